From an optimization exercise on the open Yosys and OpenROAD flow, aimed at small area, a short achievable clock period and few clock cycles per item; shortcuts taken in it are not production practice. Where RTL was checked, it was by simulation tests only, not by an equivalence proof against the original. Runs are listed by start time; runs that overlapped did not see each other's results, and the first one shown may already differ from the original design. Some runs may be left out. An edit can pass the tests and still lose a function that they never use. Only the layout flow was run in runs 7 and 8; the RTL was not checked for function there.

**design/flow/run.sh**
```bash
#!/bin/bash
# synth_recipe.tcl (not shown) runs the flow's synth.tcl, then flattens the netlist and writes it again
# the make line also repeats each setting of config.mk as NAME=value (left out here)
make -C /OpenROAD-flow-scripts/flow DESIGN_CONFIG=/design/flow/config.mk WORK_HOME=/design/flow/orfs CLKGATE_MAP_FILE= SYNTH_SCRIPT=/design/flow/synth_recipe.tcl finish
```
**design/flow/config.mk**
```make
export PLATFORM = sky130hd
export DESIGN_NAME = hash
export DESIGN_NICKNAME = hash
export VERILOG_FILES = /design/flow/design.v
export SDC_FILE = /design/flow/constraint.sdc
export NUM_CORES = 4
export LEC_CHECK = 0
export CAP_MARGIN = 20
export CORE_MARGIN = 2
export CORE_UTILIZATION = 40
export SLEW_MARGIN = 20
```
**design/flow/constraint.sdc**
```tcl
create_clock -name core_clock -period 11.0 [get_ports {clk}]
set_input_delay 2.2000 -clock core_clock [delete_from_list [all_inputs] [get_ports {clk}]]
set_output_delay 2.2000 -clock core_clock [all_outputs]
set_load 0.01 [all_outputs]
```
**design/flow/design.v**
```verilog
`timescale 1ns / 1ps
module preproc (
    input  logic       clk,
    input  logic       rst_n,
    input  logic       rx_valid,
    input  logic [7:0] rx_data,
    output logic       valid_o,      
    output logic [31:0] M_o          
);
typedef enum logic [2:0] {
    IDLE, RECEIVE, PAD1, SEND
} state_t;
state_t state;
logic [7:0] block [0:63];
logic [63:0] bit_length;
logic [6:0]  byte_cnt;
logic [3:0]  word_cnt;
always_ff @(posedge clk or negedge rst_n) begin
    if (!rst_n) begin
        state      <= IDLE;
        byte_cnt   <= '0;
        bit_length <= '0;
        word_cnt   <= '0;
        valid_o    <= 1'b0;
        M_o        <= '0;
        for (int i=0; i<64; i++) block[i] <= '0;
    end else begin
        valid_o <= 1'b0;
        case (state)
            IDLE: begin
                if (rx_valid && rx_data != 8'h0D) begin
                    block[0]   <= rx_data;
                    byte_cnt   <= 7'd1;
                    bit_length <= 64'd8;
                    state      <= RECEIVE;
                end
            end
            RECEIVE: begin
                if (rx_valid) begin
                    if (rx_data == 8'h0d) begin           
                        state <= PAD1;
                    end else if (byte_cnt < 64) begin
                        block[byte_cnt] <= rx_data;
                        byte_cnt        <= byte_cnt + 1'd1;
                        bit_length      <= bit_length + 64'd8;
                    end
                end
            end
            PAD1: begin
                block[byte_cnt] <= 8'h80;      
                block[56] <= bit_length[63:56];
                block[57] <= bit_length[55:48];
                block[58] <= bit_length[47:40];
                block[59] <= bit_length[39:32];
                block[60] <= bit_length[31:24];
                block[61] <= bit_length[23:16];
                block[62] <= bit_length[15:8];
                block[63] <= bit_length[7:0];
                state     <= SEND;
                word_cnt  <= '0;
            end
            SEND: begin
                valid_o <= 1'b1;
                M_o <= {block[word_cnt*4],   block[word_cnt*4+1],
                        block[word_cnt*4+2], block[word_cnt*4+3]};
                if (word_cnt == 15) begin
                    state <= IDLE;
                    byte_cnt   <= '0;
                    bit_length <= '0;
                    for (int i=0; i<64; i++) block[i] <= '0;
                end else begin
                    word_cnt <= word_cnt + 1'd1;
                end
            end
            default: state <= IDLE;
        endcase
    end
end
endmodule
`timescale 1ns / 1ps
module msg_sch(
    input  logic clk,
    input  logic rst_n, 
    input  logic [31:0] M_i,
    input  logic M_dv,
    output logic [31:0] W_o,
    output logic W_dv
);
    logic [5:0]  W_count;       
    logic [31:0] W_reg [0:15];  
    logic [31:0] w_next;        
    always_comb begin
        if (W_count < 16) begin
            w_next = M_i;
        end else begin
            w_next = sigma1(W_reg[14]) + W_reg[9] + sigma0(W_reg[1]) + W_reg[0];
        end
    end
    always_ff @(posedge clk or negedge rst_n) begin
        if (!rst_n) begin
            W_count <= '0;
            W_o     <= '0;
            W_dv    <= 1'b0;
            for(int i=0; i<16; i++) W_reg[i] <= '0;
        end
        else begin
            if (W_count < 16) begin
                if (M_dv) begin
                    W_reg[W_count] <= w_next;  
                    W_o            <= w_next;  
                    W_dv           <= 1'b1;
                    W_count        <= W_count + 1;
                end
                else begin
                    W_dv <= 1'b0;  
                end
            end
            else if (W_count < 64) begin
                for (int i = 0; i < 15; i++) begin
                    W_reg[i] <= W_reg[i+1];
                end
                W_reg[15] <= w_next;
                W_o       <= w_next;
                W_dv      <= 1'b1;
                if (W_count == 63) begin
                    W_count <= '0;  
                end else begin
                    W_count <= W_count + 1;
                end
            end
        end
    end
function automatic [31:0] ROTR;
    input [31:0] x;
    input [4:0]  n;
    begin
            ROTR = (x >> n) | (x << (32-n));
    end
endfunction
function automatic [31:0] SHR;
    input [31:0] x;
    input [4:0]  n;
    begin
            SHR = x >> n;
    end
endfunction
function automatic [31:0] sigma0;
    input [31:0] x;
    begin
        sigma0 = ROTR(x,7) ^ ROTR(x,18) ^ SHR(x,3);
    end
endfunction
function automatic [31:0] sigma1;
    input [31:0] x;
    begin
        sigma1 = ROTR(x,17) ^ ROTR(x,19) ^ SHR(x,10);
    end
endfunction
endmodule
`timescale 1ns / 1ps
module hash_core(
    input logic clk,
    input logic rst_n,
    input bit d_valid,
    input logic [31:0] Wt_i,       
    output logic [255:0] fin_hash,
    output logic done          
);
    logic [31:0] H0, H1, H2, H3, H4, H5, H6, H7;
  logic [31:0] a, b, c, d, e, f, g, h;
  logic [31:0] A_o, B_o, C_o, D_o, E_o, F_o, G_o, H_o;
  logic [6:0] count;
  logic [31:0] Kt_i;
  logic [31:0] T1, T2;
  function automatic logic [31:0] ROM(input logic [5:0] idx);
    case (idx)
      6'd0: ROM = 32'h428a2f98;
      6'd1: ROM = 32'h71374491;
      6'd2: ROM = 32'hb5c0fbcf;
      6'd3: ROM = 32'he9b5dba5;
      6'd4: ROM = 32'h3956c25b;
      6'd5: ROM = 32'h59f111f1;
      6'd6: ROM = 32'h923f82a4;
      6'd7: ROM = 32'hab1c5ed5;
      6'd8: ROM = 32'hd807aa98;
      6'd9: ROM = 32'h12835b01;
      6'd10: ROM = 32'h243185be;
      6'd11: ROM = 32'h550c7dc3;
      6'd12: ROM = 32'h72be5d74;
      6'd13: ROM = 32'h80deb1fe;
      6'd14: ROM = 32'h9bdc06a7;
      6'd15: ROM = 32'hc19bf174;
      6'd16: ROM = 32'he49b69c1;
      6'd17: ROM = 32'hefbe4786;
      6'd18: ROM = 32'h0fc19dc6;
      6'd19: ROM = 32'h240ca1cc;
      6'd20: ROM = 32'h2de92c6f;
      6'd21: ROM = 32'h4a7484aa;
      6'd22: ROM = 32'h5cb0a9dc;
      6'd23: ROM = 32'h76f988da;
      6'd24: ROM = 32'h983e5152;
      6'd25: ROM = 32'ha831c66d;
      6'd26: ROM = 32'hb00327c8;
      6'd27: ROM = 32'hbf597fc7;
      6'd28: ROM = 32'hc6e00bf3;
      6'd29: ROM = 32'hd5a79147;
      6'd30: ROM = 32'h06ca6351;
      6'd31: ROM = 32'h14292967;
      6'd32: ROM = 32'h27b70a85;
      6'd33: ROM = 32'h2e1b2138;
      6'd34: ROM = 32'h4d2c6dfc;
      6'd35: ROM = 32'h53380d13;
      6'd36: ROM = 32'h650a7354;
      6'd37: ROM = 32'h766a0abb;
      6'd38: ROM = 32'h81c2c92e;
      6'd39: ROM = 32'h92722c85;
      6'd40: ROM = 32'ha2bfe8a1;
      6'd41: ROM = 32'ha81a664b;
      6'd42: ROM = 32'hc24b8b70;
      6'd43: ROM = 32'hc76c51a3;
      6'd44: ROM = 32'hd192e819;
      6'd45: ROM = 32'hd6990624;
      6'd46: ROM = 32'hf40e3585;
      6'd47: ROM = 32'h106aa070;
      6'd48: ROM = 32'h19a4c116;
      6'd49: ROM = 32'h1e376c08;
      6'd50: ROM = 32'h2748774c;
      6'd51: ROM = 32'h34b0bcb5;
      6'd52: ROM = 32'h391c0cb3;
      6'd53: ROM = 32'h4ed8aa4a;
      6'd54: ROM = 32'h5b9cca4f;
      6'd55: ROM = 32'h682e6ff3;
      6'd56: ROM = 32'h748f82ee;
      6'd57: ROM = 32'h78a5636f;
      6'd58: ROM = 32'h84c87814;
      6'd59: ROM = 32'h8cc70208;
      6'd60: ROM = 32'h90befffa;
      6'd61: ROM = 32'ha4506ceb;
      6'd62: ROM = 32'hbef9a3f7;
      6'd63: ROM = 32'hc67178f2;
      default: ROM = 32'h0;
    endcase
  endfunction
        assign Kt_i = ROM(count[5:0]);
function automatic logic [31:0] rotr(input logic [31:0] x, input int n);
   rotr = (x>>n) | (x << (32-n));
endfunction
function automatic logic [31:0] Ch(input logic [31:0] x, y, z);
    Ch = (x & y) ^ (~x & z);
endfunction
function automatic logic [31:0] Maj(input logic [31:0] x, y, z);
    Maj = (x & y)^(x & z)^(y & z);
endfunction
function automatic logic [31:0] sigma_0(input logic [31:0] x);
    sigma_0 = rotr(x,2) ^ rotr(x,13) ^ rotr(x,22);
endfunction
function automatic logic [31:0] sigma_1(input logic [31:0] x);
    sigma_1 = rotr(x,6) ^ rotr(x,11) ^ rotr(x,25);
endfunction
  logic [31:0] ra, rb, rc, rd, re, rf, rg, rh;
  assign ra = (count == 7'd0) ? H0 : a;
  assign rb = (count == 7'd0) ? H1 : b;
  assign rc = (count == 7'd0) ? H2 : c;
  assign rd = (count == 7'd0) ? H3 : d;
  assign re = (count == 7'd0) ? H4 : e;
  assign rf = (count == 7'd0) ? H5 : f;
  assign rg = (count == 7'd0) ? H6 : g;
  assign rh = (count == 7'd0) ? H7 : h;
   assign  T1 = rh + sigma_1(re) + Ch(re,rf,rg) + Kt_i + Wt_i;
   assign  T2 = sigma_0(ra) + Maj(ra,rb,rc);
always_ff @(posedge clk or negedge rst_n)
 begin
    if (!rst_n) 
        begin
                count <= 7'd0;
                done <= 1'b0;
                    a <= 32'h6a09e667;
                    b <= 32'hbb67ae85; 
                    c <= 32'h3c6ef372; 
                    d <= 32'ha54ff53a;
                    e <= 32'h510e527f; 
                    f <= 32'h9b05688c; 
                    g <= 32'h1f83d9ab; 
                    h <= 32'h5be0cd19;
                    H0 <= 32'h6a09e667;
                    H1 <= 32'hbb67ae85; 
                    H2 <= 32'h3c6ef372; 
                    H3 <= 32'ha54ff53a;
                    H4 <= 32'h510e527f; 
                    H5 <= 32'h9b05688c; 
                    H6 <= 32'h1f83d9ab; 
                    H7 <= 32'h5be0cd19;
        end
    else 
        begin    
            if(d_valid == 1'b1 && count < 64)
                 begin
                    h <= rg;
                    g <= rf;
                    f <= re; 
                    d <= rc;
                    c <= rb;
                    b <= ra;
                    e <= rd + T1;
                    a <= T1 + T2;
                    count <= count + 1'b1;
                    if (count == 7'd63) begin
                        done <= 1'b1;
                        count <= 7'd0;
                    end else begin
                        done <= 1'b0;
                    end
                 end
            else if (count >= 64) begin
                done <= 1'b1;
            end
            else begin
                done <= 1'b0;
            end
        end
end
    assign A_o = a + H0;
    assign B_o = b + H1;
    assign C_o = c + H2;
    assign D_o = d + H3;
    assign E_o = e + H4;
    assign F_o = f + H5;
    assign G_o = g + H6;
    assign H_o = h + H7;
    assign fin_hash = {A_o,B_o,C_o,D_o,E_o,F_o,G_o,H_o};
endmodule
`timescale 1ns / 1ps
module hash (
    input  logic        clk,
    input  logic        rst_n,
    input  logic       rx_valid,         
    input  logic [7:0] rx_data,   
    output logic        hash_done,
    output logic [255:0] fin_hash
);
    logic        valid_o;       
    logic [31:0] M_o;           
    logic        W_dv;          
    logic [31:0] W_o;           
    preproc u_padder (
        .clk            (clk),
        .rst_n          (rst_n),
        .rx_valid     (rx_valid),
        .rx_data        (rx_data),
        .valid_o        (valid_o),
        .M_o            (M_o)
    );
    msg_sch u_sched (
        .clk        (clk),
        .rst_n      (rst_n),
        .M_dv       (valid_o),
        .M_i        (M_o),
        .W_o        (W_o),
        .W_dv       (W_dv)
    );
    hash_core u_hash (
        .clk            (clk),
        .rst_n          (rst_n),
        .d_valid        (W_dv),
        .Wt_i           (W_o),
        .fin_hash       (fin_hash),
        .done           (hash_done)
    );
endmodule
```
==> flow_metrics.tcl, run 1 <==
set metrics [dict create \
    outcome "finished clean" \
    cp.arrival_ps 10020 \
    setup_viol 0 \
    synthTopCellsByCount "1,622 x nand2_1, 1,335 x o21ai_0, 1,298 x dfrtp_1, 726 x nor2_1, 682 x clkbuf_1" \
    layoutNonFillerInstCount 12000 \
    cts_tree "built" \
    clock_sinks 1434 \
    period_minus_slack_ps 9240 \
    dp.final_hpwl_um 217000 \
    grt_setup_unrepaired "no" \
    hold_buffers 0 \
    skew_ps 55.8 \
    drtIter0Drc 7020 \
    final_nets 9530 \
    clk_latency_ps 860 \
    hold_viol_final 0 \
    ys_warn_count 5 \
    ys_seq_elements 1434 \
    antenna_found_initial 9 \
    synth.avg_cell_area_um2 8.86 \
    cts_resized 0 \
    dp.cells 11700 \
    max_freq_ghz 0.108 \
    synth_top_area_share_pct 39.1 \
    crit_path_start_kind "flop" \
    num_rows 167 \
    post_cts_buffers 0 \
    synth_area_leader_cell "dfrtp_1" \
    wl_um 307000 \
    criticalPathCategory "flop to flop" \
    endpoint_kind "flop" \
    dieArea_um2 211000 \
    avgViaCountPerCell 5.74 \
    first_global_vias 66600 \
    gp_congestion 0.976 \
    cp.required_ps 11780 \
    cts_buffers 160 \
    async_reset_ff_share_pct 100 \
    worstMarginPinSlew_ps 1160 \
    area_growth_pct 12.1 \
    hold_ws_ps 446 \
    clk_path_buf_depth 3 \
    slowest_stage "dfrtp_2" \
    portBuffers 267 \
    die_x_um 459 \
    critPathMaxFanout 42 \
    core-area_um2 207000 \
    antenna_left 0 \
    cp_top_family "adder cells" \
    cp_common_cell "fa_1" \
    track_usage_pct 28.8 \
    synth_top_cells_by_area "dfrtp_1 39%, o21ai_0 8.1%, nand2_1 7.3%" \
    synthDistinctLibCells 97 \
    fin_crit_sh_pct 84.0 \
    clockRootBuffer "clkbuf_16" \
    num_io_pins 268 \
    drive_gt1_share_pct 7.14 \
    first_pass_iters 6 \
    wl_per_cell_um 25.6 \
    grt_overflow_total 0 \
    syn_nets 9733 \
    syn_inst 9367 \
    relSlewSlack_pct 23.0 \
    synth_enable_flop_cells 0 \
    synthFlopType "dfrtp_1" \
    grt_pass1_wl_um 456000 \
    hold_class "flop to flop" \
    dieHeight_um 459 \
    synth_most_common_cell "nand2_1" \
    nFillCells 20000 \
    cts.htree.levels 4 \
    worst-path-buf-inv 3 \
    maxCapViolCount 0 \
    route.detailed.drc 0 \
    fin_tns_setup_ps 0 \
    clk_pin_slew_ps 60 \
    grt_max_degree 260 \
    cpPeakStageDelay_ps 650 \
    syn_area_um2 83000 \
    synth.yosys.seq_area_share_pct 43.4 \
    start_util_pct 40.2 \
    slew_viol_final 0 \
    vias 68900 \
]
-- metrics by stage --
step	util (%)	instance area, um2	worst slack (ps)
2_1_floorplan	-	83000	2560
3_3_place_gp	42.4	87500	1800
3_5_place_dp	42.4	87600	1760
4_1_cts	45.0	93000	1810
5_1_grt	45.0	93000	1270
6_report	45.0	93000	1760
-- metal layers --
| layer | up-vias | wire length, um | part of all wire [%] | track usage [%] |
|---|---|---|---|---|
| met2 | 2487 | 142000 | 46 | 46.1 |
| met5 | - | 35 | 0.011 | 0 |
| li1 | 31500 | - | - | - |
| met1 | 34400 | 131000 | 43 | 38.8 |
| met4 | 6 | 15300 | 5.0 | 13.0 |
| met3 | 558 | 18700 | 6.1 | 3.77 |
-- area by class of cell --
cell class	count	area [um2]	share of cell area [%]
Clock buffer	224	4500	4.84
Clock inverter	64	880	0.946
Antenna cell	2	5.00	0.00538
Timing Repair Buffer	432	4040	4.34
Multi-Input combinational cell	6917	43300	46.6
Tap cell	2704	3380	3.64
Inverter	219	822	0.884
Sequential cell	1434	36100	38.8
-- tightest hold or removal path, cell delays in order, from the launching register on --
cell,delay [ps]
dfrtp_1,340
nand2_1,50
o21ai_0,60
-- logic make-up (layout without fill, tap and decap cells) --
family | after synthesis | after routing | synth area share (%)
mux | 463 | 463 | 5.66
simple gates | 2883 | 2883 | 14.5
fa+ha+maj | 368 | 368 | 7.20
buf+inv | 1016 | 939 | 4.63
flops | 1434 | 1434 | 43.4
compound gates | 2575 | 2575 | 18.0
xor+xnor | 628 | 628 | 6.63
other cells | 0 | 2 | 0
-- path summary, 6_finish.rpt --
kind	endpoint	cells after the start	from	slack, ps
setup / recovery	u_hash.a[31]$_DFFE_PN0P_	28	u_hash.count[4]$_DFFE_PN0P_	1760
hold / removal	u_sched.W_reg[9][30]$_DFFE_PN0P_	2	u_sched.W_reg[10][30]$_DFFE_PN0P_	450
setup reg to reg	u_hash.a[31]$_DFFE_PN0P_	28	u_hash.count[4]$_DFFE_PN0P_	1760
hold reg to reg	u_sched.W_reg[9][30]$_DFFE_PN0P_	2	u_sched.W_reg[10][30]$_DFFE_PN0P_	450
max in group asynchronous	u_sched.W_reg[5][23]$_DFFE_PN0P_	3	rst_n	7410
min in group asynchronous	u_padder.block[59][0]$_DFFE_PN0P_	1	rst_n	1340
-- layout by cell type (no fill, tap or decap), drive strengths merged, types with 14 or more instances in the layout --
| master | count |
|---|---|
| a221oi | 73 |
| o21ai | 1424 |
| nor2b | 34 |
| a22o | 65 |
| nor2 | 726 |
| xor2 | 245 |
| clkbuf | 224 |
| mux2i | 450 |
| a21o | 38 |
| dfrtp | 1298 |
| buf | 166 |
| dfstp | 136 |
| o21bai | 23 |
| nand2b | 53 |
| a31oi | 54 |
| o211ai | 25 |
| o21a | 36 |
| clkdlybuf4s50 | 266 |
| or3 | 35 |
| nand4 | 44 |
| a21oi | 509 |
| a211oi | 36 |
| inv | 223 |
| a22oi | 126 |
| a21boi | 15 |
| o31ai | 31 |
| and3 | 43 |
| clkinv | 45 |
| nand2 | 1622 |
| nor3 | 72 |
| and2 | 62 |
| ha | 168 |
| xnor2 | 383 |
| nand3 | 126 |
| nor4 | 15 |
| fa | 187 |
| o221ai | 14 |
Testbench counts, summed over its fixed seeds: cycles 18,504, items 192.
Power of run 1 is left out: the tool's default activity adds up to more than one toggle a clock period on the data nets, which glitch-free logic cannot reach.
==> run 2: changes to the inputs <==
==> design/flow/design.v (replaced) <==
`timescale 1ns / 1ps
module hash (
    input  logic         clk,
    input  logic         rst_n,
    input  logic         rx_valid,
    input  logic [7:0]   rx_data,
    output logic         hash_done,
    output logic [255:0] fin_hash
);
  localparam logic [31:0] IV0 = 32'h6a09e667, IV1 = 32'hbb67ae85,
                          IV2 = 32'h3c6ef372, IV3 = 32'ha54ff53a,
                          IV4 = 32'h510e527f, IV5 = 32'h9b05688c,
                          IV6 = 32'h1f83d9ab, IV7 = 32'h5be0cd19;
  logic       in_byte, in_term;    
  logic [7:0] in_data;
  always_ff @(posedge clk or negedge rst_n)
    if (!rst_n) begin
      in_byte <= 1'b0;
      in_term <= 1'b0;
    end else begin
      in_byte <= rx_valid && (rx_data != 8'h0d);
      in_term <= rx_valid && (rx_data == 8'h0d);
    end
  always_ff @(posedge clk) in_data <= rx_data;
  logic       recv;       
  logic       gen;        
  logic [5:0] cnt;        
  logic [5:0] w;          
  logic       wf;         
  logic       qv, ql;     
  logic       done;
  logic wr, term, put, newword, shift, start;
  assign wr      = in_byte && !gen;           
  assign term    = in_term && recv;           
  assign start   = in_byte && !recv && !gen;  
  assign put     = wr || term;                
  assign newword = (cnt[1:0] == 2'd0);
  assign shift   = (put && newword) || (gen && (w != 6'd63));
  always_ff @(posedge clk or negedge rst_n)
    if (!rst_n) begin
      recv <= 1'b0;
      gen  <= 1'b0;
      cnt  <= '0;
      w    <= '0;
      wf   <= 1'b0;
      qv   <= 1'b0;
      ql   <= 1'b0;
      done <= 1'b0;
    end else begin
      qv   <= wf;
      ql   <= wf && (w == 6'd63);
      done <= qv && ql;
      wf   <= 1'b0;
      if (gen) begin
        if (w != 6'd63) begin
          w  <= w + 6'd1;
          wf <= 1'b1;
        end else begin
          gen <= 1'b0;
          cnt <= '0;
        end
      end else if (term) begin
        recv <= 1'b0;
        gen  <= 1'b1;
        w    <= cnt[5:2];
        wf   <= 1'b1;
      end else if (wr) begin
        recv <= 1'b1;
        cnt  <= cnt + 6'd1;
        w    <= cnt[5:2];
        wf   <= (cnt[1:0] == 2'd3);
      end
    end
  logic [31:0] W [0:15];
  logic [31:0] sched, genword;
  logic [7:0]  pbyte;
  assign sched   = ssig1(W[14]) + W[9] + ssig0(W[1]) + W[0];
  assign genword = (w[5:4] != 2'b00 || w[3:0] == 4'd15) ? sched :
                   (w[3:0] == 4'd14) ? {23'd0, cnt, 3'd0} : 32'd0;
  assign pbyte   = term ? 8'h80 : in_data;
  always_ff @(posedge clk) begin
    if (shift)
      for (int i = 0; i < 15; i++) W[i] <= W[i+1];
    if (gen) begin
      if (w != 6'd63) W[15] <= genword;
    end else if (put) begin
      for (int j = 0; j < 4; j++) begin
        if (cnt[1:0] == 2'(j))
          W[15][31-8*j -: 8] <= pbyte;
        else if (newword)
          W[15][31-8*j -: 8] <= 8'd0;
      end
    end
  end
  logic [31:0] q;
  always_ff @(posedge clk) q <= ROM(w) + W[15];
  logic [31:0] a, b, c, d, e, f, g, h;
  logic [31:0] t1, an, en;
  assign t1 = h + q + bsig1(e) + ch(e, f, g);
  assign an = t1 + bsig0(a) + maj(a, b, c);
  assign en = d + t1;
  always_ff @(posedge clk) begin
    if (start) begin
      a <= IV0; b <= IV1; c <= IV2; d <= IV3;
      e <= IV4; f <= IV5; g <= IV6; h <= IV7;
    end else if (qv) begin
      a <= an; b <= a; c <= b; d <= c;
      e <= en; f <= e; g <= f; h <= g;
    end
  end
  assign hash_done = done;
  assign fin_hash  = {a + IV0, b + IV1, c + IV2, d + IV3,
                      e + IV4, f + IV5, g + IV6, h + IV7};
  function automatic logic [31:0] rotr(input logic [31:0] x, input int n);
    rotr = (x >> n) | (x << (32 - n));
  endfunction
  function automatic logic [31:0] bsig0(input logic [31:0] x);
    bsig0 = rotr(x, 2) ^ rotr(x, 13) ^ rotr(x, 22);
  endfunction
  function automatic logic [31:0] bsig1(input logic [31:0] x);
    bsig1 = rotr(x, 6) ^ rotr(x, 11) ^ rotr(x, 25);
  endfunction
  function automatic logic [31:0] ssig0(input logic [31:0] x);
    ssig0 = rotr(x, 7) ^ rotr(x, 18) ^ (x >> 3);
  endfunction
  function automatic logic [31:0] ssig1(input logic [31:0] x);
    ssig1 = rotr(x, 17) ^ rotr(x, 19) ^ (x >> 10);
  endfunction
  function automatic logic [31:0] ch(input logic [31:0] x, y, z);
    ch = (x & y) ^ (~x & z);
  endfunction
  function automatic logic [31:0] maj(input logic [31:0] x, y, z);
    maj = (x & y) ^ (x & z) ^ (y & z);
  endfunction
  function automatic logic [31:0] ROM(input logic [5:0] idx);
    case (idx)
      6'd0: ROM = 32'h428a2f98;
      6'd1: ROM = 32'h71374491;
      6'd2: ROM = 32'hb5c0fbcf;
      6'd3: ROM = 32'he9b5dba5;
      6'd4: ROM = 32'h3956c25b;
      6'd5: ROM = 32'h59f111f1;
      6'd6: ROM = 32'h923f82a4;
      6'd7: ROM = 32'hab1c5ed5;
      6'd8: ROM = 32'hd807aa98;
      6'd9: ROM = 32'h12835b01;
      6'd10: ROM = 32'h243185be;
      6'd11: ROM = 32'h550c7dc3;
      6'd12: ROM = 32'h72be5d74;
      6'd13: ROM = 32'h80deb1fe;
      6'd14: ROM = 32'h9bdc06a7;
      6'd15: ROM = 32'hc19bf174;
      6'd16: ROM = 32'he49b69c1;
      6'd17: ROM = 32'hefbe4786;
      6'd18: ROM = 32'h0fc19dc6;
      6'd19: ROM = 32'h240ca1cc;
      6'd20: ROM = 32'h2de92c6f;
      6'd21: ROM = 32'h4a7484aa;
      6'd22: ROM = 32'h5cb0a9dc;
      6'd23: ROM = 32'h76f988da;
      6'd24: ROM = 32'h983e5152;
      6'd25: ROM = 32'ha831c66d;
      6'd26: ROM = 32'hb00327c8;
      6'd27: ROM = 32'hbf597fc7;
      6'd28: ROM = 32'hc6e00bf3;
      6'd29: ROM = 32'hd5a79147;
      6'd30: ROM = 32'h06ca6351;
      6'd31: ROM = 32'h14292967;
      6'd32: ROM = 32'h27b70a85;
      6'd33: ROM = 32'h2e1b2138;
      6'd34: ROM = 32'h4d2c6dfc;
      6'd35: ROM = 32'h53380d13;
      6'd36: ROM = 32'h650a7354;
      6'd37: ROM = 32'h766a0abb;
      6'd38: ROM = 32'h81c2c92e;
      6'd39: ROM = 32'h92722c85;
      6'd40: ROM = 32'ha2bfe8a1;
      6'd41: ROM = 32'ha81a664b;
      6'd42: ROM = 32'hc24b8b70;
      6'd43: ROM = 32'hc76c51a3;
      6'd44: ROM = 32'hd192e819;
      6'd45: ROM = 32'hd6990624;
      6'd46: ROM = 32'hf40e3585;
      6'd47: ROM = 32'h106aa070;
      6'd48: ROM = 32'h19a4c116;
      6'd49: ROM = 32'h1e376c08;
      6'd50: ROM = 32'h2748774c;
      6'd51: ROM = 32'h34b0bcb5;
      6'd52: ROM = 32'h391c0cb3;
      6'd53: ROM = 32'h4ed8aa4a;
      6'd54: ROM = 32'h5b9cca4f;
      6'd55: ROM = 32'h682e6ff3;
      6'd56: ROM = 32'h748f82ee;
      6'd57: ROM = 32'h78a5636f;
      6'd58: ROM = 32'h84c87814;
      6'd59: ROM = 32'h8cc70208;
      6'd60: ROM = 32'h90befffa;
      6'd61: ROM = 32'ha4506ceb;
      6'd62: ROM = 32'hbef9a3f7;
      6'd63: ROM = 32'hc67178f2;
      default: ROM = 32'h0;
    endcase
  endfunction
endmodule
==> flow_metrics.tcl, run 2 <==
set metrics [dict create \
    outcome "finished clean" \
    cts_resized 0 \
    period_minus_slack_ps 8220 \
    hold_buffers 0 \
    async_reset_ff_share_pct 2.42 \
    dp.final_hpwl_um 110000 \
    route.detailed.drc 0 \
    fin_tns_setup_ps 0 \
    synth_enable_flop_cells 512 \
    relSlewSlack_pct 20.6 \
    maxCapViolCount 0 \
    hold_class "flop to flop" \
    nFillCells 11000 \
    largest_reg_flops 512 \
    antenna_found_initial 2 \
    avgViaCountPerCell 5.50 \
    synthFlopType "edfxtp_1" \
    dieHeight_um 349 \
    wl_per_cell_um 23.6 \
    setup_viol 0 \
    syn_area_um2 47500 \
    grt_overflow_total 0 \
    endpoint_kind "flop" \
    syn_nets 4749 \
    critPathMaxFanout 9 \
    rr_endpoint "a[29]$_SDFFE_PP1P_" \
    criticalPathCategory "flop to flop" \
    n_antenna_cell 0 \
    grt_setup_unrepaired "no" \
    clk_path_buf_depth 3 \
    syn_inst 4393 \
    post_cts_buffers 0 \
    hold_viol_final 0 \
    cts_tree "built" \
    vias 33900 \
    largest-register "W" \
    dpl_cell_area_um2 51500 \
    gp_congestion 0.908 \
    max_freq_ghz 0.122 \
    fin_crit_sh_pct 74.7 \
    area_growth_pct 14.6 \
    num_rows 126 \
    hold_depth 0 \
    core-area_um2 118000 \
    synth_most_common_cell "edfxtp_1" \
    synth_top_area_share_pct 32.3 \
    slew_viol_final 0 \
    final_common_cell "edfxtp_1" \
    clk_pin_slew_ps 60 \
    synth.yosys.seq_area_share_pct 45.9 \
    first_pass_iters 6 \
    cp.arrival_ps 8770 \
    synth.avg_cell_area_um2 10.8 \
    final_nets 4910 \
    drtIter0Drc 3552 \
    wl_um 145000 \
    drive_gt1_share_pct 5.47 \
    cpPeakStageDelay_ps 730 \
    start_util_pct 40.3 \
    cts.htree.levels 3 \
    grt_pass1_wl_um 215000 \
    track_usage_pct 23.6 \
    skew_ps 51.1 \
    synth_area_leader_cell "edfxtp_1" \
    synthDistinctLibCells 101 \
    die_x_um 349 \
    synthTopCellsByCount "512 x edfxtp_1, 427 x xnor2_1, 357 x nand2_1, 332 x nor2_1, 296 x dfxtp_1" \
    synth_top_cells_by_area "edfxtp_1 32%, dfxtp_1 12%, xnor2_1 7.9%" \
    cts_buffers 89 \
    clock_sinks 828 \
    cp.required_ps 11550 \
    final_cell_mix "512 x edfxtp_1, 427 x xnor2_1, 357 x nand2_1" \
    ys_seq_elements 828 \
    clk_latency_ps 690 \
    worstMarginPinSlew_ps 1180 \
    holdPathEnd "W[6][26]$_DFFE_PP_" \
    finish.instance_area_um2 54500 \
    worstRegToRegCells 28 \
    clockRootBuffer "clkbuf_16" \
    num_io_pins 268 \
    crit_path_start_kind "flop" \
    slowest_stage "a211oi_1" \
    antenna_left 0 \
    first_global_vias 32400 \
    r2r_slack_ps 2780 \
    min_from "W[7][26]$_DFFE_PP_" \
    ys_warn_count 2 \
    dieArea_um2 122000 \
    r2r_start "e[27]$_SDFFE_PP0P_" \
    portBuffers 267 \
    grt_max_degree 188 \
]
==> run 2: changes by cell type in the layout (fill, tap and decap cells not counted), sizes merged, moves of 78 or more <==
cell    before  now
dfxtp        0  296
buf        166   41
xor2       245  167
a21oi      509  239
edfxtp       0  512
a22oi      126    1
nand2     1622  357
dfrtp     1298   20
nor2       726  333
dfstp      136    0
o21ai     1424  201
clkbuf     224  124
mux2i      450  216
==> run 2: worst max-delay path: cells and delay by family, from the launching register on <==
family / cells / cell delay (ps)
buffers and inverters: 1 / 60
AOI/OAI and AO/OA: 14 / 3750
xor gates and xnor gates: 4 / 820
and+or+nand+nor: 4 / 720
DFF: 1 / 660
adders and majority gates: 5 / 2040
==> run 2: stage by stage <==
step | hold slack [ps] | util (%) | instances | setup WS, ps
after global routing | 382 | 46.2 | 6161 | 2260
after global placement | 351 | 43.7 | 5999 | 3240
after floorplan | 346 | - | 4393 | 1650
after CTS | 364 | 46.2 | 6161 | 2990
final | 369 | 46.2 | 6161 | 2780
after detailed placement | 350 | 43.7 | 5999 | 3050
==> run 2: area by class of cell <==
cell class                 count  area, um2  share of cell area (%)
multi-input combinational   3136      24100                    44.2
sequential                   828      21800                    40.0
timing repair buffer         308       3000                    5.50
clock buffer                 124       2460                    4.52
tap                         1536       1920                    3.53
inverter                     191        717                    1.32
clock inverter                38        482                   0.884
==> run 2: worst max path at each step <==
| stage | from | slack, ps | depth (start not counted) | to |
|---|---|---|---|---|
| finish | e[27]$_SDFFE_PP0P_ | 2780 | 28 | a[29]$_SDFFE_PP1P_ |
| global route | e[27]$_SDFFE_PP0P_ | 2260 | 28 | a[29]$_SDFFE_PP1P_ |
| CTS | e[27]$_SDFFE_PP0P_ | 2990 | 28 | a[29]$_SDFFE_PP1P_ |
| detailed placement | e[27]$_SDFFE_PP0P_ | 3050 | 28 | a[29]$_SDFFE_PP1P_ |
| global placement | e[27]$_SDFFE_PP0P_ | 3240 | 28 | a[29]$_SDFFE_PP1P_ |
| floorplan | gen$_DFF_PN0_ | 1650 | 4 | W[0][0]$_DFFE_PP_ |
==> run 2: cell families (layout without fill, tap and decap cells) <==
kind of cell	Yosys count	after routing	synth area share [%]
multiplexers	237	237	5.24
XOR/XNOR	595	595	11.0
AND/OR/NAND/NOR	1053	1053	10.0
adder cells (fa/ha/maj)	374	374	12.2
buffers and inverters	429	661	3.50
flip-flops	828	828	45.9
AO/OA/AOI/OAI	877	877	12.2
==> run 2: metal layers <==
layer / GRT usage, % / routed length (um) / vias to the layer above
met5: 0 / 0 / -
met3: 4.31 / 10100 / 156
met2: 35.2 / 63200 / 1126
li1: - / - / 15800
met1: 35.4 / 69100 / 16800
met4: 5.10 / 2900 / 0
Testbench counts for the RTL of run 2, summed over its fixed seeds: cycles 17,024, items 192.
Power of run 2 is left out for the same reason.
==> run 3: changes to the inputs <==
--- a/design/flow/design.v
+++ b/design/flow/design.v
@@ -76,3 +76,6 @@
   logic [7:0]  pbyte;
-  assign sched   = ssig1(W[14]) + W[9] + ssig0(W[1]) + W[0];
+  logic [31:0] w1s, w1c, w2s, w2c;
+  assign {w1c, w1s} = csa(W[9], W[0], ssig0(W[1]));
+  assign {w2c, w2s} = csa(w1s, w1c, ssig1(W[14]));
+  assign sched   = w2s + w2c;
   assign genword = (w[5:4] != 2'b00 || w[3:0] == 4'd15) ? sched :
@@ -97,6 +100,18 @@
   logic [31:0] a, b, c, d, e, f, g, h;
-  logic [31:0] t1, an, en;
-  assign t1 = h + q + bsig1(e) + ch(e, f, g);
-  assign an = t1 + bsig0(a) + maj(a, b, c);
-  assign en = d + t1;
+  logic [31:0] s1, chv, s0, mj, an, en;
+  logic [31:0] a1s, a1c, b1s, b1c, a2s, a2c, a3s, a3c;
+  logic [31:0] e1s, e1c, e2s, e2c, e3s, e3c;
+  assign s1  = bsig1(e);
+  assign chv = ch(e, f, g);
+  assign s0  = bsig0(a);
+  assign mj  = maj(a, b, c);
+  assign {a1c, a1s} = csa(h, q, mj);
+  assign {b1c, b1s} = csa(s1, chv, s0);
+  assign {a2c, a2s} = csa(a1s, a1c, b1s);
+  assign {a3c, a3s} = csa(a2s, a2c, b1c);
+  assign an = a3s + a3c;
+  assign {e1c, e1s} = csa(d, h, q);
+  assign {e2c, e2s} = csa(e1s, e1c, s1);
+  assign {e3c, e3s} = csa(e2s, e2c, chv);
+  assign en = e3s + e3c;
   always_ff @(posedge clk) begin
@@ -113,2 +128,5 @@
                       e + IV4, f + IV5, g + IV6, h + IV7};
+  function automatic logic [63:0] csa(input logic [31:0] x, y, z);
+    csa = {((x & y) | (x & z) | (y & z)) << 1, x ^ y ^ z};
+  endfunction
   function automatic logic [31:0] rotr(input logic [31:0] x, input int n);
==> flow_metrics.tcl, run 3 <==
set metrics [dict create \
    syn_area_um2 49000 \
    synth.yosys.seq_area_share_pct 44.5 \
    hold_viol_final 0 \
    ys_seq_elements 828 \
    area_growth_pct 14.4 \
    drive_gt1_share_pct 4.64 \
    largest_reg_flops 512 \
    crit_path_start_kind "flop" \
    worstMarginPinSlew_ps 1070 \
    ys_warn_count 2 \
    hold_buffers 0 \
    first_global_vias 33700 \
    async_reset_ff_share_pct 2.42 \
    fin_tns_setup_ps 0 \
    criticalPathCategory "flop to output pin" \
    wl_per_cell_um 23.7 \
    clk_pin_slew_ps 60 \
    syn_inst 4530 \
    slew_viol_final 0 \
    drtIter0Drc 3464 \
    cts_resized 0 \
    final_common_cell "edfxtp_1" \
    num_rows 128 \
    post_cts_buffers 0 \
    route.detailed.drc 0 \
    synth.avg_cell_area_um2 10.8 \
    synth_area_leader_cell "edfxtp_1" \
    endpoint_kind "output pin" \
    vias 34400 \
    multi_input_area_um2 24900 \
    wl_um 151000 \
    critPathMaxFanout 11 \
    antenna_found_initial 8 \
    fin_crit_sh_pct 62.2 \
    cts.htree.levels 3 \
    syn_nets 4976 \
    final_cell_mix "512 x edfxtp_1, 373 x nand2_1, 369 x xnor2_1" \
    grt_pass1_wl_um 222000 \
    synthFlopType "edfxtp_1" \
    synth_most_common_cell "edfxtp_1" \
    synth_top_cells_by_area "edfxtp_1 31%, dfxtp_1 12%, fa_1 11%" \
    setup_viol 0 \
    clk_latency_ps 690 \
    seqCellArea_um2 21800 \
    dp.final_hpwl_um 116000 \
    cts_tree "built" \
    grt_overflow_total 0 \
    dieHeight_um 354 \
    start_util_pct 40.3 \
    skew_ps 49.2 \
    hold_ws_ps 383 \
    hold_class "flop to flop" \
    clk_path_buf_depth 3 \
    maxCapViolCount 0 \
    largest-register "W" \
    period_minus_slack_ps 6840 \
    max_freq_ghz 0.146 \
    cts_buffers 88 \
    portBuffers 267 \
    num_io_pins 268 \
    first_pass_iters 5 \
    final_nets 5137 \
    avgViaCountPerCell 5.39 \
    relSlewSlack_pct 28.8 \
    die_x_um 354 \
    grt_setup_unrepaired "no" \
    cp.required_ps 8800 \
    gp_congestion 0.968 \
    outcome "finished clean" \
    core-area_um2 122000 \
    grt_max_degree 198 \
    nFillCells 11600 \
    synth_top_area_share_pct 31.4 \
    dieArea_um2 125000 \
    synth_enable_flop_cells 512 \
    antenna_left 0 \
    clock_sinks 828 \
    synthDistinctLibCells 89 \
    cp.arrival_ps 4640 \
    track_usage_pct 23.8 \
    clockRootBuffer "clkbuf_16" \
    synthTopCellsByCount "512 x edfxtp_1, 373 x nand2_1, 369 x xnor2_1, 365 x inv_1, 317 x nor2_1" \
]
[run 3: cell types whose count changed in the layout (fill, tap and decap cells not counted), sizes merged, moves of 18 or more]
cell,change
fa,+120
ha,-30
xor2,+32
xnor2,-58
o21ai,+18
a21o,-31
inv,+180
[run 3: path summary, 6_finish.rpt]
kind | startpoint | slack (ps) | end | cells after the start
worst max-delay path | a[3]$_SDFFE_PP0P_ | 4160 | fin_hash[255] | 10
worst min-delay path | wf$_DFF_PN0_ | 380 | qv$_DFF_PN0_ | 0
worst max register to register | w[0]$_DFFE_PN0P_ | 4820 | q[29]$_DFF_P_ | 15
worst min register to register | wf$_DFF_PN0_ | 380 | qv$_DFF_PN0_ | 0
max in group asynchronous | rst_n | 8270 | w[3]$_DFFE_PN0P_ | 1
min in group asynchronous | rst_n | 2050 | done$_DFF_PN0_ | 1
[run 3: logic make-up (layout without fill, tap and decap cells)]
group	count (synthesis)	count (layout)	synth area share, %
other cells	0	1	0
flops	828	828	44.5
simple gates	1008	1008	9.15
xor+xnor	568	568	10.1
buf+inv	605	837	4.69
mux	232	232	4.91
compound gates	824	824	10.6
fa+ha+maj	465	465	16.0
[run 3: routing by layer]
layer / vias up / global-route usage [%] / routed length (um)
li1: 15900 / - / -
met1: 17100 / 33.0 / 65700
met2: 1203 / 38.5 / 70800
met3: 225 / 3.84 / 10400
met4: 2 / 7.05 / 4470
met5: - / 0 / 13
[run 3: cell type report]
type	instances	area share [%]
antenna	1	0.00446
clock buffer	113	4.33
clock inverter	48	0.823
inverter	369	2.47
multi-input combinational	3097	44.5
sequential	828	38.9
tap	1625	3.63
timing repair buffer	307	5.37
[run 3: worst max-delay path, cell delays in order (launching register included)]
cell	delay (ps)
dfxtp_1	790
o311ai_1	370
a21oi_1	780
o311ai_2	220
a21oi_1	350
o21ai_1	180
a21oi_1	300
o21ai_1	140
nand2_1	130
xor2_1	150
clkdlybuf4s50_1	560
[run 3: stage by stage]
stage	utilization, %	setup WS [ps]	instance area [um2]	cells
after detailed placement	43.7	4960	53200	6226
after floorplan	-	1410	49000	4530
final	46.1	4160	56100	6388
after global routing	46.1	3940	56100	6387
after global placement	43.7	4760	53200	6226
after CTS	46.1	4220	56100	6387
Testbench counts for the RTL of run 3, summed over its fixed seeds: cycles 17,024, items 192.
Power of run 3 is left out for the same reason.
==> run 4: changes to the inputs <==
--- a/design/flow/config.mk
+++ b/design/flow/config.mk
@@ -10,2 +10,3 @@
 export CORE_UTILIZATION = 40
+export SETUP_SLACK_MARGIN = 5
 export SLEW_MARGIN = 20
==> flow_metrics.tcl, run 4 <==
set metrics [dict create \
    utilization_pct 46.7 \
    num_rows 128 \
    period_minus_slack_ps 6000 \
    synth_enable_flop_cells 512 \
    antenna_found_initial 4 \
    first_global_vias 33800 \
    nFillCells 11400 \
    largest_reg_flops 512 \
    fin_crit_sh_pct 54.5 \
    fin_tns_setup_ps 0 \
    cp.arrival_ps 3800 \
    maxCapViolCount 0 \
    synth_top_area_share_pct 31.4 \
    finish.instance_area_um2 56900 \
    num_io_pins 268 \
    hold_class "flop to flop" \
    ys_seq_elements 828 \
    wl_um 152000 \
    final_cell_mix "512 x edfxtp_1, 372 x nand2_1, 369 x xnor2_1" \
    cp.required_ps 8800 \
    portBuffers 267 \
    worstMarginPinSlew_ps 1440 \
    cpPeakStageDelay_ps 620 \
    route.detailed.drc 0 \
    track_usage_pct 23.9 \
    synth_area_leader_cell "edfxtp_1" \
    slew_viol_final 0 \
    synth_top_cells_by_area "edfxtp_1 31%, dfxtp_1 12%, fa_1 11%" \
    start_util_pct 40.3 \
    synth_most_common_cell "edfxtp_1" \
    synth.yosys.seq_area_share_pct 44.5 \
    async_reset_ff_share_pct 2.42 \
    avgViaCountPerCell 5.41 \
    clk_pin_slew_ps 60 \
    synth.avg_cell_area_um2 10.8 \
    cts_tree "built" \
    seqCellArea_um2 21900 \
    worst-path-buf-inv 3 \
    core-area_um2 122000 \
    slowest_stage "clkdlybuf4s50_1" \
    clk_latency_ps 690 \
    largest-register "W" \
    dp.cells 6218 \
    vias 34700 \
    synthFlopType "edfxtp_1" \
    criticalPathCategory "flop to output pin" \
    wl_per_cell_um 23.7 \
    clock_sinks 828 \
    clockRootBuffer "clkbuf_16" \
    drive_gt1_share_pct 7.18 \
    grt_overflow_total 0 \
    gp_congestion 0.945 \
    first_pass_iters 6 \
    setup_viol 0 \
    hold_viol_final 0 \
    syn_inst 4530 \
    syn_nets 4976 \
    grt_setup_unrepaired "yes" \
    critPathMaxFanout 7 \
    drtIter0Drc 3581 \
    worstPathCellList "inv_2, ha_1, nand2b_1, a311o_1, a311oi_2, o21ai_2, a31o_2, buf_4, xor2_1, clkdlybuf4s50_1" \
    relSlewSlack_pct 4.26 \
    cp_top_family "compound AO/OA/AOI/OAI gates" \
    max_freq_ghz 0.167 \
    synthTopCellsByCount "512 x edfxtp_1, 373 x nand2_1, 369 x xnor2_1, 365 x inv_1, 317 x nor2_1" \
    dieArea_um2 125000 \
    crit_path_start_kind "flop" \
    grt_pass1_wl_um 223000 \
    dp.final_hpwl_um 115000 \
    synthDistinctLibCells 89 \
    multi_input_area_um2 25500 \
    cts.htree.levels 3 \
    final_nets 5154 \
    cts_buffers 90 \
    dpl_cell_area_um2 53200 \
    skew_ps 57.8 \
    n_antenna_cell 0 \
    endpoint_kind "output pin" \
    dieHeight_um 354 \
    final_common_cell "edfxtp_1" \
    ys_warn_count 2 \
    clk_path_buf_depth 3 \
    antenna_left 0 \
    die_x_um 354 \
    area_growth_pct 16.1 \
    syn_area_um2 49000 \
    grt_max_degree 205 \
    layoutNonFillerInstCount 6402 \
    outcome "finished clean" \
]
run 4: final timing paths:
path                                     from            endpoint  slack, ps  cells past startpoint
max                         a[1]$_SDFFE_PP1P_       fin_hash[244]       5000                     10
min                              wf$_DFF_PN0_        qv$_DFF_PN0_        380                      0
max reg2reg                a[24]$_SDFFE_PP0P_  a[31]$_SDFFE_PP0P_       5140                     18
min reg2reg                      wf$_DFF_PN0_        qv$_DFF_PN0_        380                      0
max in group asynchronous               rst_n    w[0]$_DFFE_PN0P_       9140                      1
min in group asynchronous               rst_n       gen$_DFF_PN0_       1490                      1
run 4: final cells by class:
cell class | instances | area share (%)
flip-flops and latches | 828 | 38.4
clock inverters | 51 | 1.07
repair buffers | 322 | 5.51
multi-input cells | 3097 | 44.7
inverters | 369 | 2.46
well taps | 1625 | 3.57
clock buffers | 110 | 4.23
run 4: timing repair:
item | CTS | global route
pin swaps | 18 | 23
buffers inserted | 14 | 9
hold endpoints to repair | 0 | 0
gates resized for setup | 77 | 72
setup endpoints to repair | 69 | 58
hold buffers | 0 | 0
cloned | 0 | 0
run 4: logic make-up (layout without fill, tap and decap cells):
kind of cell	after synthesis	after routing	synth area share [%]
AOI/OAI and AO/OA	824	824	10.6
xor gates and xnor gates	568	568	10.1
adders and majority gates	465	465	16.0
buffers and inverters	605	852	4.69
DFF	828	828	44.5
muxes	232	232	4.91
and+or+nand+nor	1008	1008	9.15
run 4: metal layers:
| metal | up-vias | share of wire, % | global-route usage (%) |
|---|---|---|---|
| li1 | 15900 | - | - |
| met1 | 17300 | 43 | 33.2 |
| met5 | - | 0.0073 | 0 |
| met2 | 1225 | 46 | 38.1 |
| met3 | 213 | 7.2 | 4.05 |
| met4 | 2 | 3.1 | 7.31 |
run 4: worst register-to-register path: stages (launching register included):
cell and delay, ps:
dfxtp_1 680, xor2_1 400, xnor2_1 180, fa_1 550, inv_1 50, fa_1 530, inv_1 50, fa_1 470
inv_1 40, ha_1 220, a211oi_1 250, nor2_1 130, a31oi_1 420, a21boi_1 230, a211oi_2 490, o221ai_1 390
o21a_1 280, o31ai_1 240, a211oi_1 110
run 4: per-stage QoR:
stage	worst slack, ps	hold slack [ps]
after floorplan	1650	346
after global placement	4970	356
after detailed placement	4970	354
after CTS	4950	380
after global routing	4810	388
final	5000	377
Power of run 4 is left out for the same reason.
==> run 5: changes to the inputs <==
--- a/design/flow/design.v
+++ b/design/flow/design.v
@@ -112,4 +112,7 @@
   assign an = a3s + a3c;
+  logic [31:0] ef, exs, exc;
+  assign ef = ql ? (IV4 - IV0) : 32'd0;
   assign {e1c, e1s} = csa(d, h, q);
-  assign {e2c, e2s} = csa(e1s, e1c, s1);
+  assign {exc, exs} = csa(e1s, e1c, ef);
+  assign {e2c, e2s} = csa(exs, exc, s1);
   assign {e3c, e3s} = csa(e2s, e2c, chv);
@@ -121,4 +124,6 @@
     end else if (qv) begin
-      a <= an; b <= a; c <= b; d <= c;
-      e <= en; f <= e; g <= f; h <= g;
+      a <= an;                         b <= a + (ql ? IV1 : 32'd0);
+      c <= b + (ql ? IV2 : 32'd0);     d <= c + (ql ? IV3 : 32'd0);
+      e <= en;                         f <= e + (ql ? IV5 : 32'd0);
+      g <= f + (ql ? IV6 : 32'd0);     h <= g + (ql ? IV7 : 32'd0);
     end
@@ -126,4 +131,3 @@
   assign hash_done = done;
-  assign fin_hash  = {a + IV0, b + IV1, c + IV2, d + IV3,
-                      e + IV4, f + IV5, g + IV6, h + IV7};
+  assign fin_hash  = {a, b, c, d, e, f, g, h};
   function automatic logic [63:0] csa(input logic [31:0] x, y, z);
@@ -217,3 +221,3 @@
       6'd62: ROM = 32'hbef9a3f7;
-      6'd63: ROM = 32'hc67178f2;
+      6'd63: ROM = 32'hc67178f2 + 32'h6a09e667;  
       default: ROM = 32'h0;
==> flow_metrics.tcl, run 5 <==
set metrics [dict create \
    drtIter0Drc 3757 \
    synth_most_common_cell "edfxtp_1" \
    vias 37300 \
    cp.arrival_ps 6390 \
    cp_common_cell "fa_1" \
    grt_pass1_wl_um 244000 \
    max_freq_ghz 0.172 \
    antenna_left 0 \
    cts_tree "built" \
    syn_inst 4767 \
    core-area_um2 126000 \
    antenna_found_initial 2 \
    clock_sinks 828 \
    clockRootBuffer "clkbuf_16" \
    start_util_pct 40.4 \
    synthFlopType "edfxtp_1" \
    synth_top_cells_by_area "edfxtp_1 30%, dfxtp_1 12%, fa_1 11%" \
    wl_per_cell_um 24.8 \
    criticalPathCategory "flop to flop" \
    worstMarginPinSlew_ps 1140 \
    die_x_um 360 \
    area_growth_pct 14.7 \
    setup_viol 0 \
    final_nets 5507 \
    route.detailed.drc 0 \
    fin_tns_setup_ps 0 \
    synthDistinctLibCells 95 \
    ys_warn_count 2 \
    hold_ws_ps 375 \
    slew_viol_final 0 \
    clk_pin_slew_ps 60 \
    synth.avg_cell_area_um2 10.7 \
    largest_reg_flops 512 \
    slowest_stage "dfxtp_1" \
    cp.required_ps 11590 \
    fin_crit_sh_pct 52.7 \
    synth_top_area_share_pct 30.3 \
    cpPeakStageDelay_ps 780 \
    syn_nets 5338 \
    avgViaCountPerCell 5.60 \
    largest-register "W" \
    skew_ps 51.4 \
    hold_class "flop to flop" \
    cts.htree.levels 3 \
    period_minus_slack_ps 5800 \
    syn_area_um2 50800 \
    portBuffers 267 \
    num_rows 130 \
    clk_latency_ps 730 \
    synth_area_leader_cell "edfxtp_1" \
    hold_viol_final 0 \
    track_usage_pct 25.2 \
    synth.yosys.seq_area_share_pct 42.9 \
    drive_gt1_share_pct 5.27 \
    relSlewSlack_pct 23.8 \
    worstPathCellList "mux2i_1, fa_1, fa_1, inv_1, fa_1, ha_1, a2111oi_2, o21ai_1, and3_4, and3_4, o41a_4, a31o_1, a41oi_2, o21ai_1, xnor2_1, a21oi_1" \
    num_io_pins 268 \
    outcome "finished clean" \
    first_global_vias 36000 \
    dieHeight_um 360 \
    maxCapViolCount 0 \
    synth_enable_flop_cells 512 \
    grt_setup_unrepaired "yes" \
    endpoint_kind "flop" \
    first_pass_iters 6 \
    dieArea_um2 130000 \
    final_common_cell "edfxtp_1" \
    utilization_pct 46.3 \
    crit_path_start_kind "flop" \
    grt_max_degree 201 \
    critPathMaxFanout 10 \
    final_cell_mix "512 x edfxtp_1, 421 x inv_1, 359 x xnor2_1" \
    dp.final_hpwl_um 126000 \
    wl_um 165000 \
    synthTopCellsByCount "512 x edfxtp_1, 422 x inv_1, 361 x xnor2_1, 339 x nor2_1, 324 x nand2_1" \
    ys_seq_elements 828 \
    grt_overflow_total 0 \
    async_reset_ff_share_pct 2.42 \
    cts_buffers 91 \
    gp_congestion 0.967 \
    clk_path_buf_depth 3 \
]
==> run 5: final timing paths <==
path,cells after the start,start,slack [ps],to
setup / recovery,16,e[8]$_SDFFE_PP0P_,5200,a[31]$_SDFFE_PP0P_
hold / removal,0,wf$_DFF_PN0_,370,qv$_DFF_PN0_
setup reg to reg,16,e[8]$_SDFFE_PP0P_,5200,a[31]$_SDFFE_PP0P_
hold reg to reg,0,wf$_DFF_PN0_,370,qv$_DFF_PN0_
max in group asynchronous,2,rst_n,8850,w[0]$_DFFE_PN0P_
min in group asynchronous,2,rst_n,1840,cnt[0]$_DFFE_PN0P_
==> run 5: repair_timing <==
action | in CTS | in global routing
hold buffers | 0 | 0
gates resized for setup | 3 | 20
pin swaps | 0 | 0
setup endpoints to repair | 7 | 11
buffers inserted | 0 | 0
==> run 5: logic make-up after synthesis <==
family	Yosys count	share of synthesized area [%]
DFF	828	42.9
and+or+nand+nor	1033	9.17
adders and majority gates	590	18.7
buffers and inverters	644	4.82
xor gates and xnor gates	507	8.74
AOI/OAI and AO/OA	1043	13.1
muxes	122	2.58
==> run 5: worst max-delay path: cells and delay by family, from the launching register on <==
kind	cells	cell delay (ps)
AO/OA/AOI/OAI	7	1690
buffers and inverters	1	50
AND/OR/NAND/NOR	2	430
adder cells (fa/ha/maj)	4	1940
multiplexers	1	660
flip-flops	1	780
XOR/XNOR	1	160
==> run 5: cell type report <==
class | instances | area (um2)
fillers | 11700 | 67600
multi-input cells | 3295 | 26700
flip-flops and latches | 828 | 21800
repair buffers | 296 | 2960
clock buffers | 123 | 2500
well taps | 1650 | 2060
inverters | 424 | 1600
clock inverters | 44 | 613
diodes | 5 | 12.5
==> run 5: stage by stage <==
stage / area, um2 / setup WS (ps) / std cells
global route: 58200 / 4940 / 6660
finish: 58300 / 5200 / 6665
global placement: 55000 / 4720 / 6493
CTS: 58200 / 5110 / 6660
detailed placement: 55000 / 4710 / 6493
floorplan: 50900 / 1940 / 4767
==> run 5: metal layers <==
metal	vias to the layer above	wire (um)	global-route usage, %
li1	16900	-	-
met1	18700	74300	36.3
met2	1453	74000	39.1
met3	264	11700	3.96
met4	0	5190	7.77
met5	-	0	0
Testbench counts for the RTL of run 5, summed over its fixed seeds: cycles 17,024, items 192.
Power of run 5 is left out for the same reason.
==> run 6: changes to the inputs <==
==> design/flow/flow/run.sh (new file) <==
#!/bin/bash
# Standard ORFS layout, with setup repair aimed below the clock period.
set -euo pipefail
bash standard.sh SETUP_SLACK_MARGIN=6.5 finish > orfs_flow.log 2>&1
==> design/flow/standard.sh (new file) <==
#!/bin/bash
# synth_recipe.tcl (not shown) runs the flow's synth.tcl, then flattens the netlist and writes it again
# the make line also repeats each setting of config.mk as NAME=value (left out here)
make -C /OpenROAD-flow-scripts/flow DESIGN_CONFIG=/design/flow/config.mk WORK_HOME=/design/flow/orfs CLKGATE_MAP_FILE= SYNTH_SCRIPT=/design/flow/synth_recipe.tcl "${@:-finish}"
--- a/design/flow/config.mk
+++ b/design/flow/config.mk
@@ -10,3 +10,2 @@
 export CORE_UTILIZATION = 40
-export SETUP_SLACK_MARGIN = 5
 export SLEW_MARGIN = 20
removed: design/flow/run.sh
==> flow_metrics.tcl, run 6 <==
set metrics [dict create \
    outcome "finished clean" \
    dieArea_um2 130000 \
    worstMarginPinSlew_ps 1030 \
    async_reset_ff_share_pct 2.42 \
    maxCapViolCount 0 \
    cts.htree.levels 3 \
    synth_enable_flop_cells 512 \
    clock_sinks 828 \
    setup_viol 0 \
    largest_reg_flops 512 \
    cp.required_ps 11540 \
    final_cell_mix "512 x edfxtp_1, 401 x inv_1, 321 x nor2_1" \
    hold_viol_final 0 \
    min_from "wf$_DFF_PN0_" \
    clk_path_buf_depth 3 \
    wl_per_cell_um 24.8 \
    cts_buffers 92 \
    avgViaCountPerCell 5.60 \
    die_x_um 360 \
    synth_top_area_share_pct 30.3 \
    synth_most_common_cell "edfxtp_1" \
    max_freq_ghz 0.205 \
    core-area_um2 126000 \
    final_nets 5741 \
    worstRegToRegCells 18 \
    syn_inst 4767 \
    ys_seq_elements 828 \
    fin_crit_sh_pct 44.2 \
    wl_um 171000 \
    drive_gt1_share_pct 17.3 \
    slew_viol_final 0 \
    slowest_stage "or4_4" \
    cp_num_cells 18 \
    hold_class "flop to flop" \
    synth.avg_cell_area_um2 10.7 \
    r2r_start "h[7]$_SDFFE_PP0P_" \
    dp.final_hpwl_um 124000 \
    skew_ps 63.7 \
    portBuffers 267 \
    fin_tns_setup_ps 0 \
    startpoint "h[7]$_SDFFE_PP0P_" \
    clk_latency_ps 720 \
    num_rows 130 \
    grt_overflow_total 0 \
    period_minus_slack_ps 4870 \
    cts_tree "built" \
    endpoint_kind "flop" \
    worstPathCellList "inv_1, fa_1, inv_1, ha_1, inv_2, fa_2, fa_1, inv_1, ha_4, or4_4, o21a_4, a211oi_4, o31ai_4, or2_1, a31oi_1, xnor2_1, mux2i_1, nor2_1" \
    criticalPathCategory "flop to flop" \
    grt_setup_unrepaired "yes" \
    ys_warn_count 2 \
    n_antenna_cell 0 \
    route.detailed.drc 0 \
    critPathMaxFanout 5 \
    cpPeakStageDelay_ps 540 \
    synth_area_leader_cell "edfxtp_1" \
    antenna_left 0 \
    crit_path_start_kind "flop" \
    worst-path-buf-inv 4 \
    first_pass_iters 6 \
    cp_common_cell "inv_1" \
    start_util_pct 40.4 \
    track_usage_pct 25.6 \
    cp_top_family "adder cells" \
    vias 38600 \
    clockRootBuffer "clkbuf_16" \
    hold_depth 0 \
    syn_area_um2 50800 \
    dieHeight_um 360 \
    antenna_found_initial 5 \
    dp_slack_ps 5020 \
    layoutNonFillerInstCount 6893 \
    syn_nets 5338 \
    area_growth_pct 23.8 \
    synthDistinctLibCells 95 \
    final_common_cell "edfxtp_1" \
    num_io_pins 268 \
    grt_max_degree 192 \
    cp.arrival_ps 5410 \
    synth_top_cells_by_area "edfxtp_1 30%, dfxtp_1 12%, fa_1 11%" \
    clk_pin_slew_ps 60 \
    drtIter0Drc 4125 \
    dp.cells 6506 \
    gp_congestion 0.937 \
    first_global_vias 36200 \
    synth.yosys.seq_area_share_pct 42.9 \
    setup_ws_ps 6130 \
    hold_ws_ps 385 \
    grt_pass1_wl_um 247000 \
    synthFlopType "edfxtp_1" \
    largest-register "W" \
    hold_buffers 0 \
    synthTopCellsByCount "512 x edfxtp_1, 422 x inv_1, 361 x xnor2_1, 339 x nor2_1, 324 x nand2_1" \
    relSlewSlack_pct 31.3 \
]
run 6: kinds of logic (layout without fill, tap and decap cells):
| family | count (synthesis) | in the layout | synth area share (%) |
|---|---|---|---|
| AOI/OAI and AO/OA | 1043 | 1043 | 13.1 |
| and+or+nand+nor | 1033 | 1033 | 9.17 |
| DFF | 828 | 828 | 42.9 |
| buffers and inverters | 644 | 1120 | 4.82 |
| adders and majority gates | 590 | 590 | 18.7 |
| xor gates and xnor gates | 507 | 507 | 8.74 |
| muxes | 122 | 122 | 2.58 |
run 6: final timing paths:
| check | to | slack [ps] |
|---|---|---|
| min reg2reg | qv$_DFF_PN0_ | 380 |
| max in group asynchronous | ql$_DFF_PN0_ | 9100 |
| max reg2reg | e[25]$_SDFFE_PP0P_ | 6130 |
| min in group asynchronous | cnt[5]$_DFFE_PN0P_ | 1470 |
| min | qv$_DFF_PN0_ | 380 |
| max | e[25]$_SDFFE_PP0P_ | 6130 |
run 6: metal layers:
metal	track usage [%]	vias to the layer above	part of all wire (%)
li1	-	17400	-
met1	37.0	19400	45
met2	39.4	1557	45
met3	4.12	238	7.5
met4	8.03	4	3.3
met5	0	-	0.0088
run 6: final cells by class:
type                    count  area (um2)
clock buffers             119        2440
clock inverters            48         563
fillers                 11300       63000
inverters                 424        1630
multi-input cells        3295       29000
flip-flops and latches    828       22100
well taps                1650        2060
repair buffers            528        5030
repair inverters            1        7.51
run 6: timing repair:
item	CTS	global route
endpoints found under the setup margin	90	66
gates cloned	7	0
buffers inserted	99	114
resized for setup	400	240
pin swaps	99	149
run 6: per-stage QoR:
stage / util [%] / instance area (um2)
finish: 49.9 / 62900
global route: 49.9 / 62900
CTS: 48.5 / 61000
detailed placement: 44.0 / 55400
global placement: 44.0 / 55400
floorplan: - / 51300
Power of run 6 is left out for the same reason.
==> run 7: changes to the inputs <==
--- a/design/flow/design.v
+++ b/design/flow/design.v
@@ -15,11 +15,5 @@
   logic [7:0] in_data;
-  always_ff @(posedge clk or negedge rst_n)
-    if (!rst_n) begin
-      in_byte <= 1'b0;
-      in_term <= 1'b0;
-    end else begin
-      in_byte <= rx_valid && (rx_data != 8'h0d);
-      in_term <= rx_valid && (rx_data == 8'h0d);
-    end
-  always_ff @(posedge clk) in_data <= rx_data;
+  assign in_byte = rx_valid && (rx_data != 8'h0d);
+  assign in_term = rx_valid && (rx_data == 8'h0d);
+  assign in_data = rx_data;
   logic       recv;       
@@ -29,3 +23,3 @@
   logic       wf;         
-  logic       qv, ql;     
+  logic       qv, ql, qp;  
   logic       done;
@@ -47,2 +41,3 @@
       ql   <= 1'b0;
+      qp   <= 1'b0;
       done <= 1'b0;
@@ -51,2 +46,3 @@
       ql   <= wf && (w == 6'd63);
+      qp   <= wf && (w == 6'd62);
       done <= qv && ql;
@@ -112,7 +108,4 @@
   assign an = a3s + a3c;
-  logic [31:0] ef, exs, exc;
-  assign ef = ql ? (IV4 - IV0) : 32'd0;
   assign {e1c, e1s} = csa(d, h, q);
-  assign {exc, exs} = csa(e1s, e1c, ef);
-  assign {e2c, e2s} = csa(exs, exc, s1);
+  assign {e2c, e2s} = csa(e1s, e1c, s1);
   assign {e3c, e3s} = csa(e2s, e2c, chv);
@@ -125,3 +118,4 @@
       a <= an;                         b <= a + (ql ? IV1 : 32'd0);
-      c <= b + (ql ? IV2 : 32'd0);     d <= c + (ql ? IV3 : 32'd0);
+      c <= b + (ql ? IV2 : 32'd0);
+      d <= c + (ql ? IV3 : qp ? IV4 - IV0 : 32'd0);
       e <= en;                         f <= e + (ql ? IV5 : 32'd0);
==> flow_metrics.tcl, run 7 <==
set metrics [dict create \
    synth.yosys.seq_area_share_pct 43.3 \
    track_usage_pct 24.9 \
    syn_area_um2 50000 \
    synthFlopType "edfxtp_1" \
    maxCapViolCount 0 \
    largest_reg_flops 512 \
    grt_overflow_total 0 \
    critPathMaxFanout 4 \
    clk_path_buf_depth 3 \
    synth_area_leader_cell "edfxtp_1" \
    final_cell_mix "512 x edfxtp_1, 352 x inv_1, 306 x nand2_1" \
    clockRootBuffer "clkbuf_16" \
    wl_um 164000 \
    syn_inst 4642 \
    cp.arrival_ps 5460 \
    async_reset_ff_share_pct 2.32 \
    drive_gt1_share_pct 15.4 \
    first_pass_iters 6 \
    vias 37300 \
    clk_pin_slew_ps 60 \
    criticalPathCategory "flop to flop" \
    synth.avg_cell_area_um2 10.8 \
    slew_viol_final 0 \
    grt_max_degree 187 \
    syn_nets 5186 \
    hold_viol_final 0 \
    final_common_cell "edfxtp_1" \
    ys_warn_count 2 \
    num_io_pins 268 \
    area_growth_pct 22.6 \
    hold_class "flop to flop" \
    portBuffers 267 \
    largest-register "W" \
    dieArea_um2 128000 \
    core-area_um2 124000 \
    cp.required_ps 11550 \
    dieHeight_um 357 \
    drtIter0Drc 3692 \
    antenna_left 0 \
    avgViaCountPerCell 5.58 \
    route.detailed.drc 0 \
    first_global_vias 34700 \
    fin_crit_sh_pct 44.7 \
    synth_enable_flop_cells 512 \
    skew_ps 48.9 \
    cts_buffers 91 \
    dp.final_hpwl_um 119000 \
    start_util_pct 40.4 \
    worstPathCellList "xor2_4, xnor2_4, fa_1, fa_1, inv_1, fa_1, ha_2, inv_2, fa_2, nor2b_2, o21a_2, o31ai_4, a32oi_2, a41oi_2, o21ai_4, a32oi_4, o31ai_2, mux2i_1, nand3_1" \
    max_freq_ghz 0.203 \
    ys_seq_elements 819 \
    nFillCells 11000 \
    die_x_um 357 \
    num_rows 129 \
    cpPeakStageDelay_ps 500 \
    relSlewSlack_pct 30.6 \
    wl_per_cell_um 24.5 \
    slowest_stage "fa_1" \
    antenna_found_initial 3 \
    outcome "finished clean" \
    crit_path_start_kind "flop" \
    hold_buffers 0 \
    clock_sinks 819 \
    final_nets 5521 \
    synthDistinctLibCells 102 \
    synth_top_cells_by_area "edfxtp_1 31%, dfxtp_1 12%, fa_1 11%" \
    gp_congestion 0.935 \
    fin_tns_setup_ps 0 \
    worstMarginPinSlew_ps 1040 \
    grt_pass1_wl_um 234000 \
    setup_viol 0 \
    grt_setup_unrepaired "yes" \
    period_minus_slack_ps 4920 \
    cp_common_cell "fa_1" \
    endpoint_kind "flop" \
    synthTopCellsByCount "512 x edfxtp_1, 364 x inv_1, 345 x xnor2_1, 317 x nand2_1, 312 x nor2_1" \
    synth_top_area_share_pct 30.8 \
    clk_latency_ps 700 \
    synth_most_common_cell "edfxtp_1" \
    cts.htree.levels 3 \
    cts_tree "built" \
]
-- run 7: cell count changes in the layout (fill, tap and decap cells not counted), moves of 25 or more --
cell and delta:
nor2_1 -34, inv_1 -49, a21o_1 +29, o21ai_0 +25, buf_4 -78
-- run 7: logic make-up after synthesis --
| logic type | synth area share, % |
|---|---|
| AO/OA/AOI/OAI | 13.6 |
| adder cells (fa/ha/maj) | 18.2 |
| buffers and inverters | 4.45 |
| AND/OR/NAND/NOR | 8.95 |
| multiplexers | 2.61 |
| flip-flops | 43.3 |
| XOR/XNOR | 8.96 |
-- run 7: layer usage --
metal	part of all wire (%)	global-route usage, %
met3	8.0	4.59
met1	44	35.8
met4	3.3	7.56
met2	45	38.0
met5	0.0097	0
-- run 7: through the flow --
stage	worst slack (ps)	util, %	instances	cell area, um2	hold WS (ps)
floorplan	1860	-	4642	50000	367
finish	6080	49.5	6694	61200	386
detailed placement	4620	43.8	6360	54200	405
global placement	4670	43.8	6360	54200	400
CTS	6120	47.8	6601	59200	385
global route	5940	49.5	6693	61200	390
-- run 7: critical path: cells and delay by family (launching register included) --
family,cells,cell delay (ps)
fa+ha+maj,5,1970
simple gates,2,210
buf+inv,2,90
mux,1,220
flops,1,430
compound gates,7,1370
xor+xnor,2,450
-- run 7: final timing paths --
check / start / endpoint / slack (ps) / cells past startpoint
max: e[27]$_SDFFE_PP0P_ / a[28]$_SDFFE_PP0P_ / 6080 / 19
min reg2reg: W[12][9]$_DFFE_PP_ / W[11][9]$_DFFE_PP_ / 390 / 0
min: W[12][9]$_DFFE_PP_ / W[11][9]$_DFFE_PP_ / 390 / 0
max in group asynchronous: rst_n / qv$_DFF_PN0_ / 8150 / 1
min in group asynchronous: rst_n / cnt[5]$_DFFE_PN0P_ / 2060 / 1
max reg2reg: e[27]$_SDFFE_PP0P_ / a[28]$_SDFFE_PP0P_ / 6080 / 19
-- run 7: layout make-up --
cell class | count | area (um2) | area share (%)
Multi-Input combinational cell | 3242 | 28100 | 46.0
Sequential cell | 819 | 21800 | 35.7
Timing Repair Buffer | 457 | 4540 | 7.41
Clock buffer | 111 | 2440 | 3.99
Tap cell | 1637 | 2050 | 3.34
Inverter | 366 | 1400 | 2.28
Clock inverter | 61 | 802 | 1.31
Antenna cell | 1 | 2.50 | 0.00409
-- run 7: repair_timing --
item | 4_1_cts | 5_1_grt
setup endpoints to repair | 627 | 446
setup buffers | 63 | 90
cloned | 6 | 2
pin swaps | 55 | 97
gates resized for setup | 284 | 265
Power of run 7 is left out for the same reason.
==> run 8: changes to the inputs <==
==> design/flow/flow/run.sh (replaced) <==
#!/bin/bash
# Standard ORFS layout, with setup repair aimed below the clock period and
# small port buffers.
set -euo pipefail
bash standard.sh SETUP_SLACK_MARGIN=6.5 'BUFFER_PORTS_ARGS=-buffer_cell sky130_fd_sc_hd__buf_1' finish > orfs_flow.log 2>&1
--- a/design/flow/config.mk
+++ b/design/flow/config.mk
@@ -9,3 +9,4 @@
 export CORE_MARGIN = 2
-export CORE_UTILIZATION = 40
+export CORE_UTILIZATION = 55
+export CTS_BUF_LIST = sky130_fd_sc_hd__clkbuf_8
 export SLEW_MARGIN = 20
==> flow_metrics.tcl, run 8 <==
set metrics [dict create \
    outcome "finished clean" \
    grt_overflow_total 0 \
    synth.avg_cell_area_um2 10.8 \
    ys_seq_elements 819 \
    synth_most_common_cell "edfxtp_1" \
    maxCapViolCount 0 \
    nFillCells 7234 \
    largest_reg_flops 512 \
    worstMarginPinSlew_ps 1090 \
    rr_endpoint "a[30]$_SDFFE_PP1P_" \
    muxShareOfSynthArea_pct 2.61 \
    core-area_um2 90000 \
    synth-xor-area-share_pct 8.96 \
    cp.arrival_ps 5550 \
    vias 37900 \
    grt_pass1_wl_um 235000 \
    grt_max_degree 142 \
    route.detailed.drc 0 \
    dp.cells 5896 \
    portBuffers 267 \
    fin_tns_setup_ps 0 \
    drive_gt1_share_pct 15.5 \
    synth_enable_flop_cells 512 \
    synth_compound_area_share_pct 13.6 \
    async_reset_ff_share_pct 2.32 \
    startpoint "e[15]$_SDFFE_PP0P_" \
    clk_latency_ps 870 \
    multi_input_area_um2 28000 \
    synth.yosys.seq_area_share_pct 43.3 \
    worstRegToRegCells 17 \
    grt_setup_unrepaired "yes" \
    start_util_pct 55.5 \
    final_nets 5563 \
    clk_path_buf_depth 3 \
    setup_viol 0 \
    clock_sinks 819 \
    num_io_pins 268 \
    final_cell_mix "512 x edfxtp_1, 396 x inv_1, 306 x nand2_1" \
    hold_viol_final 0 \
    synth_top_area_share_pct 30.8 \
    final_common_cell "edfxtp_1" \
    hold_class "flop to flop" \
    largest-register "W" \
    criticalPathCategory "flop to flop" \
    syn_inst 4642 \
    hold_buffers 0 \
    synthDistinctLibCells 102 \
    finish.instance_area_um2 58200 \
    num_rows 110 \
    wl_per_cell_um 25.8 \
    dieArea_um2 93300 \
    syn_area_um2 50000 \
    seqCellArea_um2 21800 \
    critPathMaxFanout 4 \
    track_usage_pct 34.2 \
    period_minus_slack_ps 4870 \
    dpl_cell_area_um2 51900 \
    max_freq_ghz 0.205 \
    cts_buffers 138 \
    syn_nets 5186 \
    ys_warn_count 2 \
    die_x_um 305 \
    first_global_vias 35200 \
    dp.final_hpwl_um 118000 \
    r2r_start "e[15]$_SDFFE_PP0P_" \
    synthTopCellsByCount "512 x edfxtp_1, 364 x inv_1, 345 x xnor2_1, 317 x nand2_1, 312 x nor2_1" \
    gp_congestion 0.976 \
    skew_ps 62.2 \
    r2r_slack_ps 6130 \
    relSlewSlack_pct 27.1 \
    avgViaCountPerCell 6.01 \
    fin_crit_sh_pct 44.3 \
    wl_um 163000 \
    slew_viol_final 0 \
    synth-simple-area-share_pct 8.95 \
    synth_top_family_by_area "adder cells" \
    clockRootBuffer "clkbuf_8" \
    endpoint_kind "flop" \
    cp-endpoint "a[30]$_SDFFE_PP1P_" \
    cts.htree.levels 4 \
    dieHeight_um 305 \
    synthFlopType "edfxtp_1" \
    antenna_found_initial 5 \
    drtIter0Drc 4169 \
    antenna_left 0 \
    synth_top_cells_by_area "edfxtp_1 31%, dfxtp_1 12%, fa_1 11%" \
    hold_depth 0 \
    cp.required_ps 11680 \
    yosys.area_share.adder_pct 18.2 \
    area_growth_pct 16.5 \
    first_pass_iters 8 \
    utilization_pct 64.6 \
    clk_pin_slew_ps 70 \
    cts_tree "built" \
    layoutNonFillerInstCount 6311 \
    crit_path_start_kind "flop" \
    synth_area_leader_cell "edfxtp_1" \
]
==> run 8: changes by cell type in the layout (fill, tap and decap cells not counted), moves of 8 or more <==
cell	change
inv_1	+44
clkbuf_8	+146
bufinv_16	-10
clkbuf_16	-94
clkdlybuf4s50_1	-267
nor2_1	+8
buf_1	+267
clkbuf_1	-12
xnor2_1	+9
xnor2_2	-13
clkinv_1	+10
==> run 8: layer usage <==
layer,GRT usage [%],vias to the layer above,part of all wire [%]
met5,0,-,0.0080
met4,11.3,2,3.7
met1,50.5,18800,43
met2,49.9,1788,43
met3,7.44,287,10
li1,-,17100,-
==> run 8: per-stage QoR <==
| step | setup WS, ps | hold slack, ps |
|---|---|---|
| 2_1_floorplan | 1860 | 367 |
| 3_3_place_gp | 5220 | 400 |
| 3_5_place_dp | 5160 | 405 |
| 4_1_cts | 6220 | 381 |
| 5_1_grt | 6040 | 397 |
| 6_report | 6130 | 392 |
==> run 8: worst min-delay path by stage <==
| stage | startpoint | to | slack [ps] |
|---|---|---|---|
| floorplan | wf$_DFF_PN0_ | qv$_DFF_PN0_ | 370 |
| global placement | W[8][7]$_DFFE_PP_ | W[7][7]$_DFFE_PP_ | 400 |
| detailed placement | W[11][10]$_DFFE_PP_ | W[10][10]$_DFFE_PP_ | 400 |
| CTS | W[12][16]$_DFFE_PP_ | W[11][16]$_DFFE_PP_ | 380 |
| global route | W[13][17]$_DFFE_PP_ | W[12][17]$_DFFE_PP_ | 400 |
| finish | W[12][16]$_DFFE_PP_ | W[11][16]$_DFFE_PP_ | 390 |
==> run 8: what timing repair did <==
action,4_1_cts,5_1_grt
pin swaps,54,107
cloned,2,1
resized for setup,275,237
endpoints found under the setup margin,488,473
buffers inserted,88,68
==> run 8: cell families after synthesis <==
group | Yosys count
compound gates | 1061
simple gates | 985
flops | 819
buf+inv | 583
fa+ha+maj | 563
xor+xnor | 511
mux | 120
==> run 8: area by class of cell <==
| class | instances | share of cell area [%] |
|---|---|---|
| multi-input cells | 3241 | 48.1 |
| flip-flops and latches | 819 | 37.5 |
| repair buffers | 453 | 4.69 |
| clock buffers | 153 | 3.62 |
| well taps | 1176 | 2.53 |
| inverters | 366 | 2.40 |
| clock inverters | 101 | 1.08 |
| diodes | 2 | 0.00860 |
==> run 8: critical path, cell delays in order, from the launching register on <==
cell and delay (ps):
dfxtp_4 380, xor2_2 190, xnor2_2 300, fa_1 490
fa_1 540, inv_2 50, fa_1 530, ha_4 220
nor2b_4 120, o21a_2 240, o31ai_4 250, a32oi_2 180
a41oi_4 340, o21ai_4 110, a32oi_4 350, o211ai_1 170
xnor2_1 170, o211ai_1 90
Power of run 8 is left out for the same reason.
==> run 9: changes to the inputs <==
--- a/design/flow/design.v
+++ b/design/flow/design.v
@@ -13,7 +13,2 @@
                           IV6 = 32'h1f83d9ab, IV7 = 32'h5be0cd19;
-  logic       in_byte, in_term;    
-  logic [7:0] in_data;
-  assign in_byte = rx_valid && (rx_data != 8'h0d);
-  assign in_term = rx_valid && (rx_data == 8'h0d);
-  assign in_data = rx_data;
   logic       recv;       
@@ -23,5 +18,7 @@
   logic       wf;         
-  logic       qv, ql, qp;  
   logic       done;
-  logic wr, term, put, newword, shift, start;
+  logic       fresh;      
+  logic in_byte, in_term, wr, term, put, newword, shift, start, last;
+  assign in_byte = rx_valid && (rx_data != 8'h0d);
+  assign in_term = rx_valid && (rx_data == 8'h0d);
   assign wr      = in_byte && !gen;           
@@ -31,3 +28,4 @@
   assign newword = (cnt[1:0] == 2'd0);
-  assign shift   = (put && newword) || (gen && (w != 6'd63));
+  assign last    = (w == 6'd63);
+  assign shift   = (put && newword) || (gen && !last);
   always_ff @(posedge clk or negedge rst_n)
@@ -39,14 +37,10 @@
       wf   <= 1'b0;
-      qv   <= 1'b0;
-      ql   <= 1'b0;
-      qp   <= 1'b0;
       done <= 1'b0;
+      fresh <= 1'b1;
     end else begin
-      qv   <= wf;
-      ql   <= wf && (w == 6'd63);
-      qp   <= wf && (w == 6'd62);
-      done <= qv && ql;
+      fresh <= 1'b0;
+      done <= wf && last;
       wf   <= 1'b0;
       if (gen) begin
-        if (w != 6'd63) begin
+        if (!last) begin
           w  <= w + 6'd1;
@@ -71,4 +65,4 @@
   logic [31:0] sched, genword;
+  logic [31:0] w1s, w1c, w2s, w2c;
   logic [7:0]  pbyte;
-  logic [31:0] w1s, w1c, w2s, w2c;
   assign {w1c, w1s} = csa(W[9], W[0], ssig0(W[1]));
@@ -78,3 +72,3 @@
                    (w[3:0] == 4'd14) ? {23'd0, cnt, 3'd0} : 32'd0;
-  assign pbyte   = term ? 8'h80 : in_data;
+  assign pbyte   = term ? 8'h80 : rx_data;
   always_ff @(posedge clk) begin
@@ -83,3 +77,3 @@
     if (gen) begin
-      if (w != 6'd63) W[15] <= genword;
+      if (!last) W[15] <= genword;
     end else if (put) begin
@@ -93,7 +87,7 @@
   end
-  logic [31:0] q;
-  always_ff @(posedge clk) q <= ROM(w) + W[15];
+  logic [31:0] k;
+  always_ff @(posedge clk) k <= ROM(gen ? w + 6'd1 : cnt[5:2]);
   logic [31:0] a, b, c, d, e, f, g, h;
   logic [31:0] s1, chv, s0, mj, an, en;
-  logic [31:0] a1s, a1c, b1s, b1c, a2s, a2c, a3s, a3c;
+  logic [31:0] p1s, p1c, p2s, p2c, b1s, b1c, a2s, a2c, a3s, a3c;
   logic [31:0] e1s, e1c, e2s, e2c, e3s, e3c;
@@ -103,8 +97,9 @@
   assign mj  = maj(a, b, c);
-  assign {a1c, a1s} = csa(h, q, mj);
+  assign {p1c, p1s} = csa(h, k, W[15]);
+  assign {p2c, p2s} = csa(p1s, p1c, mj);
   assign {b1c, b1s} = csa(s1, chv, s0);
-  assign {a2c, a2s} = csa(a1s, a1c, b1s);
+  assign {a2c, a2s} = csa(p2s, p2c, b1s);
   assign {a3c, a3s} = csa(a2s, a2c, b1c);
   assign an = a3s + a3c;
-  assign {e1c, e1s} = csa(d, h, q);
+  assign {e1c, e1s} = csa(p1s, p1c, d);
   assign {e2c, e2s} = csa(e1s, e1c, s1);
@@ -113,11 +108,8 @@
   always_ff @(posedge clk) begin
-    if (start) begin
+    if (done || fresh) begin
       a <= IV0; b <= IV1; c <= IV2; d <= IV3;
       e <= IV4; f <= IV5; g <= IV6; h <= IV7;
-    end else if (qv) begin
-      a <= an;                         b <= a + (ql ? IV1 : 32'd0);
-      c <= b + (ql ? IV2 : 32'd0);
-      d <= c + (ql ? IV3 : qp ? IV4 - IV0 : 32'd0);
-      e <= en;                         f <= e + (ql ? IV5 : 32'd0);
-      g <= f + (ql ? IV6 : 32'd0);     h <= g + (ql ? IV7 : 32'd0);
+    end else if (wf) begin
+      a <= an; b <= a; c <= b; d <= c;
+      e <= en; f <= e; g <= f; h <= g;
     end
@@ -125,3 +117,4 @@
   assign hash_done = done;
-  assign fin_hash  = {a, b, c, d, e, f, g, h};
+  assign fin_hash  = {a, b + IV1, c + IV2, d + IV3,
+                      e + (IV4 - IV0), f + IV5, g + IV6, h + IV7};
   function automatic logic [63:0] csa(input logic [31:0] x, y, z);
==> flow_metrics.tcl, run 9 <==
set metrics [dict create \
    rr_endpoint "a[20]$_SDFFE_PP0P_" \
    largest_reg_flops 512 \
    largest-register "W" \
    worstMarginPinSlew_ps 1140 \
    portBuffers 267 \
    dp.final_hpwl_um 115000 \
    final_nets 5335 \
    async_reset_ff_share_pct 2.08 \
    cp.required_ps 8800 \
    num_io_pins 268 \
    start_util_pct 55.4 \
    dieArea_um2 89500 \
    synth-xor-area-share_pct 10.0 \
    ys_seq_elements 817 \
    relSlewSlack_pct 24.1 \
    gp_congestion 0.977 \
    fin_tns_setup_ps 0 \
    skew_ps 51.3 \
    syn_inst 4394 \
    setup_viol 0 \
    hold_ws_ps 408 \
    synth_most_common_cell "edfxtp_1" \
    drive_gt1_share_pct 27.6 \
    synthTopCellsByCount "512 x edfxtp_1, 387 x inv_1, 376 x xnor2_1, 318 x nor2_1, 302 x nand2_1" \
    yosys.area_share.adder_pct 15.6 \
    hold_class "flop to flop" \
    r2r_slack_ps 5610 \
    maxCapViolCount 0 \
    final_cell_mix "512 x edfxtp_1, 402 x inv_1, 282 x xnor2_1" \
    holdPathEnd "W[12][15]$_DFFE_PP_" \
    clk_path_buf_depth 3 \
    antenna_left 0 \
    fin_crit_sh_pct 53.6 \
    nFillCells 6438 \
    synth_top_cells_by_area "edfxtp_1 32%, dfxtp_1 12%, fa_1 12%" \
    clk_pin_slew_ps 60 \
    grt_overflow_total 0 \
    syn_nets 4811 \
    vias 36400 \
    first_global_vias 35000 \
    max_freq_ghz 0.170 \
    endpoint_kind "output pin" \
    criticalPathCategory "flop to output pin" \
    die_x_um 299 \
    dieHeight_um 299 \
    grt_max_degree 154 \
    crit_path_start_kind "flop" \
    drtIter0Drc 4058 \
    ys_warn_count 2 \
    synth_top_area_share_pct 32.1 \
    cp.arrival_ps 3700 \
    cts.htree.levels 4 \
    synth.avg_cell_area_um2 10.9 \
    synth_area_leader_cell "edfxtp_1" \
    period_minus_slack_ps 5900 \
    first_pass_iters 6 \
    hold_depth 0 \
    synth-simple-area-share_pct 8.73 \
    worstRegToRegCells 28 \
    critPathMaxFanout 3 \
    wl_per_cell_um 26.4 \
    core-area_um2 86500 \
    setup_ws_ps 5100 \
    avgViaCountPerCell 5.89 \
    synthDistinctLibCells 96 \
    clk_latency_ps 840 \
    antenna_found_initial 7 \
    clock_sinks 817 \
    synth_top_family_by_area "adder cells" \
    wl_um 163000 \
    synth_enable_flop_cells 512 \
    muxShareOfSynthArea_pct 4.68 \
    synthFlopType "edfxtp_1" \
    route.detailed.drc 0 \
    num_rows 108 \
    cts_buffers 143 \
    hold_buffers 0 \
    dp_slack_ps 5450 \
    r2r_start "f[2]$_SDFFE_PP1P_" \
    grt_pass1_wl_um 233000 \
    outcome "finished clean" \
    syn_area_um2 47900 \
    synth.yosys.seq_area_share_pct 45.0 \
    min_from "W[13][15]$_DFFE_PP_" \
    slew_viol_final 0 \
    synth_compound_area_share_pct 10.6 \
    area_growth_pct 25.3 \
    cts_tree "built" \
    clockRootBuffer "clkbuf_8" \
    hold_viol_final 0 \
    track_usage_pct 35.6 \
    grt_setup_unrepaired "yes" \
    final_common_cell "edfxtp_1" \
]
-- run 9: worst max path at each step --
stage	depth (start not counted)	slack (ps)	end	from
floorplan	4	1830	W[0][0]$_DFFE_PP_	w[1]$_DFFE_PN0P_
global placement	10	5470	fin_hash[95]	f[2]$_SDFFE_PP1P_
detailed placement	8	5450	W[10][17]$_DFFE_PP_	rx_data[5]
CTS	10	5080	fin_hash[24]	h[0]$_SDFFE_PP1P_
global route	10	5030	fin_hash[24]	h[0]$_SDFFE_PP1P_
finish	10	5100	fin_hash[24]	h[0]$_SDFFE_PP1P_
-- run 9: routing by layer --
layer  vias up  GRT usage (%)  wire length, um  share of wire (%)
li1      16100              -                -                  -
met1     18000           48.2            65200                 40
met2      1826           55.6            75100                 46
met3       435           6.49            13200                8.1
met4         2           17.7             9360                5.8
met5         -              0               10             0.0061
-- run 9: per-stage QoR --
step,instance area (um2),utilization (%),cells
6_report,60000,69.4,6177
5_1_grt,60000,69.4,6177
4_1_cts,57500,66.5,6053
3_5_place_dp,49900,57.8,5591
3_3_place_gp,49900,57.7,5591
2_1_floorplan,48200,-,4394
-- run 9: cell families after synthesis --
kind of cell / Yosys count
AND/OR/NAND/NOR: 939
flip-flops: 817
AO/OA/AOI/OAI: 775
buffers and inverters: 655
XOR/XNOR: 549
adder cells (fa/ha/maj): 437
multiplexers: 221
other: 1
-- run 9: layout make-up --
type	count	area, um2	share of cell area, %
Inverter	390	1490	2.49
Sequential cell	817	21800	36.3
Tap cell	1155	1450	2.41
Antenna cell	3	7.51	0.0125
Clock inverter	93	559	0.932
Multi-Input combinational cell	2922	27800	46.3
Timing Repair Buffer	644	4820	8.04
Clock buffer	153	2110	3.51
-- run 9: worst max-delay path, stage by stage (launching register included) --
cell and delay [ps]:
dfxtp_4 360, ha_4 160, a211o_1 270, a41o_1 220, a211o_1 330, a311oi_4 360
or2_4 220, nor2_4 40, or4_4 460, xnor2_4 270, buf_2 180
-- run 9: what timing repair did --
action / 4_1_cts / 5_1_grt
setup endpoints to repair: 496 / 470
setup buffers: 215 / 120
resized for setup: 828 / 357
gates cloned: 1 / 1
pin swaps: 213 / 212
Testbench counts for the RTL of run 9, summed over its fixed seeds: cycles 16,640, items 192.
Power of run 9 is left out for the same reason.
==> run 10: changes to the inputs <==
==> design/flow/flow/run.sh (replaced) <==
#!/bin/bash
# Standard ORFS layout, with setup repair aimed below the clock period and
# small port buffers.
set -euo pipefail
bash standard.sh SETUP_SLACK_MARGIN=7.5 'BUFFER_PORTS_ARGS=-buffer_cell sky130_fd_sc_hd__buf_1' finish > orfs_flow.log 2>&1
--- a/design/flow/config.mk
+++ b/design/flow/config.mk
@@ -9,4 +9,6 @@
 export CORE_MARGIN = 2
-export CORE_UTILIZATION = 55
-export CTS_BUF_LIST = sky130_fd_sc_hd__clkbuf_8
+export CORE_UTILIZATION = 65
+export CTS_BUF_LIST = sky130_fd_sc_hd__clkbuf_16
+export CTS_CLUSTER_DIAMETER = 100
+export CTS_CLUSTER_SIZE = 30
 export SLEW_MARGIN = 20
==> flow_metrics.tcl, run 10 <==
set metrics [dict create \
    outcome "did not finish" \
    gp_congestion 1.04 \
    cts_buffers 37 \
    syn_inst 4394 \
    worst_endpoint "fin_hash[30]" \
    clockRootBuffer "clkbuf_16" \
    clk_path_buf_depth 3 \
    synth_top_cells_by_area "edfxtp_1 32%, dfxtp_1 12%, fa_1 12%" \
    error "[ERROR GRT-0232] Routing congestion too high. Check the congestion heatmap in the GUI." \
    syn_area_um2 47900 \
    ys_seq_elements 817 \
    synth_top_area_share_pct 32.1 \
    num_io_pins 268 \
    synth_enable_flop_cells 512 \
    dieHeight_um 275 \
    failing_step "5_1_grt" \
    antenna_found_initial 28 \
    synth.yosys.seq_area_share_pct 45.0 \
    portBuffers 267 \
    die_x_um 275 \
    synthTopCellsByCount "512 x edfxtp_1, 387 x inv_1, 376 x xnor2_1, 318 x nor2_1, 302 x nand2_1" \
    grt_max_degree 78 \
    synthDistinctLibCells 96 \
    async_reset_ff_share_pct 2.08 \
    clock_sinks 817 \
    cts.htree.levels 2 \
    worst-ep-kind "output port" \
    syn_nets 4811 \
    synth_area_leader_cell "edfxtp_1" \
    num_rows 99 \
    synth_most_common_cell "edfxtp_1" \
    track_usage_pct 80.3 \
    dp.final_hpwl_um 111000 \
    ys_warn_count 2 \
    start_util_pct 65.6 \
    synth.avg_cell_area_um2 10.9 \
    synthFlopType "edfxtp_1" \
    hold_buffers 0 \
    grt_overflow_total 195 \
]
==> run 10: per-stage QoR <==
| step | std cells | hold WS, ps | utilization, % | setup slack [ps] | cell area (um2) |
|---|---|---|---|---|---|
| 2_1_floorplan | 4394 | 400 | - | 1830 | 48900 |
| 3_3_place_gp | 5387 | 400 | 68.9 | 5530 | 50200 |
| 3_5_place_dp | 5387 | 405 | 68.9 | 5490 | 50200 |
| 4_1_cts | 5806 | 420 | 81.6 | 5330 | 59500 |
==> run 10: worst min path at each step <==
stage,start,end,slack [ps],cells after the start
detailed placement,W[11][24]$_DFFE_PP_,W[10][24]$_DFFE_PP_,400,0
global placement,W[4][24]$_DFFE_PP_,W[3][24]$_DFFE_PP_,400,0
CTS,W[12][26]$_DFFE_PP_,W[11][26]$_DFFE_PP_,420,0
floorplan,W[11][0]$_DFFE_PP_,W[10][0]$_DFFE_PP_,400,0
==> run 10: kinds of logic after synthesis <==
kind of cell             Yosys count  share of synthesized area [%]
AND/OR/NAND/NOR                  939                           8.73
flip-flops                       817                           45.0
AO/OA/AOI/OAI                    775                           10.6
buffers and inverters            655                           5.24
XOR/XNOR                         549                           10.0
adder cells (fa/ha/maj)          437                           15.6
multiplexers                     221                           4.68
other                              1                        0.00783
==> run 10: what timing repair did <==
item / in CTS
setup buffers: 303
setup endpoints to repair: 935
cloned: 48
pin swaps: 305
resized for setup: 1161
==> run 10: per-layer routing <==
layer,GRT usage (%),overflow
met1,80.2,3
met3,69.9,2
met2,93.0,103
met4,79.1,87
met5,40.4,0
==> run 11: changes to the inputs <==
--- a/design/flow/design.v
+++ b/design/flow/design.v
@@ -29,2 +29,5 @@
   assign last    = (w == 6'd63);
+  logic r63, r62;                             
+  assign r63     = wf && last;
+  assign r62     = wf && (w == 6'd62);
   assign shift   = (put && newword) || (gen && !last);
@@ -112,4 +115,10 @@
     end else if (wf) begin
-      a <= an; b <= a; c <= b; d <= c;
-      e <= en; f <= e; g <= f; h <= g;
+      a <= an;
+      b <= a + (r63 ? IV1 : 32'd0);
+      c <= b + (r63 ? IV2 : 32'd0);
+      d <= c + (r63 ? IV3 : r62 ? IV4 - IV0 : 32'd0);
+      e <= en;
+      f <= e + (r63 ? IV5 : 32'd0);
+      g <= f + (r63 ? IV6 : 32'd0);
+      h <= g + (r63 ? IV7 : 32'd0);
     end
@@ -117,4 +126,3 @@
   assign hash_done = done;
-  assign fin_hash  = {a, b + IV1, c + IV2, d + IV3,
-                      e + (IV4 - IV0), f + IV5, g + IV6, h + IV7};
+  assign fin_hash  = {a, b, c, d, e, f, g, h};
   function automatic logic [63:0] csa(input logic [31:0] x, y, z);
==> design/flow/flow/run.sh (replaced) <==
#!/bin/bash
# Standard ORFS layout, with setup repair aimed below the clock period and
# small port buffers.
set -euo pipefail
bash standard.sh SETUP_SLACK_MARGIN=6.5 'BUFFER_PORTS_ARGS=-buffer_cell sky130_fd_sc_hd__buf_1' finish > orfs_flow.log 2>&1
--- a/design/flow/config.mk
+++ b/design/flow/config.mk
@@ -9,6 +9,4 @@
 export CORE_MARGIN = 2
-export CORE_UTILIZATION = 65
-export CTS_BUF_LIST = sky130_fd_sc_hd__clkbuf_16
-export CTS_CLUSTER_DIAMETER = 100
-export CTS_CLUSTER_SIZE = 30
+export CORE_UTILIZATION = 55
+export CTS_BUF_LIST = sky130_fd_sc_hd__clkbuf_8
 export SLEW_MARGIN = 20
==> flow_metrics.tcl, run 11 <==
set metrics [dict create \
    drive_gt1_share_pct 15.3 \
    num_rows 109 \
    final_cell_mix "512 x edfxtp_1, 376 x inv_1, 333 x nor2_1" \
    synth_top_cells_by_area "edfxtp_1 31%, dfxtp_1 12%, fa_1 12%" \
    grt_pass1_wl_um 235000 \
    core-area_um2 88400 \
    seqCellArea_um2 21700 \
    largest-register "W" \
    outcome "finished clean" \
    synth_area_leader_cell "edfxtp_1" \
    dieHeight_um 302 \
    start_util_pct 55.4 \
    synth.avg_cell_area_um2 10.8 \
    antenna_found_initial 5 \
    ys_seq_elements 817 \
    syn_nets 5067 \
    syn_area_um2 49000 \
    skew_ps 52.3 \
    fin_crit_sh_pct 46.6 \
    cts_buffers 141 \
    slew_viol_final 0 \
    antenna_left 0 \
    hold_viol_final 0 \
    synth_most_common_cell "edfxtp_1" \
    cts.htree.levels 4 \
    multi_input_area_um2 27400 \
    wl_per_cell_um 26.5 \
    dp_slack_ps 5420 \
    route.detailed.drc 0 \
    wl_um 164000 \
    grt_setup_unrepaired "yes" \
    portBuffers 267 \
    criticalPathCategory "flop to flop" \
    clockRootBuffer "clkbuf_8" \
    synthFlopType "edfxtp_1" \
    crit_path_start_kind "flop" \
    vias 36600 \
    area_growth_pct 16.7 \
    clk_path_buf_depth 3 \
    hold_class "flop to flop" \
    synthTopCellsByCount "512 x edfxtp_1, 345 x inv_1, 344 x nor2_1, 330 x o21ai_0, 330 x xnor2_1" \
    grt_overflow_total 0 \
    avgViaCountPerCell 5.92 \
    endpoint_kind "flop" \
    num_io_pins 268 \
    cp.arrival_ps 5810 \
    dp.final_hpwl_um 121000 \
    synth.yosys.seq_area_share_pct 44.0 \
    hold_buffers 0 \
    relSlewSlack_pct 21.6 \
    gp_congestion 1.03 \
    grt_max_degree 154 \
    period_minus_slack_ps 5120 \
    async_reset_ff_share_pct 2.08 \
    setup_viol 0 \
    dieArea_um2 91400 \
    final_common_cell "edfxtp_1" \
    maxCapViolCount 0 \
    clock_sinks 817 \
    clk_pin_slew_ps 70 \
    die_x_um 302 \
    first_pass_iters 6 \
    cts_tree "built" \
    synthDistinctLibCells 95 \
    largest_reg_flops 512 \
    synth_top_area_share_pct 31.4 \
    final_nets 5423 \
    clk_latency_ps 850 \
    max_freq_ghz 0.195 \
    fin_tns_setup_ps 0 \
    syn_inst 4545 \
    worstMarginPinSlew_ps 1170 \
    cp.required_ps 11680 \
    nFillCells 6977 \
    setup_ws_ps 5880 \
    synth_enable_flop_cells 512 \
    drtIter0Drc 3361 \
    first_global_vias 35300 \
    ys_warn_count 2 \
    critPathMaxFanout 3 \
    track_usage_pct 35.5 \
]
-- run 11: logic make-up (layout without fill, tap and decap cells) --
group                      count (synthesis)  after routing  synth area share, %
AOI/OAI and AO/OA                       1010           1010                 13.1
and+or+nand+nor                          996            996                 9.14
DFF                                      817            817                 44.0
buffers and inverters                    563           1032                 4.37
adders and majority gates                542            542                 18.0
xor gates and xnor gates                 520            520                 9.30
muxes                                     96             96                 2.03
other                                      1              7              0.00766
-- run 11: worst paths after layout --
kind / start / to / slack, ps / cells past startpoint
hold reg to reg: W[11][10]$_DFFE_PP_ / W[10][10]$_DFFE_PP_ / 410 / 0
setup reg to reg: W[15][0]$_DFFE_PP_ / e[21]$_SDFFE_PP0P_ / 5880 / 19
max in group asynchronous: rst_n / wf$_DFF_PN0_ / 9320 / 1
setup / recovery: W[15][0]$_DFFE_PP_ / e[21]$_SDFFE_PP0P_ / 5880 / 19
hold / removal: W[11][10]$_DFFE_PP_ / W[10][10]$_DFFE_PP_ / 410 / 0
min in group asynchronous: rst_n / wf$_DFF_PN0_ / 1320 / 1
-- run 11: cell type report --
type                       instances  share of cell area, %
multi-input combinational       3165                   47.9
sequential                       817                   38.0
timing repair buffer             427                   4.31
clock buffer                     157                   3.78
tap                             1165                   2.55
inverter                         349                   2.31
clock inverter                    99                   1.11
antenna                            6                 0.0263
-- run 11: stage by stage --
| stage | instances | util [%] | hold slack [ps] | area, um2 |
|---|---|---|---|---|
| CTS | 6113 | 63.3 | 404 | 55900 |
| global route | 6184 | 64.7 | 418 | 57200 |
| floorplan | 4545 | - | 400 | 49700 |
| detailed placement | 5803 | 58.3 | 405 | 51600 |
| global placement | 5803 | 58.3 | 400 | 51600 |
| finish | 6185 | 64.7 | 407 | 57200 |
-- run 11: repair_timing --
item	4_1_cts	5_1_grt
cloned	1	3
endpoints found under the setup margin	142	78
setup buffers	53	63
gates resized for setup	279	156
pin swaps	110	124
-- run 11: worst max-delay path, stage by stage (launching register included) --
cell and delay [ps]:
edfxtp_1 480, fa_1 500, fa_2 560, inv_2 40, fa_2 530, inv_2 40, fa_2 430, ha_4 170
inv_2 40, fa_2 190, nand2b_4 140, a21oi_4 60, or3_4 330, a41o_4 330, a211oi_4 220, nor3b_2 90
o41ai_2 410, buf_4 190, xor2_1 140, o21ai_1 80
-- run 11: per-layer routing --
layer  GRT usage (%)  share of wire, %  vias to the layer above  wire length (um)
met2            56.6                47                     1531             76900
met1            45.6                40                    18100             64900
met4            19.4               5.8                        2              9520
met5               0            0.0049                        -                 8
li1                -                 -                    16600                 -
met3            7.24               7.5                      366             12400
Testbench counts for the RTL of run 11, summed over its fixed seeds: cycles 16,640, items 192.
Power of run 11 is left out for the same reason.
==> run 12: changes to the inputs <==
--- a/design/flow/config.mk
+++ b/design/flow/config.mk
@@ -10,3 +10,5 @@
 export CORE_UTILIZATION = 55
-export CTS_BUF_LIST = sky130_fd_sc_hd__clkbuf_8
+export CTS_BUF_LIST = sky130_fd_sc_hd__clkbuf_16
+export CTS_CLUSTER_DIAMETER = 100
+export CTS_CLUSTER_SIZE = 30
 export SLEW_MARGIN = 20
==> flow_metrics.tcl, run 12 <==
set metrics [dict create \
    final_cell_mix "512 x edfxtp_1, 342 x inv_1, 332 x nor2_1" \
    slew_viol_final 0 \
    worstRegToRegCells 21 \
    syn_nets 5067 \
    num_io_pins 268 \
    outcome "finished clean" \
    largest-register "W" \
    synth.yosys.seq_area_share_pct 44.0 \
    clock_sinks 817 \
    dieHeight_um 302 \
    setup_viol 0 \
    relSlewSlack_pct 21.4 \
    skew_ps 41.1 \
    ys_warn_count 2 \
    final_common_cell "edfxtp_1" \
    hold_class "flop to flop" \
    final_nets 5331 \
    wl_um 161000 \
    cts_tree "built" \
    dpl_cell_area_um2 51600 \
    grt_setup_unrepaired "yes" \
    clk_pin_slew_ps 110 \
    gp_congestion 1.03 \
    area_growth_pct 13.6 \
    rr_endpoint "a[24]$_SDFFE_PP0P_" \
    largest_reg_flops 512 \
    fin_crit_sh_pct 46.5 \
    min_from "W[6][6]$_DFFE_PP_" \
    drive_gt1_share_pct 12.8 \
    track_usage_pct 34.8 \
    synthDistinctLibCells 95 \
    cp.arrival_ps 5670 \
    maxCapViolCount 0 \
    holdPathEnd "W[5][6]$_DFFE_PP_" \
    r2r_slack_ps 5880 \
    die_x_um 302 \
    route.detailed.drc 0 \
    synth_most_common_cell "edfxtp_1" \
    synth_area_leader_cell "edfxtp_1" \
    criticalPathCategory "flop to flop" \
    wl_per_cell_um 26.9 \
    async_reset_ff_share_pct 2.08 \
    cp.required_ps 11550 \
    vias 36000 \
    hold_viol_final 0 \
    synth_top_cells_by_area "edfxtp_1 31%, dfxtp_1 12%, fa_1 12%" \
    synth_top_area_share_pct 31.4 \
    drtIter0Drc 3302 \
    grt_pass1_wl_um 231000 \
    dp.final_hpwl_um 121000 \
    critPathMaxFanout 3 \
    first_global_vias 34100 \
    grt_overflow_total 0 \
    crit_path_start_kind "flop" \
    first_pass_iters 5 \
    syn_inst 4545 \
    clk_latency_ps 650 \
    dieArea_um2 91400 \
    ys_seq_elements 817 \
    num_rows 109 \
    worstMarginPinSlew_ps 1180 \
    clk_path_buf_depth 3 \
    r2r_start "W[15][1]$_DFFE_PP_" \
    cts.htree.levels 2 \
    synthTopCellsByCount "512 x edfxtp_1, 345 x inv_1, 344 x nor2_1, 330 x o21ai_0, 330 x xnor2_1" \
    antenna_left 0 \
    period_minus_slack_ps 5120 \
    avgViaCountPerCell 5.99 \
    syn_area_um2 49000 \
    clockRootBuffer "clkbuf_16" \
    max_freq_ghz 0.195 \
    core-area_um2 88400 \
    synthFlopType "edfxtp_1" \
    start_util_pct 55.4 \
    portBuffers 267 \
    hold_depth 0 \
    fin_tns_setup_ps 0 \
    synth.avg_cell_area_um2 10.8 \
    grt_max_degree 154 \
    cts_buffers 42 \
    finish.instance_area_um2 55600 \
    antenna_found_initial 7 \
    synth_enable_flop_cells 512 \
    endpoint_kind "flop" \
]
[run 12: cell counts after synthesis]
Identical to the previous run, type by type.
[run 12: worst max-delay path by stage]
stage / start / to / slack, ps / cells past startpoint
final: W[15][1]$_DFFE_PP_ / a[24]$_SDFFE_PP0P_ / 5880 / 21
after global routing: W[15][9]$_DFFE_PP_ / a[31]$_SDFFE_PP0P_ / 5770 / 19
after CTS: W[15][1]$_DFFE_PP_ / e[31]$_SDFFE_PP0P_ / 5910 / 19
after detailed placement: w[2]$_DFFE_PN0P_ / g[30]$_SDFFE_PP0P_ / 5420 / 18
after global placement: w[2]$_DFFE_PN0P_ / g[30]$_SDFFE_PP0P_ / 5440 / 18
after floorplan: rx_data[4] / W[0][0]$_DFFE_PP_ / 5580 / 5
[run 12: cell type report]
type	instances	area, um2
clock buffer	43	1080
clock inverter	33	310
multi-input combinational	3166	27200
fill	7190	32800
timing repair buffer	433	2530
tap	1165	1460
antenna	5	12.5
inverter	349	1320
sequential	817	21700
[run 12: critical path, cell delays in order, from the launching register on]
cell and delay (ps):
edfxtp_1 500, fa_2 640, buf_6 120, fa_2 440, fa_2 540, inv_2 40, fa_2 320, inv_2 70
ha_4 140, inv_2 30, fa_2 350, nor2b_4 130, o21ai_2 80, a21boi_2 190, a2bb2oi_2 200, a311o_2 290
a211oi_4 80, buf_6 150, o21bai_4 140, a21oi_2 70, or4_1 420, o311ai_2 80
[run 12: cells by family after synthesis]
group / count (synthesis) / synth area share [%]
xor+xnor: 520 / 9.30
fa+ha+maj: 542 / 18.0
other cells: 1 / 0.00766
buf+inv: 563 / 4.37
mux: 96 / 2.03
flops: 817 / 44.0
simple gates: 996 / 9.14
compound gates: 1010 / 13.1
[run 12: through the flow]
step	std cells	hold slack, ps	setup WS [ps]	util, %
3_3_place_gp	5803	400	5440	58.3
4_1_cts	5933	424	5910	61.3
5_1_grt	6009	432	5770	62.9
3_5_place_dp	5803	405	5420	58.3
6_report	6011	419	5880	62.9
2_1_floorplan	4545	400	5580	-
[run 12: layer usage]
metal / up-vias / global-route usage (%) / share of wire (%)
li1: 16400 / - / -
met1: 17800 / 46.2 / 40
met2: 1412 / 56.0 / 46
met3: 361 / 5.26 / 6.9
met4: 6 / 17.0 / 6.5
met5: - / 0 / 0.019
[run 12: timing repair]
item / CTS / global route
gates resized for setup: 191 / 190
buffers inserted: 53 / 68
endpoints found under the setup margin: 144 / 445
pin swaps: 79 / 124
gates cloned: 1 / 4
hold buffers: 0 / 0
hold endpoints to repair: 0 / 0
Power of run 12 is left out for the same reason.
==> run 13: changes to the inputs <==
--- a/design/flow/design.v
+++ b/design/flow/design.v
@@ -30,4 +30,2 @@
   logic r63, r62;                             
-  assign r63     = wf && last;
-  assign r62     = wf && (w == 6'd62);
   assign shift   = (put && newword) || (gen && !last);
@@ -41,2 +39,4 @@
       done <= 1'b0;
+      r63  <= 1'b0;
+      r62  <= 1'b0;
       fresh <= 1'b1;
@@ -45,2 +45,4 @@
       done <= wf && last;
+      r63  <= gen && (w == 6'd62);
+      r62  <= gen && (w == 6'd61);
       wf   <= 1'b0;
@@ -90,7 +92,8 @@
   end
-  logic [31:0] k;
-  always_ff @(posedge clk) k <= ROM(gen ? w + 6'd1 : cnt[5:2]);
+  logic [31:0] hk, hnext;
+  assign hnext = wf ? g : h;
+  always_ff @(posedge clk) hk <= hnext + ROM(gen ? w + 6'd1 : cnt[5:2]);
   logic [31:0] a, b, c, d, e, f, g, h;
   logic [31:0] s1, chv, s0, mj, an, en;
-  logic [31:0] p1s, p1c, p2s, p2c, b1s, b1c, a2s, a2c, a3s, a3c;
+  logic [31:0] p2s, p2c, b1s, b1c, a2s, a2c, a3s, a3c;
   logic [31:0] e1s, e1c, e2s, e2c, e3s, e3c;
@@ -100,4 +103,3 @@
   assign mj  = maj(a, b, c);
-  assign {p1c, p1s} = csa(h, k, W[15]);
-  assign {p2c, p2s} = csa(p1s, p1c, mj);
+  assign {p2c, p2s} = csa(hk, W[15], mj);
   assign {b1c, b1s} = csa(s1, chv, s0);
@@ -106,3 +108,3 @@
   assign an = a3s + a3c;
-  assign {e1c, e1s} = csa(p1s, p1c, d);
+  assign {e1c, e1s} = csa(hk, W[15], d);
   assign {e2c, e2s} = csa(e1s, e1c, s1);
--- a/design/flow/config.mk
+++ b/design/flow/config.mk
@@ -10,5 +10,3 @@
 export CORE_UTILIZATION = 55
-export CTS_BUF_LIST = sky130_fd_sc_hd__clkbuf_16
-export CTS_CLUSTER_DIAMETER = 100
-export CTS_CLUSTER_SIZE = 30
+export CTS_BUF_LIST = sky130_fd_sc_hd__clkbuf_8
 export SLEW_MARGIN = 20
==> flow_metrics.tcl, run 13 <==
set metrics [dict create \
    maxCapViolCount 0 \
    cp.arrival_ps 5560 \
    grt_max_degree 178 \
    syn_area_um2 50300 \
    num_io_pins 268 \
    clk_pin_slew_ps 60 \
    antenna_left 0 \
    crit_path_start_kind "flop" \
    antenna_found_initial 8 \
    rr_endpoint "W[15][30]$_DFFE_PP_" \
    wl_per_cell_um 27.4 \
    start_util_pct 55.7 \
    synth_compound_area_share_pct 14.0 \
    ys_seq_elements 819 \
    avgViaCountPerCell 6.14 \
    grt_overflow_total 0 \
    synthFlopType "edfxtp_1" \
    synth_enable_flop_cells 512 \
    grt_pass1_wl_um 254000 \
    final_common_cell "edfxtp_1" \
    fin_tns_setup_ps 0 \
    largest-register "W" \
    muxShareOfSynthArea_pct 2.43 \
    worstMarginPinSlew_ps 1160 \
    vias 40000 \
    area_growth_pct 20.9 \
    final_nets 5774 \
    wl_um 179000 \
    portBuffers 267 \
    first_global_vias 37900 \
    syn_nets 5287 \
    cp.required_ps 11680 \
    grt_setup_unrepaired "yes" \
    dieHeight_um 307 \
    synth.avg_cell_area_um2 10.6 \
    cp-endpoint "W[15][30]$_DFFE_PP_" \
    synth_most_common_cell "edfxtp_1" \
    dieArea_um2 94000 \
    worstRegToRegCells 15 \
    r2r_slack_ps 6120 \
    cts_buffers 141 \
    drive_gt1_share_pct 19.2 \
    first_pass_iters 6 \
    hold_buffers 0 \
    r2r_start "W[1][7]$_DFFE_PP_" \
    clock_sinks 819 \
    clockRootBuffer "clkbuf_8" \
    route.detailed.drc 0 \
    criticalPathCategory "flop to flop" \
    gp_congestion 1.03 \
    synth_top_family_by_area "adder cells" \
    cts.htree.levels 4 \
    setup_viol 0 \
    synth-xor-area-share_pct 8.67 \
    die_x_um 307 \
    final_cell_mix "512 x edfxtp_1, 390 x inv_1, 315 x nand2_1" \
    cts_tree "built" \
    async_reset_ff_share_pct 2.32 \
    endpoint_kind "flop" \
    hold_class "flop to flop" \
    core-area_um2 90400 \
    synth.yosys.seq_area_share_pct 42.9 \
    ys_warn_count 2 \
    skew_ps 46.8 \
    max_freq_ghz 0.205 \
    synth_area_leader_cell "edfxtp_1" \
    synth-simple-area-share_pct 9.38 \
    syn_inst 4741 \
    clk_path_buf_depth 3 \
    synth_top_cells_by_area "edfxtp_1 31%, dfxtp_1 11%, fa_1 11%" \
    dp.final_hpwl_um 128000 \
    drtIter0Drc 4481 \
    outcome "finished clean" \
    slew_viol_final 0 \
    critPathMaxFanout 7 \
    clk_latency_ps 840 \
    hold_viol_final 0 \
    relSlewSlack_pct 22.8 \
    fin_crit_sh_pct 44.4 \
    period_minus_slack_ps 4880 \
    yosys.area_share.adder_pct 18.1 \
    track_usage_pct 37.2 \
    num_rows 110 \
    synthTopCellsByCount "512 x edfxtp_1, 363 x inv_1, 334 x xnor2_1, 331 x nand2_1, 324 x nor2_1" \
    startpoint "W[1][7]$_DFFE_PP_" \
    synthDistinctLibCells 86 \
    largest_reg_flops 512 \
    synth_top_area_share_pct 30.5 \
]
## run 13: cell count changes after synthesis, moves of 26 or more
cell and delta:
xor2_1 -26, ha_1 +28, nand3_1 +29, a21o_1 +32
o21ai_0 -60, a21oi_1 +50
## run 13: critical path: stages (launching register included)
cell	delay, ps
edfxtp_1	510
buf_4	210
xnor2_1	230
xnor2_1	190
fa_1	480
fa_1	450
ha_1	430
a21o_1	270
a21o_1	190
a21o_1	200
a21oi_1	220
o21ai_2	110
o41a_1	380
a41o_1	230
or4b_1	530
nand3_1	100
## run 13: repair_timing
item	in CTS	in global routing
gates resized for setup	451	266
setup endpoints to repair	343	134
pin swaps	124	166
cloned	14	2
setup buffers	157	101
## run 13: worst min-delay path by stage
stage / startpoint / to / slack (ps) / depth (start not counted)
6_report: W[12][16]$_DFFE_PP_ / W[11][16]$_DFFE_PP_ / 400 / 0
5_1_grt: W[13][7]$_DFFE_PP_ / W[12][7]$_DFFE_PP_ / 400 / 0
4_1_cts: W[12][16]$_DFFE_PP_ / W[11][16]$_DFFE_PP_ / 400 / 0
3_5_place_dp: W[11][10]$_DFFE_PP_ / W[10][10]$_DFFE_PP_ / 400 / 0
3_3_place_gp: W[10][12]$_DFFE_PP_ / W[9][12]$_DFFE_PP_ / 400 / 0
2_1_floorplan: W[11][0]$_DFFE_PP_ / W[10][0]$_DFFE_PP_ / 400 / 0
## run 13: cell families after synthesis
| logic type | Yosys count |
|---|---|
| AO/OA/AOI/OAI | 1109 |
| XOR/XNOR | 498 |
| adder cells (fa/ha/maj) | 565 |
| buffers and inverters | 596 |
| flip-flops | 819 |
| multiplexers | 119 |
| other | 1 |
| AND/OR/NAND/NOR | 1034 |
## run 13: area by class of cell
| class | count | area, um2 |
|---|---|---|
| diodes | 8 | 20.0 |
| clock buffers | 156 | 2150 |
| clock inverters | 94 | 614 |
| fillers | 6967 | 29600 |
| inverters | 363 | 1390 |
| multi-input cells | 3332 | 29400 |
| flip-flops and latches | 819 | 21800 |
| well taps | 1176 | 1470 |
| repair buffers | 570 | 3930 |
| repair inverters | 1 | 8.76 |
## run 13: per-layer routing
layer  track usage, %  vias up  routed length (um)
li1                 -    17800                   -
met1             48.6    19600               70100
met2             57.1     2076               80000
met3             8.48      548               16100
met4             22.1        0               12600
met5                0        -                   0
## run 13: stage by stage
step	utilization [%]	cells	worst slack (ps)	cell area [um2]	hold WS, ps
2_1_floorplan	-	4741	4120	50600	400
3_3_place_gp	58.0	5987	5140	52400	401
3_5_place_dp	58.0	5987	5070	52400	405
4_1_cts	64.9	6408	6230	58700	397
5_1_grt	67.3	6515	6000	60800	400
6_report	67.3	6519	6120	60800	402
Testbench counts for the RTL of run 13, summed over its fixed seeds: cycles 16,640, items 192.
Power of run 13 is left out for the same reason.
==> run 14: changes to the inputs <==
==> design/flow/flow/run.sh (replaced) <==
#!/bin/bash
# Standard ORFS layout, with setup repair aimed below the clock period and
# small port buffers.
set -euo pipefail
bash standard.sh SETUP_SLACK_MARGIN=7.0 'BUFFER_PORTS_ARGS=-buffer_cell sky130_fd_sc_hd__buf_1' finish > orfs_flow.log 2>&1
==> flow_metrics.tcl, run 14 <==
set metrics [dict create \
    outcome "finished clean" \
    first_global_vias 38800 \
    clk_pin_slew_ps 60 \
    r2r_start "W[15][2]$_DFFE_PP_" \
    final_cell_mix "512 x edfxtp_1, 389 x inv_1, 308 x nand2_1" \
    track_usage_pct 38.0 \
    rr_endpoint "e[24]$_SDFFE_PP1P_" \
    slowest_stage "fa_1" \
    relSlewSlack_pct 37.6 \
    synth_area_leader_cell "edfxtp_1" \
    synth_most_common_cell "edfxtp_1" \
    worst-path-buf-inv 2 \
    start_util_pct 55.7 \
    syn_nets 5287 \
    cts.htree.levels 4 \
    synthDistinctLibCells 86 \
    cp_common_cell "fa_1" \
    synth_top_cells_by_area "edfxtp_1 31%, dfxtp_1 11%, fa_1 11%" \
    max_freq_ghz 0.208 \
    grt_overflow_total 0 \
    cts_tree "built" \
    hold_viol_final 0 \
    die_x_um 307 \
    wl_per_cell_um 27.7 \
    antenna_left 0 \
    clk_latency_ps 880 \
    drive_gt1_share_pct 21.1 \
    wl_um 182000 \
    nFillCells 6811 \
    largest-register "W" \
    cp_top_family "adder cells" \
    cp_num_cells 15 \
    skew_ps 71.8 \
    cts_buffers 139 \
    worstRegToRegCells 15 \
    worstPathCellList "fa_1, inv_2, fa_1, inv_1, fa_1, ha_1, a211o_1, a211oi_2, and3b_2, o41a_1, o41ai_4, o21bai_2, a31oi_1, xor2_1, a21oi_1" \
    period_minus_slack_ps 4800 \
    num_io_pins 268 \
    setup_viol 0 \
    area_growth_pct 22.9 \
    cp.arrival_ps 5480 \
    ys_seq_elements 819 \
    syn_inst 4741 \
    synthTopCellsByCount "512 x edfxtp_1, 363 x inv_1, 334 x xnor2_1, 331 x nand2_1, 324 x nor2_1" \
    async_reset_ff_share_pct 2.32 \
    criticalPathCategory "flop to flop" \
    startpoint "W[15][2]$_DFFE_PP_" \
    dieHeight_um 307 \
    grt_max_degree 120 \
    synth.yosys.seq_area_share_pct 42.9 \
    dp_slack_ps 4710 \
    synth_top_area_share_pct 30.5 \
    final_common_cell "edfxtp_1" \
    vias 40100 \
    synthFlopType "edfxtp_1" \
    crit_path_start_kind "flop" \
    r2r_slack_ps 6200 \
    endpoint_kind "flop" \
    final_nets 5813 \
    synth_enable_flop_cells 512 \
    fin_tns_setup_ps 0 \
    num_rows 110 \
    setup_ws_ps 6200 \
    ys_warn_count 2 \
    largest_reg_flops 512 \
    grt_pass1_wl_um 259000 \
    dieArea_um2 94000 \
    first_pass_iters 6 \
    critPathMaxFanout 3 \
    dp.final_hpwl_um 129000 \
    maxCapViolCount 0 \
    drtIter0Drc 4174 \
    clk_path_buf_depth 3 \
    avgViaCountPerCell 6.12 \
    hold_class "flop to flop" \
    syn_area_um2 50300 \
    portBuffers 267 \
    worstMarginPinSlew_ps 936 \
    cp.required_ps 11680 \
    fin_crit_sh_pct 43.6 \
    clock_sinks 819 \
    cpPeakStageDelay_ps 540 \
    gp_congestion 0.989 \
    antenna_found_initial 11 \
    cp-endpoint "e[24]$_SDFFE_PP1P_" \
    core-area_um2 90400 \
    slew_viol_final 0 \
    route.detailed.drc 0 \
    clockRootBuffer "clkbuf_8" \
    grt_setup_unrepaired "yes" \
    synth.avg_cell_area_um2 10.6 \
]
-- run 14: repair_timing --
action / 4_1_cts / 5_1_grt
setup buffers: 205 / 86
cloned: 18 / 4
setup endpoints to repair: 613 / 354
pin swaps: 198 / 144
hold endpoints to repair: 0 / 0
gates resized for setup: 560 / 177
hold buffers: 0 / 0
-- run 14: stage by stage --
stage	utilization (%)	hold slack, ps	cells	instance area, um2
after global placement	58.6	400	5989	53000
after global routing	68.4	389	6554	61900
after CTS	66.6	376	6460	60200
after detailed placement	58.6	405	5989	53000
after floorplan	-	400	4741	51500
final	68.4	388	6554	61900
-- run 14: layer usage --
layer	vias to the layer above	share of wire [%]	global-route usage (%)
met5	-	0.031	0
met1	19700	39	48.8
li1	17800	-	-
met3	541	9.5	9.65
met4	6	7.5	24.4
met2	2041	44	57.6
-- run 14: layout make-up --
| class | count | area, um2 | share of cell area (%) |
|---|---|---|---|
| Timing Repair inverter | 3 | 26.3 | 0.0425 |
| Clock buffer | 149 | 2050 | 3.32 |
| Antenna cell | 4 | 10.0 | 0.0162 |
| Multi-Input combinational cell | 3330 | 29800 | 48.2 |
| Inverter | 363 | 1400 | 2.27 |
| Tap cell | 1176 | 1470 | 2.38 |
| Clock inverter | 99 | 673 | 1.09 |
| Timing Repair Buffer | 611 | 4550 | 7.36 |
| Sequential cell | 819 | 21900 | 35.3 |
-- run 14: cells by family (layout without fill, tap and decap cells) --
kind of cell / Yosys count / in the layout / synth area share [%]
other cells: 1 / 5 / 0.00745
xor+xnor: 498 / 498 / 8.67
compound gates: 1109 / 1112 / 14.0
mux: 119 / 119 / 2.43
fa+ha+maj: 565 / 565 / 18.1
simple gates: 1034 / 1035 / 9.38
buf+inv: 596 / 1225 / 4.46
flops: 819 / 819 / 42.9
-- run 14: worst min-delay path by stage --
| stage | from | end | slack, ps | cells after the start |
|---|---|---|---|---|
| final | W[4][10]$_DFFE_PP_ | W[3][10]$_DFFE_PP_ | 390 | 0 |
| after global routing | W[12][19]$_DFFE_PP_ | W[11][19]$_DFFE_PP_ | 390 | 0 |
| after CTS | W[13][22]$_DFFE_PP_ | W[12][22]$_DFFE_PP_ | 380 | 0 |
| after detailed placement | W[11][0]$_DFFE_PP_ | W[10][0]$_DFFE_PP_ | 400 | 0 |
| after global placement | W[6][2]$_DFFE_PP_ | W[5][2]$_DFFE_PP_ | 400 | 0 |
| after floorplan | W[11][0]$_DFFE_PP_ | W[10][0]$_DFFE_PP_ | 400 | 0 |
Power of run 14 is left out for the same reason.
==> run 15: changes to the inputs <==
--- a/design/flow/design.v
+++ b/design/flow/design.v
@@ -30,2 +30,4 @@
   logic r63, r62;                             
+  assign r63     = wf && last;
+  assign r62     = wf && (w == 6'd62);
   assign shift   = (put && newword) || (gen && !last);
@@ -39,4 +41,2 @@
       done <= 1'b0;
-      r63  <= 1'b0;
-      r62  <= 1'b0;
       fresh <= 1'b1;
@@ -45,4 +45,2 @@
       done <= wf && last;
-      r63  <= gen && (w == 6'd62);
-      r62  <= gen && (w == 6'd61);
       wf   <= 1'b0;
@@ -92,8 +90,7 @@
   end
-  logic [31:0] hk, hnext;
-  assign hnext = wf ? g : h;
-  always_ff @(posedge clk) hk <= hnext + ROM(gen ? w + 6'd1 : cnt[5:2]);
+  logic [31:0] k;
+  always_ff @(posedge clk) k <= ROM(gen ? w + 6'd1 : cnt[5:2]);
   logic [31:0] a, b, c, d, e, f, g, h;
   logic [31:0] s1, chv, s0, mj, an, en;
-  logic [31:0] p2s, p2c, b1s, b1c, a2s, a2c, a3s, a3c;
+  logic [31:0] p1s, p1c, p2s, p2c, b1s, b1c, a2s, a2c, a3s, a3c;
   logic [31:0] e1s, e1c, e2s, e2c, e3s, e3c;
@@ -103,3 +100,4 @@
   assign mj  = maj(a, b, c);
-  assign {p2c, p2s} = csa(hk, W[15], mj);
+  assign {p1c, p1s} = csa(h, k, W[15]);
+  assign {p2c, p2s} = csa(p1s, p1c, mj);
   assign {b1c, b1s} = csa(s1, chv, s0);
@@ -108,3 +106,3 @@
   assign an = a3s + a3c;
-  assign {e1c, e1s} = csa(hk, W[15], d);
+  assign {e1c, e1s} = csa(p1s, p1c, d);
   assign {e2c, e2s} = csa(e1s, e1c, s1);
==> design/flow/flow/run.sh (replaced) <==
#!/bin/bash
# Standard ORFS layout, with setup repair aimed below the clock period and
# small port buffers.
set -euo pipefail
bash standard.sh SETUP_SLACK_MARGIN=6.0 'BUFFER_PORTS_ARGS=-buffer_cell sky130_fd_sc_hd__buf_1' finish > orfs_flow.log 2>&1
--- a/design/flow/config.mk
+++ b/design/flow/config.mk
@@ -10,3 +10,5 @@
 export CORE_UTILIZATION = 55
-export CTS_BUF_LIST = sky130_fd_sc_hd__clkbuf_8
+export CTS_BUF_LIST = sky130_fd_sc_hd__clkbuf_16
+export CTS_CLUSTER_DIAMETER = 80
+export CTS_CLUSTER_SIZE = 20
 export SLEW_MARGIN = 20
==> flow_metrics.tcl, run 15 <==
set metrics [dict create \
    grt_setup_unrepaired "yes" \
    hold_depth 0 \
    cp.required_ps 11560 \
    maxCapViolCount 0 \
    hold_viol_final 0 \
    muxShareOfSynthArea_pct 2.03 \
    die_x_um 302 \
    synthDistinctLibCells 95 \
    area_growth_pct 11.4 \
    crit_path_start_kind "flop" \
    yosys.area_share.adder_pct 18.0 \
    cp_common_cell "fa_1" \
    grt_max_degree 188 \
    synth_most_common_cell "edfxtp_1" \
    n_antenna_cell 0 \
    synth_area_leader_cell "edfxtp_1" \
    cp.arrival_ps 5710 \
    synth_top_area_share_pct 31.4 \
    holdPathEnd "W[12][14]$_DFFE_PP_" \
    slowest_stage "fa_1" \
    synthFlopType "edfxtp_1" \
    largest-register "W" \
    fin_crit_sh_pct 46.8 \
    criticalPathCategory "flop to flop" \
    syn_nets 5067 \
    synthTopCellsByCount "512 x edfxtp_1, 345 x inv_1, 344 x nor2_1, 330 x o21ai_0, 330 x xnor2_1" \
    wl_um 158000 \
    r2r_start "e[7]$_SDFFE_PP0P_" \
    antenna_found_initial 3 \
    portBuffers 267 \
    worstRegToRegCells 17 \
    period_minus_slack_ps 5150 \
    skew_ps 42.5 \
    antenna_left 0 \
    core-area_um2 88400 \
    ys_seq_elements 817 \
    async_reset_ff_share_pct 2.08 \
    clk_latency_ps 680 \
    track_usage_pct 34.2 \
    syn_area_um2 49000 \
    vias 35500 \
    hold_class "flop to flop" \
    num_io_pins 268 \
    rr_endpoint "a[31]$_SDFFE_PP0P_" \
    ys_warn_count 2 \
    setup_viol 0 \
    synth.avg_cell_area_um2 10.8 \
    first_global_vias 34100 \
    synth_compound_area_share_pct 13.1 \
    avgViaCountPerCell 5.95 \
    clk_pin_slew_ps 90 \
    dieArea_um2 91400 \
    grt_pass1_wl_um 228000 \
    first_pass_iters 6 \
    drive_gt1_share_pct 9.54 \
    r2r_slack_ps 5850 \
    syn_inst 4545 \
    cp_top_family "adder cells" \
    nFillCells 7323 \
    clock_sinks 817 \
    num_rows 109 \
    worstPathCellList "mux2i_2, fa_1, fa_1, inv_1, fa_1, ha_2, o21a_1, o21ai_1, nand3b_1, o211ai_1, a21oi_2, buf_6, o41ai_4, and4_1, a2111oi_4, nand4b_1, a32o_1" \
    largest_reg_flops 512 \
    grt_overflow_total 0 \
    min_from "W[13][14]$_DFFE_PP_" \
    worst-path-buf-inv 2 \
    fin_tns_setup_ps 0 \
    synth_enable_flop_cells 512 \
    max_freq_ghz 0.194 \
    synth.yosys.seq_area_share_pct 44.0 \
    start_util_pct 55.4 \
    synth_top_family_by_area "adder cells" \
    outcome "finished clean" \
    cts.htree.levels 2 \
    final_common_cell "edfxtp_1" \
    clk_path_buf_depth 3 \
    synth-xor-area-share_pct 9.30 \
    dp.final_hpwl_um 120000 \
    critPathMaxFanout 7 \
    slew_viol_final 0 \
    clockRootBuffer "clkbuf_16" \
    final_nets 5278 \
    cpPeakStageDelay_ps 550 \
    synth-simple-area-share_pct 9.14 \
    cts_buffers 54 \
    gp_congestion 1.03 \
    relSlewSlack_pct 25.3 \
    final_cell_mix "512 x edfxtp_1, 359 x inv_1, 338 x nor2_1" \
    dieHeight_um 302 \
    cts_tree "built" \
    route.detailed.drc 0 \
    endpoint_kind "flop" \
    drtIter0Drc 3313 \
    wl_per_cell_um 26.4 \
    worstMarginPinSlew_ps 1110 \
    synth_top_cells_by_area "edfxtp_1 31%, dfxtp_1 12%, fa_1 12%" \
    hold_buffers 0 \
]
run 15: cell types whose count changed after synthesis, moves of 18 or more:
cell and delta:
ha_1 -28, inv_1 -18, nand3_1 -29, clkbuf_1 -24
a21oi_1 -50, nor2_1 +20, mux2_2 -19, a21o_1 -32
a31oi_1 -24, xor2_1 +26, o21ai_0 +60
run 15: logic make-up after synthesis:
| family | Yosys count |
|---|---|
| muxes | 96 |
| and+or+nand+nor | 996 |
| adders and majority gates | 542 |
| AOI/OAI and AO/OA | 1010 |
| other | 1 |
| buffers and inverters | 563 |
| xor gates and xnor gates | 520 |
| DFF | 817 |
run 15: metrics by stage:
step	cells	hold slack, ps	instance area, um2	setup WS [ps]	utilization (%)
after floorplan	4545	400	49000	5580	-
after CTS	5935	419	53800	5860	60.9
final	5967	418	54600	5850	61.7
after global routing	5967	423	54600	5710	61.7
after global placement	5804	400	51100	5260	57.8
after detailed placement	5804	405	51100	5190	57.8
run 15: worst register-to-register path: stages, from the launching register on:
cell and delay, ps:
dfxtp_2 490, mux2i_2 420, fa_1 510, fa_1 550, inv_1 50, fa_1 440
ha_2 350, o21a_1 130, o21ai_1 80, nand3b_1 240, o211ai_1 340, a21oi_2 100
buf_6 140, o41ai_4 360, and4_1 290, a2111oi_4 70, nand4b_1 200, a32o_1 260
run 15: worst max path at each step:
stage | startpoint | to | slack (ps) | cells past startpoint
after floorplan | rx_data[4] | W[0][0]$_DFFE_PP_ | 5580 | 5
after global placement | e[27]$_SDFFE_PP0P_ | a[30]$_SDFFE_PP1P_ | 5260 | 19
after detailed placement | e[27]$_SDFFE_PP0P_ | a[24]$_SDFFE_PP0P_ | 5190 | 19
after CTS | W[15][1]$_DFFE_PP_ | a[24]$_SDFFE_PP0P_ | 5860 | 19
after global routing | W[15][6]$_DFFE_PP_ | a[31]$_SDFFE_PP0P_ | 5710 | 19
final | e[7]$_SDFFE_PP0P_ | a[31]$_SDFFE_PP0P_ | 5850 | 17
run 15: per-layer routing:
layer	part of all wire (%)	up-vias	GRT usage [%]
met2	46	1473	54.9
met3	7.6	351	5.57
met1	39	17400	44.7
met4	6.5	0	18.3
li1	-	16300	-
met5	0	-	0
run 15: what timing repair did:
action                     4_1_cts  5_1_grt
pin swaps                       44       51
gates resized for setup        199      121
setup endpoints to repair       35       62
setup buffers                   29       32
run 15: cell type report:
class	count	area, um2	area share [%]
repair buffers	369	1830	3.36
multi-input cells	3165	26500	48.5
well taps	1165	1460	2.67
clock inverters	47	359	0.658
inverters	349	1320	2.42
flip-flops and latches	817	21700	39.8
clock buffers	55	1380	2.52
Testbench counts for the RTL of run 15, summed over its fixed seeds: cycles 16,640, items 192.
Power of run 15 is left out for the same reason.
==> run 16: changes to the inputs <==
==> design/flow/flow/run.sh (replaced) <==
#!/bin/bash
# Standard ORFS layout, with setup repair aimed below the clock period and
# small port buffers.
set -euo pipefail
bash standard.sh SETUP_SLACK_MARGIN=5.5 'BUFFER_PORTS_ARGS=-buffer_cell sky130_fd_sc_hd__buf_1' finish > orfs_flow.log 2>&1
==> flow_metrics.tcl, run 16 <==
set metrics [dict create \
    vias 35400 \
    antenna_found_initial 2 \
    final_nets 5230 \
    wl_per_cell_um 26.5 \
    wl_um 157000 \
    synthTopCellsByCount "512 x edfxtp_1, 345 x inv_1, 344 x nor2_1, 330 x o21ai_0, 330 x xnor2_1" \
    portBuffers 267 \
    dieArea_um2 91400 \
    num_rows 109 \
    area_growth_pct 8.61 \
    skew_ps 31.0 \
    cts_buffers 54 \
    hold_viol_final 0 \
    synth_area_leader_cell "edfxtp_1" \
    clockRootBuffer "clkbuf_16" \
    gp_congestion 1.01 \
    track_usage_pct 34.4 \
    grt_pass1_wl_um 229000 \
    endpoint_kind "flop" \
    maxCapViolCount 0 \
    die_x_um 302 \
    clk_latency_ps 670 \
    start_util_pct 55.4 \
    cp.arrival_ps 5930 \
    synth_top_area_share_pct 31.4 \
    cpPeakStageDelay_ps 710 \
    dp.final_hpwl_um 122000 \
    avgViaCountPerCell 5.98 \
    rr_endpoint "a[31]$_SDFFE_PP0P_" \
    syn_area_um2 49000 \
    first_pass_iters 9 \
    route.detailed.drc 0 \
    worstPathCellList "xor2_1, xnor2_1, fa_1, fa_1, inv_1, fa_1, ha_1, a21o_1, a21oi_1, o211ai_1, a21oi_2, o41ai_2, and4_1, a2111oi_4, nand3b_1, a32o_1" \
    synth_most_common_cell "edfxtp_1" \
    hold_depth 0 \
    cp_top_family "adder cells" \
    final_common_cell "edfxtp_1" \
    worstMarginPinSlew_ps 1190 \
    async_reset_ff_share_pct 2.08 \
    first_global_vias 33900 \
    r2r_start "e[20]$_SDFFE_PP0P_" \
    cp_common_cell "fa_1" \
    clk_path_buf_depth 3 \
    drive_gt1_share_pct 5.43 \
    clk_pin_slew_ps 90 \
    relSlewSlack_pct 20.2 \
    core-area_um2 88400 \
    cp.required_ps 11570 \
    r2r_slack_ps 5640 \
    syn_inst 4545 \
    grt_max_degree 189 \
    slowest_stage "dfxtp_1" \
    synth_enable_flop_cells 512 \
    synthDistinctLibCells 95 \
    setup_viol 0 \
    fin_crit_sh_pct 48.8 \
    ys_seq_elements 817 \
    synth.avg_cell_area_um2 10.8 \
    startpoint "e[20]$_SDFFE_PP0P_" \
    dieHeight_um 302 \
    synth.yosys.seq_area_share_pct 44.0 \
    antenna_left 0 \
    worstRegToRegCells 16 \
    outcome "finished clean" \
    cts_tree "built" \
    cp_num_cells 16 \
    grt_overflow_total 0 \
    ys_warn_count 2 \
    worst-path-buf-inv 1 \
    cts.htree.levels 2 \
    holdPathEnd "W[10][1]$_DFFE_PP_" \
    hold_class "flop to flop" \
    max_freq_ghz 0.186 \
    period_minus_slack_ps 5360 \
    crit_path_start_kind "flop" \
    clock_sinks 817 \
    min_from "W[11][1]$_DFFE_PP_" \
    num_io_pins 268 \
    critPathMaxFanout 9 \
    synth_top_cells_by_area "edfxtp_1 31%, dfxtp_1 12%, fa_1 12%" \
    largest_reg_flops 512 \
    criticalPathCategory "flop to flop" \
    syn_nets 5067 \
    synthFlopType "edfxtp_1" \
    slew_viol_final 0 \
    drtIter0Drc 2937 \
    largest-register "W" \
    final_cell_mix "512 x edfxtp_1, 366 x inv_1, 341 x nor2_1" \
    grt_setup_unrepaired "yes" \
    fin_tns_setup_ps 0 \
]
run 16: cells by family (layout without fill, tap and decap cells):
family	count (synthesis)	count (layout)	share of synthesized area [%]
adder cells (fa/ha/maj)	542	542	18.0
flip-flops	817	817	44.0
AND/OR/NAND/NOR	996	996	9.14
XOR/XNOR	520	520	9.30
multiplexers	96	96	2.03
buffers and inverters	563	771	4.37
other	1	3	0.00766
AO/OA/AOI/OAI	1010	1010	13.1
run 16: repair_timing:
item | in CTS | in global routing
resized for setup | 23 | 55
setup buffers | 1 | 4
hold endpoints to repair | 0 | 0
endpoints found under the setup margin | 14 | 22
pin swaps | 1 | 8
hold buffers | 0 | 0
run 16: area by class of cell:
type	instances	area [um2]
fillers	7442	35200
multi-input cells	3165	25600
flip-flops and latches	817	21600
well taps	1165	1460
repair buffers	321	1420
clock buffers	56	1400
inverters	349	1320
clock inverters	45	394
diodes	2	5.00
run 16: how the worst max path moves through the flow:
| stage | end | slack (ps) |
|---|---|---|
| 2_1_floorplan | W[0][0]$_DFFE_PP_ | 5540 |
| 3_3_place_gp | W[13][11]$_DFFE_PP_ | 5160 |
| 3_5_place_dp | a[30]$_SDFFE_PP1P_ | 5120 |
| 4_1_cts | a[30]$_SDFFE_PP1P_ | 5500 |
| 5_1_grt | e[28]$_SDFFE_PP1P_ | 5390 |
| 6_report | a[31]$_SDFFE_PP0P_ | 5640 |
run 16: per-layer routing:
| metal | routed length [um] | vias up | track usage [%] |
|---|---|---|---|
| met5 | 0 | - | 0 |
| met4 | 8780 | 0 | 16.3 |
| met3 | 11200 | 307 | 5.29 |
| met2 | 74800 | 1395 | 56.6 |
| met1 | 62200 | 17500 | 44.7 |
| li1 | - | 16200 | - |
run 16: stage by stage:
stage / hold slack (ps) / instances / utilization (%) / cell area [um2] / setup WS, ps
6_report: 414 / 5920 / 60.2 / 53200 / 5640
4_1_cts: 419 / 5914 / 59.9 / 53000 / 5500
3_3_place_gp: 400 / 5812 / 57.8 / 51100 / 5160
5_1_grt: 424 / 5918 / 60.2 / 53200 / 5390
2_1_floorplan: 400 / 4545 / - / 49000 / 5540
3_5_place_dp: 405 / 5812 / 57.8 / 51100 / 5120
Power of run 16 is left out for the same reason.
==> run 17: changes to the inputs <==
==> design/flow/flow/run.sh (replaced) <==
#!/bin/bash
# Standard ORFS layout, with setup repair aimed below the clock period and
# small port buffers.
set -euo pipefail
bash standard.sh SETUP_SLACK_MARGIN=6.5 'BUFFER_PORTS_ARGS=-buffer_cell sky130_fd_sc_hd__buf_1' finish > orfs_flow.log 2>&1
--- a/design/flow/config.mk
+++ b/design/flow/config.mk
@@ -14 +14,2 @@
 export SLEW_MARGIN = 20
+export TNS_END_PERCENT = 5
==> flow_metrics.tcl, run 17 <==
set metrics [dict create \
    outcome "finished clean" \
    final_cell_mix "512 x edfxtp_1, 353 x inv_1, 337 x nor2_1" \
    holdPathEnd "W[11][12]$_DFFE_PP_" \
    antenna_found_initial 1 \
    area_growth_pct 12.1 \
    synthFlopType "edfxtp_1" \
    hold_viol_final 0 \
    ys_warn_count 2 \
    setup_viol 0 \
    fin_crit_sh_pct 46.8 \
    async_reset_ff_share_pct 2.08 \
    drtIter0Drc 3193 \
    critPathMaxFanout 3 \
    synth_top_area_share_pct 31.4 \
    avgViaCountPerCell 6.01 \
    cp_top_family "adder cells" \
    clk_pin_slew_ps 90 \
    synth.yosys.seq_area_share_pct 44.0 \
    dp.final_hpwl_um 124000 \
    slew_viol_final 0 \
    cts_tree "built" \
    rr_endpoint "a[24]$_SDFFE_PP0P_" \
    synthTopCellsByCount "512 x edfxtp_1, 345 x inv_1, 344 x nor2_1, 330 x o21ai_0, 330 x xnor2_1" \
    num_rows 109 \
    syn_inst 4545 \
    portBuffers 267 \
    grt_setup_unrepaired "yes" \
    period_minus_slack_ps 5150 \
    max_freq_ghz 0.194 \
    ys_seq_elements 817 \
    core-area_um2 88400 \
    track_usage_pct 35.5 \
    worstMarginPinSlew_ps 1200 \
    start_util_pct 55.4 \
    final_nets 5298 \
    drive_gt1_share_pct 10.5 \
    syn_nets 5067 \
    dieArea_um2 91400 \
    cpPeakStageDelay_ps 620 \
    crit_path_start_kind "flop" \
    synthDistinctLibCells 95 \
    syn_area_um2 49000 \
    r2r_start "W[15][1]$_DFFE_PP_" \
    skew_ps 58.2 \
    antenna_left 0 \
    synth_top_cells_by_area "edfxtp_1 31%, dfxtp_1 12%, fa_1 12%" \
    endpoint_kind "flop" \
    first_pass_iters 6 \
    synth_area_leader_cell "edfxtp_1" \
    synth_enable_flop_cells 512 \
    maxCapViolCount 0 \
    layoutNonFillerInstCount 5986 \
    criticalPathCategory "flop to flop" \
    wl_um 163000 \
    dieHeight_um 302 \
    slowest_stage "fa_2" \
    grt_pass1_wl_um 236000 \
    clock_sinks 817 \
    dp.cells 5810 \
    multi_input_area_um2 26600 \
    vias 36000 \
    die_x_um 302 \
    cp.required_ps 11540 \
    clk_latency_ps 690 \
    nFillCells 7238 \
    worstPathCellList "fa_2, buf_6, fa_2, fa_2, inv_2, fa_2, inv_2, ha_4, inv_2, fa_2, nor2b_4, o21ai_2, a21boi_2, a2bb2oi_2, a311o_2, a211oi_4, o21bai_1, a21oi_2, or4_1, o311ai_1" \
    synth.avg_cell_area_um2 10.8 \
    relSlewSlack_pct 19.5 \
    cp.arrival_ps 5690 \
    worstRegToRegCells 20 \
    clockRootBuffer "clkbuf_16" \
    hold_class "flop to flop" \
    fin_tns_setup_ps 0 \
    hold_ws_ps 409 \
    largest_reg_flops 512 \
    first_global_vias 34500 \
    gp_congestion 1.01 \
    min_from "W[12][12]$_DFFE_PP_" \
    route.detailed.drc 0 \
    wl_per_cell_um 27.3 \
    seqCellArea_um2 21700 \
    cts.htree.levels 2 \
    cp_common_cell "fa_2" \
    cts_buffers 53 \
    synth_most_common_cell "edfxtp_1" \
    hold_depth 0 \
    r2r_slack_ps 5850 \
    hold_buffers 0 \
    grt_overflow_total 0 \
    clk_path_buf_depth 3 \
    largest-register "W" \
    final_common_cell "edfxtp_1" \
    grt_max_degree 151 \
    utilization_pct 62.1 \
    worst-path-buf-inv 4 \
    num_io_pins 268 \
]
run 17: layout make-up:
type | instances | area share (%)
Timing Repair inverter | 1 | 0.0160
Multi-Input combinational cell | 3165 | 48.5
Tap cell | 1165 | 2.66
Timing Repair Buffer | 389 | 3.73
Antenna cell | 1 | 0.00456
Sequential cell | 817 | 39.6
Clock buffer | 54 | 2.46
Clock inverter | 45 | 0.597
Inverter | 349 | 2.42
run 17: cell families after synthesis:
group | share of synthesized area, %
other | 0.00766
DFF | 44.0
muxes | 2.03
buffers and inverters | 4.37
and+or+nand+nor | 9.14
xor gates and xnor gates | 9.30
adders and majority gates | 18.0
AOI/OAI and AO/OA | 13.1
run 17: per-layer routing:
metal / track usage [%] / share of wire (%) / vias to the layer above
li1: - / - / 16300
met5: 0 / 0 / -
met3: 6.29 / 7.5 / 344
met2: 59.3 / 48 / 1525
met4: 17.0 / 5.9 / 0
met1: 44.9 / 39 / 17800
run 17: worst max-delay path by stage:
stage | start | to | cells after the start
final | W[15][1]$_DFFE_PP_ | a[24]$_SDFFE_PP0P_ | 20
after global placement | a[23]$_SDFFE_PP0P_ | a[30]$_SDFFE_PP1P_ | 21
after global routing | W[15][1]$_DFFE_PP_ | a[24]$_SDFFE_PP0P_ | 20
after CTS | W[15][1]$_DFFE_PP_ | e[28]$_SDFFE_PP1P_ | 17
after floorplan | rx_data[4] | W[0][0]$_DFFE_PP_ | 5
after detailed placement | rx_data[5] | W[2][3]$_DFFE_PP_ | 8
run 17: per-stage QoR:
| step | setup slack [ps] | area (um2) |
|---|---|---|
| 5_1_grt | 5740 | 54900 |
| 3_5_place_dp | 5150 | 51100 |
| 6_report | 5850 | 54900 |
| 4_1_cts | 5910 | 54100 |
| 2_1_floorplan | 5580 | 49000 |
| 3_3_place_gp | 5180 | 51100 |
run 17: timing repair:
item / in CTS / in global routing
cloned: 2 / 0
pin swaps: 64 / 58
buffers inserted: 42 / 32
endpoints found under the setup margin: 370 / 450
resized for setup: 249 / 111
Power of run 17 is left out for the same reason.
==> run 18: changes to the inputs <==
==> design/flow/flow/run.sh (replaced) <==
#!/bin/bash
# Standard ORFS layout, with setup repair aimed below the clock period and
# small port buffers.
set -euo pipefail
bash standard.sh SETUP_SLACK_MARGIN=7.0 'BUFFER_PORTS_ARGS=-buffer_cell sky130_fd_sc_hd__buf_1' finish > orfs_flow.log 2>&1
==> flow_metrics.tcl, run 18 <==
set metrics [dict create \
    outcome "finished clean" \
    criticalPathCategory "flop to flop" \
    hold_viol_final 0 \
    vias 36300 \
    syn_area_um2 49000 \
    largest-register "W" \
    r2r_start "W[15][1]$_DFFE_PP_" \
    maxCapViolCount 0 \
    first_pass_iters 5 \
    r2r_slack_ps 5880 \
    setup_viol 0 \
    synth_area_leader_cell "edfxtp_1" \
    largest_reg_flops 512 \
    portBuffers 267 \
    synth.avg_cell_area_um2 10.8 \
    synth_top_area_share_pct 31.4 \
    cts_tree "built" \
    seqCellArea_um2 21700 \
    ys_warn_count 2 \
    rr_endpoint "a[24]$_SDFFE_PP0P_" \
    cp.arrival_ps 5670 \
    relSlewSlack_pct 24.9 \
    clockRootBuffer "clkbuf_16" \
    clk_path_buf_depth 3 \
    synth_most_common_cell "edfxtp_1" \
    cp_common_cell "fa_2" \
    hold_class "flop to flop" \
    cp.required_ps 11540 \
    synth_enable_flop_cells 512 \
    syn_nets 5067 \
    synthDistinctLibCells 95 \
    min_from "W[8][5]$_DFFE_PP_" \
    endpoint_kind "flop" \
    worst-path-buf-inv 4 \
    synth_top_cells_by_area "edfxtp_1 31%, dfxtp_1 12%, fa_1 12%" \
    multi_input_area_um2 27000 \
    synthFlopType "edfxtp_1" \
    crit_path_start_kind "flop" \
    worstMarginPinSlew_ps 1120 \
    syn_inst 4545 \
    antenna_found_initial 3 \
    holdPathEnd "W[7][5]$_DFFE_PP_" \
    clk_pin_slew_ps 110 \
    grt_max_degree 151 \
    worstPathCellList "fa_2, buf_6, fa_2, fa_2, inv_2, fa_2, inv_2, ha_4, inv_2, fa_2, nor2b_4, o21ai_2, a21boi_2, a2bb2oi_2, a311o_2, a211oi_4, o21bai_1, a21oi_2, or4_1, o311ai_1" \
    wl_per_cell_um 27.7 \
    fin_tns_setup_ps 0 \
    grt_pass1_wl_um 237000 \
    cp_top_family "adder cells" \
    wl_um 167000 \
    hold_depth 0 \
    start_util_pct 55.4 \
    num_rows 109 \
    core-area_um2 88400 \
    clock_sinks 817 \
    gp_congestion 1.01 \
    track_usage_pct 35.8 \
    first_global_vias 34800 \
    route.detailed.drc 0 \
    ys_seq_elements 817 \
    dp.final_hpwl_um 124000 \
    cpPeakStageDelay_ps 610 \
    avgViaCountPerCell 6.02 \
    num_io_pins 268 \
    async_reset_ff_share_pct 2.08 \
    die_x_um 302 \
    cts.htree.levels 2 \
    critPathMaxFanout 3 \
    antenna_left 0 \
    dieArea_um2 91400 \
    slowest_stage "fa_2" \
    skew_ps 58.6 \
    cts_buffers 53 \
    final_common_cell "edfxtp_1" \
    max_freq_ghz 0.195 \
    area_growth_pct 13.6 \
    hold_ws_ps 401 \
    grt_setup_unrepaired "yes" \
    nFillCells 7142 \
    period_minus_slack_ps 5120 \
    worstRegToRegCells 20 \
    dieHeight_um 302 \
    final_nets 5339 \
    final_cell_mix "512 x edfxtp_1, 350 x inv_1, 335 x nor2_1" \
    synthTopCellsByCount "512 x edfxtp_1, 345 x inv_1, 344 x nor2_1, 330 x o21ai_0, 330 x xnor2_1" \
    drive_gt1_share_pct 12.1 \
    fin_crit_sh_pct 46.6 \
    grt_overflow_total 0 \
    synth.yosys.seq_area_share_pct 44.0 \
    drtIter0Drc 3439 \
    clk_latency_ps 690 \
    slew_viol_final 0 \
]
## run 18: cell counts after synthesis
No cell type changed its count.
## run 18: worst max-delay path by stage
stage	from	to	slack, ps	cells past startpoint
floorplan	rx_data[4]	W[0][0]$_DFFE_PP_	5580	5
global placement	a[23]$_SDFFE_PP0P_	a[30]$_SDFFE_PP1P_	5180	21
detailed placement	rx_data[5]	W[2][3]$_DFFE_PP_	5150	8
CTS	W[15][1]$_DFFE_PP_	e[28]$_SDFFE_PP1P_	5910	17
global route	W[15][1]$_DFFE_PP_	a[24]$_SDFFE_PP0P_	5750	20
finish	W[15][1]$_DFFE_PP_	a[24]$_SDFFE_PP0P_	5880	20
## run 18: worst reg2reg max path: stages, from the launching register on
cell	delay, ps
edfxtp_1	450
fa_2	610
buf_6	120
fa_2	440
fa_2	540
inv_2	40
fa_2	330
inv_2	70
ha_4	150
inv_2	40
fa_2	350
nor2b_4	140
o21ai_2	80
a21boi_2	160
a2bb2oi_2	190
a311o_2	290
a211oi_4	100
o21bai_1	190
a21oi_2	80
or4_1	500
o311ai_1	100
## run 18: cell type report
cell class                      instances  share of cell area (%)
Multi-Input combinational cell       3168                    48.5
Sequential cell                       817                    39.0
Timing Repair Buffer                  426                    4.40
Tap cell                             1165                    2.62
Clock buffer                           54                    2.43
Inverter                              349                    2.39
Clock inverter                         45                   0.590
Timing Repair inverter                  2                  0.0315
Antenna cell                            1                 0.00450
## run 18: timing repair
action,CTS,global route
cloned,4,5
hold buffers,0,0
buffers inserted,63,45
pin swaps,78,80
endpoints found under the setup margin,621,552
resized for setup,279,148
## run 18: logic make-up after synthesis
| kind of cell | count (synthesis) | share of synthesized area (%) |
|---|---|---|
| adder cells (fa/ha/maj) | 542 | 18.0 |
| buffers and inverters | 563 | 4.37 |
| other | 1 | 0.00766 |
| XOR/XNOR | 520 | 9.30 |
| AND/OR/NAND/NOR | 996 | 9.14 |
| flip-flops | 817 | 44.0 |
| multiplexers | 96 | 2.03 |
| AO/OA/AOI/OAI | 1010 | 13.1 |
## run 18: per-layer routing
layer	share of wire (%)	track usage, %	vias up	wire length (um)
li1	-	-	16400	-
met1	38	44.9	17900	64100
met2	48	60.0	1631	79700
met3	7.9	6.74	359	13100
met4	5.9	17.0	0	9770
met5	0	0	-	0
## run 18: stage by stage
step | area [um2] | worst slack, ps | utilization [%] | std cells
floorplan | 49000 | 5580 | - | 4545
global placement | 51100 | 5180 | 57.8 | 5808
detailed placement | 51100 | 5150 | 57.8 | 5810
CTS | 54500 | 5910 | 61.7 | 5976
global route | 55600 | 5750 | 62.9 | 6026
finish | 55600 | 5880 | 62.9 | 6027
Power of run 18 is left out for the same reason.
==> run 19: changes to the inputs <==
--- a/design/flow/design.v
+++ b/design/flow/design.v
@@ -30,4 +30,2 @@
   logic r63, r62;                             
-  assign r63     = wf && last;
-  assign r62     = wf && (w == 6'd62);
   assign shift   = (put && newword) || (gen && !last);
@@ -41,2 +39,4 @@
       done <= 1'b0;
+      r63  <= 1'b0;
+      r62  <= 1'b0;
       fresh <= 1'b1;
@@ -45,2 +45,4 @@
       done <= wf && last;
+      r63  <= gen && (w == 6'd62);
+      r62  <= gen && (w == 6'd61);
       wf   <= 1'b0;
@@ -90,7 +92,8 @@
   end
-  logic [31:0] k;
-  always_ff @(posedge clk) k <= ROM(gen ? w + 6'd1 : cnt[5:2]);
+  logic [31:0] hk, hnext;
+  assign hnext = wf ? g : h;
+  always_ff @(posedge clk) hk <= hnext + ROM(gen ? w + 6'd1 : cnt[5:2]);
   logic [31:0] a, b, c, d, e, f, g, h;
   logic [31:0] s1, chv, s0, mj, an, en;
-  logic [31:0] p1s, p1c, p2s, p2c, b1s, b1c, a2s, a2c, a3s, a3c;
+  logic [31:0] p2s, p2c, b1s, b1c, a2s, a2c, a3s, a3c;
   logic [31:0] e1s, e1c, e2s, e2c, e3s, e3c;
@@ -100,4 +103,3 @@
   assign mj  = maj(a, b, c);
-  assign {p1c, p1s} = csa(h, k, W[15]);
-  assign {p2c, p2s} = csa(p1s, p1c, mj);
+  assign {p2c, p2s} = csa(hk, W[15], mj);
   assign {b1c, b1s} = csa(s1, chv, s0);
@@ -106,3 +108,3 @@
   assign an = a3s + a3c;
-  assign {e1c, e1s} = csa(p1s, p1c, d);
+  assign {e1c, e1s} = csa(hk, W[15], d);
   assign {e2c, e2s} = csa(e1s, e1c, s1);
==> design/flow/flow/run.sh (replaced) <==
#!/bin/bash
# Standard ORFS layout, with setup repair aimed below the clock period and
# small port buffers.
set -euo pipefail
bash standard.sh SETUP_SLACK_MARGIN=6.0 'BUFFER_PORTS_ARGS=-buffer_cell sky130_fd_sc_hd__buf_1' finish > orfs_flow.log 2>&1
==> flow_metrics.tcl, run 19 <==
set metrics [dict create \
    drive_gt1_share_pct 8.34 \
    final_common_cell "edfxtp_1" \
    setup_viol 0 \
    crit_path_start_kind "flop" \
    hold_viol_final 0 \
    grt_overflow_total 0 \
    worstPathCellList "xnor2_1, xnor2_1, fa_1, inv_1, fa_1, inv_1, ha_1, or4_4, o21ai_2, a21oi_2, a221oi_2, o21ai_2, o41a_1, a41o_1, or4b_1, nand3_1" \
    synthFlopType "edfxtp_1" \
    outcome "finished clean" \
    clk_pin_slew_ps 90 \
    gp_congestion 0.996 \
    cp.required_ps 11550 \
    drtIter0Drc 3930 \
    holdPathEnd "W[7][1]$_DFFE_PP_" \
    first_pass_iters 6 \
    nFillCells 7515 \
    synthTopCellsByCount "512 x edfxtp_1, 363 x inv_1, 334 x xnor2_1, 331 x nand2_1, 324 x nor2_1" \
    track_usage_pct 35.4 \
    setup_ws_ps 5990 \
    cp.arrival_ps 5560 \
    cp_top_family "compound AO/OA/AOI/OAI gates" \
    avgViaCountPerCell 6.12 \
    final_nets 5466 \
    grt_setup_unrepaired "yes" \
    dieHeight_um 307 \
    cts_tree "built" \
    hold_buffers 0 \
    antenna_found_initial 10 \
    min_from "W[8][1]$_DFFE_PP_" \
    syn_nets 5287 \
    num_io_pins 268 \
    syn_area_um2 50300 \
    dp_slack_ps 4370 \
    hold_depth 0 \
    period_minus_slack_ps 5010 \
    clock_sinks 819 \
    criticalPathCategory "flop to flop" \
    worstMarginPinSlew_ps 1050 \
    critPathMaxFanout 4 \
    cpPeakStageDelay_ps 550 \
    dp.final_hpwl_um 128000 \
    core-area_um2 90400 \
    num_rows 110 \
    slew_viol_final 0 \
    cts_buffers 53 \
    synth.yosys.seq_area_share_pct 42.9 \
    first_global_vias 35500 \
    synthDistinctLibCells 86 \
    vias 37600 \
    worst-path-buf-inv 2 \
    r2r_start "W[1][8]$_DFFE_PP_" \
    fin_crit_sh_pct 45.5 \
    skew_ps 34.8 \
    max_freq_ghz 0.200 \
    area_growth_pct 10.3 \
    relSlewSlack_pct 30.1 \
    grt_pass1_wl_um 243000 \
    largest_reg_flops 512 \
    syn_inst 4741 \
    wl_per_cell_um 27.4 \
    largest-register "W" \
    maxCapViolCount 0 \
    clk_path_buf_depth 3 \
    wl_um 168000 \
    ys_seq_elements 819 \
    start_util_pct 55.7 \
    route.detailed.drc 0 \
    cts.htree.levels 2 \
    synth_top_area_share_pct 30.5 \
    rr_endpoint "W[15][30]$_DFFE_PP_" \
    final_cell_mix "512 x edfxtp_1, 382 x inv_1, 327 x nand2_1" \
    ys_warn_count 2 \
    dieArea_um2 94000 \
    fin_tns_setup_ps 0 \
    synth_top_cells_by_area "edfxtp_1 31%, dfxtp_1 11%, fa_1 11%" \
    synth_most_common_cell "edfxtp_1" \
    die_x_um 307 \
    synth_enable_flop_cells 512 \
    grt_max_degree 188 \
    synth_area_leader_cell "edfxtp_1" \
    hold_class "flop to flop" \
    antenna_left 0 \
    clockRootBuffer "clkbuf_16" \
    clk_latency_ps 700 \
    slowest_stage "or4_4" \
    r2r_slack_ps 5990 \
    endpoint_kind "flop" \
    portBuffers 267 \
    async_reset_ff_share_pct 2.32 \
    worstRegToRegCells 16 \
    synth.avg_cell_area_um2 10.6 \
]
## run 19: worst max-delay path by stage
| stage | slack, ps | cells past startpoint | end | startpoint |
|---|---|---|---|---|
| floorplan | 4120 | 5 | W[0][0]$_DFFE_PP_ | rx_data[6] |
| global placement | 4460 | 22 | hk[30]$_DFF_P_ | w[0]$_DFFE_PN0P_ |
| detailed placement | 4370 | 22 | hk[30]$_DFF_P_ | w[0]$_DFFE_PN0P_ |
| CTS | 5770 | 15 | a[28]$_SDFFE_PP0P_ | e[29]$_SDFFE_PP0P_ |
| global route | 5790 | 23 | hk[30]$_DFF_P_ | w[0]$_DFFE_PN0P_ |
| finish | 5990 | 16 | W[15][30]$_DFFE_PP_ | W[1][8]$_DFFE_PP_ |
## run 19: timing repair
item	in CTS	in global routing
gates cloned	4	3
endpoints found under the setup margin	119	111
buffers inserted	12	34
resized for setup	118	149
pin swaps	9	29
## run 19: metal layers
layer / track usage, % / wire length, um / up-vias / part of all wire [%]
li1: - / - / 17000 / -
met4: 17.3 / 9360 / 2 / 5.6
met1: 47.6 / 68400 / 18600 / 41
met5: 0 / 9 / - / 0.0054
met3: 6.02 / 13600 / 321 / 8.1
met2: 55.7 / 76600 / 1622 / 46
## run 19: worst reg2reg max path, delay by kind of cell, from the launching register on
family | cells | cell delay, ps
XOR/XNOR | 2 | 550
AO/OA/AOI/OAI | 6 | 1350
buffers and inverters | 2 | 160
AND/OR/NAND/NOR | 3 | 1110
adder cells (fa/ha/maj) | 3 | 1170
flip-flops | 1 | 530
## run 19: stage by stage
| stage | util, % | area (um2) | hold WS [ps] | cells |
|---|---|---|---|---|
| CTS | 60.4 | 54600 | 418 | 6102 |
| global route | 61.4 | 55500 | 424 | 6140 |
| detailed placement | 57.9 | 52300 | 405 | 5988 |
| global placement | 57.9 | 52300 | 400 | 5988 |
| finish | 61.4 | 55500 | 416 | 6141 |
| floorplan | - | 50400 | 400 | 4741 |
## run 19: kinds of logic after synthesis
group	Yosys count	share of synthesized area, %
compound gates	1109	14.0
mux	119	2.43
simple gates	1034	9.38
flops	819	42.9
fa+ha+maj	565	18.1
other cells	1	0.00745
xor+xnor	498	8.67
buf+inv	596	4.46
## run 19: layout make-up
class	instances	area (um2)	area share, %
timing repair buffer	354	1880	3.38
multi-input combinational	3329	27300	49.2
sequential	819	21800	39.2
clock buffer	54	1350	2.43
antenna	2	5.00	0.00901
tap	1176	1470	2.65
clock inverter	44	358	0.644
inverter	363	1380	2.48
Testbench counts for the RTL of run 19, summed over its fixed seeds: cycles 16,640, items 192.
Power of run 19 is left out for the same reason.
==> run 20: changes to the inputs <==
--- a/design/flow/design.v
+++ b/design/flow/design.v
@@ -30,2 +30,4 @@
   logic r63, r62;                             
+  assign r63     = wf && last;
+  assign r62     = wf && (w == 6'd62);
   assign shift   = (put && newword) || (gen && !last);
@@ -39,4 +41,2 @@
       done <= 1'b0;
-      r63  <= 1'b0;
-      r62  <= 1'b0;
       fresh <= 1'b1;
@@ -45,4 +45,2 @@
       done <= wf && last;
-      r63  <= gen && (w == 6'd62);
-      r62  <= gen && (w == 6'd61);
       wf   <= 1'b0;
@@ -92,8 +90,7 @@
   end
-  logic [31:0] hk, hnext;
-  assign hnext = wf ? g : h;
-  always_ff @(posedge clk) hk <= hnext + ROM(gen ? w + 6'd1 : cnt[5:2]);
+  logic [31:0] k;
+  always_ff @(posedge clk) k <= ROM(gen ? w + 6'd1 : cnt[5:2]);
   logic [31:0] a, b, c, d, e, f, g, h;
   logic [31:0] s1, chv, s0, mj, an, en;
-  logic [31:0] p2s, p2c, b1s, b1c, a2s, a2c, a3s, a3c;
+  logic [31:0] p1s, p1c, p2s, p2c, b1s, b1c, a2s, a2c, a3s, a3c;
   logic [31:0] e1s, e1c, e2s, e2c, e3s, e3c;
@@ -103,3 +100,4 @@
   assign mj  = maj(a, b, c);
-  assign {p2c, p2s} = csa(hk, W[15], mj);
+  assign {p1c, p1s} = csa(h, k, W[15]);
+  assign {p2c, p2s} = csa(p1s, p1c, mj);
   assign {b1c, b1s} = csa(s1, chv, s0);
@@ -108,3 +106,3 @@
   assign an = a3s + a3c;
-  assign {e1c, e1s} = csa(hk, W[15], d);
+  assign {e1c, e1s} = csa(p1s, p1c, d);
   assign {e2c, e2s} = csa(e1s, e1c, s1);
--- a/design/flow/config.mk
+++ b/design/flow/config.mk
@@ -9,3 +9,3 @@
 export CORE_MARGIN = 2
-export CORE_UTILIZATION = 55
+export CORE_UTILIZATION = 60
 export CTS_BUF_LIST = sky130_fd_sc_hd__clkbuf_16
==> flow_metrics.tcl, run 20 <==
set metrics [dict create \
    final_cell_mix "512 x edfxtp_1, 358 x inv_1, 339 x nor2_1" \
    grt_overflow_total 0 \
    synthDistinctLibCells 95 \
    dieHeight_um 290 \
    worstPathCellList "xor2_2, xnor2_2, fa_1, fa_1, inv_1, fa_1, ha_1, or4_1, nand3b_1, o211ai_1, a21oi_2, o41ai_2, and4_1, a2111oi_4, nand3b_1, a32o_1" \
    cp_common_cell "fa_1" \
    clk_latency_ps 680 \
    synth-simple-area-share_pct 9.14 \
    async_reset_ff_share_pct 2.08 \
    synth.yosys.seq_area_share_pct 44.0 \
    period_minus_slack_ps 5120 \
    slowest_stage "fa_1" \
    slew_viol_final 0 \
    setup_viol 0 \
    criticalPathCategory "flop to flop" \
    grt_max_degree 163 \
    skew_ps 50.8 \
    routed.top_layer "met5" \
    die_x_um 290 \
    cpPeakStageDelay_ps 560 \
    antenna_left 0 \
    area_growth_pct 9.70 \
    maxCapViolCount 0 \
    fin_tns_setup_ps 0 \
    clock_sinks 817 \
    synth-xor-area-share_pct 9.30 \
    num_rows 104 \
    hold_viol_final 0 \
    drtIter0Drc 3963 \
    cp.arrival_ps 5680 \
    synth_area_leader_cell "edfxtp_1" \
    final_nets 5253 \
    dp.final_hpwl_um 120000 \
    largest-register "W" \
    clk_path_buf_depth 3 \
    first_global_vias 34400 \
    route.detailed.drc 0 \
    wl_met2_um 71800 \
    cp.required_ps 11560 \
    final_common_cell "edfxtp_1" \
    wl_met1_um 62300 \
    ys_seq_elements 817 \
    worstMarginPinSlew_ps 1130 \
    synthTopCellsByCount "512 x edfxtp_1, 345 x inv_1, 344 x nor2_1, 330 x o21ai_0, 330 x xnor2_1" \
    cts_tree "built" \
    nFillCells 6294 \
    outcome "finished clean" \
    synthFlopType "edfxtp_1" \
    wl_um 159000 \
    cp_num_cells 16 \
    wl_per_cell_um 27.2 \
    start_util_pct 60.7 \
    synth.avg_cell_area_um2 10.8 \
    track_usage_pct 37.4 \
    vias 36300 \
    max_freq_ghz 0.195 \
    avgViaCountPerCell 6.22 \
    clockRootBuffer "clkbuf_16" \
    antenna_found_initial 3 \
    cts_buffers 55 \
    muxShareOfSynthArea_pct 2.03 \
    synth_top_family_by_area "adder cells" \
    endpoint_kind "flop" \
    worstRegToRegCells 16 \
    largest_reg_flops 512 \
    yosys.area_share.adder_pct 18.0 \
    hold_depth 0 \
    hold_ws_ps 413 \
    syn_inst 4545 \
    synth_top_area_share_pct 31.4 \
    relSlewSlack_pct 23.9 \
    clk_pin_slew_ps 90 \
    wl_met3_um 13800 \
    ys_warn_count 2 \
    synth_top_cells_by_area "edfxtp_1 31%, dfxtp_1 12%, fa_1 12%" \
    syn_nets 5067 \
    cts.htree.levels 2 \
    drive_gt1_share_pct 7.73 \
    synth_most_common_cell "edfxtp_1" \
    synth_compound_area_share_pct 13.1 \
    first_pass_iters 6 \
    core-area_um2 80700 \
    crit_path_start_kind "flop" \
    cp_top_family "adder cells" \
    critPathMaxFanout 7 \
    worst-path-buf-inv 1 \
    num_io_pins 268 \
    syn_area_um2 49000 \
    dieArea_um2 83900 \
    fin_crit_sh_pct 46.5 \
    grt_setup_unrepaired "yes" \
    gp_congestion 1.00 \
    grt_pass1_wl_um 229000 \
    synth_enable_flop_cells 512 \
    portBuffers 267 \
    hold_class "flop to flop" \
]
[run 20: changes by cell type in the layout (fill, tap and decap cells not counted), sizes merged, moves of 20 or more]
cell,change
o21ai,+58
xor2,+26
nand3,-29
a31oi,-24
ha,-28
nor2,+20
a21o,-34
a21oi,-49
[run 20: cell type report]
type | instances | area, um2 | area share, %
Clock buffer | 56 | 1400 | 2.61
Antenna cell | 1 | 2.50 | 0.00466
Inverter | 349 | 1320 | 2.45
Multi-Input combinational cell | 3165 | 26000 | 48.4
Clock inverter | 44 | 369 | 0.687
Sequential cell | 817 | 21700 | 40.4
Tap cell | 1060 | 1330 | 2.47
Timing Repair Buffer | 343 | 1630 | 3.03
[run 20: layer usage]
metal / vias up / GRT usage (%)
met1: 17800 / 50.5
met4: 2 / 20.1
met3: 379 / 5.67
met2: 1842 / 58.5
li1: 16200 / -
met5: - / 0
[run 20: stage by stage]
| step | setup slack, ps | util (%) | area, um2 | cells |
|---|---|---|---|---|
| after global routing | 5750 | 66.6 | 53700 | 5834 |
| after floorplan | 5580 | - | 49000 | 4545 |
| after detailed placement | 5240 | 63.1 | 50900 | 5695 |
| final | 5880 | 66.6 | 53700 | 5835 |
| after CTS | 5940 | 66.0 | 53300 | 5819 |
| after global placement | 5390 | 63.1 | 50900 | 5695 |
[run 20: kinds of logic (layout without fill, tap and decap cells)]
| kind of cell | Yosys count | count (layout) |
|---|---|---|
| multiplexers | 96 | 96 |
| XOR/XNOR | 520 | 520 |
| buffers and inverters | 563 | 792 |
| adder cells (fa/ha/maj) | 542 | 542 |
| AO/OA/AOI/OAI | 1010 | 1010 |
| AND/OR/NAND/NOR | 996 | 996 |
| other | 1 | 2 |
| flip-flops | 817 | 817 |
[run 20: final timing paths]
| kind | startpoint | endpoint | slack (ps) |
|---|---|---|---|
| max | e[14]$_SDFFE_PP1P_ | a[31]$_SDFFE_PP0P_ | 5880 |
| min | W[5][21]$_DFFE_PP_ | W[4][21]$_DFFE_PP_ | 410 |
| max reg2reg | e[14]$_SDFFE_PP1P_ | a[31]$_SDFFE_PP0P_ | 5880 |
| min reg2reg | W[5][21]$_DFFE_PP_ | W[4][21]$_DFFE_PP_ | 410 |
| max in group asynchronous | rst_n | wf$_DFF_PN0_ | 8610 |
| min in group asynchronous | rst_n | cnt[0]$_DFFE_PN0P_ | 1680 |
[run 20: timing repair]
item	4_1_cts	5_1_grt
hold buffers	0	0
resized for setup	118	85
pin swaps	41	39
cloned	0	0
setup buffers	24	14
endpoints found under the setup margin	38	116
Testbench counts for the RTL of run 20, summed over its fixed seeds: cycles 16,640, items 192.
Power of run 20 is left out for the same reason.
==> run 21: changes to the inputs <==
--- a/design/flow/design.v
+++ b/design/flow/design.v
@@ -30,4 +30,2 @@
   logic r63, r62;                             
-  assign r63     = wf && last;
-  assign r62     = wf && (w == 6'd62);
   assign shift   = (put && newword) || (gen && !last);
@@ -41,2 +39,4 @@
       done <= 1'b0;
+      r63  <= 1'b0;
+      r62  <= 1'b0;
       fresh <= 1'b1;
@@ -45,2 +45,4 @@
       done <= wf && last;
+      r63  <= gen && (w == 6'd62);
+      r62  <= gen && (w == 6'd61);
       wf   <= 1'b0;
@@ -90,7 +92,8 @@
   end
-  logic [31:0] k;
-  always_ff @(posedge clk) k <= ROM(gen ? w + 6'd1 : cnt[5:2]);
+  logic [31:0] hk, hnext;
+  assign hnext = wf ? g : h;
+  always_ff @(posedge clk) hk <= hnext + ROM(gen ? w + 6'd1 : cnt[5:2]);
   logic [31:0] a, b, c, d, e, f, g, h;
   logic [31:0] s1, chv, s0, mj, an, en;
-  logic [31:0] p1s, p1c, p2s, p2c, b1s, b1c, a2s, a2c, a3s, a3c;
+  logic [31:0] p2s, p2c, b1s, b1c, a2s, a2c, a3s, a3c;
   logic [31:0] e1s, e1c, e2s, e2c, e3s, e3c;
@@ -100,4 +103,3 @@
   assign mj  = maj(a, b, c);
-  assign {p1c, p1s} = csa(h, k, W[15]);
-  assign {p2c, p2s} = csa(p1s, p1c, mj);
+  assign {p2c, p2s} = csa(hk, W[15], mj);
   assign {b1c, b1s} = csa(s1, chv, s0);
@@ -106,3 +108,3 @@
   assign an = a3s + a3c;
-  assign {e1c, e1s} = csa(p1s, p1c, d);
+  assign {e1c, e1s} = csa(hk, W[15], d);
   assign {e2c, e2s} = csa(e1s, e1c, s1);
==> flow_metrics.tcl, run 21 <==
set metrics [dict create \
    outcome "finished clean" \
    fin_tns_setup_ps 0 \
    muxShareOfSynthArea_pct 2.43 \
    holdPathEnd "W[11][0]$_DFFE_PP_" \
    period_minus_slack_ps 5100 \
    wl_per_cell_um 27.7 \
    fin_crit_sh_pct 46.4 \
    grt_setup_unrepaired "yes" \
    cts_tree "built" \
    clockRootBuffer "clkbuf_16" \
    portBuffers 267 \
    hold_viol_final 0 \
    drive_gt1_share_pct 9.24 \
    grt_overflow_total 0 \
    grt_max_degree 223 \
    min_from "W[12][0]$_DFFE_PP_" \
    core-area_um2 83400 \
    relSlewSlack_pct 23.4 \
    synth_top_family_by_area "adder cells" \
    antenna_left 0 \
    ys_warn_count 2 \
    cts.htree.levels 2 \
    num_rows 106 \
    vias 38300 \
    syn_area_um2 50300 \
    skew_ps 41.9 \
    dieHeight_um 294 \
    cts_buffers 51 \
    yosys.area_share.adder_pct 18.1 \
    wl_um 168000 \
    layoutNonFillerInstCount 6066 \
    first_global_vias 36300 \
    crit_path_start_kind "flop" \
    hold_depth 0 \
    endpoint_kind "flop" \
    synth-xor-area-share_pct 8.67 \
    clk_latency_ps 670 \
    criticalPathCategory "flop to flop" \
    final_common_cell "edfxtp_1" \
    first_pass_iters 6 \
    antenna_found_initial 4 \
    synth_most_common_cell "edfxtp_1" \
    synth_area_leader_cell "edfxtp_1" \
    clk_path_buf_depth 3 \
    clock_sinks 819 \
    worstRegToRegCells 16 \
    dieArea_um2 86200 \
    avgViaCountPerCell 6.31 \
    async_reset_ff_share_pct 2.32 \
    critPathMaxFanout 4 \
    start_util_pct 60.3 \
    setup_viol 0 \
    ys_seq_elements 819 \
    num_io_pins 268 \
    largest_reg_flops 512 \
    hold_buffers 0 \
    synthTopCellsByCount "512 x edfxtp_1, 363 x inv_1, 334 x xnor2_1, 331 x nand2_1, 324 x nor2_1" \
    largest-register "W" \
    die_x_um 294 \
    final_cell_mix "512 x edfxtp_1, 369 x inv_1, 324 x nand2_1" \
    synth_compound_area_share_pct 14.0 \
    drtIter0Drc 3660 \
    synth.yosys.seq_area_share_pct 42.9 \
    synth.avg_cell_area_um2 10.6 \
    syn_inst 4741 \
    r2r_slack_ps 5900 \
    dp.cells 5895 \
    maxCapViolCount 0 \
    track_usage_pct 38.1 \
    synth_enable_flop_cells 512 \
    utilization_pct 66.8 \
    worstMarginPinSlew_ps 1140 \
    cp.arrival_ps 5620 \
    synth_top_cells_by_area "edfxtp_1 31%, dfxtp_1 11%, fa_1 11%" \
    grt_pass1_wl_um 241000 \
    rr_endpoint "W[15][30]$_DFFE_PP_" \
    final_nets 5495 \
    gp_congestion 0.992 \
    syn_nets 5287 \
    max_freq_ghz 0.196 \
    synthFlopType "edfxtp_1" \
    dp.final_hpwl_um 126000 \
    slew_viol_final 0 \
    clk_pin_slew_ps 80 \
    area_growth_pct 10.6 \
    hold_class "flop to flop" \
    synth-simple-area-share_pct 9.38 \
    synthDistinctLibCells 86 \
    cp.required_ps 11520 \
    r2r_start "W[1][23]$_DFFE_PP_" \
    route.detailed.drc 0 \
    synth_top_area_share_pct 30.5 \
]
[run 21: cell count changes after synthesis, sizes merged, moves of 26 or more]
| cell | change |
|---|---|
| o21ai | -58 |
| a21oi | +49 |
| a21o | +32 |
| nand3 | +29 |
| ha | +28 |
| xor2 | -26 |
[run 21: stage by stage]
stage               hold WS (ps)  area [um2]  setup WS (ps)
floorplan                    400       50400           4120
global placement             400       52200           4430
detailed placement           405       52200           4440
CTS                          417       54500           5850
global route                 416       55700           5860
finish                       405       55700           5900
[run 21: final cells by class]
class | instances | area, um2
Clock inverter | 32 | 270
Inverter | 363 | 1380
Clock buffer | 53 | 1330
Fill cell | 6412 | 27700
Multi-Input combinational cell | 3327 | 27400
Antenna cell | 5 | 12.5
Timing Repair Buffer | 387 | 2190
Sequential cell | 819 | 21700
Tap cell | 1080 | 1350
[run 21: layer usage]
layer / part of all wire (%) / global-route usage [%] / vias up
li1: - / - / 17100
met2: 44 / 59.0 / 1970
met5: 0 / 0 / -
met4: 7.6 / 23.1 / 0
met1: 39 / 50.0 / 18700
met3: 9.1 / 7.15 / 458
[run 21: repair_timing]
item | CTS | global route
pin swaps | 7 | 45
setup endpoints to repair | 232 | 223
gates cloned | 2 | 4
gates resized for setup | 144 | 156
setup buffers | 14 | 60
[run 21: worst max path at each step]
stage	start	endpoint	slack [ps]	depth (start not counted)
global route	W[1][23]$_DFFE_PP_	W[15][30]$_DFFE_PP_	5860	16
floorplan	rx_data[6]	W[0][0]$_DFFE_PP_	4120	5
CTS	e[2]$_SDFFE_PP1P_	a[28]$_SDFFE_PP0P_	5850	18
finish	W[1][23]$_DFFE_PP_	W[15][30]$_DFFE_PP_	5900	16
global placement	w[0]$_DFFE_PN0P_	hk[30]$_DFF_P_	4430	21
detailed placement	w[0]$_DFFE_PN0P_	hk[30]$_DFF_P_	4440	21
[run 21: cells by family after synthesis]
family | after synthesis
adders and majority gates | 565
DFF | 819
and+or+nand+nor | 1034
other | 1
buffers and inverters | 596
xor gates and xnor gates | 498
muxes | 119
AOI/OAI and AO/OA | 1109
[run 21: critical path, stage by stage, from the launching register on]
cell	delay, ps
edfxtp_1	570
xnor2_1	210
xnor2_1	300
fa_1	470
inv_1	100
fa_1	430
inv_1	80
ha_1	270
or4_4	550
o21ai_2	90
a21oi_2	90
a221oi_2	350
o21ai_1	200
o41a_1	380
a41o_1	270
or4b_1	480
nand3_1	100
Testbench counts for the RTL of run 21, summed over its fixed seeds: cycles 16,640, items 192.
Power of run 21 is left out for the same reason.
==> run 22: changes to the inputs <==
--- a/design/flow/design.v
+++ b/design/flow/design.v
@@ -30,2 +30,4 @@
   logic r63, r62;                             
+  assign r63     = wf && last;
+  assign r62     = wf && (w == 6'd62);
   assign shift   = (put && newword) || (gen && !last);
@@ -39,4 +41,2 @@
       done <= 1'b0;
-      r63  <= 1'b0;
-      r62  <= 1'b0;
       fresh <= 1'b1;
@@ -45,4 +45,2 @@
       done <= wf && last;
-      r63  <= gen && (w == 6'd62);
-      r62  <= gen && (w == 6'd61);
       wf   <= 1'b0;
@@ -92,8 +90,7 @@
   end
-  logic [31:0] hk, hnext;
-  assign hnext = wf ? g : h;
-  always_ff @(posedge clk) hk <= hnext + ROM(gen ? w + 6'd1 : cnt[5:2]);
+  logic [31:0] k;
+  always_ff @(posedge clk) k <= ROM(gen ? w + 6'd1 : cnt[5:2]);
   logic [31:0] a, b, c, d, e, f, g, h;
   logic [31:0] s1, chv, s0, mj, an, en;
-  logic [31:0] p2s, p2c, b1s, b1c, a2s, a2c, a3s, a3c;
+  logic [31:0] p1s, p1c, p2s, p2c, b1s, b1c, a2s, a2c, a3s, a3c;
   logic [31:0] e1s, e1c, e2s, e2c, e3s, e3c;
@@ -103,3 +100,4 @@
   assign mj  = maj(a, b, c);
-  assign {p2c, p2s} = csa(hk, W[15], mj);
+  assign {p1c, p1s} = csa(h, k, W[15]);
+  assign {p2c, p2s} = csa(p1s, p1c, mj);
   assign {b1c, b1s} = csa(s1, chv, s0);
@@ -108,3 +106,3 @@
   assign an = a3s + a3c;
-  assign {e1c, e1s} = csa(hk, W[15], d);
+  assign {e1c, e1s} = csa(p1s, p1c, d);
   assign {e2c, e2s} = csa(e1s, e1c, s1);
--- a/design/flow/config.mk
+++ b/design/flow/config.mk
@@ -13,2 +13,3 @@
 export CTS_CLUSTER_SIZE = 20
+export PLACE_DENSITY = 0.72
 export SLEW_MARGIN = 20
==> flow_metrics.tcl, run 22 <==
set metrics [dict create \
    outcome "finished clean" \
    setup_ws_ps 5890 \
    maxCapViolCount 0 \
    dp_slack_ps 5020 \
    cp_common_cell "fa_1" \
    dieHeight_um 290 \
    cts_tree "built" \
    num_rows 104 \
    synth_most_common_cell "edfxtp_1" \
    first_global_vias 34400 \
    synthDistinctLibCells 95 \
    finish.instance_area_um2 53700 \
    die_x_um 290 \
    vias 35800 \
    grt_max_degree 170 \
    syn_area_um2 49000 \
    period_minus_slack_ps 5110 \
    slew_viol_final 0 \
    cp_top_family "adder cells" \
    wl_per_cell_um 26.6 \
    synthTopCellsByCount "512 x edfxtp_1, 345 x inv_1, 344 x nor2_1, 330 x o21ai_0, 330 x xnor2_1" \
    synth.avg_cell_area_um2 10.8 \
    cts_buffers 54 \
    syn_nets 5067 \
    antenna_found_initial 1 \
    syn_inst 4545 \
    max_freq_ghz 0.196 \
    antenna_left 0 \
    wl_um 155000 \
    fin_crit_sh_pct 46.4 \
    n_antenna_cell 0 \
    dp.final_hpwl_um 117000 \
    worstPathCellList "inv_1, fa_1, xor2_1, xnor2_1, fa_1, fa_1, inv_1, ha_1, a21oi_1, o21a_1, o21a_1, a21oi_4, nor4_1, or4b_1, nand2b_1, xnor2_1, o21ai_0" \
    hold_class "flop to flop" \
    fin_tns_setup_ps 0 \
    track_usage_pct 36.6 \
    portBuffers 267 \
    dpl_cell_area_um2 50900 \
    dieArea_um2 83900 \
    synth_enable_flop_cells 512 \
    drtIter0Drc 3277 \
    drive_gt1_share_pct 7.49 \
    hold_viol_final 0 \
    clk_path_buf_depth 3 \
    route.detailed.drc 0 \
    endpoint_kind "flop" \
    worst-path-buf-inv 2 \
    core-area_um2 80700 \
    cp.required_ps 11540 \
    cp.arrival_ps 5650 \
    synth.yosys.seq_area_share_pct 44.0 \
    crit_path_start_kind "flop" \
    final_nets 5245 \
    nFillCells 6291 \
    start_util_pct 60.7 \
    synth_area_leader_cell "edfxtp_1" \
    dp.cells 5701 \
    grt_overflow_total 0 \
    seqCellArea_um2 21700 \
    clk_pin_slew_ps 90 \
    cts.htree.levels 2 \
    synth_top_area_share_pct 31.4 \
    avgViaCountPerCell 6.14 \
    gp_congestion 1.02 \
    slowest_stage "fa_1" \
    cpPeakStageDelay_ps 720 \
    layoutNonFillerInstCount 5826 \
    largest_reg_flops 512 \
    setup_viol 0 \
    final_common_cell "edfxtp_1" \
    grt_setup_unrepaired "yes" \
    synth_top_cells_by_area "edfxtp_1 31%, dfxtp_1 12%, fa_1 12%" \
    criticalPathCategory "flop to flop" \
    clk_latency_ps 680 \
    clockRootBuffer "clkbuf_16" \
    ys_warn_count 2 \
    synthFlopType "edfxtp_1" \
    num_io_pins 268 \
    multi_input_area_um2 26000 \
    largest-register "W" \
    async_reset_ff_share_pct 2.08 \
    area_growth_pct 9.62 \
    relSlewSlack_pct 25.4 \
    first_pass_iters 5 \
    clock_sinks 817 \
    hold_buffers 0 \
    critPathMaxFanout 6 \
    worstMarginPinSlew_ps 1120 \
    ys_seq_elements 817 \
    grt_pass1_wl_um 225000 \
    skew_ps 45.4 \
    final_cell_mix "512 x edfxtp_1, 362 x inv_1, 338 x nor2_1" \
]
[run 22: cell count changes after synthesis, sizes merged, moves of 13 or more]
cell,change
xor2,+26
nor3,+16
nand3,-29
a21o,-32
nand2,-17
ha,-28
clkbuf,-23
mux2,-19
o21ai,+58
a31oi,-24
nor2,+20
a21oi,-49
and3,-13
inv,-17
[run 22: cell type report]
| type | count | area share, % |
|---|---|---|
| Clock buffer | 54 | 2.52 |
| Clock inverter | 45 | 0.825 |
| Inverter | 349 | 2.46 |
| Multi-Input combinational cell | 3165 | 48.4 |
| Sequential cell | 817 | 40.4 |
| Tap cell | 1060 | 2.47 |
| Timing Repair Buffer | 336 | 2.91 |
[run 22: cells by family after synthesis]
logic type,after synthesis,share of synthesized area [%]
and+or+nand+nor,996,9.14
other,1,0.00766
DFF,817,44.0
buffers and inverters,563,4.37
xor gates and xnor gates,520,9.30
adders and majority gates,542,18.0
muxes,96,2.03
AOI/OAI and AO/OA,1010,13.1
[run 22: stage by stage]
step / hold WS, ps / util (%)
2_1_floorplan: 400 / -
3_5_place_dp: 405 / 63.1
6_report: 407 / 66.5
3_3_place_gp: 400 / 63.1
5_1_grt: 417 / 66.5
4_1_cts: 403 / 66.1
[run 22: final timing paths]
| check | start | to | slack [ps] | cells past startpoint |
|---|---|---|---|---|
| min reg2reg | W[5][18]$_DFFE_PP_ | W[4][18]$_DFFE_PP_ | 410 | 0 |
| min | W[5][18]$_DFFE_PP_ | W[4][18]$_DFFE_PP_ | 410 | 0 |
| max reg2reg | h[10]$_SDFFE_PP1P_ | e[28]$_SDFFE_PP1P_ | 5890 | 17 |
| min in group asynchronous | rst_n | done$_DFF_PN0_ | 1470 | 2 |
| max in group asynchronous | rst_n | wf$_DFF_PN0_ | 9260 | 2 |
| max | h[10]$_SDFFE_PP1P_ | e[28]$_SDFFE_PP1P_ | 5890 | 17 |
[run 22: what timing repair did]
action,CTS,global route
resized for setup,131,77
pin swaps,15,44
buffers inserted,13,13
setup endpoints to repair,108,131
[run 22: worst register-to-register path: stages, from the launching register on]
cell	delay, ps
dfxtp_1	390
inv_1	100
fa_1	720
xor2_1	290
xnor2_1	200
fa_1	490
fa_1	520
inv_1	40
ha_1	430
a21oi_1	150
o21a_1	230
o21a_1	210
a21oi_4	210
nor4_1	70
or4b_1	600
nand2b_1	130
xnor2_1	110
o21ai_0	80
[run 22: metal layers]
| layer | wire length, um | global-route usage (%) | vias up | share of wire, % |
|---|---|---|---|---|
| li1 | - | - | 16200 | - |
| met1 | 59500 | 46.5 | 17700 | 38 |
| met2 | 73400 | 60.3 | 1537 | 47 |
| met3 | 12300 | 6.51 | 356 | 7.9 |
| met4 | 9720 | 18.8 | 0 | 6.3 |
| met5 | 0 | 0 | - | 0 |
Testbench counts for the RTL of run 22, summed over its fixed seeds: cycles 16,640, items 192.
Power of run 22 is left out for the same reason.
==> run 23: changes to the inputs <==
--- a/design/flow/config.mk
+++ b/design/flow/config.mk
@@ -10,6 +10,5 @@
 export CORE_UTILIZATION = 60
-export CTS_BUF_LIST = sky130_fd_sc_hd__clkbuf_16
-export CTS_CLUSTER_DIAMETER = 80
-export CTS_CLUSTER_SIZE = 20
-export PLACE_DENSITY = 0.72
+export CTS_BUF_LIST = sky130_fd_sc_hd__clkbuf_8 sky130_fd_sc_hd__clkbuf_16
+export CTS_CLUSTER_DIAMETER = 70
+export CTS_CLUSTER_SIZE = 16
 export SLEW_MARGIN = 20
==> flow_metrics.tcl, run 23 <==
set metrics [dict create \
    final_common_cell "edfxtp_1" \
    synth.yosys.seq_area_share_pct 44.0 \
    antenna_found_initial 4 \
    synth_top_cells_by_area "edfxtp_1 31%, dfxtp_1 12%, fa_1 12%" \
    area_growth_pct 10.4 \
    met2_usage_pct 58.9 \
    dieHeight_um 290 \
    cp.arrival_ps 5610 \
    cts.htree.levels 3 \
    grt_pass1_wl_um 233000 \
    globalRouteMet1Util_pct 50.7 \
    largest_reg_flops 512 \
    wl_um 160000 \
    final_cell_mix "512 x edfxtp_1, 365 x inv_1, 339 x nor2_1" \
    cts_buffers 69 \
    dp.final_hpwl_um 120000 \
    criticalPathCategory "flop to flop" \
    synth_top_area_share_pct 31.4 \
    outcome "finished clean" \
    fin_tns_setup_ps 0 \
    synth.avg_cell_area_um2 10.8 \
    start_util_pct 60.7 \
    period_minus_slack_ps 5130 \
    relSlewSlack_pct 24.7 \
    max_freq_ghz 0.195 \
    clk_pin_slew_ps 80 \
    core-area_um2 80700 \
    first_pass_iters 6 \
    fin_crit_sh_pct 46.6 \
    slew_viol_final 0 \
    clk_path_buf_depth 3 \
    syn_area_um2 49000 \
    syn_nets 5067 \
    portBuffers 267 \
    wl_per_cell_um 27.4 \
    skew_ps 46.8 \
    largest-register "W" \
    first_global_vias 34900 \
    vias 36500 \
    clockRootBuffer "clkbuf_16" \
    top_usage_layer "met2" \
    syn_inst 4545 \
    synth_most_common_cell "edfxtp_1" \
    grt_setup_unrepaired "yes" \
    hold_viol_final 0 \
    cp.required_ps 11480 \
    endpoint_kind "flop" \
    drtIter0Drc 4058 \
    synthDistinctLibCells 95 \
    ys_seq_elements 817 \
    worstMarginPinSlew_ps 1130 \
    hold_class "flop to flop" \
    avgViaCountPerCell 6.23 \
    synthFlopType "edfxtp_1" \
    grt_overflow_total 0 \
    dieArea_um2 83900 \
    num_io_pins 268 \
    maxCapViolCount 0 \
    gp_congestion 1.00 \
    async_reset_ff_share_pct 2.08 \
    final_nets 5260 \
    synth_area_leader_cell "edfxtp_1" \
    setup_viol 0 \
    synthTopCellsByCount "512 x edfxtp_1, 345 x inv_1, 344 x nor2_1, 330 x o21ai_0, 330 x xnor2_1" \
    antenna_left 0 \
    track_usage_pct 38.1 \
    drive_gt1_share_pct 7.80 \
    hold_buffers 0 \
    synth_enable_flop_cells 512 \
    clock_sinks 817 \
    ys_warn_count 2 \
    cts_tree "built" \
    use_met3_pct 6.64 \
    clk_latency_ps 650 \
    num_rows 104 \
    grt_max_degree 163 \
    route.detailed.drc 0 \
    crit_path_start_kind "flop" \
    critPathMaxFanout 4 \
    die_x_um 290 \
]
[run 23: cell types whose count changed in the layout (fill, tap and decap cells not counted), sizes merged]
cell / change
bufinv: -3
clkbuf: +17
clkinv: +4
clkinvlp: +1
diode: +1
inv: +7
[run 23: final cells by class]
type	count	area, um2
clock buffer	71	1770
antenna	1	2.50
multi-input combinational	3165	25900
tap	1060	1330
inverter	349	1320
sequential	817	21700
timing repair buffer	336	1580
fill	6228	26600
clock inverter	54	447
[run 23: path summary, 6_finish.rpt]
check / cells after the start / start / endpoint / slack (ps)
setup / recovery: 17 / W[15][8]$_DFFE_PP_ / e[15]$_SDFFE_PP0P_ / 5870
hold / removal: 0 / W[10][24]$_DFFE_PP_ / W[9][24]$_DFFE_PP_ / 410
setup reg to reg: 17 / W[15][8]$_DFFE_PP_ / e[15]$_SDFFE_PP0P_ / 5870
hold reg to reg: 0 / W[10][24]$_DFFE_PP_ / W[9][24]$_DFFE_PP_ / 410
max in group asynchronous: 1 / rst_n / wf$_DFF_PN0_ / 8550
min in group asynchronous: 1 / rst_n / w[4]$_DFFE_PN0P_ / 1730
[run 23: metal layers]
metal / routed length (um) / vias to the layer above / share of wire [%]
li1: - / 16300 / -
met1: 62300 / 17900 / 39
met2: 72300 / 1877 / 45
met3: 14600 / 424 / 9.1
met4: 11000 / 2 / 6.8
met5: 13 / - / 0.0081
[run 23: per-stage QoR]
stage / instance area, um2 / util (%) / std cells / setup slack, ps / hold WS [ps]
2_1_floorplan: 49000 / - / 4545 / 5580 / 400
6_report: 54000 / 67.0 / 5853 / 5870 / 411
5_1_grt: 54000 / 67.0 / 5852 / 5720 / 422
4_1_cts: 53700 / 66.5 / 5842 / 5900 / 413
3_5_place_dp: 50900 / 63.1 / 5695 / 5240 / 405
3_3_place_gp: 50900 / 63.1 / 5695 / 5390 / 400
[run 23: critical path: stages, from the launching register on]
cell and delay [ps]:
edfxtp_1 430, inv_2 70, fa_2 670, xor2_2 210, xnor2_1 190, fa_1 460
fa_1 510, inv_1 60, ha_1 320, a211o_1 320, or3_4 390, a41o_4 310
a21o_1 180, a21o_1 200, a21o_1 200, a21oi_1 190, xor2_1 160, o21ai_0 80
[run 23: timing repair]
action	CTS	global route
resized for setup	111	72
buffers inserted	22	9
pin swaps	35	40
endpoints found under the setup margin	38	143
[run 23: cells by family (layout without fill, tap and decap cells)]
group | after synthesis | count (layout) | synth area share (%)
compound gates | 1010 | 1010 | 13.1
xor+xnor | 520 | 520 | 9.30
fa+ha+maj | 542 | 542 | 18.0
buf+inv | 563 | 810 | 4.37
flops | 817 | 817 | 44.0
mux | 96 | 96 | 2.03
other cells | 1 | 2 | 0.00766
simple gates | 996 | 996 | 9.14
Power of run 23 is left out for the same reason.
==> run 24: changes to the inputs <==
--- a/design/flow/design.v
+++ b/design/flow/design.v
@@ -30,4 +30,2 @@
   logic r63, r62;                             
-  assign r63     = wf && last;
-  assign r62     = wf && (w == 6'd62);
   assign shift   = (put && newword) || (gen && !last);
@@ -41,2 +39,4 @@
       done <= 1'b0;
+      r63  <= 1'b0;
+      r62  <= 1'b0;
       fresh <= 1'b1;
@@ -45,2 +45,4 @@
       done <= wf && last;
+      r63  <= gen && (w == 6'd62);
+      r62  <= gen && (w == 6'd61);
       wf   <= 1'b0;
@@ -90,7 +92,8 @@
   end
-  logic [31:0] k;
-  always_ff @(posedge clk) k <= ROM(gen ? w + 6'd1 : cnt[5:2]);
+  logic [31:0] hk, hnext;
+  assign hnext = wf ? g : h;
+  always_ff @(posedge clk) hk <= hnext + ROM(gen ? w + 6'd1 : cnt[5:2]);
   logic [31:0] a, b, c, d, e, f, g, h;
   logic [31:0] s1, chv, s0, mj, an, en;
-  logic [31:0] p1s, p1c, p2s, p2c, b1s, b1c, a2s, a2c, a3s, a3c;
+  logic [31:0] p2s, p2c, b1s, b1c, a2s, a2c, a3s, a3c;
   logic [31:0] e1s, e1c, e2s, e2c, e3s, e3c;
@@ -100,4 +103,3 @@
   assign mj  = maj(a, b, c);
-  assign {p1c, p1s} = csa(h, k, W[15]);
-  assign {p2c, p2s} = csa(p1s, p1c, mj);
+  assign {p2c, p2s} = csa(hk, W[15], mj);
   assign {b1c, b1s} = csa(s1, chv, s0);
@@ -106,3 +108,3 @@
   assign an = a3s + a3c;
-  assign {e1c, e1s} = csa(p1s, p1c, d);
+  assign {e1c, e1s} = csa(hk, W[15], d);
   assign {e2c, e2s} = csa(e1s, e1c, s1);
--- a/design/flow/config.mk
+++ b/design/flow/config.mk
@@ -10,5 +10,6 @@
 export CORE_UTILIZATION = 60
-export CTS_BUF_LIST = sky130_fd_sc_hd__clkbuf_8 sky130_fd_sc_hd__clkbuf_16
-export CTS_CLUSTER_DIAMETER = 70
-export CTS_CLUSTER_SIZE = 16
+export CTS_BUF_LIST = sky130_fd_sc_hd__clkbuf_16
+export CTS_CLUSTER_DIAMETER = 80
+export CTS_CLUSTER_SIZE = 20
+export PLACE_DENSITY = 0.72
 export SLEW_MARGIN = 20
==> flow_metrics.tcl, run 24 <==
set metrics [dict create \
    grt_pass1_wl_um 238000 \
    fin_crit_sh_pct 45.2 \
    max_freq_ghz 0.201 \
    outcome "finished clean" \
    first_global_vias 36100 \
    rr_endpoint "a[28]$_SDFFE_PP0P_" \
    synthTopCellsByCount "512 x edfxtp_1, 363 x inv_1, 334 x xnor2_1, 331 x nand2_1, 324 x nor2_1" \
    synth_top_area_share_pct 30.5 \
    setup_viol 0 \
    final_nets 5487 \
    vias 37900 \
    slowest_stage "dfxtp_1" \
    synth_most_common_cell "edfxtp_1" \
    ys_seq_elements 819 \
    worstRegToRegCells 14 \
    wl_um 165000 \
    cp.required_ps 11560 \
    start_util_pct 60.3 \
    synth.yosys.seq_area_share_pct 42.9 \
    worstMarginPinSlew_ps 1240 \
    crit_path_start_kind "flop" \
    cts.htree.levels 2 \
    relSlewSlack_pct 17.2 \
    final_common_cell "edfxtp_1" \
    syn_nets 5287 \
    critPathMaxFanout 7 \
    cp_common_cell "fa_1" \
    cp.arrival_ps 5540 \
    period_minus_slack_ps 4980 \
    maxCapViolCount 0 \
    clock_sinks 819 \
    drive_gt1_share_pct 8.17 \
    cts_buffers 50 \
    grt_setup_unrepaired "yes" \
    antenna_found_initial 3 \
    clk_latency_ps 670 \
    area_growth_pct 10.0 \
    cts_tree "built" \
    synth_area_leader_cell "edfxtp_1" \
    synthDistinctLibCells 86 \
    clk_path_buf_depth 3 \
    core-area_um2 83400 \
    holdPathEnd "W[6][3]$_DFFE_PP_" \
    wl_per_cell_um 27.2 \
    first_pass_iters 8 \
    fin_tns_setup_ps 0 \
    endpoint_kind "flop" \
    syn_area_um2 50300 \
    hold_depth 0 \
    track_usage_pct 37.7 \
    skew_ps 46.3 \
    dieArea_um2 86200 \
    synthFlopType "edfxtp_1" \
    nFillCells 6553 \
    hold_class "flop to flop" \
    dp.final_hpwl_um 123000 \
    r2r_slack_ps 6020 \
    antenna_left 0 \
    route.detailed.drc 0 \
    ys_warn_count 2 \
    synth_enable_flop_cells 512 \
    worstPathCellList "mux2i_2, fa_1, fa_1, inv_1, fa_1, ha_1, or2_2, a21oi_1, a21oi_1, a21o_1, o2111ai_4, a21oi_2, or3_1, a32o_1" \
    r2r_start "e[18]$_SDFFE_PP1P_" \
    hold_buffers 0 \
    grt_max_degree 183 \
    min_from "W[7][3]$_DFFE_PP_" \
    synth_top_cells_by_area "edfxtp_1 31%, dfxtp_1 11%, fa_1 11%" \
    cpPeakStageDelay_ps 680 \
    num_io_pins 268 \
    clockRootBuffer "clkbuf_16" \
    syn_inst 4741 \
    largest_reg_flops 512 \
    portBuffers 267 \
    num_rows 106 \
    avgViaCountPerCell 6.24 \
    hold_viol_final 0 \
    largest-register "W" \
    async_reset_ff_share_pct 2.32 \
    utilization_pct 66.4 \
    slew_viol_final 0 \
    cp_top_family "adder cells" \
    clk_pin_slew_ps 90 \
    criticalPathCategory "flop to flop" \
    final_cell_mix "512 x edfxtp_1, 385 x inv_1, 328 x nand2_1" \
    worst-path-buf-inv 1 \
    drtIter0Drc 3496 \
    synth.avg_cell_area_um2 10.6 \
    grt_overflow_total 0 \
    die_x_um 294 \
    dieHeight_um 294 \
    gp_congestion 1.02 \
]
[run 24: changes by cell type in the layout (fill, tap and decap cells not counted), sizes merged, moves of 19 or more]
cell,before,now
ha,227,255
mux2,6,25
buf,336,371
a31oi,42,66
a21o,50,84
a21oi,251,300
o21ai,337,279
nor2,344,324
nand3,67,96
xor2,190,164
[run 24: kinds of logic (layout without fill, tap and decap cells)]
family                     Yosys count  in the layout  synth area share, %
and+or+nand+nor                   1034           1034                 9.38
other                                1              6              0.00745
xor gates and xnor gates           498            498                 8.67
adders and majority gates          565            565                 18.1
muxes                              119            119                 2.43
AOI/OAI and AO/OA                 1109           1111                 14.0
buffers and inverters              596            832                 4.46
DFF                                819            819                 42.9
[run 24: layout make-up]
type / count / area (um2) / share of cell area (%)
antenna: 5 / 12.5 / 0.0226
clock buffer: 50 / 1250 / 2.26
clock inverter: 40 / 300 / 0.542
inverter: 363 / 1380 / 2.49
multi-input combinational: 3328 / 27200 / 49.2
sequential: 819 / 21700 / 39.2
tap: 1080 / 1350 / 2.44
timing repair buffer: 379 / 2130 / 3.85
[run 24: per-layer routing]
metal / up-vias / share of wire [%] / global-route usage (%)
met4: 0 / 6.7 / 21.2
met1: 18500 / 40 / 49.7
met2: 1837 / 45 / 58.5
li1: 17100 / - / -
met5: - / 0 / 0
met3: 429 / 8.8 / 7.82
[run 24: worst max path at each step]
stage                            start            endpoint  depth (start not counted)
floorplan                   rx_data[6]   W[0][0]$_DFFE_PP_                          5
global placement      w[0]$_DFFE_PN0P_      hk[30]$_DFF_P_                         22
detailed placement    w[0]$_DFFE_PN0P_      hk[30]$_DFF_P_                         22
CTS                      gen$_DFF_PN0_      hk[30]$_DFF_P_                         20
global route        e[13]$_SDFFE_PP0P_  a[28]$_SDFFE_PP0P_                         19
finish              e[18]$_SDFFE_PP1P_  a[28]$_SDFFE_PP0P_                         14
[run 24: through the flow]
stage | instance area, um2 | std cells | setup slack (ps) | hold slack [ps]
3_5_place_dp | 52200 | 5885 | 4370 | 405
4_1_cts | 54500 | 6000 | 5930 | 413
3_3_place_gp | 52200 | 5885 | 4420 | 400
5_1_grt | 55400 | 6061 | 5860 | 420
2_1_floorplan | 50400 | 4741 | 4120 | 400
6_report | 55400 | 6064 | 6020 | 408
[run 24: what timing repair did]
action	CTS	global route
setup buffers	19	57
resized for setup	140	83
gates cloned	6	2
pin swaps	6	24
setup endpoints to repair	53	44
endpoints found under the hold margin	0	0
Testbench counts for the RTL of run 24, summed over its fixed seeds: cycles 16,640, items 192.
Power of run 24 is left out for the same reason.
==> run 25: changes to the inputs <==
--- a/design/flow/design.v
+++ b/design/flow/design.v
@@ -92,8 +92,7 @@
   end
-  logic [31:0] hk, hnext;
-  assign hnext = wf ? g : h;
-  always_ff @(posedge clk) hk <= hnext + ROM(gen ? w + 6'd1 : cnt[5:2]);
+  logic [31:0] k;
+  always_ff @(posedge clk) k <= ROM(gen ? w + 6'd1 : cnt[5:2]);
   logic [31:0] a, b, c, d, e, f, g, h;
   logic [31:0] s1, chv, s0, mj, an, en;
-  logic [31:0] p2s, p2c, b1s, b1c, a2s, a2c, a3s, a3c;
+  logic [31:0] p1s, p1c, p2s, p2c, b1s, b1c, a2s, a2c, a3s, a3c;
   logic [31:0] e1s, e1c, e2s, e2c, e3s, e3c;
@@ -103,3 +102,4 @@
   assign mj  = maj(a, b, c);
-  assign {p2c, p2s} = csa(hk, W[15], mj);
+  assign {p1c, p1s} = csa(h, k, W[15]);
+  assign {p2c, p2s} = csa(p1s, p1c, mj);
   assign {b1c, b1s} = csa(s1, chv, s0);
@@ -108,3 +108,3 @@
   assign an = a3s + a3c;
-  assign {e1c, e1s} = csa(hk, W[15], d);
+  assign {e1c, e1s} = csa(p1s, p1c, d);
   assign {e2c, e2s} = csa(e1s, e1c, s1);
==> flow_metrics.tcl, run 25 <==
set metrics [dict create \
    drtIter0Drc 3604 \
    hold_viol_final 0 \
    worstRegToRegCells 16 \
    synthFlopType "edfxtp_1" \
    grt_max_degree 176 \
    r2r_slack_ps 5900 \
    portBuffers 267 \
    die_x_um 291 \
    fin_tns_setup_ps 0 \
    cts_buffers 53 \
    wl_met2_um 74500 \
    worstMarginPinSlew_ps 1200 \
    fin_crit_sh_pct 46.3 \
    synth.avg_cell_area_um2 10.8 \
    clk_path_buf_depth 3 \
    avgViaCountPerCell 6.17 \
    cpPeakStageDelay_ps 540 \
    routed.top_layer "met4" \
    clock_sinks 819 \
    endpoint_kind "flop" \
    num_io_pins 268 \
    gp_congestion 1.01 \
    wl_um 160000 \
    route.detailed.drc 0 \
    synth_most_common_cell "edfxtp_1" \
    synth_top_area_share_pct 31.2 \
    synthTopCellsByCount "512 x edfxtp_1, 361 x xnor2_1, 335 x nor2_1, 329 x nand2_1, 327 x inv_1" \
    num_rows 105 \
    worstPathCellList "xor2_2, xnor2_1, fa_1, fa_1, inv_1, fa_1, ha_2, a2111o_1, a31oi_4, o31a_4, o21ai_4, a41o_1, a31oi_4, nor2b_1, or3_1, a32o_1" \
    cp.required_ps 11550 \
    largest-register "W" \
    critPathMaxFanout 7 \
    synth_top_cells_by_area "edfxtp_1 31%, dfxtp_1 12%, fa_1 12%" \
    dpl_cell_area_um2 51200 \
    antenna_left 0 \
    criticalPathCategory "flop to flop" \
    synth.yosys.seq_area_share_pct 43.9 \
    start_util_pct 60.3 \
    dieArea_um2 84400 \
    grt_overflow_total 0 \
    dp_slack_ps 5280 \
    first_pass_iters 6 \
    final_common_cell "edfxtp_1" \
    final_cell_mix "512 x edfxtp_1, 353 x inv_1, 352 x xnor2_1" \
    max_freq_ghz 0.196 \
    cp_common_cell "fa_1" \
    syn_inst 4568 \
    slew_viol_final 0 \
    antenna_found_initial 0 \
    finish.instance_area_um2 53700 \
    relSlewSlack_pct 19.5 \
    drive_gt1_share_pct 6.99 \
    vias 36100 \
    cts_tree "built" \
    grt_setup_unrepaired "yes" \
    wl_per_cell_um 27.3 \
    clk_pin_slew_ps 90 \
    wl_met3_um 13600 \
    synthDistinctLibCells 97 \
    cts.htree.levels 2 \
    setup_viol 0 \
    first_global_vias 34900 \
    syn_nets 5091 \
    dieHeight_um 291 \
    clockRootBuffer "clkbuf_16" \
    area_growth_pct 8.93 \
    crit_path_start_kind "flop" \
    final_nets 5256 \
    setup_ws_ps 5900 \
    dp.final_hpwl_um 122000 \
    outcome "finished clean" \
    hold_ws_ps 405 \
    cp.arrival_ps 5650 \
    startpoint "a[28]$_SDFFE_PP0P_" \
    r2r_start "a[28]$_SDFFE_PP0P_" \
    ys_warn_count 2 \
    wl_met1_um 60600 \
    cp-endpoint "a[26]$_SDFFE_PP0P_" \
    slowest_stage "fa_1" \
    rr_endpoint "a[26]$_SDFFE_PP0P_" \
    synth_enable_flop_cells 512 \
    hold_class "flop to flop" \
    skew_ps 40.4 \
    ys_seq_elements 819 \
    track_usage_pct 37.3 \
    clk_latency_ps 670 \
    largest_reg_flops 512 \
    synth_area_leader_cell "edfxtp_1" \
    syn_area_um2 49300 \
    period_minus_slack_ps 5100 \
    async_reset_ff_share_pct 2.32 \
    grt_pass1_wl_um 232000 \
    maxCapViolCount 0 \
    core-area_um2 81700 \
]
==> run 25: cells by family (layout without fill, tap and decap cells) <==
| group | count (synthesis) | after routing | synth area share, % |
|---|---|---|---|
| compound gates | 1012 | 1012 | 13.1 |
| xor+xnor | 514 | 514 | 9.13 |
| fa+ha+maj | 543 | 543 | 18.0 |
| buf+inv | 550 | 760 | 4.26 |
| flops | 819 | 819 | 43.9 |
| mux | 116 | 116 | 2.42 |
| other cells | 1 | 5 | 0.00761 |
| simple gates | 1013 | 1013 | 9.22 |
==> run 25: through the flow <==
step	utilization [%]	std cells
after floorplan	-	4568
after global placement	62.6	5730
after detailed placement	62.6	5730
after CTS	64.9	5832
after global routing	65.7	5848
final	65.7	5852
==> run 25: worst min path at each step <==
stage / startpoint / endpoint / slack, ps / cells past startpoint
after floorplan: W[11][0]$_DFFE_PP_ / W[10][0]$_DFFE_PP_ / 400 / 0
after global placement: W[7][7]$_DFFE_PP_ / W[6][7]$_DFFE_PP_ / 400 / 0
after detailed placement: W[11][24]$_DFFE_PP_ / W[10][24]$_DFFE_PP_ / 400 / 0
after CTS: W[12][23]$_DFFE_PP_ / W[11][23]$_DFFE_PP_ / 400 / 0
after global routing: W[12][23]$_DFFE_PP_ / W[11][23]$_DFFE_PP_ / 410 / 0
final: W[12][23]$_DFFE_PP_ / W[11][23]$_DFFE_PP_ / 410 / 0
==> run 25: what timing repair did <==
item	in CTS	in global routing
setup buffers	2	15
gates resized for setup	52	123
hold buffers	0	0
pin swaps	2	36
endpoints found under the setup margin	29	261
==> run 25: critical path, delay by kind of cell (launching register included) <==
family / cells / cell delay, ps
AND/OR/NAND/NOR: 2 / 390
XOR/XNOR: 2 / 510
AO/OA/AOI/OAI: 7 / 1710
buffers and inverters: 1 / 50
adder cells (fa/ha/maj): 4 / 1830
flip-flops: 1 / 500
==> run 25: layout make-up <==
cell class	count	area, um2
repair buffers	331	1520
diodes	4	10.0
multi-input cells	3199	26200
flip-flops and latches	819	21700
clock buffers	53	1330
fillers	6468	28000
inverters	329	1240
clock inverters	47	355
well taps	1070	1340
==> run 25: per-layer routing <==
layer  vias to the layer above  track usage, %
met2                      1643            60.6
li1                      16400               -
met5                         -               0
met4                         0            21.3
met3                       372            7.82
met1                     17700            46.6
Testbench counts for the RTL of run 25, summed over its fixed seeds: cycles 16,640, items 192.
Power of run 25 is left out for the same reason.
==> run 26: changes to the inputs <==
==> design/flow/flow/run.sh (replaced) <==
#!/bin/bash
# Standard ORFS layout, with setup repair aimed below the clock period and
# small port buffers.
set -euo pipefail
bash standard.sh SETUP_SLACK_MARGIN=6.5 'BUFFER_PORTS_ARGS=-buffer_cell sky130_fd_sc_hd__buf_1' finish > orfs_flow.log 2>&1
==> flow_metrics.tcl, run 26 <==
set metrics [dict create \
    outcome "finished clean" \
    dpl_cell_area_um2 51200 \
    syn_inst 4568 \
    largest_reg_flops 512 \
    num_rows 105 \
    slowest_stage "fa_2" \
    maxCapViolCount 0 \
    syn_nets 5091 \
    clk_latency_ps 670 \
    drtIter0Drc 3924 \
    cpPeakStageDelay_ps 680 \
    hold_buffers 0 \
    avgViaCountPerCell 6.22 \
    grt_max_degree 176 \
    cts_buffers 53 \
    worstMarginPinSlew_ps 1220 \
    start_util_pct 60.3 \
    die_x_um 291 \
    cp.required_ps 11500 \
    r2r_slack_ps 6050 \
    portBuffers 267 \
    hold_viol_final 0 \
    async_reset_ff_share_pct 2.32 \
    grt_pass1_wl_um 234000 \
    cp.arrival_ps 5450 \
    wl_um 162000 \
    vias 36600 \
    fin_tns_setup_ps 0 \
    clock_sinks 819 \
    worst-path-buf-inv 2 \
    synth.yosys.seq_area_share_pct 43.9 \
    clk_path_buf_depth 3 \
    num_io_pins 268 \
    synth_area_leader_cell "edfxtp_1" \
    area_growth_pct 10.5 \
    relSlewSlack_pct 18.3 \
    skew_ps 38.5 \
    track_usage_pct 37.8 \
    finish.instance_area_um2 54400 \
    clockRootBuffer "clkbuf_16" \
    grt_overflow_total 0 \
    gp_congestion 1.01 \
    cts.htree.levels 2 \
    final_cell_mix "512 x edfxtp_1, 350 x inv_1, 337 x xnor2_1" \
    antenna_found_initial 0 \
    cp_top_family "adder cells" \
    synth_most_common_cell "edfxtp_1" \
    period_minus_slack_ps 4950 \
    final_nets 5295 \
    cts_tree "built" \
    dp.final_hpwl_um 122000 \
    core-area_um2 81700 \
    ys_warn_count 2 \
    ys_seq_elements 819 \
    dieArea_um2 84400 \
    dieHeight_um 291 \
    synthFlopType "edfxtp_1" \
    synth_enable_flop_cells 512 \
    hold_class "flop to flop" \
    crit_path_start_kind "flop" \
    slew_viol_final 0 \
    worstPathCellList "inv_1, fa_2, xor2_4, xnor2_2, fa_1, fa_1, inv_1, ha_4, nor2_1, o31a_1, o211ai_1, nand4_1, a211oi_2, o31ai_2, a21boi_1, xnor2_1, a21oi_1" \
    drive_gt1_share_pct 9.11 \
    synthTopCellsByCount "512 x edfxtp_1, 361 x xnor2_1, 335 x nor2_1, 329 x nand2_1, 327 x inv_1" \
    endpoint_kind "flop" \
    final_common_cell "edfxtp_1" \
    grt_setup_unrepaired "yes" \
    r2r_start "h[3]$_SDFFE_PP1P_" \
    critPathMaxFanout 4 \
    min_from "W[12][23]$_DFFE_PP_" \
    synth_top_area_share_pct 31.2 \
    largest-register "W" \
    startpoint "h[3]$_SDFFE_PP1P_" \
    synth_top_cells_by_area "edfxtp_1 31%, dfxtp_1 12%, fa_1 12%" \
    synth.avg_cell_area_um2 10.8 \
    syn_area_um2 49300 \
    first_pass_iters 6 \
    fin_crit_sh_pct 45.0 \
    setup_viol 0 \
    clk_pin_slew_ps 90 \
    criticalPathCategory "flop to flop" \
    wl_per_cell_um 27.6 \
    route.detailed.drc 0 \
    first_global_vias 35300 \
    antenna_left 0 \
    max_freq_ghz 0.202 \
    synthDistinctLibCells 97 \
]
-- run 26: repair_timing --
action,CTS,global route
pin swaps,58,43
resized for setup,217,64
gates cloned,0,1
setup endpoints to repair,376,397
setup buffers,48,8
-- run 26: area by class of cell --
cell class                 instances  area [um2]
timing repair buffer             370        1840
inverter                         329        1240
antenna                            2        5.00
sequential                       819       21700
clock inverter                    47         355
multi-input combinational       3199       26600
fill                            6386       27300
clock buffer                      53        1330
tap                             1070        1340
-- run 26: worst register-to-register path, stage by stage (launching register included) --
cell and delay (ps):
dfxtp_1 350, inv_1 90, fa_2 680, xor2_4 200
xnor2_2 140, fa_1 470, fa_1 530, inv_1 70
ha_4 300, nor2_1 60, o31a_1 350, o211ai_1 290
nand4_1 290, a211oi_2 390, o31ai_2 150, a21boi_1 210
xnor2_1 150, a21oi_1 90
-- run 26: metrics by stage --
step | utilization (%) | cells | hold WS (ps) | setup slack [ps]
after detailed placement | 62.6 | 5730 | 405 | 5280
after global routing | 66.6 | 5887 | 405 | 5950
after global placement | 62.6 | 5730 | 400 | 5330
final | 66.6 | 5889 | 406 | 6050
after floorplan | - | 4568 | 400 | 2050
after CTS | 66.2 | 5878 | 401 | 6090
-- run 26: cell families (layout without fill, tap and decap cells) --
group | after synthesis | count (layout) | synth area share [%]
DFF | 819 | 819 | 43.9
other | 1 | 3 | 0.00761
buffers and inverters | 550 | 799 | 4.26
AOI/OAI and AO/OA | 1012 | 1012 | 13.1
muxes | 116 | 116 | 2.42
adders and majority gates | 543 | 543 | 18.0
xor gates and xnor gates | 514 | 514 | 9.13
and+or+nand+nor | 1013 | 1013 | 9.22
-- run 26: final timing paths --
kind / endpoint / cells past startpoint
max: e[28]$_SDFFE_PP1P_ / 17
min: W[11][23]$_DFFE_PP_ / 0
max reg2reg: e[28]$_SDFFE_PP1P_ / 17
min reg2reg: W[11][23]$_DFFE_PP_ / 0
max in group asynchronous: r63$_DFF_PN0_ / 1
min in group asynchronous: w[0]$_DFFE_PN0P_ / 1
-- run 26: per-layer routing --
layer | wire length (um) | vias up | GRT usage, % | part of all wire [%]
li1 | - | 16400 | - | -
met1 | 60300 | 18000 | 47.1 | 37
met2 | 75200 | 1829 | 61.0 | 46
met3 | 14600 | 409 | 7.82 | 9.0
met4 | 12200 | 0 | 22.7 | 7.5
met5 | 0 | - | 0 | 0
Power of run 26 is left out for the same reason.
==> run 27: changes to the inputs <==
==> design/flow/flow/run.sh (replaced) <==
#!/bin/bash
# Standard ORFS layout, with setup repair aimed below the clock period and
# small port buffers.
set -euo pipefail
bash standard.sh SETUP_SLACK_MARGIN=7.0 'BUFFER_PORTS_ARGS=-buffer_cell sky130_fd_sc_hd__buf_1' finish > orfs_flow.log 2>&1
==> flow_metrics.tcl, run 27 <==
set metrics [dict create \
    portBuffers 267 \
    track_usage_pct 38.2 \
    clk_path_buf_depth 3 \
    synthFlopType "edfxtp_1" \
    dieHeight_um 291 \
    first_pass_iters 7 \
    period_minus_slack_ps 4960 \
    grt_setup_unrepaired "yes" \
    wl_per_cell_um 27.8 \
    ys_seq_elements 819 \
    cts_buffers 53 \
    fin_crit_sh_pct 45.1 \
    grt_overflow_total 0 \
    cts.htree.levels 2 \
    max_freq_ghz 0.201 \
    synth_area_leader_cell "edfxtp_1" \
    core-area_um2 81700 \
    synth_enable_flop_cells 512 \
    largest_reg_flops 512 \
    clk_latency_ps 670 \
    slew_viol_final 0 \
    hold_viol_final 0 \
    layoutNonFillerInstCount 5927 \
    synth.avg_cell_area_um2 10.8 \
    clock_sinks 819 \
    maxCapViolCount 0 \
    largest-register "W" \
    synth.yosys.seq_area_share_pct 43.9 \
    first_global_vias 35600 \
    relSlewSlack_pct 20.9 \
    synthTopCellsByCount "512 x edfxtp_1, 361 x xnor2_1, 335 x nor2_1, 329 x nand2_1, 327 x inv_1" \
    cp.required_ps 11560 \
    syn_inst 4568 \
    cts_tree "built" \
    num_rows 105 \
    wl_um 165000 \
    start_util_pct 60.3 \
    outcome "finished clean" \
    hold_class "flop to flop" \
    async_reset_ff_share_pct 2.32 \
    final_cell_mix "512 x edfxtp_1, 349 x inv_1, 334 x xnor2_1" \
    endpoint_kind "flop" \
    avgViaCountPerCell 6.21 \
    area_growth_pct 11.9 \
    syn_nets 5091 \
    synthDistinctLibCells 97 \
    clk_pin_slew_ps 90 \
    syn_area_um2 49300 \
    worstMarginPinSlew_ps 1180 \
    grt_pass1_wl_um 237000 \
    final_common_cell "edfxtp_1" \
    antenna_found_initial 2 \
    drtIter0Drc 3775 \
    drive_gt1_share_pct 10.7 \
    route.detailed.drc 0 \
    dp.final_hpwl_um 122000 \
    synth_most_common_cell "edfxtp_1" \
    ys_warn_count 2 \
    num_io_pins 268 \
    cp.arrival_ps 5530 \
    criticalPathCategory "flop to flop" \
    setup_viol 0 \
    dieArea_um2 84400 \
    fin_tns_setup_ps 0 \
    critPathMaxFanout 4 \
    gp_congestion 1.01 \
    clockRootBuffer "clkbuf_16" \
    die_x_um 291 \
    skew_ps 41.4 \
    utilization_pct 67.5 \
    vias 36800 \
    synth_top_area_share_pct 31.2 \
    grt_max_degree 176 \
    antenna_left 0 \
    crit_path_start_kind "flop" \
    synth_top_cells_by_area "edfxtp_1 31%, dfxtp_1 12%, fa_1 12%" \
    dp.cells 5730 \
    final_nets 5332 \
]
## run 27: area by class of cell
type	instances	area [um2]
Antenna cell	3	7.51
Tap cell	1070	1340
Fill cell	6274	26600
Clock inverter	47	355
Clock buffer	53	1330
Multi-Input combinational cell	3199	26900
Sequential cell	819	21700
Timing Repair Buffer	407	2210
Inverter	329	1240
## run 27: critical path, cell delays in order (launching register included)
cell and delay, ps:
dfxtp_1 490, xor2_2 280, xnor2_1 220, fa_1 470, fa_1 520, fa_1 500, inv_1 40, ha_1 330
a21o_1 170, a31oi_2 110, o31a_2 370, o21ai_4 290, a41o_1 280, a31oi_4 130, o21ai_2 150, mux2_2 340
o211ai_1 170
## run 27: kinds of logic (layout without fill, tap and decap cells)
family          after synthesis  count (layout)  share of synthesized area, %
other cells                   1               4                       0.00761
flops                       819             819                          43.9
buf+inv                     550             836                          4.26
xor+xnor                    514             514                          9.13
compound gates             1012            1012                          13.1
fa+ha+maj                   543             543                          18.0
mux                         116             116                          2.42
simple gates               1013            1013                          9.22
## run 27: metrics by stage
| step | area [um2] | hold slack [ps] | worst slack, ps |
|---|---|---|---|
| finish | 55200 | 412 | 6040 |
| global route | 55100 | 407 | 5940 |
| CTS | 54600 | 401 | 6090 |
| detailed placement | 51200 | 405 | 5280 |
| global placement | 51200 | 400 | 5330 |
| floorplan | 49300 | 400 | 2050 |
## run 27: final timing paths
kind / from / end / slack [ps] / depth (start not counted)
hold / removal: W[12][23]$_DFFE_PP_ / W[11][23]$_DFFE_PP_ / 410 / 0
setup / recovery: a[26]$_SDFFE_PP0P_ / a[30]$_SDFFE_PP1P_ / 6040 / 16
hold reg to reg: W[12][23]$_DFFE_PP_ / W[11][23]$_DFFE_PP_ / 410 / 0
setup reg to reg: a[26]$_SDFFE_PP0P_ / a[30]$_SDFFE_PP1P_ / 6040 / 16
min in group asynchronous: rst_n / w[0]$_DFFE_PN0P_ / 1490 / 1
max in group asynchronous: rst_n / r63$_DFF_PN0_ / 9130 / 1
## run 27: timing repair
action / CTS / global route
setup endpoints to repair: 580 / 674
resized for setup: 282 / 78
hold buffers: 0 / 0
pin swaps: 102 / 45
gates cloned: 0 / 5
buffers inserted: 75 / 14
## run 27: per-layer routing
metal,vias up,global-route usage [%],share of wire (%)
met3,431,8.24,8.7
met4,2,24.2,7.8
met1,18000,47.2,37
li1,16500,-,-
met2,1879,61.2,46
met5,-,0,0.0079
Power of run 27 is left out for the same reason.
==> run 28: changes to the inputs <==
==> design/flow/flow/run.sh (replaced) <==
#!/bin/bash
# Standard ORFS layout, with setup repair aimed below the clock period and
# small port buffers.
set -euo pipefail
bash standard.sh SETUP_SLACK_MARGIN=6.5 'BUFFER_PORTS_ARGS=-buffer_cell sky130_fd_sc_hd__buf_1' finish > orfs_flow.log 2>&1
--- a/design/flow/config.mk
+++ b/design/flow/config.mk
@@ -11,5 +11,5 @@
 export CTS_BUF_LIST = sky130_fd_sc_hd__clkbuf_16
-export CTS_CLUSTER_DIAMETER = 80
-export CTS_CLUSTER_SIZE = 20
-export PLACE_DENSITY = 0.72
+export CTS_CLUSTER_DIAMETER = 90
+export CTS_CLUSTER_SIZE = 25
+export PLACE_DENSITY = 0.8
 export SLEW_MARGIN = 20
==> flow_metrics.tcl, run 28 <==
set metrics [dict create \
    outcome "finished clean" \
    synth.avg_cell_area_um2 10.8 \
    async_reset_ff_share_pct 2.32 \
    syn_inst 4568 \
    route.detailed.drc 0 \
    maxCapViolCount 0 \
    fin_crit_sh_pct 45.3 \
    wl_per_cell_um 27.0 \
    cp-endpoint "a[26]$_SDFFE_PP0P_" \
    worstRegToRegCells 18 \
    synth.yosys.seq_area_share_pct 43.9 \
    nFillCells 6204 \
    final_nets 5281 \
    largest_reg_flops 512 \
    avgViaCountPerCell 6.28 \
    first_global_vias 35000 \
    dieHeight_um 291 \
    grt_overflow_total 0 \
    synth_top_cells_by_area "edfxtp_1 31%, dfxtp_1 12%, fa_1 12%" \
    wl_um 159000 \
    hold_class "flop to flop" \
    final_common_cell "edfxtp_1" \
    r2r_slack_ps 6010 \
    clk_latency_ps 670 \
    syn_nets 5091 \
    antenna_left 0 \
    slew_viol_final 0 \
    synth_most_common_cell "edfxtp_1" \
    synth_enable_flop_cells 512 \
    worstMarginPinSlew_ps 1180 \
    critPathMaxFanout 4 \
    grt_pass1_wl_um 228000 \
    final_cell_mix "512 x edfxtp_1, 334 x xnor2_1, 334 x inv_1" \
    fin_tns_setup_ps 0 \
    synthFlopType "edfxtp_1" \
    multi_input_area_um2 26700 \
    setup_viol 0 \
    crit_path_start_kind "flop" \
    cts.htree.levels 2 \
    die_x_um 291 \
    dieArea_um2 84400 \
    synthDistinctLibCells 97 \
    startpoint "h[5]$_SDFFE_PP0P_" \
    largest-register "W" \
    endpoint_kind "flop" \
    synthTopCellsByCount "512 x edfxtp_1, 361 x xnor2_1, 335 x nor2_1, 329 x nand2_1, 327 x inv_1" \
    cp.required_ps 11570 \
    antenna_found_initial 4 \
    portBuffers 267 \
    synth_area_leader_cell "edfxtp_1" \
    utilization_pct 66.6 \
    cts_tree "built" \
    grt_setup_unrepaired "yes" \
    clk_path_buf_depth 3 \
    start_util_pct 60.3 \
    ys_seq_elements 819 \
    clockRootBuffer "clkbuf_16" \
    hold_ws_ps 415 \
    num_rows 105 \
    relSlewSlack_pct 20.4 \
    drive_gt1_share_pct 9.28 \
    max_freq_ghz 0.201 \
    dp.final_hpwl_um 118000 \
    skew_ps 42.1 \
    period_minus_slack_ps 4990 \
    clock_sinks 819 \
    clk_pin_slew_ps 100 \
    syn_area_um2 49300 \
    rr_endpoint "a[26]$_SDFFE_PP0P_" \
    num_io_pins 268 \
    core-area_um2 81700 \
    cts_buffers 46 \
    grt_max_degree 196 \
    gp_congestion 1.09 \
    area_growth_pct 10.4 \
    drtIter0Drc 4089 \
    track_usage_pct 36.5 \
    ys_warn_count 2 \
    criticalPathCategory "flop to flop" \
    vias 36800 \
    hold_viol_final 0 \
    first_pass_iters 7 \
    synth_top_area_share_pct 31.2 \
    r2r_start "h[5]$_SDFFE_PP0P_" \
    cp.arrival_ps 5560 \
    seqCellArea_um2 21800 \
]
-- run 28: routing by layer --
layer | wire (um) | global-route usage (%) | up-vias
met5 | 15 | 0 | -
met4 | 12400 | 22.6 | 2
met3 | 15900 | 7.53 | 429
met2 | 70800 | 56.5 | 2071
met1 | 59500 | 47.3 | 17900
li1 | - | - | 16400
-- run 28: through the flow --
step / instances / setup slack [ps] / area (um2)
CTS: 5831 / 6090 / 53600
global route: 5866 / 5880 / 54400
floorplan: 4568 / 2050 / 49300
detailed placement: 5719 / 5010 / 51100
global placement: 5719 / 5070 / 51100
finish: 5867 / 6010 / 54400
-- run 28: critical path: stages, from the launching register on --
cell,delay (ps)
dfxtp_2,370
inv_2,50
fa_2,670
xor2_2,240
buf_4,160
xnor2_1,130
fa_1,440
inv_1,80
fa_1,430
ha_1,270
a2111o_1,440
a31oi_4,200
o31a_4,190
o21ai_4,90
a41o_1,290
a31oi_4,210
nor2b_1,80
or3_1,300
a32o_1,240
-- run 28: final cells by class --
class                   count  share of cell area (%)
multi-input cells        3199                    49.1
flip-flops and latches    819                    40.0
repair buffers            363                    3.35
well taps                1070                    2.46
inverters                 329                    2.28
clock buffers              46                    2.12
clock inverters            40                   0.704
diodes                      1                 0.00460
-- run 28: cell families (layout without fill, tap and decap cells) --
group | count (synthesis) | in the layout | share of synthesized area, %
and+or+nand+nor | 1013 | 1013 | 9.22
AOI/OAI and AO/OA | 1012 | 1012 | 13.1
DFF | 819 | 819 | 43.9
buffers and inverters | 550 | 778 | 4.26
adders and majority gates | 543 | 543 | 18.0
xor gates and xnor gates | 514 | 514 | 9.13
muxes | 116 | 116 | 2.42
other | 1 | 2 | 0.00761
-- run 28: what timing repair did --
action | 4_1_cts | 5_1_grt
cloned | 1 | 0
buffers inserted | 25 | 35
pin swaps | 38 | 71
resized for setup | 194 | 111
setup endpoints to repair | 154 | 373
hold buffers | 0 | 0
-- run 28: how the worst min path moves through the flow --
stage                               end                start  depth (start not counted)  slack [ps]
floorplan            W[10][0]$_DFFE_PP_   W[11][0]$_DFFE_PP_                          0         400
global placement    W[12][13]$_DFFE_PP_  W[13][13]$_DFFE_PP_                          0         400
CTS                  W[9][22]$_DFFE_PP_  W[10][22]$_DFFE_PP_                          0         420
detailed placement  W[10][12]$_DFFE_PP_  W[11][12]$_DFFE_PP_                          0         400
finish               W[9][22]$_DFFE_PP_  W[10][22]$_DFFE_PP_                          0         420
global route         W[7][17]$_DFFE_PP_   W[8][17]$_DFFE_PP_                          0         430
Power of run 28 is left out for the same reason.

port drivers added, routing unchanged:
The flow's constraints put no driver on any port. The routed layouts listed below were extracted and timed again, unchanged, in two steps.
Step 1 assumes that a clkbuf_16 drives the clock port and a buf_2 every other input.
Step 2 times the ports against the registers' clock, not the clock port: input delays grow and output delays shrink by t, the midpoint of the rising clock arrivals with the driver on.
a / b / c = ideal ports / drivers / drivers and shift; a / b = the first two.
run | shift t [ns] | slack for setup (ns) | worst setup path after step 2 | clock arrival spread, ns
run 1 | 0.914 | 1.759 / 1.759 / 1.759 | register to register | 0.069 / 0.070
run 2 | 0.730 | 2.781 / 2.781 / 2.781 | register to register | 0.054 / 0.053
run 3 | 0.738 | 4.158 / 4.086 / 4.818 | register to register | 0.049 / 0.049
run 4 | 0.725 | 5.001 / 4.934 / 5.141 | register to register | 0.060 / 0.060
run 5 | 0.776 | 5.202 / 5.202 / 5.202 | register to register | 0.052 / 0.052
run 6 | 0.758 | 6.133 / 6.133 / 6.133 | register to register | 0.065 / 0.065
run 7 | 0.752 | 6.084 / 6.084 / 5.886 | input to register | 0.049 / 0.049
run 8 | 0.905 | 6.132 / 6.132 / 5.667 | input to register | 0.063 / 0.062
run 9 | 0.885 | 5.104 / 5.031 / 5.607 | register to register | 0.055 / 0.054
run 11 | 0.901 | 5.878 / 5.878 / 5.790 | input to register | 0.056 / 0.056
run 12 | 0.709 | 5.880 / 5.880 / 5.880 | register to register | 0.042 / 0.042
run 13 | 0.892 | 6.118 / 6.118 / 5.710 | input to register | 0.047 / 0.048
run 14 | 0.923 | 6.202 / 6.202 / 6.176 | input to register | 0.076 / 0.075
run 15 | 0.734 | 5.851 / 5.851 / 5.732 | input to register | 0.048 / 0.047
run 16 | 0.732 | 5.636 / 5.636 / 5.142 | input to register | 0.033 / 0.032
run 17 | 0.740 | 5.852 / 5.852 / 5.381 | input to register | 0.060 / 0.060
run 18 | 0.736 | 5.877 / 5.877 / 5.846 | input to register | 0.060 / 0.060
run 19 | 0.756 | 5.992 / 5.992 / 5.513 | input to register | 0.035 / 0.035
run 20 | 0.727 | 5.881 / 5.881 / 5.470 | input to register | 0.054 / 0.054
run 21 | 0.726 | 5.901 / 5.901 / 5.563 | input to register | 0.042 / 0.042
run 22 | 0.731 | 5.892 / 5.892 / 5.276 | input to register | 0.049 / 0.050
run 23 | 0.703 | 5.869 / 5.869 / 5.468 | input to register | 0.047 / 0.047
run 24 | 0.720 | 6.023 / 6.023 / 5.673 | input to register | 0.047 / 0.047
run 25 | 0.727 | 5.903 / 5.903 / 5.314 | input to register | 0.041 / 0.040
run 26 | 0.724 | 6.049 / 6.049 / 5.789 | input to register | 0.038 / 0.038
run 27 | 0.722 | 6.036 / 6.036 / 5.903 | input to register | 0.042 / 0.043
run 28 | 0.723 | 6.014 / 6.014 / 5.570 | input to register | 0.046 / 0.046
After both steps every run listed still meets setup and hold. For run 22, which loses most, drivers alone change the setup slack by 0.000 ns; drivers and shift together by -0.616 ns.
